This design comes from an exercise in tuning for a short achievable clock period on the open sky130 flow, not from production work. Where RTL was checked, it was by simulation tests only, not by an equivalence proof against the original. Order is by start time. A run may have started before the one above it ended, and the first run may already hold edits. Some runs may be left out. An edit can pass the tests and still lose a function that they never use. No functional check of the RTL was part of run 1. Power is estimated from default activity; no workload was simulated.

==> flow/design.v <==
module uartprobe #(
    parameter [31:0] GPO_ON_RESET      = 32'hDEAD_BEEF,
    parameter [31:0] AXI_ADDR_ON_RESET = 32'b0
)(
input             clk,
input             m_aresetn,
input             rx_valid,
input      [ 7:0] rx_data,
output            rx_ready,
output            tx_valid,
output     [ 7:0] tx_data,
input             tx_ready,
output reg [31:0] gpo,
input      [31:0] gpi,
output     [31:0] m_axi_araddr,
input             m_axi_arready,
output     [ 2:0] m_axi_arsize,
output            m_axi_arvalid,
output     [31:0] m_axi_awaddr,
input             m_axi_awready,
output     [ 2:0] m_axi_awsize,
output            m_axi_awvalid,
output            m_axi_bready,
input      [ 1:0] m_axi_bresp,
input             m_axi_bvalid,
input      [31:0] m_axi_rdata,
output            m_axi_rready,
input      [ 1:0] m_axi_rresp,
input             m_axi_rvalid,
output reg [31:0] m_axi_wdata,
input             m_axi_wready,
output     [ 3:0] m_axi_wstrb,
output            m_axi_wvalid
);
reg         st_idle;
reg         st_oth;
reg  [3:0]  st_gpi_rd;       
reg  [3:0]  st_gpo_rd;       
reg  [3:0]  st_gpo_wr;       
reg  [3:0]  st_adr_rd;       
reg  [3:0]  st_adr_wr;       
reg  [3:0]  st_dat_rd;       
reg  [3:0]  st_dat_wr;       
reg         st_rst_rd;       
reg         st_rct_wr;       
reg         st_wst_rd;       
reg         st_wct_wr;       
reg         st_rd;           
reg         st_wr;           
reg         rx_ready_r;
reg  [ 7:0] tx_oth;          
reg         axi_rd_go;
reg         axi_wr_go;
reg         axi_wa_go;
reg  [31:0] axi_addr;
reg  [31:0] axi_data;
reg         axi_ctrl_ae;
reg         axi_ctrl_rv;
reg         axi_ctrl_wv;
reg  [ 1:0] axi_ctrl_rr;
reg  [ 1:0] axi_ctrl_wr;
assign rx_ready      = rx_ready_r & rx_valid;
assign tx_valid      = st_rd;
assign tx_data       = ({8{st_gpi_rd[0]}} & gpi[ 7: 0]) |
                       ({8{st_gpi_rd[1]}} & gpi[15: 8]) |
                       ({8{st_gpi_rd[2]}} & gpi[23:16]) |
                       ({8{st_gpi_rd[3]}} & gpi[31:24]) |
                       tx_oth;
assign m_axi_arsize  = 3'b0;
assign m_axi_arvalid = axi_rd_go;
assign m_axi_awsize  = 3'b0;
assign m_axi_awvalid = axi_wa_go;
assign m_axi_bready  = m_axi_bvalid;
assign m_axi_rready  = m_axi_rvalid;
assign m_axi_wstrb   = 4'b1111;
assign m_axi_wvalid  = axi_wr_go;
assign m_axi_araddr  = axi_addr;
assign m_axi_awaddr  = axi_addr;
wire [5:0]  rc    = rx_data[5:0];
wire        rxr   = rx_ready;
wire        enter = st_idle & rxr;            
wire        hold_rd = ~tx_ready;              
wire        hold_wr = ~rxr;                   
wire        hold  = (st_rd & hold_rd) | (st_wr & hold_wr);
wire        n_idle = st_idle ? (~rxr | (rc == 6'h01)) : ~hold;
wire        n_oth  = enter & ((rc == 6'h00) | (rc >= 6'h22));
reg  [3:0]  n_gpi_rd, n_gpo_rd, n_gpo_wr, n_adr_rd, n_adr_wr, n_dat_rd, n_dat_wr;
integer i;
always @(*) begin
    for (i = 0; i < 4; i = i + 1) begin
        n_gpi_rd[i] = (enter & (rc == 6'h02 + i)) | (st_gpi_rd[i] & hold_rd);
        n_gpo_rd[i] = (enter & (rc == 6'h06 + i)) | (st_gpo_rd[i] & hold_rd);
        n_gpo_wr[i] = (enter & (rc == 6'h0A + i)) | (st_gpo_wr[i] & hold_wr);
        n_adr_rd[i] = (enter & (rc == 6'h0E + i)) | (st_adr_rd[i] & hold_rd);
        n_adr_wr[i] = (enter & (rc == 6'h12 + i)) | (st_adr_wr[i] & hold_wr);
        n_dat_rd[i] = (enter & (rc == 6'h16 + i)) | (st_dat_rd[i] & hold_rd);
        n_dat_wr[i] = (enter & (rc == 6'h1A + i)) | (st_dat_wr[i] & hold_wr);
    end
end
wire        n_rst_rd = (enter & (rc == 6'h1E)) | (st_rst_rd & hold_rd);
wire        n_rct_wr = (enter & (rc == 6'h1F)) | (st_rct_wr & hold_wr);
wire        n_wst_rd = (enter & (rc == 6'h20)) | (st_wst_rd & hold_rd);
wire        n_wct_wr = (enter & (rc == 6'h21)) | (st_wct_wr & hold_wr);
wire        rc_rd = ((rc >= 6'h02) & (rc <= 6'h09)) |
                    ((rc >= 6'h0E) & (rc <= 6'h11)) |
                    ((rc >= 6'h16) & (rc <= 6'h19)) |
                    (rc == 6'h1E) | (rc == 6'h20);
wire        rc_wr = ((rc >= 6'h0A) & (rc <= 6'h0D)) |
                    ((rc >= 6'h12) & (rc <= 6'h15)) |
                    ((rc >= 6'h1A) & (rc <= 6'h1D)) |
                    (rc == 6'h1F) | (rc == 6'h21);
wire        n_rd  = (enter & rc_rd) | (st_rd & hold_rd);
wire        n_wr  = (enter & rc_wr) | (st_wr & hold_wr);
always @(posedge clk, negedge m_aresetn) begin : p_fsm
    if (!m_aresetn) begin
        st_idle   <= 1'b0;
        st_oth    <= 1'b1;
        st_gpi_rd <= 4'b0;
        st_gpo_rd <= 4'b0;
        st_gpo_wr <= 4'b0;
        st_adr_rd <= 4'b0;
        st_adr_wr <= 4'b0;
        st_dat_rd <= 4'b0;
        st_dat_wr <= 4'b0;
        st_rst_rd <= 1'b0;
        st_rct_wr <= 1'b0;
        st_wst_rd <= 1'b0;
        st_wct_wr <= 1'b0;
        st_rd     <= 1'b0;
        st_wr     <= 1'b0;
    end else begin
        st_idle   <= n_idle;
        st_oth    <= n_oth;
        st_gpi_rd <= n_gpi_rd;
        st_gpo_rd <= n_gpo_rd;
        st_gpo_wr <= n_gpo_wr;
        st_adr_rd <= n_adr_rd;
        st_adr_wr <= n_adr_wr;
        st_dat_rd <= n_dat_rd;
        st_dat_wr <= n_dat_wr;
        st_rst_rd <= n_rst_rd;
        st_rct_wr <= n_rct_wr;
        st_wst_rd <= n_wst_rd;
        st_wct_wr <= n_wct_wr;
        st_rd     <= n_rd;
        st_wr     <= n_wr;
    end
end
always @(posedge clk) rx_ready_r <= rx_valid;
wire        ctl_wr  = st_rct_wr | st_wct_wr;
wire        rv_d    = m_axi_rvalid | (axi_ctrl_rv & ~(st_rst_rd & tx_ready));
wire        wv_d    = m_axi_bvalid | (axi_ctrl_wv & ~(st_wst_rd & tx_ready));
wire [ 1:0] rr_d    = m_axi_rvalid ? m_axi_rresp : axi_ctrl_rr;
wire [ 1:0] wr_d    = m_axi_bvalid ? m_axi_bresp : axi_ctrl_wr;
wire [31:0] data_d  = m_axi_rvalid ? m_axi_rdata : axi_data;
wire        inc     = (m_axi_rvalid | m_axi_bvalid) & axi_ctrl_ae;
wire [31:0] addr_p4 = axi_addr + 32'h4;
wire [31:0] addr_ri = inc ? addr_p4 : axi_addr;
reg  [31:0] n_axi_addr;
always @(*) begin
    n_axi_addr = axi_addr;
    if (rxr) begin
        if (st_adr_wr[0]) n_axi_addr[ 7: 0] = rx_data;
        if (st_adr_wr[1]) n_axi_addr[15: 8] = rx_data;
        if (st_adr_wr[2]) n_axi_addr[23:16] = rx_data;
        if (st_adr_wr[3]) n_axi_addr[31:24] = rx_data;
    end
    if (inc) n_axi_addr = addr_p4;
end
always @(posedge clk, negedge m_aresetn) begin : p_axi_go
    if (!m_aresetn) begin
        axi_rd_go <= 1'b0;
        axi_wa_go <= 1'b0;
        axi_wr_go <= 1'b0;
    end else begin
        if (m_axi_arready)
            axi_rd_go <= 1'b0;
        else if (st_rct_wr && rx_valid && rx_data[0])
            axi_rd_go <= 1'b1;
        if (m_axi_awready)
            axi_wa_go <= 1'b0;
        else if (st_wct_wr && rx_valid && rx_data[0])
            axi_wa_go <= 1'b1;
        if (m_axi_wready)
            axi_wr_go <= 1'b0;
        else if (st_wct_wr && rx_valid && rx_data[0])
            axi_wr_go <= 1'b1;
    end
end
always @(posedge clk, negedge m_aresetn) begin : p_axi_ctrl
    if (!m_aresetn) begin
        axi_ctrl_ae <= 1'b1;
        axi_ctrl_rv <= 1'b1;
        axi_ctrl_wv <= 1'b1;
    end else begin
        if (ctl_wr && rx_valid)
            axi_ctrl_ae <= rx_data[1];
        axi_ctrl_rv <= rv_d;
        axi_ctrl_wv <= wv_d;
    end
end
always @(posedge clk) begin : p_axi_resp
    axi_ctrl_rr <= rr_d;
    axi_ctrl_wr <= wr_d;
    axi_data    <= data_d;
end
always @(posedge clk) begin : p_axi_wdata
    if (st_dat_wr[0] && rx_valid) m_axi_wdata[ 7: 0] <= rx_data;
    if (st_dat_wr[1] && rx_valid) m_axi_wdata[15: 8] <= rx_data;
    if (st_dat_wr[2] && rx_valid) m_axi_wdata[23:16] <= rx_data;
    if (st_dat_wr[3] && rx_valid) m_axi_wdata[31:24] <= rx_data;
end
always @(posedge clk, negedge m_aresetn) begin : p_axi_addr
    if (!m_aresetn)
        axi_addr <= AXI_ADDR_ON_RESET;
    else
        axi_addr <= n_axi_addr;
end
always @(posedge clk, negedge m_aresetn) begin : p_gpo
    if (!m_aresetn) begin
        gpo <= GPO_ON_RESET;
    end else begin
        if (st_gpo_wr[0] && rx_valid) gpo[ 7: 0] <= rx_data;
        if (st_gpo_wr[1] && rx_valid) gpo[15: 8] <= rx_data;
        if (st_gpo_wr[2] && rx_valid) gpo[23:16] <= rx_data;
        if (st_gpo_wr[3] && rx_valid) gpo[31:24] <= rx_data;
    end
end
wire [ 7:0] rst_d = {rr_d[0], 2'b00, rv_d, 2'b00, axi_ctrl_ae, 1'b0};
wire [ 7:0] wst_d = {wr_d[0], 2'b00, wv_d, 2'b00, axi_ctrl_ae, 1'b0};
wire [ 7:0] n_tx_oth =
    ({8{n_gpo_rd[0]}} & gpo[ 7: 0])     |
    ({8{n_gpo_rd[1]}} & gpo[15: 8])     |
    ({8{n_gpo_rd[2]}} & gpo[23:16])     |
    ({8{n_gpo_rd[3]}} & gpo[31:24])     |
    ({8{n_adr_rd[0]}} & addr_ri[ 7: 0]) |
    ({8{n_adr_rd[1]}} & addr_ri[15: 8]) |
    ({8{n_adr_rd[2]}} & addr_ri[23:16]) |
    ({8{n_adr_rd[3]}} & addr_ri[31:24]) |
    ({8{n_dat_rd[0]}} & data_d[ 7: 0])  |
    ({8{n_dat_rd[1]}} & data_d[15: 8])  |
    ({8{n_dat_rd[2]}} & data_d[23:16])  |
    ({8{n_dat_rd[3]}} & data_d[31:24])  |
    ({8{n_rst_rd}}    & rst_d)          |
    ({8{n_wst_rd}}    & wst_d)          ;
always @(posedge clk, negedge m_aresetn) begin : p_tx_oth
    if (!m_aresetn)
        tx_oth <= 8'b0;
    else
        tx_oth <= n_tx_oth;
end
endmodule
==> flow/run.sh <==
#!/bin/bash
# synth_recipe.tcl (not shown) runs the flow's synth.tcl, then flattens the netlist and writes it again
# the make line also repeats each setting of config.mk as NAME=value (left out here)
make -C /OpenROAD-flow-scripts/flow DESIGN_CONFIG=/design/flow/config.mk WORK_HOME=/design/flow/orfs CLKGATE_MAP_FILE= SYNTH_SCRIPT=/design/flow/synth_recipe.tcl finish
==> flow/config.mk <==
export PLATFORM = sky130hd
export DESIGN_NAME = uartprobe
export DESIGN_NICKNAME = uartprobe
export VERILOG_FILES = /design/flow/design.v
export SDC_FILE = /design/flow/constraint.sdc
export NUM_CORES = 4
export LEC_CHECK = 0
export ABC_CLOCK_PERIOD_IN_PS = 2000
export CAP_MARGIN = 20
export CORE_MARGIN = 2
export CORE_UTILIZATION = 40
export SETUP_SLACK_MARGIN = 2.4
export SLEW_MARGIN = 20
==> flow/constraint.sdc <==
create_clock -name core_clock -period 4.5 [get_ports {clk}]
set_input_delay 0.9000 -clock core_clock [delete_from_list [all_inputs] [get_ports {clk}]]
set_output_delay 0.9000 -clock core_clock [all_outputs]
set_load 0.01 [all_outputs]
==> flow_summary.yaml, run 1 <==
sta:
  post-route-period-util_pct: 55.3
  slew_headroom_pct: 38.7
  hold_viol_final: 0
  fin_skew_ns: 0.0128
  setup_viol: 0
  max_freq_mhz: 402
  worst_pin_slew_ns: 0.919
  setup-tns-final_ns: 0
  drv_slew: 0
  rsz0062_at_grt: "yes"
  min_period_ns: 2.49
flow_run:
  drv_cap: 0
global_routing:
  top_usage_layer: "met2"
  grt_pass1_vias: 8649
  grt_pass1_wl_um: 53700
  grtUsageMet2_pct: 44.6
  antenna_found_initial: 0
  met1_usage_pct: 41.2
  grt_max_degree: 69
  grt.overflow.total: 0
  grt_util_met3_pct: 5.94
  track_usage_pct: 29.0
floorplan:
  ios: 238
  die-area_mm2: 0.0249
  die_h_um: 158
  core_mm2: 0.0233
  start_util_pct: 40.5
  rows: 56
  die_x_um: 158
pwr:
  p_leak_nw: 6.24
  power_w: 0.00593
  cellPowerDensity_mw_per_mm2: 416
  vdd_ir_drop_max_v: 0.000301
run_status:
  status: "timing/DRC/antenna clean"
min_path:
  min_from: "axi_data[17]$_DFF_P_"
  hold_class: "reg2reg"
  worstHoldPathCells: 1
logic_synthesis:
  syn_inst: 909
  synth_seq_area_share_pct: 47.8
  synth_top_area_cell: "dfrtp_1"
  yosys-top-cells-area: "dfrtp_1 23%, edfxtp_1 10%, dfstp_2 7.5%"
  ys.flop_type: "dfrtp_1"
  synth_area_mm2: 0.00945
  synth.top_cell.area_share_pct: 22.8
  synth_seq_cells: 180
  async_reset_ff_share_pct: 62.8
  synth_edf_count: 32
  syn_area_per_cell_um2: 10.4
  ys_types: 79
  yosys_warnings: 1
placed_design:
  dp_hpwl_um: 24000
  portBuffers: 225
  gp_congestion: 0.924
clock_network:
  worstSkewPairLatency_ns: 0.45
  clock_sink_count: 180
  clk_pin_slew_ns: 0.07
  clockBufferDepth: 2
  numCtsBuffers: 17
  htree_levels: 4
  root_buffer: "clkbuf_16"
  cts_tree: "built"
routing:
  first_pass_iters: 7
  vias_per_cell: 5.83
  drt_iter0_markers: 926
  route.detailed.drc: 0
  routed_wl_um: 36800
  wl_per_cell_um: 23.3
  ant_nets: 0
  vias: 9210
critical_path:
  crit_type: "reg2out"
  arrival_ns: 1.59
  crit_start: "st_gpi_rd[1]$_DFF_PN0_"
  rr_worst_depth: 7
  cp_data_required_time_ns: 3.60
  crit_fanout: 6
  reg2reg_from: "st_idle$_DFF_PN0_"
  critPathLaunchType: "flip-flop"
  crit_path_end_kind: "primary output"
final_layout:
  final_common_cell: "buf_4"
  nets: 1334
  syn_to_final_growth_pct: 50.6
  drive_above_1_share_pct: 41.4
  mostFrequentLayoutCells: "146 x buf_4, 109 x dlygate4sd2_1, 61 x nand2_1"
  diodes: 0
worst max-delay path, cell delays in order (launching register included):
cell and delay (ns):
dfrtp_2 0.47, buf_6 0.16, a222oi_1 0.30, nand2_1 0.07
buf_2 0.14
logic make-up after synthesis:
kind of cell	Yosys count	share of synthesized area, %
flops	180	47.8
buf+inv	124	7.15
compound gates	255	19.3
simple gates	248	14.5
other cells	2	0.0794
mux	72	8.50
fa+ha+maj	1	0.132
xor+xnor	27	2.50
layer usage:
layer / wire (um) / vias to the layer above
met5: 0 / -
met4: 992 / 0
met3: 3400 / 74
met2: 16700 / 542
met1: 15700 / 4542
li1: - / 4052
final timing paths:
| kind | end | slack [ns] |
|---|---|---|
| worst max-delay path | tx_data[0] | 2.01 |
| worst min-delay path | axi_data[17]$_DFF_P_ | 0.50 |
| worst max register to register | tx_oth[3]$_DFF_PN0_ | 2.17 |
| worst min register to register | axi_data[17]$_DFF_P_ | 0.50 |
| max in group asynchronous | gpo[27]$_DFFE_PN1P_ | 2.98 |
| min in group asynchronous | tx_oth[1]$_DFF_PN0_ | 0.58 |
where the power goes:
group	internal, W	switching (W)
clock	0.000756	0.000769
sequential	0.00191	0.000176
combinational	0.00110	0.00122
total	0.00377	0.00216
final cells by class:
| type | instances | area, um^2 |
|---|---|---|
| Clock buffer | 17 | 425 |
| Clock inverter | 15 | 169 |
| Fill cell | 1976 | 9100 |
| Inverter | 24 | 101 |
| Multi-Input combinational cell | 613 | 4940 |
| Sequential cell | 180 | 4560 |
| Tap cell | 319 | 399 |
| Timing Repair Buffer | 412 | 3630 |
through the flow:
| stage | util (%) | instances | worst slack, ns | hold WS, ns | instance area (um^2) |
|---|---|---|---|---|---|
| 5_1_grt | 61.0 | 1580 | 1.94 | 0.509 | 14200 |
| 4_1_cts | 58.2 | 1538 | 1.98 | 0.492 | 13600 |
| 3_5_place_dp | 51.1 | 1394 | 0.646 | 0.474 | 11900 |
| 2_1_floorplan | - | 917 | 2.08 | 0.440 | 9690 |
| 3_3_place_gp | 51.1 | 1394 | 0.664 | 0.471 | 11900 |
| 6_report | 61.0 | 1580 | 2.01 | 0.495 | 14200 |
synthesized netlist by cell type, types with 4 or more instances:
library cell and instances:
nand2_1 65, dfstp_2 27, o22ai_1 8, nor3_1 11
o22a_1 7, dfxtp_1 35, nor2b_1 10, a222oi_1 13
clkbuf_1 23, a211oi_1 6, nor2_1 53, a32o_1 12
and3_1 10, a221o_1 7, nand4_1 13, nand4b_1 5
o21ai_0 41, xnor2_1 19, nand3_1 24, buf_4 44
a31oi_1 14, or2_2 4, dfrtp_1 86, o211ai_1 6
mux2_2 62, nor4_2 4, a22o_1 11, a41oi_1 4
xor2_1 8, mux2i_1 9, a2111oi_0 4, nand2b_1 6
buf_1 7, buf_2 24, and2_1 15, edfxtp_1 32
inv_1 23, a32oi_1 5, a22oi_1 26, a21oi_1 60
sequential cells by signal (all words and copies together) (netlist names), 4 cells and up:
register / cells
st_dat_wr: 4
st_adr_rd: 4
st_gpo_rd: 4
tx_oth: 8
axi_data: 32
st_adr_wr: 4
st_gpo_wr: 4
axi_addr: 32
m_axi_wdata: 32
st_gpi_rd: 4
gpo: 32
st_dat_rd: 4
timing repair:
action | 4_1_cts | 5_1_grt
setup buffers | 107 | 41
gates resized for setup | 511 | 114
pin swaps | 55 | 41
cloned | 5 | 1
setup endpoints to repair | 222 | 47
hold buffers | 0 | 0
==> run 2: changes to the inputs <==
==> flow/design.v (replaced) <==
module uartprobe #(
    parameter [31:0] GPO_ON_RESET      = 32'hDEAD_BEEF,
    parameter [31:0] AXI_ADDR_ON_RESET = 32'b0
)(
input             clk,
input             m_aresetn,
input             rx_valid,
input      [ 7:0] rx_data,
output            rx_ready,
output            tx_valid,
output     [ 7:0] tx_data,
input             tx_ready,
output reg [31:0] gpo,
input      [31:0] gpi,
output     [31:0] m_axi_araddr,
input             m_axi_arready,
output     [ 2:0] m_axi_arsize,
output            m_axi_arvalid,
output     [31:0] m_axi_awaddr,
input             m_axi_awready,
output     [ 2:0] m_axi_awsize,
output            m_axi_awvalid,
output            m_axi_bready,
input      [ 1:0] m_axi_bresp,
input             m_axi_bvalid,
input      [31:0] m_axi_rdata,
output            m_axi_rready,
input      [ 1:0] m_axi_rresp,
input             m_axi_rvalid,
output reg [31:0] m_axi_wdata,
input             m_axi_wready,
output     [ 3:0] m_axi_wstrb,
output            m_axi_wvalid
);
reg         st_idle;
reg  [3:0]  st_gpo_rd;       
reg  [3:0]  st_gpo_wr;       
reg  [3:0]  st_adr_rd;       
reg  [3:0]  st_adr_wr;       
reg  [3:0]  st_dat_rd;       
reg  [3:0]  st_dat_wr;       
reg         st_rst_rd;       
reg         st_rct_wr;       
reg         st_wst_rd;       
reg         st_wct_wr;       
reg         st_rd;           
reg         st_wr;           
reg         tx_valid_q;      
reg  [31:0] st_gpi_rd;       
reg         rx_ready_r;      
reg         idle_rr;         
reg         wr_rr;           
reg  [ 7:0] tx_oth;          
reg         axi_rd_go;
reg         axi_wr_go;
reg         axi_wa_go;
reg  [31:0] axi_addr;
reg  [31:0] axi_data;
reg         axi_ctrl_ae;
reg         axi_ctrl_rv;
reg         axi_ctrl_wv;
reg  [ 1:0] axi_ctrl_rr;
reg  [ 1:0] axi_ctrl_wr;
uartprobe_and2 u_rx_ready (.a(rx_ready_r), .b(rx_valid), .y(rx_ready));
assign tx_valid      = tx_valid_q;
genvar gb;
generate
    for (gb = 0; gb < 8; gb = gb + 1) begin : g_tx
        wire n0, n1, n2, n3;
        uartprobe_nand2 u_n0 (.a(st_gpi_rd[     gb]), .b(gpi[     gb]), .y(n0));
        uartprobe_nand2 u_n1 (.a(st_gpi_rd[ 8 + gb]), .b(gpi[ 8 + gb]), .y(n1));
        uartprobe_nand2 u_n2 (.a(st_gpi_rd[16 + gb]), .b(gpi[16 + gb]), .y(n2));
        uartprobe_a21oi u_n3 (.a1(st_gpi_rd[24 + gb]), .a2(gpi[24 + gb]),
                              .b1(tx_oth[gb]), .y(n3));
        uartprobe_nand4 u_o  (.a(n0), .b(n1), .c(n2), .d(n3), .y(tx_data[gb]));
    end
endgenerate
assign m_axi_arsize  = 3'b0;
assign m_axi_arvalid = axi_rd_go;
assign m_axi_awsize  = 3'b0;
assign m_axi_awvalid = axi_wa_go;
assign m_axi_bready  = m_axi_bvalid;
assign m_axi_rready  = m_axi_rvalid;
assign m_axi_wstrb   = 4'b1111;
assign m_axi_wvalid  = axi_wr_go;
assign m_axi_araddr  = axi_addr;
assign m_axi_awaddr  = axi_addr;
wire [5:0]  rc      = rx_data[5:0];
wire        enter;                            
wire        wr_acc;                           
uartprobe_and2 u_enter  (.a(idle_rr), .b(rx_valid), .y(enter));
uartprobe_and2 u_wr_acc (.a(wr_rr),   .b(rx_valid), .y(wr_acc));
wire        hold_rd = ~tx_ready;              
wire        hold_wr = ~wr_acc;                
wire        hold    = (st_rd & hold_rd) | (st_wr & hold_wr);
wire        n_idle  = st_idle ? ~(idle_rr & rx_valid & (rc != 6'h01)) : ~hold;
reg  [3:0]  d_gpi_rd, d_gpo_rd, d_gpo_wr, d_adr_rd, d_adr_wr, d_dat_rd, d_dat_wr;
integer i;
always @(*) begin
    for (i = 0; i < 4; i = i + 1) begin
        d_gpi_rd[i] = (rc == 6'h02 + i);
        d_gpo_rd[i] = (rc == 6'h06 + i);
        d_gpo_wr[i] = (rc == 6'h0A + i);
        d_adr_rd[i] = (rc == 6'h0E + i);
        d_adr_wr[i] = (rc == 6'h12 + i);
        d_dat_rd[i] = (rc == 6'h16 + i);
        d_dat_wr[i] = (rc == 6'h1A + i);
    end
end
wire        d_rst_rd = (rc == 6'h1E);
wire        d_rct_wr = (rc == 6'h1F);
wire        d_wst_rd = (rc == 6'h20);
wire        d_wct_wr = (rc == 6'h21);
wire        d_rd     = (|d_gpi_rd) | (|d_gpo_rd) | (|d_adr_rd) | (|d_dat_rd) |
                       d_rst_rd | d_wst_rd;
wire        d_wr     = (|d_gpo_wr) | (|d_adr_wr) | (|d_dat_wr) |
                       d_rct_wr | d_wct_wr;
wire [3:0]  n_gpo_rd = enter ? d_gpo_rd : st_gpo_rd & {4{hold_rd}};
wire [3:0]  n_gpo_wr = enter ? d_gpo_wr : st_gpo_wr & {4{hold_wr}};
wire [3:0]  n_adr_rd = enter ? d_adr_rd : st_adr_rd & {4{hold_rd}};
wire [3:0]  n_adr_wr = enter ? d_adr_wr : st_adr_wr & {4{hold_wr}};
wire [3:0]  n_dat_rd = enter ? d_dat_rd : st_dat_rd & {4{hold_rd}};
wire [3:0]  n_dat_wr = enter ? d_dat_wr : st_dat_wr & {4{hold_wr}};
wire        n_rst_rd = enter ? d_rst_rd : st_rst_rd & hold_rd;
wire        n_rct_wr = enter ? d_rct_wr : st_rct_wr & hold_wr;
wire        n_wst_rd = enter ? d_wst_rd : st_wst_rd & hold_rd;
wire        n_wct_wr = enter ? d_wct_wr : st_wct_wr & hold_wr;
wire        n_rd     = enter ? d_rd     : st_rd & hold_rd;
wire        n_wr     = enter ? d_wr     : st_wr & hold_wr;
always @(posedge clk, negedge m_aresetn) begin : p_fsm
    if (!m_aresetn) begin
        st_idle    <= 1'b0;
        st_gpo_rd  <= 4'b0;
        st_gpo_wr  <= 4'b0;
        st_adr_rd  <= 4'b0;
        st_adr_wr  <= 4'b0;
        st_dat_rd  <= 4'b0;
        st_dat_wr  <= 4'b0;
        st_rst_rd  <= 1'b0;
        st_rct_wr  <= 1'b0;
        st_wst_rd  <= 1'b0;
        st_wct_wr  <= 1'b0;
        st_rd      <= 1'b0;
        st_wr      <= 1'b0;
        tx_valid_q <= 1'b0;
        st_gpi_rd  <= 32'b0;
        idle_rr    <= 1'b0;
        wr_rr      <= 1'b0;
    end else begin
        st_idle    <= n_idle;
        st_gpo_rd  <= n_gpo_rd;
        st_gpo_wr  <= n_gpo_wr;
        st_adr_rd  <= n_adr_rd;
        st_adr_wr  <= n_adr_wr;
        st_dat_rd  <= n_dat_rd;
        st_dat_wr  <= n_dat_wr;
        st_rst_rd  <= n_rst_rd;
        st_rct_wr  <= n_rct_wr;
        st_wst_rd  <= n_wst_rd;
        st_wct_wr  <= n_wct_wr;
        st_rd      <= n_rd;
        st_wr      <= n_wr;
        tx_valid_q <= enter ? d_rd : tx_valid_q & hold_rd;
        for (i = 0; i < 32; i = i + 1)
            st_gpi_rd[i] <= enter ? d_gpi_rd[i / 8] : st_gpi_rd[i] & hold_rd;
        idle_rr    <= n_idle & rx_valid;
        wr_rr      <= n_wr & rx_valid;
    end
end
always @(posedge clk) rx_ready_r <= rx_valid;
wire        ctl_wr  = st_rct_wr | st_wct_wr;
wire        go_set  = st_wct_wr & rx_valid & rx_data[0];
wire        rv_d    = m_axi_rvalid | (axi_ctrl_rv & ~(st_rst_rd & tx_ready));
wire        wv_d    = m_axi_bvalid | (axi_ctrl_wv & ~(st_wst_rd & tx_ready));
wire [ 1:0] rr_d    = m_axi_rvalid ? m_axi_rresp : axi_ctrl_rr;
wire [ 1:0] wr_d    = m_axi_bvalid ? m_axi_bresp : axi_ctrl_wr;
wire [31:0] data_d  = m_axi_rvalid ? m_axi_rdata : axi_data;
wire        inc     = (m_axi_rvalid | m_axi_bvalid) & axi_ctrl_ae;
wire [31:0] addr_p4;
assign addr_p4[1:0] = axi_addr[1:0];
uartprobe_inc30 u_inc (.a(axi_addr[31:2]), .y(addr_p4[31:2]));
reg  [31:0] addr_wr;         
always @(*) begin
    addr_wr = axi_addr;
    if (wr_acc) begin
        if (st_adr_wr[0]) addr_wr[ 7: 0] = rx_data;
        if (st_adr_wr[1]) addr_wr[15: 8] = rx_data;
        if (st_adr_wr[2]) addr_wr[23:16] = rx_data;
        if (st_adr_wr[3]) addr_wr[31:24] = rx_data;
    end
end
wire [31:0] addr_d;          
wire [31:0] addr_ri;         
generate
    for (gb = 0; gb < 32; gb = gb + 1) begin : g_addr
        uartprobe_mux2 u_d  (.s(inc), .a(addr_wr[gb]),  .b(addr_p4[gb]), .y(addr_d[gb]));
        uartprobe_mux2 u_ri (.s(inc), .a(axi_addr[gb]), .b(addr_p4[gb]), .y(addr_ri[gb]));
    end
endgenerate
always @(posedge clk, negedge m_aresetn) begin : p_axi_go
    if (!m_aresetn) begin
        axi_rd_go <= 1'b0;
        axi_wa_go <= 1'b0;
        axi_wr_go <= 1'b0;
    end else begin
        if (m_axi_arready)
            axi_rd_go <= 1'b0;
        else if (st_rct_wr && rx_valid && rx_data[0])
            axi_rd_go <= 1'b1;
        if (m_axi_awready)
            axi_wa_go <= 1'b0;
        else if (go_set)
            axi_wa_go <= 1'b1;
        if (m_axi_wready)
            axi_wr_go <= 1'b0;
        else if (go_set)
            axi_wr_go <= 1'b1;
    end
end
always @(posedge clk, negedge m_aresetn) begin : p_axi_ctrl
    if (!m_aresetn) begin
        axi_ctrl_ae <= 1'b1;
        axi_ctrl_rv <= 1'b1;
        axi_ctrl_wv <= 1'b1;
    end else begin
        if (ctl_wr && rx_valid)
            axi_ctrl_ae <= rx_data[1];
        axi_ctrl_rv <= rv_d;
        axi_ctrl_wv <= wv_d;
    end
end
always @(posedge clk) begin : p_axi_resp
    axi_ctrl_rr <= rr_d;
    axi_ctrl_wr <= wr_d;
    axi_data    <= data_d;
end
always @(posedge clk) begin : p_axi_wdata
    if (st_dat_wr[0] && rx_valid) m_axi_wdata[ 7: 0] <= rx_data;
    if (st_dat_wr[1] && rx_valid) m_axi_wdata[15: 8] <= rx_data;
    if (st_dat_wr[2] && rx_valid) m_axi_wdata[23:16] <= rx_data;
    if (st_dat_wr[3] && rx_valid) m_axi_wdata[31:24] <= rx_data;
end
always @(posedge clk, negedge m_aresetn) begin : p_axi_addr
    if (!m_aresetn)
        axi_addr <= AXI_ADDR_ON_RESET;
    else
        axi_addr <= addr_d;
end
always @(posedge clk, negedge m_aresetn) begin : p_gpo
    if (!m_aresetn) begin
        gpo <= GPO_ON_RESET;
    end else begin
        if (st_gpo_wr[0] && rx_valid) gpo[ 7: 0] <= rx_data;
        if (st_gpo_wr[1] && rx_valid) gpo[15: 8] <= rx_data;
        if (st_gpo_wr[2] && rx_valid) gpo[23:16] <= rx_data;
        if (st_gpo_wr[3] && rx_valid) gpo[31:24] <= rx_data;
    end
end
wire [ 7:0] rst_d   = {rr_d[0], 2'b00, rv_d, 2'b00, axi_ctrl_ae, 1'b0};
wire [ 7:0] wst_d   = {wr_d[0], 2'b00, wv_d, 2'b00, axi_ctrl_ae, 1'b0};
wire [ 7:0] n_tx_oth;
generate
    for (gb = 0; gb < 8; gb = gb + 1) begin : g_tx_oth
        wire e0, e1, e2, e3, e4, e5, e6, ey0, ey1;    
        wire s0, s1, s2, s3, s4, s5, s6, sy0, sy1;    
        wire ne0, ne1, ns;
        uartprobe_a22oi u_e0 (.a1(d_gpo_rd[0]), .a2(gpo[gb]),          .b1(d_gpo_rd[1]), .b2(gpo[8 + gb]),      .y(e0));
        uartprobe_a22oi u_e1 (.a1(d_gpo_rd[2]), .a2(gpo[16 + gb]),     .b1(d_gpo_rd[3]), .b2(gpo[24 + gb]),     .y(e1));
        uartprobe_a22oi u_e2 (.a1(d_adr_rd[0]), .a2(addr_ri[gb]),      .b1(d_adr_rd[1]), .b2(addr_ri[8 + gb]),  .y(e2));
        uartprobe_a22oi u_e3 (.a1(d_adr_rd[2]), .a2(addr_ri[16 + gb]), .b1(d_adr_rd[3]), .b2(addr_ri[24 + gb]), .y(e3));
        uartprobe_a22oi u_e4 (.a1(d_dat_rd[0]), .a2(data_d[gb]),       .b1(d_dat_rd[1]), .b2(data_d[8 + gb]),   .y(e4));
        uartprobe_a22oi u_e5 (.a1(d_dat_rd[2]), .a2(data_d[16 + gb]),  .b1(d_dat_rd[3]), .b2(data_d[24 + gb]),  .y(e5));
        uartprobe_a22oi u_s0 (.a1(st_gpo_rd[0]), .a2(gpo[gb]),          .b1(st_gpo_rd[1]), .b2(gpo[8 + gb]),      .y(s0));
        uartprobe_a22oi u_s1 (.a1(st_gpo_rd[2]), .a2(gpo[16 + gb]),     .b1(st_gpo_rd[3]), .b2(gpo[24 + gb]),     .y(s1));
        uartprobe_a22oi u_s2 (.a1(st_adr_rd[0]), .a2(addr_ri[gb]),      .b1(st_adr_rd[1]), .b2(addr_ri[8 + gb]),  .y(s2));
        uartprobe_a22oi u_s3 (.a1(st_adr_rd[2]), .a2(addr_ri[16 + gb]), .b1(st_adr_rd[3]), .b2(addr_ri[24 + gb]), .y(s3));
        uartprobe_a22oi u_s4 (.a1(st_dat_rd[0]), .a2(data_d[gb]),       .b1(st_dat_rd[1]), .b2(data_d[8 + gb]),   .y(s4));
        uartprobe_a22oi u_s5 (.a1(st_dat_rd[2]), .a2(data_d[16 + gb]),  .b1(st_dat_rd[3]), .b2(data_d[24 + gb]),  .y(s5));
        if (gb == 1 || gb == 4 || gb == 7) begin : g_st
            uartprobe_a22oi u_e6 (.a1(d_rst_rd),  .a2(rst_d[gb]), .b1(d_wst_rd),  .b2(wst_d[gb]), .y(e6));
            uartprobe_a22oi u_s6 (.a1(st_rst_rd), .a2(rst_d[gb]), .b1(st_wst_rd), .b2(wst_d[gb]), .y(s6));
            uartprobe_nand3 u_ey1 (.a(e4), .b(e5), .c(e6), .y(ey1));
            uartprobe_nand3 u_sy1 (.a(s4), .b(s5), .c(s6), .y(sy1));
        end else begin : g_nst
            uartprobe_nand2 u_ey1 (.a(e4), .b(e5), .y(ey1));
            uartprobe_nand2 u_sy1 (.a(s4), .b(s5), .y(sy1));
        end
        uartprobe_nand4 u_ey0 (.a(e0), .b(e1), .c(e2), .d(e3), .y(ey0));
        uartprobe_nand4 u_sy0 (.a(s0), .b(s1), .c(s2), .d(s3), .y(sy0));
        uartprobe_nand2 u_ne0 (.a(enter), .b(ey0), .y(ne0));
        uartprobe_nand2 u_ne1 (.a(enter), .b(ey1), .y(ne1));
        uartprobe_o21ai u_ns  (.a1(sy0), .a2(sy1), .b1(hold_rd), .y(ns));
        uartprobe_nand3 u_n   (.a(ne0), .b(ne1), .c(ns), .y(n_tx_oth[gb]));
    end
endgenerate
always @(posedge clk, negedge m_aresetn) begin : p_tx_oth
    if (!m_aresetn)
        tx_oth <= 8'b0;
    else
        tx_oth <= n_tx_oth;
end
endmodule
module uartprobe_nand2 (input a, input b, output y);
    assign y = ~(a & b);
endmodule
module uartprobe_and2 (input a, input b, output y);
    assign y = a & b;
endmodule
module uartprobe_a21oi (input a1, input a2, input b1, output y);
    assign y = ~((a1 & a2) | b1);
endmodule
module uartprobe_nand4 (input a, input b, input c, input d, output y);
    assign y = ~(a & b & c & d);
endmodule
module uartprobe_inc30 (input [29:0] a, output [29:0] y);
    wire p1_1;
    wire p1_2;
    wire p1_3;
    wire p1_4;
    wire p1_5;
    wire p1_6;
    wire p1_7;
    wire p1_8;
    wire p1_9;
    wire p1_10;
    wire p1_11;
    wire p1_12;
    wire p1_13;
    wire p1_14;
    wire p1_15;
    wire p1_16;
    wire p1_17;
    wire p1_18;
    wire p1_19;
    wire p1_20;
    wire p1_21;
    wire p1_22;
    wire p1_23;
    wire p1_24;
    wire p1_25;
    wire p1_26;
    wire p1_27;
    wire p1_28;
    wire i_a_0;
    wire p2_2;
    wire p2_3;
    wire p2_4;
    wire p2_5;
    wire p2_6;
    wire p2_7;
    wire p2_8;
    wire p2_9;
    wire p2_10;
    wire p2_11;
    wire p2_12;
    wire p2_13;
    wire p2_14;
    wire p2_15;
    wire p2_16;
    wire p2_17;
    wire p2_18;
    wire p2_19;
    wire p2_20;
    wire p2_21;
    wire p2_22;
    wire p2_23;
    wire p2_24;
    wire p2_25;
    wire p2_26;
    wire p2_27;
    wire p2_28;
    wire p3_4;
    wire i_p1_1;
    wire p3_5;
    wire p3_6;
    wire p3_7;
    wire p3_8;
    wire p3_9;
    wire p3_10;
    wire p3_11;
    wire p3_12;
    wire p3_13;
    wire p3_14;
    wire p3_15;
    wire p3_16;
    wire p3_17;
    wire p3_18;
    wire p3_19;
    wire p3_20;
    wire p3_21;
    wire p3_22;
    wire p3_23;
    wire p3_24;
    wire p3_25;
    wire p3_26;
    wire p3_27;
    wire p3_28;
    wire p4_8;
    wire p4_9;
    wire i_p2_2;
    wire p4_10;
    wire i_p2_3;
    wire p4_11;
    wire p4_12;
    wire p4_13;
    wire p4_14;
    wire p4_15;
    wire p4_16;
    wire p4_17;
    wire p4_18;
    wire p4_19;
    wire p4_20;
    wire p4_21;
    wire p4_22;
    wire p4_23;
    wire p4_24;
    wire p4_25;
    wire p4_26;
    wire p4_27;
    wire p4_28;
    wire p5_16;
    wire p5_17;
    wire p5_18;
    wire p5_19;
    wire i_p3_4;
    wire p5_20;
    wire i_p3_5;
    wire p5_21;
    wire i_p3_6;
    wire p5_22;
    wire i_p3_7;
    wire p5_23;
    wire p5_24;
    wire p5_25;
    wire p5_26;
    wire p5_27;
    wire p5_28;
    uartprobe_nand2 u1 (.a(a[1]), .b(a[0]), .y(p1_1));
    uartprobe_nand2 u2 (.a(a[2]), .b(a[1]), .y(p1_2));
    uartprobe_nand2 u3 (.a(a[3]), .b(a[2]), .y(p1_3));
    uartprobe_nand2 u4 (.a(a[4]), .b(a[3]), .y(p1_4));
    uartprobe_nand2 u5 (.a(a[5]), .b(a[4]), .y(p1_5));
    uartprobe_nand2 u6 (.a(a[6]), .b(a[5]), .y(p1_6));
    uartprobe_nand2 u7 (.a(a[7]), .b(a[6]), .y(p1_7));
    uartprobe_nand2 u8 (.a(a[8]), .b(a[7]), .y(p1_8));
    uartprobe_nand2 u9 (.a(a[9]), .b(a[8]), .y(p1_9));
    uartprobe_nand2 u10 (.a(a[10]), .b(a[9]), .y(p1_10));
    uartprobe_nand2 u11 (.a(a[11]), .b(a[10]), .y(p1_11));
    uartprobe_nand2 u12 (.a(a[12]), .b(a[11]), .y(p1_12));
    uartprobe_nand2 u13 (.a(a[13]), .b(a[12]), .y(p1_13));
    uartprobe_nand2 u14 (.a(a[14]), .b(a[13]), .y(p1_14));
    uartprobe_nand2 u15 (.a(a[15]), .b(a[14]), .y(p1_15));
    uartprobe_nand2 u16 (.a(a[16]), .b(a[15]), .y(p1_16));
    uartprobe_nand2 u17 (.a(a[17]), .b(a[16]), .y(p1_17));
    uartprobe_nand2 u18 (.a(a[18]), .b(a[17]), .y(p1_18));
    uartprobe_nand2 u19 (.a(a[19]), .b(a[18]), .y(p1_19));
    uartprobe_nand2 u20 (.a(a[20]), .b(a[19]), .y(p1_20));
    uartprobe_nand2 u21 (.a(a[21]), .b(a[20]), .y(p1_21));
    uartprobe_nand2 u22 (.a(a[22]), .b(a[21]), .y(p1_22));
    uartprobe_nand2 u23 (.a(a[23]), .b(a[22]), .y(p1_23));
    uartprobe_nand2 u24 (.a(a[24]), .b(a[23]), .y(p1_24));
    uartprobe_nand2 u25 (.a(a[25]), .b(a[24]), .y(p1_25));
    uartprobe_nand2 u26 (.a(a[26]), .b(a[25]), .y(p1_26));
    uartprobe_nand2 u27 (.a(a[27]), .b(a[26]), .y(p1_27));
    uartprobe_nand2 u28 (.a(a[28]), .b(a[27]), .y(p1_28));
    uartprobe_inv u29 (.a(a[0]), .y(i_a_0));
    uartprobe_nor2 u30 (.a(p1_2), .b(i_a_0), .y(p2_2));
    uartprobe_nor2 u31 (.a(p1_3), .b(p1_1), .y(p2_3));
    uartprobe_nor2 u32 (.a(p1_4), .b(p1_2), .y(p2_4));
    uartprobe_nor2 u33 (.a(p1_5), .b(p1_3), .y(p2_5));
    uartprobe_nor2 u34 (.a(p1_6), .b(p1_4), .y(p2_6));
    uartprobe_nor2 u35 (.a(p1_7), .b(p1_5), .y(p2_7));
    uartprobe_nor2 u36 (.a(p1_8), .b(p1_6), .y(p2_8));
    uartprobe_nor2 u37 (.a(p1_9), .b(p1_7), .y(p2_9));
    uartprobe_nor2 u38 (.a(p1_10), .b(p1_8), .y(p2_10));
    uartprobe_nor2 u39 (.a(p1_11), .b(p1_9), .y(p2_11));
    uartprobe_nor2 u40 (.a(p1_12), .b(p1_10), .y(p2_12));
    uartprobe_nor2 u41 (.a(p1_13), .b(p1_11), .y(p2_13));
    uartprobe_nor2 u42 (.a(p1_14), .b(p1_12), .y(p2_14));
    uartprobe_nor2 u43 (.a(p1_15), .b(p1_13), .y(p2_15));
    uartprobe_nor2 u44 (.a(p1_16), .b(p1_14), .y(p2_16));
    uartprobe_nor2 u45 (.a(p1_17), .b(p1_15), .y(p2_17));
    uartprobe_nor2 u46 (.a(p1_18), .b(p1_16), .y(p2_18));
    uartprobe_nor2 u47 (.a(p1_19), .b(p1_17), .y(p2_19));
    uartprobe_nor2 u48 (.a(p1_20), .b(p1_18), .y(p2_20));
    uartprobe_nor2 u49 (.a(p1_21), .b(p1_19), .y(p2_21));
    uartprobe_nor2 u50 (.a(p1_22), .b(p1_20), .y(p2_22));
    uartprobe_nor2 u51 (.a(p1_23), .b(p1_21), .y(p2_23));
    uartprobe_nor2 u52 (.a(p1_24), .b(p1_22), .y(p2_24));
    uartprobe_nor2 u53 (.a(p1_25), .b(p1_23), .y(p2_25));
    uartprobe_nor2 u54 (.a(p1_26), .b(p1_24), .y(p2_26));
    uartprobe_nor2 u55 (.a(p1_27), .b(p1_25), .y(p2_27));
    uartprobe_nor2 u56 (.a(p1_28), .b(p1_26), .y(p2_28));
    uartprobe_nand2 u57 (.a(p2_4), .b(a[0]), .y(p3_4));
    uartprobe_inv u58 (.a(p1_1), .y(i_p1_1));
    uartprobe_nand2 u59 (.a(p2_5), .b(i_p1_1), .y(p3_5));
    uartprobe_nand2 u60 (.a(p2_6), .b(p2_2), .y(p3_6));
    uartprobe_nand2 u61 (.a(p2_7), .b(p2_3), .y(p3_7));
    uartprobe_nand2 u62 (.a(p2_8), .b(p2_4), .y(p3_8));
    uartprobe_nand2 u63 (.a(p2_9), .b(p2_5), .y(p3_9));
    uartprobe_nand2 u64 (.a(p2_10), .b(p2_6), .y(p3_10));
    uartprobe_nand2 u65 (.a(p2_11), .b(p2_7), .y(p3_11));
    uartprobe_nand2 u66 (.a(p2_12), .b(p2_8), .y(p3_12));
    uartprobe_nand2 u67 (.a(p2_13), .b(p2_9), .y(p3_13));
    uartprobe_nand2 u68 (.a(p2_14), .b(p2_10), .y(p3_14));
    uartprobe_nand2 u69 (.a(p2_15), .b(p2_11), .y(p3_15));
    uartprobe_nand2 u70 (.a(p2_16), .b(p2_12), .y(p3_16));
    uartprobe_nand2 u71 (.a(p2_17), .b(p2_13), .y(p3_17));
    uartprobe_nand2 u72 (.a(p2_18), .b(p2_14), .y(p3_18));
    uartprobe_nand2 u73 (.a(p2_19), .b(p2_15), .y(p3_19));
    uartprobe_nand2 u74 (.a(p2_20), .b(p2_16), .y(p3_20));
    uartprobe_nand2 u75 (.a(p2_21), .b(p2_17), .y(p3_21));
    uartprobe_nand2 u76 (.a(p2_22), .b(p2_18), .y(p3_22));
    uartprobe_nand2 u77 (.a(p2_23), .b(p2_19), .y(p3_23));
    uartprobe_nand2 u78 (.a(p2_24), .b(p2_20), .y(p3_24));
    uartprobe_nand2 u79 (.a(p2_25), .b(p2_21), .y(p3_25));
    uartprobe_nand2 u80 (.a(p2_26), .b(p2_22), .y(p3_26));
    uartprobe_nand2 u81 (.a(p2_27), .b(p2_23), .y(p3_27));
    uartprobe_nand2 u82 (.a(p2_28), .b(p2_24), .y(p3_28));
    uartprobe_nor2 u83 (.a(p3_8), .b(i_a_0), .y(p4_8));
    uartprobe_nor2 u84 (.a(p3_9), .b(p1_1), .y(p4_9));
    uartprobe_inv u85 (.a(p2_2), .y(i_p2_2));
    uartprobe_nor2 u86 (.a(p3_10), .b(i_p2_2), .y(p4_10));
    uartprobe_inv u87 (.a(p2_3), .y(i_p2_3));
    uartprobe_nor2 u88 (.a(p3_11), .b(i_p2_3), .y(p4_11));
    uartprobe_nor2 u89 (.a(p3_12), .b(p3_4), .y(p4_12));
    uartprobe_nor2 u90 (.a(p3_13), .b(p3_5), .y(p4_13));
    uartprobe_nor2 u91 (.a(p3_14), .b(p3_6), .y(p4_14));
    uartprobe_nor2 u92 (.a(p3_15), .b(p3_7), .y(p4_15));
    uartprobe_nor2 u93 (.a(p3_16), .b(p3_8), .y(p4_16));
    uartprobe_nor2 u94 (.a(p3_17), .b(p3_9), .y(p4_17));
    uartprobe_nor2 u95 (.a(p3_18), .b(p3_10), .y(p4_18));
    uartprobe_nor2 u96 (.a(p3_19), .b(p3_11), .y(p4_19));
    uartprobe_nor2 u97 (.a(p3_20), .b(p3_12), .y(p4_20));
    uartprobe_nor2 u98 (.a(p3_21), .b(p3_13), .y(p4_21));
    uartprobe_nor2 u99 (.a(p3_22), .b(p3_14), .y(p4_22));
    uartprobe_nor2 u100 (.a(p3_23), .b(p3_15), .y(p4_23));
    uartprobe_nor2 u101 (.a(p3_24), .b(p3_16), .y(p4_24));
    uartprobe_nor2 u102 (.a(p3_25), .b(p3_17), .y(p4_25));
    uartprobe_nor2 u103 (.a(p3_26), .b(p3_18), .y(p4_26));
    uartprobe_nor2 u104 (.a(p3_27), .b(p3_19), .y(p4_27));
    uartprobe_nor2 u105 (.a(p3_28), .b(p3_20), .y(p4_28));
    uartprobe_nand2 u106 (.a(p4_16), .b(a[0]), .y(p5_16));
    uartprobe_nand2 u107 (.a(p4_17), .b(i_p1_1), .y(p5_17));
    uartprobe_nand2 u108 (.a(p4_18), .b(p2_2), .y(p5_18));
    uartprobe_nand2 u109 (.a(p4_19), .b(p2_3), .y(p5_19));
    uartprobe_inv u110 (.a(p3_4), .y(i_p3_4));
    uartprobe_nand2 u111 (.a(p4_20), .b(i_p3_4), .y(p5_20));
    uartprobe_inv u112 (.a(p3_5), .y(i_p3_5));
    uartprobe_nand2 u113 (.a(p4_21), .b(i_p3_5), .y(p5_21));
    uartprobe_inv u114 (.a(p3_6), .y(i_p3_6));
    uartprobe_nand2 u115 (.a(p4_22), .b(i_p3_6), .y(p5_22));
    uartprobe_inv u116 (.a(p3_7), .y(i_p3_7));
    uartprobe_nand2 u117 (.a(p4_23), .b(i_p3_7), .y(p5_23));
    uartprobe_nand2 u118 (.a(p4_24), .b(p4_8), .y(p5_24));
    uartprobe_nand2 u119 (.a(p4_25), .b(p4_9), .y(p5_25));
    uartprobe_nand2 u120 (.a(p4_26), .b(p4_10), .y(p5_26));
    uartprobe_nand2 u121 (.a(p4_27), .b(p4_11), .y(p5_27));
    uartprobe_nand2 u122 (.a(p4_28), .b(p4_12), .y(p5_28));
    uartprobe_inv u123 (.a(a[0]), .y(y[0]));
    uartprobe_xor2 u124 (.a(a[1]), .b(a[0]), .y(y[1]));
    uartprobe_xnor2 u125 (.a(a[2]), .b(p1_1), .y(y[2]));
    uartprobe_xor2 u126 (.a(a[3]), .b(p2_2), .y(y[3]));
    uartprobe_xor2 u127 (.a(a[4]), .b(p2_3), .y(y[4]));
    uartprobe_xnor2 u128 (.a(a[5]), .b(p3_4), .y(y[5]));
    uartprobe_xnor2 u129 (.a(a[6]), .b(p3_5), .y(y[6]));
    uartprobe_xnor2 u130 (.a(a[7]), .b(p3_6), .y(y[7]));
    uartprobe_xnor2 u131 (.a(a[8]), .b(p3_7), .y(y[8]));
    uartprobe_xor2 u132 (.a(a[9]), .b(p4_8), .y(y[9]));
    uartprobe_xor2 u133 (.a(a[10]), .b(p4_9), .y(y[10]));
    uartprobe_xor2 u134 (.a(a[11]), .b(p4_10), .y(y[11]));
    uartprobe_xor2 u135 (.a(a[12]), .b(p4_11), .y(y[12]));
    uartprobe_xor2 u136 (.a(a[13]), .b(p4_12), .y(y[13]));
    uartprobe_xor2 u137 (.a(a[14]), .b(p4_13), .y(y[14]));
    uartprobe_xor2 u138 (.a(a[15]), .b(p4_14), .y(y[15]));
    uartprobe_xor2 u139 (.a(a[16]), .b(p4_15), .y(y[16]));
    uartprobe_xnor2 u140 (.a(a[17]), .b(p5_16), .y(y[17]));
    uartprobe_xnor2 u141 (.a(a[18]), .b(p5_17), .y(y[18]));
    uartprobe_xnor2 u142 (.a(a[19]), .b(p5_18), .y(y[19]));
    uartprobe_xnor2 u143 (.a(a[20]), .b(p5_19), .y(y[20]));
    uartprobe_xnor2 u144 (.a(a[21]), .b(p5_20), .y(y[21]));
    uartprobe_xnor2 u145 (.a(a[22]), .b(p5_21), .y(y[22]));
    uartprobe_xnor2 u146 (.a(a[23]), .b(p5_22), .y(y[23]));
    uartprobe_xnor2 u147 (.a(a[24]), .b(p5_23), .y(y[24]));
    uartprobe_xnor2 u148 (.a(a[25]), .b(p5_24), .y(y[25]));
    uartprobe_xnor2 u149 (.a(a[26]), .b(p5_25), .y(y[26]));
    uartprobe_xnor2 u150 (.a(a[27]), .b(p5_26), .y(y[27]));
    uartprobe_xnor2 u151 (.a(a[28]), .b(p5_27), .y(y[28]));
    uartprobe_xnor2 u152 (.a(a[29]), .b(p5_28), .y(y[29]));
endmodule
module uartprobe_mux2 (input s, input a, input b, output y);
    assign y = s ? b : a;
endmodule
module uartprobe_nor2 (input a, input b, output y);
    assign y = ~(a | b);
endmodule
module uartprobe_inv (input a, output y);
    assign y = ~a;
endmodule
module uartprobe_xor2 (input a, input b, output y);
    assign y = a ^ b;
endmodule
module uartprobe_xnor2 (input a, input b, output y);
    assign y = ~(a ^ b);
endmodule
module uartprobe_nand3 (input a, input b, input c, output y);
    assign y = ~(a & b & c);
endmodule
module uartprobe_a22oi (input a1, input a2, input b1, input b2, output y);
    assign y = ~((a1 & a2) | (b1 & b2));
endmodule
module uartprobe_o21ai (input a1, input a2, input b1, output y);
    assign y = ~((a1 | a2) & b1);
endmodule
--- a/flow/config.mk
+++ b/flow/config.mk
@@ -7,3 +7,3 @@
 export LEC_CHECK = 0
-export ABC_CLOCK_PERIOD_IN_PS = 2000
+export ABC_CLOCK_PERIOD_IN_PS = 1500
 export CAP_MARGIN = 20
@@ -11,3 +11,4 @@
 export CORE_UTILIZATION = 40
-export SETUP_SLACK_MARGIN = 2.4
+export SETUP_SLACK_MARGIN = 2.6
 export SLEW_MARGIN = 20
+export SYNTH_HIERARCHICAL = 1
==> run 2 against run 1 <==
Compared with the run above: global-route usage decreased by 4.4 points; maximum frequency increased by 9.4%; utilization increased by 1.5 points; sequential share of layout area decreased by 2.0 points.
==> flow_summary.yaml, run 2 <==
critical_path:
  cp_data_required_time_ns: 4.89
  crit_path_end_kind: "flip-flop"
  reg2reg_to: "tx_oth[1]$_DFF_PN0_"
  reg2reg_from: "axi_addr[2]$_DFF_PN0_"
  crit_type: "reg2reg"
  crit_start: "axi_addr[2]$_DFF_PN0_"
  arrival_ns: 2.66
  crit_fanout: 4
  rrSetupSlack_ns: 2.22
  rr_worst_depth: 12
  crit_path_end: "tx_oth[1]$_DFF_PN0_"
  critPathLaunchType: "flip-flop"
placed_design:
  dp_slack_ns: 0.805
  dpl.cell_count: 1546
  portBuffers: 225
  dp_hpwl_um: 24300
  gp_congestion: 0.860
final_layout:
  syn_to_final_growth_pct: 55.0
  finalNonFillerCells: 1800
  nets: 1483
  diodes: 0
  drive_above_1_share_pct: 64.1
  mostFrequentLayoutCells: "190 x buf_6, 113 x buf_4, 102 x a22oi_2"
  final_common_cell: "buf_6"
global_routing:
  track_usage_pct: 24.6
  grt.overflow.total: 0
  met1_usage_pct: 33.9
  grtUsageMet2_pct: 40.3
  antenna_found_initial: 0
  grt_max_degree: 83
  grt_pass1_wl_um: 57900
  top_usage_layer: "met2"
  grt_pass1_vias: 9607
  grt_util_met3_pct: 4.36
sta:
  drv_slew: 0
  slew_headroom_pct: 45.6
  timing.final.ws_setup_ns: 2.22
  worst_pin_slew_ns: 0.815
  setup_viol: 0
  setup-tns-final_ns: 0
  max_freq_mhz: 439
  hold_viol_final: 0
  min_period_ns: 2.28
  rsz0062_at_grt: "yes"
  post-route-period-util_pct: 50.6
  fin_skew_ns: 0.0220
floorplan:
  core_mm2: 0.0285
  ios: 238
  die_x_um: 173
  rows: 62
  die_h_um: 173
  die-area_mm2: 0.0301
  start_util_pct: 40.3
logic_synthesis:
  async_reset_ff_share_pct: 68.2
  synth_edf_count: 32
  yosys_warnings: 7
  synth_area_mm2: 0.0115
  yosysMostFrequentCell: "nand2_1"
  syn_inst: 993
  synth_seq_cells: 211
  synth_common_cells: "152 x nand2_1, 117 x dfrtp_1, 102 x a22oi_2"
  synth_seq_area_share_pct: 46.1
  ys.flop_type: "dfrtp_1"
  yosys-top-cells-area: "dfrtp_1 25%, a22oi_2 11%, mux2_2 8.8%"
  synth_top_area_cell: "dfrtp_1"
  synth.top_cell.area_share_pct: 25.5
  ys_types: 50
  syn_area_per_cell_um2: 11.6
clock_network:
  htree_levels: 1
  numCtsBuffers: 24
  worstSkewPairLatency_ns: 0.52
  clk_pin_slew_ns: 0.06
  cts_tree: "built"
  root_buffer: "clkbuf_16"
  clock_sink_count: 211
  clockBufferDepth: 3
routing:
  ant_nets: 0
  vias: 9790
  wl_per_cell_um: 21.9
  routed_wl_um: 39500
  route.detailed.drc: 0
  drt_iter0_markers: 673
  vias_per_cell: 5.44
  first_pass_iters: 5
pwr:
  cellPowerDensity_mw_per_mm2: 456
  vdd_ir_drop_max_v: 0.000299
  p_leak_nw: 8.14
  power_w: 0.00812
min_path:
  hold_class: "in2async"
run_status:
  status: "timing/DRC/antenna clean"
flow_run:
  drv_cap: 0
==> run 2: changes by cell type after synthesis, sizes merged, moves of 31 or more <==
cell and delta:
a21o +32, a21oi -51, a22oi +76, dfrtp +31, mux2 +91, nand2 +86
==> run 2: critical path: stages (launching register included) <==
cell     delay, ns
dfrtp_2       0.40
buf_6         0.13
buf_6         0.12
inv_2         0.06
nor2_4        0.14
nand2_1       0.13
nor2_1        0.20
xor2_1        0.11
mux2_4        0.28
a22oi_2       0.18
nand4_1       0.16
o21ai_1       0.15
nand3_1       0.09
==> run 2: timing repair <==
action,4_1_cts,5_1_grt
endpoints found under the hold margin,0,0
setup endpoints to repair,280,215
gates cloned,5,0
pin swaps,97,90
hold buffers,0,0
gates resized for setup,1015,140
setup buffers,144,61
==> run 2: modules after synthesis, one instance, submodules excluded, a selection <==
module           area, um^2  flops+latches  cells
uartprobe              7990            211    568
uartprobe_mux2         15.0              0      1
uartprobe_a22oi        12.5              0      1
uartprobe_a21oi        8.76              0      1
uartprobe_xnor2        8.76              0      1
uartprobe_xor2         8.76              0      1
uartprobe_and2         6.26              0      1
uartprobe_nand4        6.26              0      1
uartprobe_nand3        5.00              0      1
uartprobe_o21ai        5.00              0      1
uartprobe_inv          3.75              0      1
uartprobe_nand2        3.75              0      1
==> run 2: area by class of cell <==
cell class | count | area, um^2
inverters | 11 | 48.8
flip-flops and latches | 211 | 5340
multi-input cells | 700 | 6630
repair buffers | 450 | 4510
well taps | 384 | 480
fillers | 2224 | 10700
clock inverters | 7 | 37.5
clock buffers | 37 | 743
==> run 2: logic make-up (layout without fill, tap and decap cells) <==
| logic type | after synthesis | in the layout | synth area share, % |
|---|---|---|---|
| AO/OA/AOI/OAI | 207 | 207 | 17.9 |
| XOR/XNOR | 30 | 30 | 2.29 |
| buffers and inverters | 91 | 505 | 4.53 |
| flip-flops | 211 | 211 | 46.1 |
| multiplexers | 155 | 155 | 17.3 |
| other | 2 | 10 | 0.0654 |
| AND/OR/NAND/NOR | 297 | 298 | 11.7 |
==> run 2: worst min path at each step <==
stage	start	end	slack, ns	depth (start not counted)
3_3_place_gp	st_adr_wr[1]$_DFF_PN0_	st_adr_wr[1]$_DFF_PN0_	0.46	2
6_report	m_aresetn	st_wst_rd$_DFF_PN0_	0.43	1
3_5_place_dp	st_gpi_rd[14]$_DFF_PN0_	st_gpi_rd[14]$_DFF_PN0_	0.47	1
2_1_floorplan	st_dat_wr[0]$_DFF_PN0_	st_dat_wr[0]$_DFF_PN0_	0.44	2
4_1_cts	m_aresetn	st_wst_rd$_DFF_PN0_	0.46	1
5_1_grt	st_gpi_rd[10]$_DFF_PN0_	st_gpi_rd[10]$_DFF_PN0_	0.49	1
==> run 2: report_power, final <==
part / switching [W] / total [W] / leakage (nW) / internal (W)
combinational: 0.00159 / 0.00369 / 5.33 / 0.00209
clock: 0.000794 / 0.00193 / 0.390 / 0.00114
sequential: 0.000242 / 0.00250 / 2.43 / 0.00226
total: 0.00263 / 0.00812 / 8.14 / 0.00549
==> run 2: metrics by stage <==
stage               hold WS (ns)  util, %  cell area (um^2)
finish                     0.431     62.5             17800
global route               0.491     62.5             17800
CTS                        0.464     59.2             16800
detailed placement         0.466     49.8             14200
global placement           0.458     49.8             14200
floorplan                  0.440        -             12000
==> run 2: routing by layer <==
metal / part of all wire (%) / wire length, um
met1: 43 / 16900
met2: 48 / 18800
met3: 6.5 / 2580
met4: 3.0 / 1190
met5: 0 / 0
==> run 3: changes to the inputs <==
--- a/flow/design.v
+++ b/flow/design.v
@@ -56,3 +56,4 @@
 reg         axi_wa_go;
-reg  [31:0] axi_addr;
+reg  [31:0] axi_addr;        
+reg  [31:0] addr_i;          
 reg  [31:0] axi_data;
@@ -179,7 +180,7 @@
 wire [31:0] addr_p4;
-assign addr_p4[1:0] = axi_addr[1:0];
-uartprobe_inc30 u_inc (.a(axi_addr[31:2]), .y(addr_p4[31:2]));
+assign addr_p4[1:0] = addr_i[1:0];
+uartprobe_inc30 u_inc (.a(addr_i[31:2]), .y(addr_p4[31:2]));
 reg  [31:0] addr_wr;         
 always @(*) begin
-    addr_wr = axi_addr;
+    addr_wr = addr_i;
     if (wr_acc) begin
@@ -192,2 +193,3 @@
 wire [31:0] addr_d;          
+wire [31:0] addr_di;         
 wire [31:0] addr_ri;         
@@ -195,4 +197,5 @@
     for (gb = 0; gb < 32; gb = gb + 1) begin : g_addr
-        uartprobe_mux2 u_d  (.s(inc), .a(addr_wr[gb]),  .b(addr_p4[gb]), .y(addr_d[gb]));
-        uartprobe_mux2 u_ri (.s(inc), .a(axi_addr[gb]), .b(addr_p4[gb]), .y(addr_ri[gb]));
+        uartprobe_mux2 u_d  (.s(inc), .a(addr_wr[gb]), .b(addr_p4[gb]), .y(addr_d[gb]));
+        uartprobe_mux2 u_di (.s(inc), .a(addr_wr[gb]), .b(addr_p4[gb]), .y(addr_di[gb]));
+        uartprobe_mux2 u_ri (.s(inc), .a(addr_i[gb]),  .b(addr_p4[gb]), .y(addr_ri[gb]));
     end
@@ -243,6 +246,9 @@
 always @(posedge clk, negedge m_aresetn) begin : p_axi_addr
-    if (!m_aresetn)
+    if (!m_aresetn) begin
         axi_addr <= AXI_ADDR_ON_RESET;
-    else
+        addr_i   <= AXI_ADDR_ON_RESET;
+    end else begin
         axi_addr <= addr_d;
+        addr_i   <= addr_di;
+    end
 end
--- a/flow/config.mk
+++ b/flow/config.mk
@@ -10,3 +10,3 @@
 export CORE_MARGIN = 2
-export CORE_UTILIZATION = 40
+export CORE_UTILIZATION = 60
 export SETUP_SLACK_MARGIN = 2.6
==> run 3 against run 2 <==
Compared with the run above: clock power is 9% higher; first-iteration DRC count grew 22%; power is 0.61% higher; critical path type unchanged; critical endpoint is now tx_oth[6]$_DFF_PN0_; largest cell class unchanged.
==> flow_summary.yaml, run 3 <==
clock_network:
  cts_hold_buf: 0
  htree_levels: 1
  cts_tree: "built"
  clk_pin_slew_ns: 0.06
  root_buffer: "clkbuf_16"
  worstSkewPairLatency_ns: 0.52
  numCtsBuffers: 25
  clockBufferDepth: 3
  clock_sink_count: 243
routing:
  ant_nets: 0
  vias_per_cell: 6.06
  route.detailed.drc: 0
  vias: 10300
  drt_iter0_markers: 821
  first_pass_iters: 5
  routed_wl_um: 39500
  wl_per_cell_um: 23.2
floorplan:
  core_mm2: 0.0210
  die_x_um: 150
  rows: 53
  die_h_um: 150
  die-area_mm2: 0.0225
  ios: 238
  start_util_pct: 61.0
critical_path:
  reg2reg_to: "tx_oth[6]$_DFF_PN0_"
  cp_slowest_cell: "dfrtp_1"
  rrSetupSlack_ns: 2.17
  slowest_delay_ns: 0.40
  crit_type: "reg2reg"
  reg2reg_from: "addr_i[22]$_DFF_PN0_"
  crit_path_end_kind: "flip-flop"
  path_cells: "nand2_1, nor2_1, nand2_1, nor2_2, nand2_2, xnor2_2, mux2_4, a22oi_2, nand4_1, o21ai_1, nand3_1"
  critPathLaunchType: "flip-flop"
  crit_fanout: 3
  rr_worst_depth: 11
  cp_common_cell: "nand2_1"
  cp_data_required_time_ns: 4.90
  arrival_ns: 2.72
placed_design:
  gp_congestion: 0.928
  dp_hpwl_um: 24700
  portBuffers: 225
logic_synthesis:
  yosys-top-cells-area: "dfrtp_1 29%, mux2_4 11%, a22oi_2 10%"
  synth_seq_cells: 243
  yosysMostFrequentCell: "nand2_1"
  synth_top_area_cell: "dfrtp_1"
  synth_edf_count: 32
  ys_types: 47
  ys.flop_type: "dfrtp_1"
  synth_common_cells: "161 x nand2_1, 149 x dfrtp_1, 102 x a22oi_2"
  syn_area_per_cell_um2: 11.9
  syn_inst: 1071
  yosys_warnings: 7
  async_reset_ff_share_pct: 72.4
  synth_area_mm2: 0.0128
  synth_seq_area_share_pct: 47.7
  synth.top_cell.area_share_pct: 29.2
min_path:
  hold_class: "in2async"
global_routing:
  grt.overflow.total: 0
  grt_pass1_wl_um: 58000
  met1_usage_pct: 42.2
  antenna_found_initial: 0
  grt_max_degree: 95
  grt_pass1_vias: 10200
  grt_util_met3_pct: 5.06
  grtUsageMet2_pct: 58.1
  top_usage_layer: "met2"
  track_usage_pct: 33.9
sta:
  min_period_ns: 2.33
  max_freq_mhz: 430
  setup-tns-final_ns: 0
  post-route-period-util_pct: 51.7
  fin_skew_ns: 0.0177
  drv_slew: 0
  rsz0062_at_grt: "yes"
  holdWs_ns: 0.428
  hold_viol_final: 0
  setup_viol: 0
  worst_pin_slew_ns: 0.824
  slew_headroom_pct: 45.1
final_layout:
  mostFrequentLayoutCells: "127 x nand2_1, 125 x dfrtp_1, 120 x buf_4"
  fillerInstances: 1222
  final_common_cell: "nand2_1"
  diodes: 0
  syn_to_final_growth_pct: 34.9
  postLayoutCoreUtil_pct: 82.2
  drive_above_1_share_pct: 57.8
  nets: 1495
pwr:
  vdd_ir_drop_max_v: 0.000435
  p_leak_nw: 7.98
  cellPowerDensity_mw_per_mm2: 474
run_status:
  status: "timing/DRC/antenna clean"
flow_run:
  drv_cap: 0
[run 3: cell families (layout without fill, tap and decap cells)]
logic type	Yosys count	after routing	share of synthesized area [%]
xor+xnor	29	29	1.99
flops	243	243	47.7
other cells	2	10	0.0588
buf+inv	83	431	3.96
simple gates	317	317	11.2
mux	187	187	19.3
compound gates	210	211	15.7
[run 3: power breakdown]
part | leakage (nW) | switching (W) | internal (W) | total [W]
logic | 4.69 | 0.00142 | 0.00167 | 0.00309
clock network | 0.409 | 0.000854 | 0.00126 | 0.00211
registers | 2.88 | 0.000321 | 0.00265 | 0.00297
total | 7.98 | 0.00260 | 0.00557 | 0.00817
[run 3: how the worst max path moves through the flow]
stage	cells after the start	slack, ns	end	startpoint
2_1_floorplan	8	1.28	tx_oth[0]$_DFF_PN0_	m_axi_rvalid
3_3_place_gp	10	1.05	tx_oth[7]$_DFF_PN0_	rx_data[1]
3_5_place_dp	10	1.00	tx_oth[6]$_DFF_PN0_	rx_data[1]
4_1_cts	4	2.21	tx_data[0]	gpi[24]
5_1_grt	11	2.08	tx_oth[7]$_DFF_PN0_	addr_i[20]$_DFF_PN0_
6_report	11	2.17	tx_oth[6]$_DFF_PN0_	addr_i[22]$_DFF_PN0_
[run 3: timing repair]
item                       4_1_cts  5_1_grt
hold endpoints to repair         0        0
setup endpoints to repair      347      228
buffers inserted               100       23
pin swaps                       80       44
resized for setup              873       88
cloned                           5        0
[run 3: final cells by class]
class	count	area [um^2]	area share, %
multi-input cells	754	6720	39.0
flip-flops and latches	243	6130	35.6
repair buffers	375	3170	18.4
clock buffers	35	703	4.08
well taps	275	344	2.00
clock inverters	10	123	0.711
inverters	11	45.0	0.261
[run 3: modules after synthesis (local to each module, per instance), a selection]
module           cell area (um^2)  cells  flops+latches
uartprobe_xnor2              8.76      1              0
uartprobe_a22oi              12.5      1              0
uartprobe_inv                3.75      1              0
uartprobe                    8810    614            243
uartprobe_nand4              6.26      1              0
uartprobe_mux2               15.0      1              0
uartprobe_a21oi              8.76      1              0
[run 3: per-layer routing]
metal  vias to the layer above  wire, um
met4                         0      2160
met3                       153      3050
li1                       4510         -
met2                       562     19200
met1                      5100     15100
met5                         -         0
[run 3: per-stage QoR]
step | cells | setup slack (ns) | area [um^2] | total power (W)
floorplan | 1079 | 1.28 | 12900 | 0.00452
global placement | 1530 | 1.05 | 15200 | 0.00540
detailed placement | 1530 | 1.00 | 15200 | 0.00546
CTS | 1680 | 2.21 | 16900 | 0.00799
global route | 1703 | 2.08 | 17200 | 0.00845
finish | 1703 | 2.17 | 17200 | 0.00817
[run 3: worst max-delay path: cells and delay by family (launching register included)]
| family | cells | cell delay, ns |
|---|---|---|
| compound gates | 2 | 0.30 |
| xor+xnor | 1 | 0.15 |
| simple gates | 7 | 1.05 |
| flops | 1 | 0.40 |
| mux | 1 | 0.30 |
==> run 4: changes to the inputs <==
--- a/flow/config.mk
+++ b/flow/config.mk
@@ -10,3 +10,3 @@
 export CORE_MARGIN = 2
-export CORE_UTILIZATION = 60
+export CORE_UTILIZATION = 40
 export SETUP_SLACK_MARGIN = 2.6
==> run 4 against run 3 <==
Compared with the run above: still clean on timing, DRC and antenna; critical path type is now in2out; highest routed layer unchanged; via count decreased by 5.0%; register-to-register slack improved by 0.08 ns; first-iteration DRC count decreased by 31%; design area grew 2.9%; flip-flop and latch count unchanged.
==> flow_summary.yaml, run 4 <==
logic_synthesis:
  syn_area_per_cell_um2: 11.9
  synth_seq_cells: 243
  synth_edf_count: 32
  synth_area_mm2: 0.0128
  synth_top_area_cell: "dfrtp_1"
  ys.flop_type: "dfrtp_1"
  synth.top_cell.area_share_pct: 29.2
  yosysMostFrequentCell: "nand2_1"
  yosys_warnings: 7
  synth_seq_area_share_pct: 47.7
  yosys-top-cells-area: "dfrtp_1 29%, mux2_4 11%, a22oi_2 10%"
  synth_common_cells: "161 x nand2_1, 149 x dfrtp_1, 102 x a22oi_2"
  syn_inst: 1071
  async_reset_ff_share_pct: 72.4
  ys_types: 47
final_layout:
  final_common_cell: "dfrtp_1"
  drive_above_1_share_pct: 57.7
  mostFrequentLayoutCells: "127 x dfrtp_1, 116 x nand2_1, 116 x buf_4"
  multi_input_area_mm2: 0.00680
  nets: 1500
  syn_to_final_growth_pct: 38.8
  finalNonFillerCells: 1839
  fillerInstances: 2655
  area.sequential_mm2: 0.00613
routing:
  vias: 9808
  ant_nets: 0
  wl_per_cell_um: 22.0
  drt_iter0_markers: 566
  first_pass_iters: 5
  route.detailed.drc: 0
  routed_wl_um: 40500
  vias_per_cell: 5.33
sta:
  fin_skew_ns: 0.0186
  min_period_ns: 2.30
  setup_viol: 0
  setup-tns-final_ns: 0
  hold_viol_final: 0
  slew_headroom_pct: 38.7
  max_freq_mhz: 435
  rsz0062_at_grt: "yes"
  worst_pin_slew_ns: 0.919
  post-route-period-util_pct: 51.1
  drv_slew: 0
global_routing:
  grt_pass1_wl_um: 60200
  antenna_found_initial: 1
  track_usage_pct: 23.6
  grt_max_degree: 90
  grt.overflow.total: 0
  grt_pass1_vias: 10000
critical_path:
  crit_start: "gpi[24]"
  slowest_delay_ns: 0.15
  reg2reg_to: "tx_oth[2]$_DFF_PN0_"
  crit_fanout: 1
  rrSetupSlack_ns: 2.25
  critPathLaunchType: "input pin"
  crit_type: "in2out"
  cp_data_required_time_ns: 3.60
  crit_path_end_kind: "primary output"
  cp_slowest_cell: "buf_2"
  reg2reg_from: "addr_i[10]$_DFF_PN0_"
  path_cells: "buf_6, a21oi_4, nand4_1, buf_2"
  arrival_ns: 1.40
  rr_worst_depth: 12
  crit_path_end: "tx_data[0]"
pwr:
  pwr-share-clk_pct: 25.4
  switchingPower_w: 0.00263
  switching_share_pct: 32.1
  p_leak_nw: 8.15
  pwr-share-comb_pct: 38.3
  cellPowerDensity_mw_per_mm2: 461
  vdd_ir_drop_max_v: 0.000275
  p_int_w: 0.00555
  pwr-share-seq_pct: 36.4
clock_network:
  cts_hold_buf: 0
  cts_tree: "built"
  htree_levels: 1
  clock_sink_count: 243
  worstSkewPairLatency_ns: 0.54
  numCtsBuffers: 27
  clk_pin_slew_ns: 0.06
  clockBufferDepth: 3
  root_buffer: "clkbuf_16"
floorplan:
  ios: 238
  die_x_um: 183
  start_util_pct: 40.6
  die_h_um: 183
  rows: 65
  die-area_mm2: 0.0334
  core_mm2: 0.0315
placed_design:
  dp_hpwl_um: 27000
  dpl.cell_count: 1661
  gp_congestion: 0.912
  portBuffers: 225
run_status:
  status: "timing/DRC/antenna clean"
flow_run:
  drv_cap: 0
min_path:
  hold_class: "in2async"
run 4: cell types whose count changed in the layout (fill, tap and decap cells not counted), sizes merged, moves of 2 or more:
cell	change
clkbuf	-12
clkdlybuf4s15	+12
bufinv	-3
buf	-2
diode	+2
clkinv	+4
bufbuf	+4
run 4: layout make-up:
class / instances / share of cell area [%]
antenna: 2 / 0.0282
clock buffer: 36 / 4.23
clock inverter: 13 / 0.402
inverter: 11 / 0.247
multi-input combinational: 754 / 38.4
sequential: 243 / 34.6
tap: 402 / 2.84
timing repair buffer: 378 / 19.3
run 4: what timing repair did:
| action | CTS | global route |
|---|---|---|
| endpoints found under the setup margin | 344 | 202 |
| pin swaps | 81 | 62 |
| gates cloned | 10 | 3 |
| gates resized for setup | 881 | 82 |
| setup buffers | 96 | 18 |
run 4: per-layer routing:
layer | vias up | track usage, % | part of all wire [%]
met1 | 4918 | 31.4 | 43
met2 | 302 | 39.7 | 48
met3 | 73 | 3.63 | 5.5
met4 | 0 | 7.74 | 3.2
li1 | 4515 | - | -
met5 | - | 0 | 0
run 4: worst min path at each step:
stage,slack [ns],end,cells after the start,start
after global routing,0.48,st_gpi_rd[10]$_DFF_PN0_,1,m_aresetn
final,0.40,st_gpi_rd[10]$_DFF_PN0_,1,m_aresetn
after global placement,0.46,st_gpi_rd[9]$_DFF_PN0_,1,st_gpi_rd[9]$_DFF_PN0_
after floorplan,0.44,st_dat_wr[2]$_DFF_PN0_,2,st_dat_wr[2]$_DFF_PN0_
after detailed placement,0.47,st_gpi_rd[12]$_DFF_PN0_,1,st_gpi_rd[12]$_DFF_PN0_
after CTS,0.47,st_gpi_rd[2]$_DFF_PN0_,1,m_aresetn
run 4: through the flow:
step,hold slack (ns),power [W],setup slack [ns],area (um^2),utilization [%]
floorplan,0.442,0.00452,1.28,12900,-
finish,0.399,0.00817,2.20,17700,56.3
global route,0.476,0.00855,2.14,17700,56.3
detailed placement,0.466,0.00547,1.05,15400,48.8
global placement,0.461,0.00544,0.993,15400,48.8
CTS,0.468,0.00802,2.21,17300,55.0
run 4: worst max-delay path: cells and delay by family:
| kind | cells | cell delay, ns |
|---|---|---|
| buffers and inverters | 2 | 0.25 |
| AND/OR/NAND/NOR | 1 | 0.11 |
| AO/OA/AOI/OAI | 1 | 0.14 |
run 4: power by group through the flow:
stage	Clock, W	Combinational [W]	Sequential, W
after floorplan	0	0.00146	0.00305
after CTS	0.00212	0.00296	0.00295
after global placement	0	0.00237	0.00307
final	0.00207	0.00313	0.00297
after global routing	0.00223	0.00330	0.00302
after detailed placement	0	0.00239	0.00308
run 4: kinds of logic (layout without fill, tap and decap cells):
family	Yosys count	count (layout)	share of synthesized area (%)
DFF	243	243	47.7
and+or+nand+nor	317	318	11.2
other	2	12	0.0588
xor gates and xnor gates	29	29	1.99
muxes	187	187	19.3
AOI/OAI and AO/OA	210	210	15.7
buffers and inverters	83	438	3.96
run 4: Yosys stat by module (local to each module, per instance), a selection:
module	cells	times used	flip-flops and latches	cell area [um^2]
uartprobe	614	1	243	8810
uartprobe_mux2	1	96	0	15.0
uartprobe_a22oi	1	102	0	12.5
uartprobe_a21oi	1	8	0	8.76
uartprobe_xnor2	1	18	0	8.76
uartprobe_xor2	1	11	0	8.76
uartprobe_and2	1	3	0	6.26
uartprobe_nand4	1	24	0	6.26
uartprobe_nand3	1	14	0	5.00
uartprobe_o21ai	1	8	0	5.00
uartprobe_inv	1	9	0	3.75
uartprobe_nand2	1	116	0	3.75
uartprobe_nor2	1	48	0	3.75
==> run 5: changes to the inputs <==
--- a/flow/design.v
+++ b/flow/design.v
@@ -58,2 +58,3 @@
 reg  [31:0] addr_i;          
+reg  [31:2] p4_q;            
 reg  [31:0] axi_data;
@@ -179,5 +180,5 @@
 wire        inc     = (m_axi_rvalid | m_axi_bvalid) & axi_ctrl_ae;
-wire [31:0] addr_p4;
-assign addr_p4[1:0] = addr_i[1:0];
-uartprobe_inc30 u_inc (.a(addr_i[31:2]), .y(addr_p4[31:2]));
+wire [31:0] addr_p4 = {p4_q, addr_i[1:0]};
+wire [31:2] p4_p4;           
+uartprobe_inc30 u_inc (.a(p4_q), .y(p4_p4));
 reg  [31:0] addr_wr;         
@@ -202,2 +203,35 @@
 endgenerate
+wire [7:0]  rx_p1  = rx_data + 8'd1;
+wire [7:2]  rx_p10 = rx_data[7:2] + 6'd1;
+wire        rx_one = &rx_data;
+wire        rx_one0 = &rx_data[7:2];
+wire [3:0]  a_one  = {&addr_i[31:24], &addr_i[23:16], &addr_i[15:8], &addr_i[7:2]};
+wire [31:0] a_p1   = {addr_i[31:24] + 8'd1, addr_i[23:16] + 8'd1,
+                      addr_i[15:8] + 8'd1, addr_i[7:2] + 6'd1, 2'b00};
+reg  [31:0] p4w;
+reg         cy;
+integer n, k;
+always @(*) begin
+    p4w = addr_p4;
+    for (n = 0; n < 4; n = n + 1) begin
+        if (st_adr_wr[n]) begin
+            cy = 1'b1;
+            for (k = 0; k < n; k = k + 1)
+                cy = cy & a_one[k];
+            if (n == 0) begin
+                p4w[7:2] = rx_p10;
+                cy = rx_one0;
+            end else begin
+                p4w[8 * n +: 8] = cy ? rx_p1 : rx_data;
+                cy = cy & rx_one;
+            end
+            for (k = n + 1; k < 4; k = k + 1) begin
+                p4w[8 * k +: 8] = cy ? a_p1[8 * k +: 8] : addr_i[8 * k +: 8];
+                cy = cy & a_one[k];
+            end
+        end
+    end
+end
+wire        adr_wr_acc = wr_acc & (|st_adr_wr);
+wire [31:2] p4_d = inc ? p4_p4 : adr_wr_acc ? p4w[31:2] : p4_q;
 always @(posedge clk, negedge m_aresetn) begin : p_axi_go
@@ -249,2 +283,3 @@
         addr_i   <= AXI_ADDR_ON_RESET;
+        p4_q     <= AXI_ADDR_ON_RESET[31:2] + 30'd1;
     end else begin
@@ -252,2 +287,3 @@
         addr_i   <= addr_di;
+        p4_q     <= p4_d;
     end
==> run 5 against run 4 <==
Compared with the run above: first-iteration DRC count grew 120%; sequential power grew 15%; die area grew 20%; critical path type unchanged; critical endpoint is now tx_data[4]; largest power group is now registers.
==> flow_summary.yaml, run 5 <==
final_layout:
  nets: 1902
  postLayoutCoreUtil_pct: 56.5
  area.sequential_mm2: 0.00690
  finalNonFillerCells: 2339
  drive_above_1_share_pct: 49.6
  diodes: 0
  fillerInstances: 3211
  syn_to_final_growth_pct: 38.5
  final_common_cell: "nand2_1"
  multi_input_area_mm2: 0.00898
  mostFrequentLayoutCells: "206 x nand2_1, 144 x dfrtp_1, 132 x buf_4"
global_routing:
  antenna_found_initial: 0
  grt.overflow.total: 0
  grt_pass1_wl_um: 81400
  track_usage_pct: 26.2
  grt_util_met3_pct: 4.47
  met1_usage_pct: 34.7
  top_usage_layer: "met2"
  grt_pass1_vias: 12800
  grtUsageMet2_pct: 42.9
  grt_max_degree: 76
pwr:
  pwr-share-comb_pct: 34.6
  p_int_w: 0.00607
  pwr-share-seq_pct: 37.4
  cellPowerDensity_mw_per_mm2: 429
  vdd_ir_drop_max_v: 0.000267
  switchingPower_w: 0.00308
  p_leak_nw: 9.37
  switching_share_pct: 33.6
  pwr-share-clk_pct: 28.0
logic_synthesis:
  async_reset_ff_share_pct: 75.5
  syn_inst: 1447
  yosysMostFrequentCell: "nand2_1"
  synthAdderAreaFrac_pct: 1.06
  ys.flop_type: "dfrtp_1"
  synth_common_cells: "232 x nand2_1, 178 x dfrtp_1, 102 x a22oi_2"
  synth_top_area_cell: "dfrtp_1"
  yosys-top-cells-area: "dfrtp_1 29%, mux2_4 9.4%, a22oi_2 8.3%"
  synth_top_family_by_area: "compound AO/OA/AOI/OAI gates"
  synthXorXnorAreaFrac_pct: 4.21
  synth_seq_area_share_pct: 44.5
  synth_seq_cells: 273
  synth-compound-area-share_pct: 18.1
  syn_area_per_cell_um2: 10.6
  synth.area.mux_share_pct: 14.7
  synth_area_mm2: 0.0154
  synth_edf_count: 32
  synthSimpleGateAreaFrac_pct: 13.2
  synth.top_cell.area_share_pct: 28.9
  ys_types: 64
  yosys_warnings: 7
clock_network:
  clockBufferDepth: 3
  clk_pin_slew_ns: 0.06
  htree_levels: 1
  cts_hold_buf: 0
  root_buffer: "clkbuf_16"
  numCtsBuffers: 30
  worstSkewPairLatency_ns: 0.59
  clock_sink_count: 273
  cts_tree: "built"
sta:
  holdWs_ns: 0.352
  slew_headroom_pct: 36.7
  fin_skew_ns: 0.0229
  setup_viol: 0
  setup-tns-final_ns: 0
  min_period_ns: 2.26
  drv_slew: 0
  hold_viol_final: 0
  max_freq_mhz: 442
  post-route-period-util_pct: 50.2
  rsz0062_at_grt: "yes"
  worst_pin_slew_ns: 0.950
routing:
  ant_nets: 0
  vias_per_cell: 5.60
  first_pass_iters: 6
  drt_iter0_markers: 1218
  wl_per_cell_um: 23.4
  vias: 13100
  route.detailed.drc: 0
  routed_wl_um: 54800
placed_design:
  dpl.cell_count: 2114
  portBuffers: 225
  gp_congestion: 0.944
  dp_hpwl_um: 35700
critical_path:
  crit_fanout: 1
  cp_data_required_time_ns: 3.60
  crit_path_end_kind: "primary output"
  arrival_ns: 1.36
  crit_type: "in2out"
  critPathLaunchType: "input pin"
floorplan:
  die_x_um: 200
  ios: 238
  rows: 71
  die-area_mm2: 0.0401
  start_util_pct: 40.8
  die_h_um: 200
  core_mm2: 0.0378
flow_run:
  drv_cap: 0
run_status:
  status: "timing/DRC/antenna clean"
min_path:
  hold_class: "in2async"
## run 5: layout make-up
class,instances,area share [%]
Clock inverter,15,0.774
Timing Repair Buffer,411,16.8
Multi-Input combinational cell,1066,42.1
Sequential cell,273,32.3
Clock buffer,41,4.09
Tap cell,511,3.00
Inverter,18,0.639
Timing Repair inverter,4,0.276
## run 5: Yosys stat by module (local to each module, per instance), excerpt
module | times used | flip-flops and latches | area [um^2] | cells inside
uartprobe_nor2 | 48 | 0 | 3.75 | 1
uartprobe | 1 | 273 | 11400 | 990
uartprobe_and2 | 3 | 0 | 6.26 | 1
uartprobe_a21oi | 8 | 0 | 8.76 | 1
uartprobe_xnor2 | 18 | 0 | 8.76 | 1
uartprobe_inv | 9 | 0 | 3.75 | 1
uartprobe_a22oi | 102 | 0 | 12.5 | 1
## run 5: power by group through the flow
stage | Clock [W] | Sequential [W] | Combinational (W)
after floorplan | 0 | 0.00344 | 0.00160
after global placement | 0 | 0.00353 | 0.00255
after detailed placement | 0 | 0.00355 | 0.00258
after CTS | 0.00261 | 0.00341 | 0.00299
after global routing | 0.00272 | 0.00347 | 0.00335
final | 0.00256 | 0.00342 | 0.00317
## run 5: repair_timing
action / in CTS / in global routing
endpoints found under the hold margin: 0 / 0
gates cloned: 11 / 5
gates resized for setup: 938 / 123
setup endpoints to repair: 316 / 227
pin swaps: 74 / 51
buffers inserted: 101 / 52
## run 5: final timing paths
path	from	to	slack (ns)	cells past startpoint
hold reg to reg	st_gpi_rd[0]$_DFF_PN0_	st_gpi_rd[0]$_DFF_PN0_	0.48	1
setup / recovery	gpi[28]	tx_data[4]	2.24	4
max in group asynchronous	m_aresetn	gpo[28]$_DFFE_PN1P_	3.16	2
min in group core_clock	st_gpi_rd[0]$_DFF_PN0_	st_gpi_rd[0]$_DFF_PN0_	0.48	1
setup reg to reg	st_adr_wr[3]$_DFF_PN0_	p4_q[31]$_DFFE_PN0P_	2.38	6
hold / removal	m_aresetn	st_gpi_rd[21]$_DFF_PN0_	0.35	1
## run 5: through the flow
stage                     worst slack (ns)  total power, W  area [um^2]
after floorplan                       1.71         0.00504        16100
after global placement               0.603         0.00609        18300
after detailed placement             0.543         0.00613        18300
after CTS                             2.24         0.00900        20400
after global routing                  2.18         0.00954        21300
final                                 2.24         0.00915        21300
## run 5: logic make-up (layout without fill, tap and decap cells)
kind of cell	count (synthesis)	in the layout
simple gates	456	463
xor+xnor	74	74
buf+inv	123	489
mux	169	169
compound gates	337	337
other cells	2	10
flops	273	273
fa+ha+maj	13	13
## run 5: per-layer routing
layer  vias up  wire (um)
li1       5912          -
met1      6475      23200
met2       566      25500
met3       145       3640
met4         0       2500
met5         -          0
## run 5: critical path, cell delays in order
cell and delay, ns:
buf_6 0.10, a21oi_4 0.13, nand4_1 0.08, buf_2 0.15
==> run 6: changes to the inputs <==
--- a/flow/config.mk
+++ b/flow/config.mk
@@ -11,3 +11,3 @@
 export CORE_UTILIZATION = 40
-export SETUP_SLACK_MARGIN = 2.6
+export SETUP_SLACK_MARGIN = 2.35
 export SLEW_MARGIN = 20
==> run 6 against run 5 <==
Compared with the run above: still clean on timing, DRC and antenna; final cell count down 3.6%; design area down 6.4%; clock-buffer cell count up 6; maximum frequency down 0.91%; utilization down 3.6 points; combinational power down 12%; register-to-register slack worse by 0.02 ns; critical path type unchanged; critical endpoint is now tx_data[1]; largest power group unchanged.
==> flow_summary.yaml, run 6 <==
sta:
  post-route-period-util_pct: 50.7
  timing.final.ws_setup_ns: 2.22
  rsz0062_at_grt: "yes"
  min_period_ns: 2.28
  hold_viol_final: 0
  setup-tns-final_ns: 0
  fin_skew_ns: 0.0125
  drv_slew: 0
  worst_pin_slew_ns: 0.945
  setup_viol: 0
  slew_headroom_pct: 36.8
  max_freq_mhz: 438
pwr:
  p_leak_nw: 8.56
  vdd_ir_drop_max_v: 0.000333
  cellPowerDensity_mw_per_mm2: 441
final_layout:
  drive_above_1_share_pct: 36.7
  nets: 1816
  diodes: 0
  finalNonFillerCells: 2254
  area.sequential_mm2: 0.00687
  fillerInstances: 3397
  final_common_cell: "nand2_1"
  mostFrequentLayoutCells: "223 x nand2_1, 165 x dfrtp_1, 102 x a22oi_2"
  syn_to_final_growth_pct: 29.7
  multi_input_area_mm2: 0.00829
  design_area_mm2: 0.0200
routing:
  route.detailed.drc: 0
  routed_wl_um: 49800
  ant_nets: 0
  wl_per_cell_um: 22.1
  vias_per_cell: 5.54
  drt_iter0_markers: 1016
  first_pass_iters: 5
  vias: 12500
placed_design:
  dpl.cell_count: 2121
  gp_congestion: 0.984
  portBuffers: 225
  dpl_cell_area_mm2: 0.0182
  dp_hpwl_um: 34900
  dp_slack_ns: 0.713
logic_synthesis:
  synth_common_cells: "232 x nand2_1, 178 x dfrtp_1, 102 x a22oi_2"
  synth_seq_area_share_pct: 44.5
  synth_top_area_cell: "dfrtp_1"
  synth.top_cell.area_share_pct: 28.9
  yosys-top-cells-area: "dfrtp_1 29%, mux2_4 9.4%, a22oi_2 8.3%"
  synthXorXnorAreaFrac_pct: 4.21
  synth-compound-area-share_pct: 18.1
  synth_top_family_by_area: "compound AO/OA/AOI/OAI gates"
  yosys_warnings: 7
  ys_types: 64
  ys.flop_type: "dfrtp_1"
  synthAdderAreaFrac_pct: 1.06
  synth_edf_count: 32
  synthSimpleGateAreaFrac_pct: 13.2
  synth_seq_cells: 273
  synth_area_mm2: 0.0154
  syn_area_per_cell_um2: 10.6
  yosysMostFrequentCell: "nand2_1"
  async_reset_ff_share_pct: 75.5
  syn_inst: 1447
  synth.area.mux_share_pct: 14.7
critical_path:
  arrival_ns: 1.38
  cp_data_required_time_ns: 3.60
  rrSetupSlack_ns: 2.36
  cp_slowest_cell: "buf_2"
  crit_fanout: 1
  critPathLaunchType: "input pin"
  path_cells: "buf_6, a21oi_2, nand4_1, buf_2"
  slowest_delay_ns: 0.15
  crit_path_end_kind: "primary output"
  crit_type: "in2out"
min_path:
  hold_class: "in2async"
global_routing:
  grt.overflow.total: 0
  grt_pass1_wl_um: 76100
  track_usage_pct: 24.2
  grt_pass1_vias: 12300
  grt_max_degree: 112
  antenna_found_initial: 0
clock_network:
  worstSkewPairLatency_ns: 0.59
  clock_sink_count: 273
  clk_pin_slew_ns: 0.06
  root_buffer: "clkbuf_16"
  htree_levels: 1
  numCtsBuffers: 31
  cts_tree: "built"
  clockBufferDepth: 3
floorplan:
  rows: 71
  ios: 238
  die_h_um: 200
  core_mm2: 0.0378
  start_util_pct: 40.8
  die_x_um: 200
  die-area_mm2: 0.0401
run_status:
  status: "timing/DRC/antenna clean"
flow_run:
  drv_cap: 0
==> run 6: cell counts after synthesis <==
No cell type changed its count.
==> run 6: final cells by class <==
type                            instances  share of cell area [%]
Clock inverter                         11                   0.651
Tap cell                              511                    3.20
Multi-Input combinational cell       1060                    41.5
Timing Repair inverter                  3                   0.169
Inverter                               18                   0.576
Sequential cell                       273                    34.4
Clock buffer                           47                    4.64
Timing Repair Buffer                  331                    14.9
==> run 6: path summary, 6_finish.rpt <==
path | start | to | cells past startpoint
hold / removal | m_aresetn | st_dat_rd[0]$_DFF_PN0_ | 1
setup / recovery | gpi[25] | tx_data[1] | 4
setup reg to reg | p4_q[2]$_DFFE_PN1P_ | p4_q[29]$_DFFE_PN0P_ | 9
max in group asynchronous | m_aresetn | p4_q[3]$_DFFE_PN0P_ | 2
min in group core_clock | st_gpi_rd[15]$_DFF_PN0_ | st_gpi_rd[15]$_DFF_PN0_ | 1
hold reg to reg | st_gpi_rd[15]$_DFF_PN0_ | st_gpi_rd[15]$_DFF_PN0_ | 1
==> run 6: logic make-up (layout without fill, tap and decap cells) <==
logic type	Yosys count	count (layout)
multiplexers	169	169
adder cells (fa/ha/maj)	13	13
other	2	10
buffers and inverters	123	410
flip-flops	273	273
XOR/XNOR	74	74
AND/OR/NAND/NOR	456	457
AO/OA/AOI/OAI	337	337
==> run 6: stage by stage <==
step	total power, W	utilization (%)	hold WS [ns]
after floorplan	0.00501	-	0.442
after global placement	0.00603	48.2	0.460
after detailed placement	0.00605	48.2	0.467
after CTS	0.00882	52.6	0.465
after global routing	0.00921	52.9	0.491
final	0.00881	52.9	0.445
==> run 6: modules after synthesis (local to each module, per instance), a selection <==
module | cells inside | times used
uartprobe_and2 | 1 | 3
uartprobe_nand4 | 1 | 24
uartprobe_mux2 | 1 | 96
uartprobe_inv | 1 | 9
uartprobe_a22oi | 1 | 102
uartprobe_o21ai | 1 | 8
uartprobe_xor2 | 1 | 11
uartprobe_a21oi | 1 | 8
uartprobe_xnor2 | 1 | 18
uartprobe_nand3 | 1 | 14
uartprobe_nand2 | 1 | 116
uartprobe | 990 | 1
uartprobe_nor2 | 1 | 48
==> run 6: power breakdown <==
| group | leakage, nW | switching [W] | internal, W |
|---|---|---|---|
| sequential | 3.23 | 0.000462 | 0.00294 |
| combinational | 4.82 | 0.00137 | 0.00142 |
| clock | 0.517 | 0.00106 | 0.00154 |
| total | 8.56 | 0.00290 | 0.00591 |
==> run 6: metal layers <==
| metal | global-route usage (%) | vias to the layer above | wire, um |
|---|---|---|---|
| li1 | - | 5716 | - |
| met1 | 31.8 | 6202 | 21300 |
| met2 | 40.6 | 467 | 23600 |
| met3 | 4.00 | 113 | 3230 |
| met4 | 7.76 | 0 | 1740 |
| met5 | 0 | - | 0 |
==> run 6: repair_timing <==
item / in CTS / in global routing
gates resized for setup: 603 / 69
setup buffers: 59 / 10
pin swaps: 29 / 8
setup endpoints to repair: 311 / 136
cloned: 3 / 2
hold buffers: 0 / 0
==> run 6: worst max-delay path, delay by kind of cell <==
family,cells,cell delay [ns]
buf+inv,2,0.24
compound gates,1,0.14
simple gates,1,0.10
==> run 7: changes to the inputs <==
--- a/flow/design.v
+++ b/flow/design.v
@@ -215,2 +215,3 @@
     p4w = addr_p4;
+    cy  = 1'b0;
     for (n = 0; n < 4; n = n + 1) begin
--- a/flow/config.mk
+++ b/flow/config.mk
@@ -11,3 +11,3 @@
 export CORE_UTILIZATION = 40
-export SETUP_SLACK_MARGIN = 2.35
+export SETUP_SLACK_MARGIN = 2.6
 export SLEW_MARGIN = 20
==> run 7 against run 6 <==
Compared with the run above: final cell count increased by 4.2%; maximum frequency is 1.9% lower; setup slack worse by 0.045 ns; synthesized cell count is 1.7% higher; critical path depth up 5; power increased by 7.4%; area after synthesis up 0.81%; sequential power rose by 5%; worst hold slack lost 0.059 ns.
==> flow_summary.yaml, run 7 <==
clock_network:
  clockBufferDepth: 3
  clk_pin_slew_ns: 0.06
  root_buffer: "clkbuf_16"
  numCtsBuffers: 31
  worstSkewPairLatency_ns: 0.57
  htree_levels: 1
  cts_tree: "built"
  clock_sink_count: 273
routing:
  routed_wl_um: 54500
  wl_met1_um: 23700
  route.detailed.drc: 0
  met3_length_um: 3510
  vias_per_cell: 5.55
  wl_per_cell_um: 23.2
  wl_met2_um: 25800
  vias: 13000
  first_pass_iters: 5
  ant_nets: 0
  highest_layer: "met4"
  drt_iter0_markers: 1049
logic_synthesis:
  yosysMostFrequentCell: "nand2_1"
  async_reset_ff_share_pct: 75.5
  ys.flop_type: "dfrtp_1"
  synth_area_mm2: 0.0155
  synth_edf_count: 32
  syn_area_per_cell_um2: 10.6
  ys_types: 65
  synth_seq_cells: 273
  yosys_warnings: 7
  synth_top_area_cell: "dfrtp_1"
  synth_common_cells: "228 x nand2_1, 178 x dfrtp_1, 103 x nor2_1"
  yosys-top-cells-area: "dfrtp_1 29%, mux2_4 9.3%, a22oi_2 8.2%"
  syn_inst: 1471
  synth.top_cell.area_share_pct: 28.7
  synth_seq_area_share_pct: 44.1
critical_path:
  cp_data_required_time_ns: 4.94
  rrSetupSlack_ns: 2.21
  crit_fanout: 4
  crit_path_end_kind: "flip-flop"
  critPathLaunchType: "input pin"
  crit_type: "in2reg"
  arrival_ns: 2.76
final_layout:
  nets: 1903
  finalNonFillerCells: 2348
  syn_to_final_growth_pct: 36.1
  mostFrequentLayoutCells: "210 x nand2_1, 160 x dfrtp_1, 127 x buf_4"
  drive_above_1_share_pct: 45.2
  postLayoutCoreUtil_pct: 55.0
  diodes: 0
  design_area_mm2: 0.0211
  final_common_cell: "nand2_1"
placed_design:
  dpl.cell_count: 2145
  dp_hpwl_um: 37100
  portBuffers: 225
  dpl_cell_area_mm2: 0.0186
  gp_congestion: 0.961
sta:
  min_period_ns: 2.33
  slew_headroom_pct: 49.5
  rsz0062_at_grt: "yes"
  hold_viol_final: 0
  drv_slew: 0
  worst_pin_slew_ns: 0.758
  setup_viol: 0
  fin_skew_ns: 0.00820
  setup-tns-final_ns: 0
  max_freq_mhz: 430
  post-route-period-util_pct: 51.7
floorplan:
  ios: 238
  start_util_pct: 40.4
  core_mm2: 0.0385
  rows: 72
  die-area_mm2: 0.0404
  die_x_um: 201
  die_h_um: 201
global_routing:
  grt_pass1_wl_um: 80700
  grt_max_degree: 88
  grt_pass1_vias: 12900
  track_usage_pct: 26.0
  antenna_found_initial: 0
  grt.overflow.total: 0
min_path:
  hold_class: "in2async"
run_status:
  status: "timing/DRC/antenna clean"
flow_run:
  drv_cap: 0
pwr:
  vdd_ir_drop_max_v: 0.000278
  p_leak_nw: 9.16
  cellPowerDensity_mw_per_mm2: 447
-- run 7: cell types whose count changed in the layout (fill, tap and decap cells not counted), sizes merged, moves of 6 or more --
cell | previous run | this run
clkdlybuf4s15 | 96 | 18
and3 | 9 | 15
a21oi | 33 | 45
o21ai | 98 | 88
buf | 176 | 335
nor2 | 95 | 104
clkbuf | 66 | 51
-- run 7: per-layer routing --
| layer | vias to the layer above | track usage (%) |
|---|---|---|
| met1 | 6505 | 35.4 |
| met3 | 92 | 4.79 |
| li1 | 5937 | - |
| met5 | - | 0 |
| met4 | 0 | 7.04 |
| met2 | 488 | 42.4 |
-- run 7: Yosys stat by module, one instance, submodules excluded, a selection --
module,area [um^2],cells inside,flops+latches
uartprobe,11600,1014,273
uartprobe_a21oi,8.76,1,0
uartprobe_a22oi,12.5,1,0
uartprobe_and2,6.26,1,0
uartprobe_inv,3.75,1,0
uartprobe_mux2,15.0,1,0
uartprobe_nand2,3.75,1,0
uartprobe_nand3,5.00,1,0
uartprobe_nand4,6.26,1,0
uartprobe_nor2,3.75,1,0
uartprobe_o21ai,5.00,1,0
uartprobe_xnor2,8.76,1,0
uartprobe_xor2,8.76,1,0
-- run 7: repair_timing --
| action | CTS | global route |
|---|---|---|
| setup endpoints to repair | 312 | 247 |
| hold buffers | 0 | 0 |
| buffers inserted | 93 | 41 |
| resized for setup | 865 | 90 |
| pin swaps | 51 | 44 |
| cloned | 6 | 5 |
-- run 7: kinds of logic (layout without fill, tap and decap cells) --
family / count (synthesis) / count (layout) / share of synthesized area, %
multiplexers: 166 / 166 / 14.3
other: 2 / 10 / 0.0484
buffers and inverters: 133 / 481 / 4.42
AND/OR/NAND/NOR: 467 / 470 / 13.6
flip-flops: 273 / 273 / 44.1
XOR/XNOR: 75 / 75 / 4.23
AO/OA/AOI/OAI: 342 / 342 / 18.2
adder cells (fa/ha/maj): 13 / 13 / 1.05
-- run 7: per-stage QoR --
stage                     hold slack (ns)  setup WS (ns)  power, W
final                               0.386           2.17   0.00946
after detailed placement            0.468          0.815   0.00657
after CTS                           0.402           2.15   0.00928
after global placement              0.459          0.802   0.00653
after floorplan                     0.450           1.74   0.00543
after global routing                0.429           2.13   0.00987
-- run 7: critical path, stage by stage --
cell,delay (ns)
buf_8,0.07
buf_6,0.09
ha_4,0.18
nand4_4,0.09
or4_4,0.56
a21oi_4,0.16
mux2_4,0.32
a2111oi_4,0.29
a21oi_1,0.10
-- run 7: layout make-up --
class	count	area, um^2
Timing Repair inverter	3	41.3
Multi-Input combinational cell	1076	8870
Clock inverter	13	174
Timing Repair Buffer	398	3500
Tap cell	518	648
Sequential cell	273	6880
Inverter	22	155
Clock buffer	45	878
Fill cell	3423	17300
-- run 7: final timing paths --
kind | end | cells past startpoint | from
max in group asynchronous | p4_q[2]$_DFFE_PN1P_ | 2 | m_aresetn
min | st_gpi_rd[9]$_DFF_PN0_ | 1 | m_aresetn
max | p4_q[25]$_DFFE_PN0P_ | 9 | rx_data[2]
min in group core_clock | st_gpi_rd[5]$_DFF_PN0_ | 1 | st_gpi_rd[5]$_DFF_PN0_
min reg2reg | st_gpi_rd[5]$_DFF_PN0_ | 1 | st_gpi_rd[5]$_DFF_PN0_
max reg2reg | p4_q[25]$_DFFE_PN0P_ | 5 | st_adr_wr[1]$_DFF_PN0_
-- run 7: where the power goes --
group	internal [W]	leakage, nW	switching (W)
logic	0.00167	5.48	0.00159
registers	0.00296	3.16	0.000634
clock network	0.00158	0.517	0.00103
total	0.00621	9.16	0.00325
==> run 8: changes to the inputs <==
--- a/flow/config.mk
+++ b/flow/config.mk
@@ -10,3 +10,3 @@
 export CORE_MARGIN = 2
-export CORE_UTILIZATION = 40
+export CORE_UTILIZATION = 30
 export SETUP_SLACK_MARGIN = 2.6
==> run 8 against run 7 <==
Compared with the run above: combinational power rose by 5%; final cell count rose by 6.7%; critical path type is now in2out; clock-buffer cell count rose by 4; design area rose by 2.0%.
==> flow_summary.yaml, run 8 <==
floorplan:
  start_util_pct: 30.3
  core_mm2: 0.0512
  die_x_um: 232
  die-area_mm2: 0.0536
  die_h_um: 232
  rows: 83
  ios: 238
sta:
  rsz0062_at_grt: "yes"
  min_period_ns: 2.34
  hold_viol_final: 0
  slew_headroom_pct: 43.7
  setup_viol: 0
  post-route-period-util_pct: 52.0
  worst_pin_slew_ns: 0.845
  drv_slew: 0
  fin_skew_ns: 0.0101
  max_freq_mhz: 427
  timing.final.ws_setup_ns: 2.16
  setup-tns-final_ns: 0
critical_path:
  crit_fanout: 1
  reg2reg_from: "addr_i[10]$_DFF_PN0_"
  critPathLaunchType: "input pin"
  crit_type: "in2out"
  crit_start: "gpi[13]"
  crit_path_end_kind: "primary output"
  cp_data_required_time_ns: 3.60
  arrival_ns: 1.44
clock_network:
  clk_pin_slew_ns: 0.06
  numCtsBuffers: 31
  worstSkewPairLatency_ns: 0.59
  cts_tree: "built"
  clockBufferDepth: 3
  clock_sink_count: 273
  root_buffer: "clkbuf_16"
  htree_levels: 1
logic_synthesis:
  synth_area_mm2: 0.0155
  async_reset_ff_share_pct: 75.5
  syn_inst: 1471
  yosysMostFrequentCell: "nand2_1"
  yosys-top-cells-area: "dfrtp_1 29%, mux2_4 9.3%, a22oi_2 8.2%"
  synth_seq_area_share_pct: 44.1
  synth_top_area_cell: "dfrtp_1"
  yosys_warnings: 7
  ys_types: 65
  synth_edf_count: 32
  ys.flop_type: "dfrtp_1"
  synth.top_cell.area_share_pct: 28.7
  syn_area_per_cell_um2: 10.6
  synth_seq_cells: 273
  synth_common_cells: "228 x nand2_1, 178 x dfrtp_1, 103 x nor2_1"
pwr:
  p_leak_nw: 9.20
  vdd_ir_drop_max_v: 0.000364
  cellPowerDensity_mw_per_mm2: 444
routing:
  routed_wl_um: 56200
  vias: 13000
  vias_per_cell: 5.20
  drt_iter0_markers: 925
  first_pass_iters: 6
  ant_nets: 0
  wl_per_cell_um: 22.4
  route.detailed.drc: 0
global_routing:
  antenna_found_initial: 0
  grt_max_degree: 96
  grt_pass1_vias: 12900
  grt_pass1_wl_um: 83200
  grt.overflow.total: 0
  track_usage_pct: 20.3
min_path:
  hold_class: "in2async"
final_layout:
  syn_to_final_growth_pct: 38.9
  final_common_cell: "nand2_1"
  nets: 1898
  finalNonFillerCells: 2505
  diodes: 0
  postLayoutCoreUtil_pct: 42.1
  fillerInstances: 4853
  drive_above_1_share_pct: 46.7
  mostFrequentLayoutCells: "208 x nand2_1, 152 x dfrtp_1, 121 x buf_4"
run_status:
  status: "timing/DRC/antenna clean"
placed_design:
  portBuffers: 225
  dpl.cell_count: 2306
  dp_slack_ns: 0.739
  gp_congestion: 0.965
  dp_hpwl_um: 38700
flow_run:
  drv_cap: 0
run 8: cell types whose count changed in the layout (fill, tap and decap cells not counted), moves of 6 or more:
| cell | before | now |
|---|---|---|
| dfrtp_2 | 16 | 25 |
| mux2_2 | 54 | 63 |
| o21ai_0 | 60 | 66 |
| mux2_4 | 108 | 99 |
| buf_4 | 127 | 121 |
| dfrtp_1 | 160 | 152 |
run 8: cell families (layout without fill, tap and decap cells):
kind of cell / Yosys count / in the layout / synth area share [%]
compound gates: 342 / 342 / 18.2
xor+xnor: 75 / 75 / 4.23
fa+ha+maj: 13 / 13 / 1.05
buf+inv: 133 / 478 / 4.42
flops: 273 / 273 / 44.1
mux: 166 / 166 / 14.3
other cells: 2 / 10 / 0.0484
simple gates: 467 / 468 / 13.6
run 8: worst max-delay path, stage by stage:
cell           delay [ns]
dlygate4sd2_1        0.23
nand2_1              0.05
nand4_1              0.10
buf_2                0.16
run 8: timing repair:
item / in CTS / in global routing
gates resized for setup: 899 / 82
endpoints found under the setup margin: 339 / 209
pin swaps: 77 / 50
gates cloned: 7 / 1
hold buffers: 0 / 0
setup buffers: 90 / 43
run 8: path summary, 6_finish.rpt:
check	end	slack, ns	cells past startpoint
max	tx_data[5]	2.16	4
min	st_gpi_rd[1]$_DFF_PN0_	0.40	1
max reg2reg	p4_q[25]$_DFFE_PN0P_	2.28	6
min reg2reg	st_rd$_DFF_PN0_	0.48	1
max in group asynchronous	gpo[18]$_DFFE_PN1P_	3.11	2
min in group core_clock	st_rd$_DFF_PN0_	0.48	1
run 8: area by class of cell:
class	instances	area, um^2	area share [%]
clock buffer	49	997	4.62
clock inverter	9	66.3	0.307
inverter	22	156	0.725
multi-input combinational	1074	8980	41.6
sequential	273	6890	31.9
tap	680	851	3.94
timing repair buffer	398	3640	16.9
run 8: layer usage:
| metal | track usage (%) | wire [um] | vias to the layer above |
|---|---|---|---|
| met5 | 0 | 0 | - |
| met3 | 3.51 | 3590 | 123 |
| met2 | 33.2 | 26400 | 473 |
| li1 | - | - | 5927 |
| met4 | 7.02 | 2180 | 0 |
| met1 | 27.0 | 24000 | 6501 |
run 8: through the flow:
step / cell area [um^2] / hold WS (ns) / total power [W]
2_1_floorplan: 16300 / 0.450 / 0.00543
3_3_place_gp: 18800 / 0.460 / 0.00660
3_5_place_dp: 18800 / 0.466 / 0.00664
4_1_cts: 20900 / 0.417 / 0.00947
5_1_grt: 21600 / 0.458 / 0.0100
6_report: 21600 / 0.396 / 0.00958
run 8: power by group:
part / total, W / leakage [nW] / internal (W) / switching [W]
combinational: 0.00341 / 5.53 / 0.00175 / 0.00166
sequential: 0.00358 / 3.15 / 0.00297 / 0.000611
clock: 0.00259 / 0.528 / 0.00152 / 0.00107
total: 0.00958 / 9.20 / 0.00624 / 0.00334
run 8: Yosys stat by module (local to each module, per instance), excerpt:
module,flip-flops and latches,cells inside,times used,cell area [um^2]
uartprobe_xnor2,0,1,18,8.76
uartprobe,273,1014,1,11600
uartprobe_nand3,0,1,14,5.00
uartprobe_and2,0,1,3,6.26
uartprobe_mux2,0,1,96,15.0
uartprobe_a21oi,0,1,8,8.76
uartprobe_a22oi,0,1,102,12.5
uartprobe_o21ai,0,1,8,5.00
uartprobe_inv,0,1,9,3.75
uartprobe_nand2,0,1,116,3.75
uartprobe_xor2,0,1,11,8.76
uartprobe_nand4,0,1,24,6.26
uartprobe_nor2,0,1,48,3.75
==> run 9: changes to the inputs <==
--- a/flow/design.v
+++ b/flow/design.v
@@ -203,36 +203,35 @@
 endgenerate
-wire [7:0]  rx_p1  = rx_data + 8'd1;
-wire [7:2]  rx_p10 = rx_data[7:2] + 6'd1;
-wire        rx_one = &rx_data;
+wire [7:0]  rx_p1;
+wire [7:0]  rx_p10;          
+uartprobe_inc8 u_rx_p1  (.a(rx_data), .y(rx_p1));
+uartprobe_inc8 u_rx_p10 (.a({2'b00, rx_data[7:2]}), .y(rx_p10));
+wire        rx_one  = &rx_data;
 wire        rx_one0 = &rx_data[7:2];
-wire [3:0]  a_one  = {&addr_i[31:24], &addr_i[23:16], &addr_i[15:8], &addr_i[7:2]};
-wire [31:0] a_p1   = {addr_i[31:24] + 8'd1, addr_i[23:16] + 8'd1,
-                      addr_i[15:8] + 8'd1, addr_i[7:2] + 6'd1, 2'b00};
+wire [3:0]  a_one   = {&addr_i[31:24], &addr_i[23:16], &addr_i[15:8], &addr_i[7:2]};
+wire [31:0] a_p1    = {addr_i[31:24] + 8'd1, addr_i[23:16] + 8'd1,
+                       addr_i[15:8] + 8'd1, addr_i[7:2] + 6'd1, 2'b00};
+wire [3:0]  cyin    = {a_one[0] & a_one[1] & a_one[2], a_one[0] & a_one[1], a_one[0], 1'b1};
+wire [3:0]  below   = {|st_adr_wr[2:0], |st_adr_wr[1:0], st_adr_wr[0], 1'b0};
+wire [3:0]  e0      = {st_adr_wr[0] & a_one[1] & a_one[2], st_adr_wr[0] & a_one[1],
+                       st_adr_wr[0], 1'b0};
+wire [3:0]  e1      = {(st_adr_wr[1] & cyin[1] & a_one[2]) | (st_adr_wr[2] & cyin[2]),
+                       st_adr_wr[1] & cyin[1], 2'b00};
+wire [3:0]  cy_hi   = (e0 & {4{rx_one0}}) | (e1 & {4{rx_one}});
 reg  [31:0] p4w;
-reg         cy;
-integer n, k;
+integer k;
 always @(*) begin
-    p4w = addr_p4;
-    cy  = 1'b0;
-    for (n = 0; n < 4; n = n + 1) begin
-        if (st_adr_wr[n]) begin
-            cy = 1'b1;
-            for (k = 0; k < n; k = k + 1)
-                cy = cy & a_one[k];
-            if (n == 0) begin
-                p4w[7:2] = rx_p10;
-                cy = rx_one0;
-            end else begin
-                p4w[8 * n +: 8] = cy ? rx_p1 : rx_data;
-                cy = cy & rx_one;
-            end
-            for (k = n + 1; k < 4; k = k + 1) begin
-                p4w[8 * k +: 8] = cy ? a_p1[8 * k +: 8] : addr_i[8 * k +: 8];
-                cy = cy & a_one[k];
-            end
-        end
-    end
+    p4w[1:0] = 2'b00;
+    p4w[7:2] = st_adr_wr[0] ? rx_p10[5:0] : p4_q[7:2];
+    for (k = 1; k < 4; k = k + 1)
+        p4w[8 * k +: 8] = st_adr_wr[k] ? (cyin[k] ? rx_p1 : rx_data) :
+                          below[k]     ? (cy_hi[k] ? a_p1[8 * k +: 8] : addr_i[8 * k +: 8]) :
+                                         p4_q[8 * k +: 8];
 end
-wire        adr_wr_acc = wr_acc & (|st_adr_wr);
-wire [31:2] p4_d = inc ? p4_p4 : adr_wr_acc ? p4w[31:2] : p4_q;
+wire [31:2] p4_w, p4_d;
+generate
+    for (gb = 2; gb < 32; gb = gb + 1) begin : g_p4
+        uartprobe_mux2 u_w (.s(wr_acc), .a(p4_q[gb]), .b(p4w[gb]),  .y(p4_w[gb]));
+        uartprobe_mux2 u_d (.s(inc),    .a(p4_w[gb]), .b(p4_p4[gb]), .y(p4_d[gb]));
+    end
+endgenerate
 always @(posedge clk, negedge m_aresetn) begin : p_axi_go
@@ -633,2 +632,5 @@
 endmodule
+module uartprobe_inc8 (input [7:0] a, output [7:0] y);
+    assign y = a + 8'd1;
+endmodule
 module uartprobe_mux2 (input s, input a, input b, output y);
--- a/flow/config.mk
+++ b/flow/config.mk
@@ -10,3 +10,3 @@
 export CORE_MARGIN = 2
-export CORE_UTILIZATION = 30
+export CORE_UTILIZATION = 40
 export SETUP_SLACK_MARGIN = 2.6
==> run 9 against run 8 <==
Compared with the run above: maximum frequency is 6.1% lower; combinational power is 15% higher; clock skew increased by 0.013 ns; die area down 23%; global-route usage increased by 5.1 points; register-to-register slack got worse by 0.27 ns; non-clock buffer count is 21 higher; worst hold slack got worse by 0.080 ns.
==> flow_summary.yaml, run 9 <==
routing:
  route.detailed.drc: 0
  vias_per_cell: 5.54
  drt_iter0_markers: 795
  wl_per_cell_um: 23.6
  vias: 12700
  first_pass_iters: 5
  ant_nets: 0
  routed_wl_um: 54300
sta:
  hold_viol_final: 0
  rsz0062_at_grt: "yes"
  slew_headroom_pct: 54.4
  worst_pin_slew_ns: 0.677
  drv_slew: 0
  setup-tns-final_ns: 0
  min_period_ns: 2.49
  post-route-period-util_pct: 55.4
  fin_skew_ns: 0.0229
  max_freq_mhz: 401
  setup_viol: 0
critical_path:
  arrival_ns: 2.97
  crit_path_end_kind: "flip-flop"
  crit_type: "reg2reg"
  slowest_delay_ns: 0.37
  path_cells: "nand4_1, buf_4, buf_6, buf_4, buf_6, nor2_4, buf_6, mux2_4, a21o_1, mux2_4, mux2_4"
  critPathLaunchType: "flip-flop"
  crit_fanout: 4
  critPathTopFamily: "multiplexers"
  cp_data_required_time_ns: 4.97
  crit_buf_inv: 5
  cp_slowest_cell: "dfrtp_1"
floorplan:
  die_x_um: 203
  die_h_um: 203
  start_util_pct: 40.7
  rows: 72
  core_mm2: 0.0389
  ios: 238
  die-area_mm2: 0.0412
global_routing:
  grt_pass1_vias: 12700
  grt_pass1_wl_um: 79600
  track_usage_pct: 25.4
  grt_max_degree: 74
  antenna_found_initial: 1
  grt.overflow.total: 0
final_layout:
  fillerInstances: 3371
  area.sequential_mm2: 0.00687
  multi_input_area_mm2: 0.00909
  syn_to_final_growth_pct: 35.9
  nets: 1849
  diodes: 0
  mostFrequentLayoutCells: "180 x nand2_1, 169 x mux2_4, 160 x dfrtp_1"
  finalNonFillerCells: 2301
  final_common_cell: "nand2_1"
  drive_above_1_share_pct: 52.2
logic_synthesis:
  syn_area_per_cell_um2: 11.5
  syn_inst: 1381
  yosys_warnings: 7
  synth_area_mm2: 0.0159
clock_network:
  numCtsBuffers: 30
  cts_hold_buf: 0
  clk_pin_slew_ns: 0.07
  clockBufferDepth: 3
  root_buffer: "clkbuf_16"
  cts_tree: "built"
  htree_levels: 1
  worstSkewPairLatency_ns: 0.60
  clock_sink_count: 273
pwr:
  p_leak_nw: 9.58
  vdd_ir_drop_max_v: 0.000289
  cellPowerDensity_mw_per_mm2: 461
min_path:
  hold_class: "in2async"
placed_design:
  gp_congestion: 0.927
  portBuffers: 225
  dpl.cell_count: 2076
  dp_hpwl_um: 34400
run_status:
  status: "timing/DRC/antenna clean"
flow_run:
  drv_cap: 0
[run 9: path summary, 6_finish.rpt]
check	from	endpoint	slack [ns]	depth (start not counted)
worst max-delay path	addr_i[2]$_DFF_PN0_	p4_q[14]$_DFF_PN0_	2.01	11
worst min-delay path	m_aresetn	axi_wr_go$_DFFE_PN0P_	0.32	1
worst max register to register	addr_i[2]$_DFF_PN0_	p4_q[14]$_DFF_PN0_	2.01	11
worst min register to register	st_idle$_DFF_PN0_	st_idle$_DFF_PN0_	0.46	1
max in group asynchronous	m_aresetn	gpo[30]$_DFFE_PN1P_	3.27	2
min in group core_clock	st_idle$_DFF_PN0_	st_idle$_DFF_PN0_	0.46	1
[run 9: repair_timing]
action	CTS	global route
endpoints found under the setup margin	341	255
resized for setup	944	60
buffers inserted	108	46
cloned	13	2
pin swaps	70	44
[run 9: power breakdown]
group / internal (W) / leakage, nW / total (W) / switching, W
sequential: 0.00302 / 3.29 / 0.00368 / 0.000662
clock: 0.00131 / 0.449 / 0.00235 / 0.00104
combinational: 0.00224 / 5.84 / 0.00391 / 0.00167
[run 9: per-stage QoR]
step	hold slack, ns	cell area (um^2)	util, %	power, W	setup slack (ns)
2_1_floorplan	0.427	16100	-	0.00594	0.950
3_3_place_gp	0.440	18600	47.8	0.00708	0.426
3_5_place_dp	0.451	18600	47.8	0.00714	0.417
4_1_cts	0.333	20900	53.7	0.00980	2.07
5_1_grt	0.357	21500	55.4	0.0104	1.91
6_report	0.315	21500	55.4	0.00994	2.01
[run 9: worst reg2reg max path, stage by stage, from the launching register on]
cell     delay (ns)
dfrtp_1        0.37
nand4_1        0.17
buf_4          0.19
buf_6          0.11
buf_4          0.13
buf_6          0.11
nor2_4         0.19
buf_6          0.15
mux2_4         0.30
a21o_1         0.15
mux2_4         0.25
mux2_4         0.26
[run 9: final cells by class]
| cell class | count | area share, % |
|---|---|---|
| multi-input cells | 1016 | 42.2 |
| flip-flops and latches | 273 | 31.9 |
| repair buffers | 419 | 18.3 |
| clock buffers | 48 | 3.99 |
| well taps | 518 | 3.01 |
| inverters | 19 | 0.331 |
| clock inverters | 8 | 0.314 |
[run 9: metal layers]
metal | vias up | track usage (%) | part of all wire [%]
met5 | - | 0 | 0
met4 | 0 | 6.78 | 2.7
met3 | 100 | 3.55 | 5.9
met2 | 460 | 43.9 | 50
met1 | 6453 | 33.4 | 42
li1 | 5731 | - | -
==> run 10: changes to the inputs <==
--- a/flow/config.mk
+++ b/flow/config.mk
@@ -11,3 +11,3 @@
 export CORE_UTILIZATION = 40
-export SETUP_SLACK_MARGIN = 2.6
+export SETUP_SLACK_MARGIN = 3.0
 export SLEW_MARGIN = 20
==> run 10 against run 9 <==
Compared with the run above: critical endpoint is now p4_q[31]$_DFF_PN0_; sequential share of layout area decreased by 1.9 points; register-to-register slack improved by 0.02 ns; largest cell class unchanged; area after synthesis unchanged; setup slack about the same; flip-flop and latch count unchanged; power increased by 10%; critical path type is now in2reg; die area unchanged.
==> flow_summary.yaml, run 10 <==
floorplan:
  core_mm2: 0.0389
  ios: 238
  die_x_um: 203
  start_util_pct: 40.7
  die-area_mm2: 0.0412
  rows: 72
  die_h_um: 203
critical_path:
  cp_data_required_time_ns: 4.97
  path_cells: "buf_8, nand4_1, buf_6, nor4_4, buf_6, o21ai_4, a211oi_2, xnor2_1, o221ai_1, mux2_4, mux2_4"
  crit_type: "in2reg"
  critPathLaunchType: "input pin"
  rr_worst_depth: 10
  crit_path_end_kind: "flip-flop"
  critPathTopFamily: "multiplexers"
  crit_cells: 11
  crit_buf_inv: 3
  slowest_delay_ns: 0.30
  arrival_ns: 2.96
  cp_slowest_cell: "nor4_4"
  crit_fanout: 10
logic_synthesis:
  synth_area_mm2: 0.0159
  syn_inst: 1381
  yosys_warnings: 7
  syn_area_per_cell_um2: 11.5
run_status:
  status: "timing/DRC/antenna clean"
sta:
  slew_headroom_pct: 27.1
  fin_skew_ns: 0.0112
  setup_viol: 0
  post-route-period-util_pct: 55.4
  min_period_ns: 2.49
  drv_slew: 0
  max_freq_mhz: 401
  hold_viol_final: 0
  rsz0062_at_grt: "yes"
  setup-tns-final_ns: 0
  worst_pin_slew_ns: 1.08
  holdWs_ns: 0.257
clock_network:
  clk_pin_slew_ns: 0.06
  numCtsBuffers: 31
  cts_tree: "built"
  cts_hold_buf: 0
  htree_levels: 1
  root_buffer: "clkbuf_16"
  clock_sink_count: 273
  worstSkewPairLatency_ns: 0.59
  clockBufferDepth: 3
global_routing:
  antenna_found_initial: 0
  grt.overflow.total: 0
  grt_pass1_wl_um: 81900
  grt_pass1_vias: 12800
  track_usage_pct: 26.1
  grt_max_degree: 111
placed_design:
  dp_hpwl_um: 35800
  portBuffers: 225
  dpl.cell_count: 2084
  gp_congestion: 0.917
final_layout:
  drive_above_1_share_pct: 55.6
  mostFrequentLayoutCells: "220 x mux2_4, 178 x nand2_1, 164 x dfrtp_1"
  finalNonFillerCells: 2350
  nets: 1897
  syn_to_final_growth_pct: 44.3
  diodes: 0
  final_common_cell: "mux2_4"
pwr:
  p_leak_nw: 10.3
  vdd_ir_drop_max_v: 0.000336
  cellPowerDensity_mw_per_mm2: 479
routing:
  first_pass_iters: 5
  vias: 13000
  routed_wl_um: 56900
  route.detailed.drc: 0
  ant_nets: 0
  wl_per_cell_um: 24.2
  drt_iter0_markers: 999
  vias_per_cell: 5.53
min_path:
  hold_class: "in2async"
flow_run:
  drv_cap: 0
[run 10: layout make-up]
| type | instances | area [um^2] |
|---|---|---|
| fillers | 3212 | 16000 |
| flip-flops and latches | 273 | 6870 |
| repair buffers | 466 | 4670 |
| well taps | 518 | 648 |
| multi-input cells | 1016 | 9520 |
| inverters | 19 | 83.8 |
| clock buffers | 36 | 845 |
| clock inverters | 22 | 228 |
[run 10: worst register-to-register path: stages, from the launching register on]
cell and delay [ns]:
dfrtp_1 0.37, nand4_1 0.19, nor4_2 0.31, buf_4 0.19, buf_12 0.13, buf_6 0.09
mux2_4 0.29, a22oi_2 0.14, o21ai_1 0.09, mux2_4 0.29, mux2_4 0.26
[run 10: path summary, 6_finish.rpt]
path	start	to	slack, ns
min	m_aresetn	st_rst_rd$_DFF_PN0_	0.26
max reg2reg	addr_i[2]$_DFF_PN0_	p4_q[22]$_DFF_PN0_	2.03
min in group core_clock	st_idle$_DFF_PN0_	st_idle$_DFF_PN0_	0.46
max	rx_data[0]	p4_q[31]$_DFF_PN0_	2.01
min reg2reg	st_idle$_DFF_PN0_	st_idle$_DFF_PN0_	0.46
max in group asynchronous	m_aresetn	gpo[9]$_DFFE_PN1P_	3.38
[run 10: power by group]
| group | total (W) | switching (W) | internal [W] |
|---|---|---|---|
| Combinational | 0.00461 | 0.00192 | 0.00270 |
| Sequential | 0.00367 | 0.000652 | 0.00302 |
| Clock | 0.00267 | 0.00110 | 0.00157 |
| Total | 0.0109 | 0.00366 | 0.00728 |
[run 10: what timing repair did]
| action | in CTS | in global routing |
|---|---|---|
| gates resized for setup | 1005 | 114 |
| cloned | 21 | 10 |
| endpoints found under the hold margin | 0 | 0 |
| pin swaps | 78 | 49 |
| buffers inserted | 127 | 50 |
| endpoints found under the setup margin | 413 | 360 |
[run 10: per-layer routing]
layer  part of all wire [%]  GRT usage (%)  wire (um)
met4                    4.7           9.91       2650
met3                    6.4           3.88       3640
met2                     49           44.2      27600
met1                     40           33.8      22900
met5                      0              0          0
[run 10: metrics by stage]
step	util, %	setup WS, ns	area, um^2	power [W]
finish	58.8	2.01	22900	0.0109
global route	58.8	1.96	22900	0.0114
CTS	56.2	2.10	21900	0.0106
detailed placement	48.5	0.605	18900	0.00722
global placement	48.5	0.636	18900	0.00716
floorplan	-	0.951	16400	0.00600
==> run 11: changes to the inputs <==
--- a/flow/design.v
+++ b/flow/design.v
@@ -59,2 +59,4 @@
 reg  [31:2] p4_q;            
+reg  [3:0]  a_one;           
+reg  [31:2] a_p1;            
 reg  [31:0] axi_data;
@@ -209,6 +211,11 @@
 wire        rx_one0 = &rx_data[7:2];
-wire [3:0]  a_one   = {&addr_i[31:24], &addr_i[23:16], &addr_i[15:8], &addr_i[7:2]};
-wire [31:0] a_p1    = {addr_i[31:24] + 8'd1, addr_i[23:16] + 8'd1,
-                       addr_i[15:8] + 8'd1, addr_i[7:2] + 6'd1, 2'b00};
 wire [3:0]  cyin    = {a_one[0] & a_one[1] & a_one[2], a_one[0] & a_one[1], a_one[0], 1'b1};
+function [3:0] a_one_of;
+    input [31:0] a;
+    a_one_of = {&a[31:24], &a[23:16], &a[15:8], &a[7:2]};
+endfunction
+function [31:2] a_p1_of;
+    input [31:0] a;
+    a_p1_of = {a[31:24] + 8'd1, a[23:16] + 8'd1, a[15:8] + 8'd1, a[7:2] + 6'd1};
+endfunction
 wire [3:0]  below   = {|st_adr_wr[2:0], |st_adr_wr[1:0], st_adr_wr[0], 1'b0};
@@ -284,2 +291,4 @@
         p4_q     <= AXI_ADDR_ON_RESET[31:2] + 30'd1;
+        a_one    <= a_one_of(AXI_ADDR_ON_RESET);
+        a_p1     <= a_p1_of(AXI_ADDR_ON_RESET);
     end else begin
@@ -288,2 +297,4 @@
         p4_q     <= p4_d;
+        a_one    <= a_one_of(addr_di);
+        a_p1     <= a_p1_of(addr_di);
     end
--- a/flow/config.mk
+++ b/flow/config.mk
@@ -11,3 +11,3 @@
 export CORE_UTILIZATION = 40
-export SETUP_SLACK_MARGIN = 3.0
+export SETUP_SLACK_MARGIN = 2.6
 export SLEW_MARGIN = 20
==> run 11 against run 10 <==
Compared with the run above: area after synthesis grew 5.7%; sequential power grew 8.7%; clock power grew 6%; register-to-register slack gained 0.20 ns; global-route usage is essentially flat; critical path depth shrank 2; via count grew 7.6%; non-clock buffer count shrank 5; power grew 3.6%; critical path type is now reg2reg; die area grew 5.6%; clock-buffer cell count grew 15; clock skew grew 0.013 ns; still clean.
==> flow_summary.yaml, run 11 <==
critical_path:
  crit_type: "reg2reg"
  path_cells: "o21a_4, buf_12, buf_12, buf_16, mux2_4, a22oi_2, nand4_1, o21ai_2, nand3_1"
  slowest_delay_ns: 0.54
  cp_data_required_time_ns: 4.91
  crit_fanout: 8
  critPathLaunchType: "flip-flop"
  crit_buf_inv: 3
  cp_common_cell: "buf_12"
  crit_path_end_kind: "flip-flop"
  critPathTopFamily: "flip-flops"
  cp_slowest_cell: "dfstp_2"
  arrival_ns: 2.68
sta:
  setup_viol: 0
  setup-tns-final_ns: 0
  slew_headroom_pct: 59.9
  max_freq_mhz: 440
  worst_pin_slew_ns: 0.599
  min_period_ns: 2.27
  rsz0062_at_grt: "yes"
  fin_skew_ns: 0.0245
  timing.final.ws_setup_ns: 2.23
  hold_viol_final: 0
  post-route-period-util_pct: 50.5
  drv_slew: 0
flow_run:
  drv_cap: 0
final_layout:
  syn_to_final_growth_pct: 41.7
  diodes: 0
  design_area_mm2: 0.0237
  nets: 2015
  final_common_cell: "nand2_1"
  mostFrequentLayoutCells: "223 x nand2_1, 192 x dfrtp_1, 167 x mux2_4"
  drive_above_1_share_pct: 50.7
  postLayoutCoreUtil_pct: 57.7
logic_synthesis:
  synth_area_mm2: 0.0168
  syn_area_per_cell_um2: 11.1
  yosys_warnings: 7
  syn_inst: 1511
routing:
  vias: 14000
  ant_nets: 0
  routed_wl_um: 58700
  drt_iter0_markers: 1022
  vias_per_cell: 5.63
  route.detailed.drc: 0
  wl_per_cell_um: 23.6
  first_pass_iters: 5
floorplan:
  die_x_um: 209
  die-area_mm2: 0.0435
  die_h_um: 209
  start_util_pct: 40.8
  rows: 74
  ios: 238
  core_mm2: 0.0411
global_routing:
  grt_pass1_wl_um: 87500
  grt_pass1_vias: 14200
  antenna_found_initial: 0
  track_usage_pct: 26.2
  grt_max_degree: 125
  grt.overflow.total: 0
clock_network:
  htree_levels: 2
  cts_tree: "built"
  clk_pin_slew_ns: 0.07
  numCtsBuffers: 35
  root_buffer: "clkbuf_16"
  worstSkewPairLatency_ns: 0.54
  clockBufferDepth: 3
  clock_sink_count: 300
pwr:
  cellPowerDensity_mw_per_mm2: 478
  vdd_ir_drop_max_v: 0.000242
  p_leak_nw: 10.5
placed_design:
  dp_hpwl_um: 37600
  dp_slack_ns: 0.711
  gp_congestion: 0.914
  portBuffers: 225
  dpl_cell_area_mm2: 0.0197
min_path:
  hold_class: "in2async"
run_status:
  status: "timing/DRC/antenna clean"
[run 11: cell count changes in the layout (fill, tap and decap cells not counted), moves of 8 or more]
cell	previous run	this run
a21o_1	37	49
dfrtp_1	164	192
buf_6	86	77
o21ai_0	12	73
nand2_1	178	223
a311oi_2	0	8
nand2_8	11	2
nand4_1	26	40
nand3_4	2	20
o21ai_2	14	4
xnor2_1	39	23
a22o_1	2	11
mux2_4	220	167
a21oi_2	13	3
[run 11: final timing paths]
path / startpoint / depth (start not counted) / slack, ns / to
min in group core_clock: st_gpi_rd[13]$_DFF_PN0_ / 1 / 0.47 / st_gpi_rd[13]$_DFF_PN0_
worst max register to register: axi_ctrl_ae$_DFFE_PN1P_ / 9 / 2.23 / tx_oth[5]$_DFF_PN0_
worst min register to register: st_gpi_rd[13]$_DFF_PN0_ / 1 / 0.47 / st_gpi_rd[13]$_DFF_PN0_
worst max-delay path: axi_ctrl_ae$_DFFE_PN1P_ / 9 / 2.23 / tx_oth[5]$_DFF_PN0_
max in group asynchronous: m_aresetn / 3 / 3.10 / gpo[3]$_DFFE_PN1P_
worst min-delay path: m_aresetn / 1 / 0.22 / addr_i[1]$_DFF_PN0_
[run 11: metrics by stage]
stage	total power (W)	std cells	hold WS [ns]
2_1_floorplan	0.00635	1519	0.448
3_3_place_gp	0.00759	2226	0.462
3_5_place_dp	0.00765	2226	0.466
4_1_cts	0.0111	2440	0.479
5_1_grt	0.0118	2484	0.217
6_report	0.0113	2484	0.218
[run 11: worst reg2reg max path, cell delays in order (launching register included)]
cell     delay [ns]
dfstp_2        0.54
o21a_4         0.19
buf_12         0.17
buf_12         0.14
buf_16         0.13
mux2_4         0.33
a22oi_2        0.17
nand4_1        0.20
o21ai_2        0.17
nand3_1        0.09
[run 11: metal layers]
metal | global-route usage [%] | share of wire (%) | wire length, um | vias up
met2 | 43.9 | 49 | 28600 | 538
met4 | 11.5 | 4.4 | 2600 | 0
met3 | 4.13 | 6.0 | 3510 | 163
met1 | 33.5 | 41 | 24100 | 7019
li1 | - | - | - | 6274
met5 | 0 | 0 | 0 | -
[run 11: area by class of cell]
type	instances	area [um^2]
Clock buffer	51	1050
Clock inverter	13	85.1
Fill cell	3476	17400
Inverter	27	124
Multi-Input combinational cell	1100	9760
Sequential cell	300	7550
Tap cell	532	666
Timing Repair Buffer	461	4510
[run 11: what timing repair did]
item / in CTS / in global routing
cloned: 17 / 2
buffers inserted: 133 / 41
pin swaps: 124 / 82
hold buffers: 0 / 0
setup endpoints to repair: 367 / 217
hold endpoints to repair: 0 / 0
resized for setup: 1031 / 83
[run 11: power breakdown]
group,total (W),internal (W),switching [W]
Sequential,0.00399,0.00334,0.000646
Combinational,0.00452,0.00249,0.00203
Clock,0.00283,0.00162,0.00120
==> run 12: changes to the inputs <==
--- a/flow/design.v
+++ b/flow/design.v
@@ -100,23 +100,12 @@
 wire        n_idle  = st_idle ? ~(idle_rr & rx_valid & (rc != 6'h01)) : ~hold;
-reg  [3:0]  d_gpi_rd, d_gpo_rd, d_gpo_wr, d_adr_rd, d_adr_wr, d_dat_rd, d_dat_wr;
+wire [3:0]  d_gpi_rd, d_gpo_rd, d_gpo_wr, d_adr_rd, d_adr_wr, d_dat_rd, d_dat_wr;
+wire        d_rst_rd, d_rct_wr, d_wst_rd, d_wct_wr, d_rd, d_wr;
+uartprobe_dec u_dec (
+    .rc(rc),
+    .gpi_rd(d_gpi_rd), .gpo_rd(d_gpo_rd), .gpo_wr(d_gpo_wr), .adr_rd(d_adr_rd),
+    .adr_wr(d_adr_wr), .dat_rd(d_dat_rd), .dat_wr(d_dat_wr),
+    .rst_rd(d_rst_rd), .rct_wr(d_rct_wr), .wst_rd(d_wst_rd), .wct_wr(d_wct_wr),
+    .rd(d_rd), .wr(d_wr)
+);
 integer i;
-always @(*) begin
-    for (i = 0; i < 4; i = i + 1) begin
-        d_gpi_rd[i] = (rc == 6'h02 + i);
-        d_gpo_rd[i] = (rc == 6'h06 + i);
-        d_gpo_wr[i] = (rc == 6'h0A + i);
-        d_adr_rd[i] = (rc == 6'h0E + i);
-        d_adr_wr[i] = (rc == 6'h12 + i);
-        d_dat_rd[i] = (rc == 6'h16 + i);
-        d_dat_wr[i] = (rc == 6'h1A + i);
-    end
-end
-wire        d_rst_rd = (rc == 6'h1E);
-wire        d_rct_wr = (rc == 6'h1F);
-wire        d_wst_rd = (rc == 6'h20);
-wire        d_wct_wr = (rc == 6'h21);
-wire        d_rd     = (|d_gpi_rd) | (|d_gpo_rd) | (|d_adr_rd) | (|d_dat_rd) |
-                       d_rst_rd | d_wst_rd;
-wire        d_wr     = (|d_gpo_wr) | (|d_adr_wr) | (|d_dat_wr) |
-                       d_rct_wr | d_wct_wr;
 wire [3:0]  n_gpo_rd = enter ? d_gpo_rd : st_gpo_rd & {4{hold_rd}};
@@ -643,2 +632,26 @@
 endmodule
+module uartprobe_dec (
+    input  [5:0] rc,
+    output reg [3:0] gpi_rd, gpo_rd, gpo_wr, adr_rd, adr_wr, dat_rd, dat_wr,
+    output rst_rd, rct_wr, wst_rd, wct_wr, rd, wr
+);
+    integer i;
+    always @(*) begin
+        for (i = 0; i < 4; i = i + 1) begin
+            gpi_rd[i] = (rc == 6'h02 + i);
+            gpo_rd[i] = (rc == 6'h06 + i);
+            gpo_wr[i] = (rc == 6'h0A + i);
+            adr_rd[i] = (rc == 6'h0E + i);
+            adr_wr[i] = (rc == 6'h12 + i);
+            dat_rd[i] = (rc == 6'h16 + i);
+            dat_wr[i] = (rc == 6'h1A + i);
+        end
+    end
+    assign rst_rd = (rc == 6'h1E);
+    assign rct_wr = (rc == 6'h1F);
+    assign wst_rd = (rc == 6'h20);
+    assign wct_wr = (rc == 6'h21);
+    assign rd     = (|gpi_rd) | (|gpo_rd) | (|adr_rd) | (|dat_rd) | rst_rd | wst_rd;
+    assign wr     = (|gpo_wr) | (|adr_wr) | (|dat_wr) | rct_wr | wct_wr;
+endmodule
 module uartprobe_inc8 (input [7:0] a, output [7:0] y);
--- a/flow/config.mk
+++ b/flow/config.mk
@@ -10,3 +10,3 @@
 export CORE_MARGIN = 2
-export CORE_UTILIZATION = 40
+export CORE_UTILIZATION = 35
 export SETUP_SLACK_MARGIN = 2.6
==> run 12 against run 11 <==
Compared with the run above: still clean on timing, DRC and antenna; clock power grew 13%; flip-flop and latch count is the same; design area grew 2.9%; utilization shrank 6.2 points; maximum frequency shrank 0.79%; critical endpoint is now tx_data[5]; largest power group is now registers.
==> flow_summary.yaml, run 12 <==
final_layout:
  final_common_cell: "nand2_1"
  postLayoutCoreUtil_pct: 51.5
  mostFrequentLayoutCells: "194 x nand2_1, 187 x dfrtp_1, 163 x mux2_4"
  fillerInstances: 4137
  nets: 2029
  syn_to_final_growth_pct: 45.8
  diodes: 0
  drive_above_1_share_pct: 51.9
  finalNonFillerCells: 2583
  multi_input_area_mm2: 0.00991
  area.sequential_mm2: 0.00756
floorplan:
  die_x_um: 223
  rows: 80
  ios: 238
  die-area_mm2: 0.0496
  core_mm2: 0.0474
  die_h_um: 223
  start_util_pct: 35.3
routing:
  route.detailed.drc: 0
  vias: 14000
  vias_per_cell: 5.41
  first_pass_iters: 6
  wl_per_cell_um: 23.5
  drt_iter0_markers: 1229
  ant_nets: 0
  routed_wl_um: 60600
sta:
  drv_slew: 0
  max_freq_mhz: 437
  min_period_ns: 2.29
  hold_viol_final: 0
  worst_pin_slew_ns: 1.01
  setup_viol: 0
  slew_headroom_pct: 32.4
  rsz0062_at_grt: "yes"
  setup-tns-final_ns: 0
  fin_skew_ns: 0.0198
  post-route-period-util_pct: 50.9
min_path:
  hold_class: "in2async"
critical_path:
  reg2reg_from: "axi_ctrl_ae$_DFFE_PN1P_"
  rrSetupSlack_ns: 2.34
  crit_start: "gpi[29]"
  crit_type: "in2out"
  crit_fanout: 1
  critPathLaunchType: "input pin"
  arrival_ns: 1.39
  cp_data_required_time_ns: 3.60
  crit_path_end_kind: "primary output"
clock_network:
  clockBufferDepth: 3
  root_buffer: "clkbuf_16"
  htree_levels: 2
  cts_tree: "built"
  worstSkewPairLatency_ns: 0.57
  clk_pin_slew_ns: 0.06
  clock_sink_count: 300
  numCtsBuffers: 37
flow_run:
  drv_cap: 0
pwr:
  vdd_ir_drop_max_v: 0.000275
  power_w: 0.0103
  cellPowerDensity_mw_per_mm2: 421
  p_leak_nw: 10.7
global_routing:
  met1_usage_pct: 29.8
  track_usage_pct: 23.5
  grtUsageMet2_pct: 38.7
  grt_max_degree: 119
  grt_pass1_vias: 14100
  grt_pass1_wl_um: 88400
  top_usage_layer: "met2"
  grt_util_met3_pct: 5.50
  antenna_found_initial: 0
  grt.overflow.total: 0
placed_design:
  portBuffers: 225
  dpl.cell_count: 2292
  dp_hpwl_um: 37300
  gp_congestion: 0.898
logic_synthesis:
  syn_inst: 1512
  syn_area_per_cell_um2: 11.1
  synth_area_mm2: 0.0168
  yosys_warnings: 8
run_status:
  status: "timing/DRC/antenna clean"
==> run 12: power breakdown <==
group	internal [W]	switching [W]	leakage (nW)	total, W
clock	0.00193	0.00126	0.629	0.00319
combinational	0.00190	0.00155	6.37	0.00345
sequential	0.00318	0.000471	3.67	0.00365
==> run 12: area by class of cell <==
cell class / instances / share of cell area, %
Clock buffer: 55 / 4.31
Multi-Input combinational cell: 1104 / 40.6
Clock inverter: 13 / 0.983
Timing Repair Buffer: 472 / 19.6
Inverter: 24 / 0.476
Tap cell: 615 / 3.15
Sequential cell: 300 / 30.9
==> run 12: worst paths after layout <==
kind	endpoint	depth (start not counted)
min in group core_clock	st_idle$_DFF_PN0_	1
worst min register to register	st_idle$_DFF_PN0_	1
worst min-delay path	axi_wr_go$_DFFE_PN0P_	1
worst max-delay path	tx_data[5]	4
worst max register to register	tx_oth[3]$_DFF_PN0_	8
max in group asynchronous	a_p1[24]$_DFF_PN1_	2
==> run 12: per-stage QoR <==
step | hold slack, ns | cell area [um^2] | setup slack [ns]
global placement | 0.448 | 19700 | 0.735
floorplan | 0.429 | 17100 | 0.883
CTS | 0.420 | 23300 | 2.20
global route | 0.413 | 24400 | 2.16
finish | 0.350 | 24400 | 2.21
detailed placement | 0.451 | 19700 | 0.715
==> run 12: what timing repair did <==
action                                  in CTS  in global routing
hold buffers                                 0                  0
hold endpoints to repair                     0                  0
buffers inserted                           154                 50
endpoints found under the setup margin     401                255
pin swaps                                  106                 81
resized for setup                         1030                139
cloned                                      16                  3
==> run 12: routing by layer <==
metal / wire [um] / vias up
met4: 2340 / 2
met1: 24900 / 7004
met5: 57 / -
met3: 3990 / 129
met2: 29400 / 531
li1: - / 6298
==> run 12: critical path: stages <==
cell and delay (ns):
buf_6 0.10, a21oi_2 0.15, nand4_1 0.09, buf_2 0.15
==> run 13: changes to the inputs <==
--- a/flow/config.mk
+++ b/flow/config.mk
@@ -10,3 +10,3 @@
 export CORE_MARGIN = 2
-export CORE_UTILIZATION = 35
+export CORE_UTILIZATION = 40
 export SETUP_SLACK_MARGIN = 2.6
==> run 13 against run 12 <==
Compared with the run above: still clean; sequential power about the same; global-route usage grew 2.6 points; setup slack improved by 0.0023 ns; sequential share of layout area up 0.84 points; area after synthesis stayed put; worst hold slack better by 0.016 ns; register-to-register slack got worse by 0.09 ns; largest cell class unchanged.
==> flow_summary.yaml, run 13 <==
critical_path:
  reg2reg_from: "p4_q[7]$_DFF_PN0_"
  crit_fanout: 1
  crit_path_end_kind: "primary output"
  crit_type: "in2out"
  critPathLaunchType: "input pin"
  reg2reg_to: "p4_q[27]$_DFF_PN0_"
  cp_data_required_time_ns: 3.60
  arrival_ns: 1.39
  rrSetupSlack_ns: 2.25
  rr_worst_depth: 7
clock_network:
  cts_tree: "built"
  worstSkewPairLatency_ns: 0.55
  clock_sink_count: 300
  cts_hold_buf: 0
  numCtsBuffers: 36
  htree_levels: 2
  root_buffer: "clkbuf_16"
  clk_pin_slew_ns: 0.05
  clockBufferDepth: 3
flow_run:
  drv_cap: 0
sta:
  max_freq_mhz: 437
  rsz0062_at_grt: "yes"
  post-route-period-util_pct: 50.8
  slew_headroom_pct: 42.6
  worst_pin_slew_ns: 0.862
  min_period_ns: 2.29
  fin_skew_ns: 0.0142
  setup-tns-final_ns: 0
  drv_slew: 0
  timing.final.ws_setup_ns: 2.21
  hold_viol_final: 0
  holdWs_ns: 0.366
  setup_viol: 0
placed_design:
  dp_hpwl_um: 36400
  dpl_cell_area_mm2: 0.0196
  dp_slack_ns: 0.730
  portBuffers: 225
  gp_congestion: 0.934
global_routing:
  track_usage_pct: 26.1
  antenna_found_initial: 0
  grt.overflow.total: 0
  grt_pass1_wl_um: 86900
  grt_max_degree: 104
  grt_pass1_vias: 14100
floorplan:
  die_x_um: 209
  die-area_mm2: 0.0435
  rows: 74
  die_h_um: 209
  core_mm2: 0.0411
  ios: 238
  start_util_pct: 40.8
routing:
  vias: 14000
  first_pass_iters: 5
  routed_wl_um: 58600
  vias_per_cell: 5.59
  ant_nets: 0
  wl_per_cell_um: 23.4
  route.detailed.drc: 0
  drt_iter0_markers: 1014
pwr:
  p_leak_nw: 10.6
  cellPowerDensity_mw_per_mm2: 420
  vdd_ir_drop_max_v: 0.000265
final_layout:
  drive_above_1_share_pct: 50.5
  postLayoutCoreUtil_pct: 57.9
  final_common_cell: "nand2_1"
  area.sequential_mm2: 0.00756
  design_area_mm2: 0.0238
  syn_to_final_growth_pct: 42.0
  multi_input_area_mm2: 0.00965
  diodes: 0
  mostFrequentLayoutCells: "210 x nand2_1, 190 x dfrtp_1, 164 x mux2_4"
  fillerInstances: 3424
  nets: 2031
run_status:
  status: "timing/DRC/antenna clean"
min_path:
  hold_class: "in2async"
logic_synthesis:
  syn_area_per_cell_um2: 11.1
  syn_inst: 1512
  synth_area_mm2: 0.0168
  yosys_warnings: 8
-- run 13: repair_timing --
item / 4_1_cts / 5_1_grt
pin swaps: 110 / 64
gates cloned: 15 / 2
buffers inserted: 158 / 47
resized for setup: 1023 / 79
setup endpoints to repair: 389 / 229
-- run 13: through the flow --
| step | instances | power, W |
|---|---|---|
| 3_5_place_dp | 2213 | 0.00632 |
| 3_3_place_gp | 2213 | 0.00628 |
| 2_1_floorplan | 1520 | 0.00536 |
| 4_1_cts | 2452 | 0.00980 |
| 5_1_grt | 2501 | 0.0104 |
| 6_report | 2501 | 0.00999 |
-- run 13: area by class of cell --
class	instances	share of cell area, %
multi-input combinational	1104	40.6
sequential	300	31.8
timing repair buffer	475	19.3
clock buffer	53	4.50
tap	532	2.80
clock inverter	13	0.589
inverter	24	0.473
-- run 13: how the worst max path moves through the flow --
stage / from / endpoint / cells after the start / slack (ns)
floorplan: m_axi_rvalid / a_p1[22]$_DFF_PN0_ / 7 / 0.88
global placement: rx_data[1] / p4_q[28]$_DFF_PN0_ / 11 / 0.77
detailed placement: rx_data[1] / p4_q[28]$_DFF_PN0_ / 11 / 0.73
CTS: gpi[28] / tx_data[4] / 4 / 2.21
global route: gpi[26] / tx_data[2] / 4 / 2.18
finish: gpi[28] / tx_data[4] / 4 / 2.21
-- run 13: metal layers --
| layer | up-vias | track usage (%) | part of all wire, % |
|---|---|---|---|
| li1 | 6306 | - | - |
| met1 | 7021 | 32.3 | 41 |
| met2 | 500 | 44.4 | 49 |
| met3 | 150 | 5.03 | 5.8 |
| met4 | 0 | 11.4 | 4.4 |
| met5 | - | 0 | 0 |
-- run 13: critical path, stage by stage --
cell,delay (ns)
buf_6,0.10
a21oi_2,0.14
nand4_1,0.09
buf_2,0.16
-- run 13: report_power, final --
group          total [W]  switching, W  internal [W]
Combinational    0.00338       0.00150       0.00188
Sequential       0.00364      0.000459       0.00318
Clock            0.00297       0.00119       0.00178
==> run 14: changes to the inputs <==
--- a/flow/design.v
+++ b/flow/design.v
@@ -59,2 +59,3 @@
 reg  [31:2] p4_q;            
+reg  [31:2] p4_c;            
 reg  [3:0]  a_one;           
@@ -173,3 +174,3 @@
 wire [31:2] p4_p4;           
-uartprobe_inc30 u_inc (.a(p4_q), .y(p4_p4));
+uartprobe_inc30 u_inc (.a(p4_c), .y(p4_p4));
 reg  [31:0] addr_wr;         
@@ -225,7 +226,8 @@
 end
-wire [31:2] p4_w, p4_d;
+wire [31:2] p4_w, p4_d, p4_dc;
 generate
     for (gb = 2; gb < 32; gb = gb + 1) begin : g_p4
-        uartprobe_mux2 u_w (.s(wr_acc), .a(p4_q[gb]), .b(p4w[gb]),  .y(p4_w[gb]));
-        uartprobe_mux2 u_d (.s(inc),    .a(p4_w[gb]), .b(p4_p4[gb]), .y(p4_d[gb]));
+        uartprobe_mux2 u_w  (.s(wr_acc), .a(p4_q[gb]), .b(p4w[gb]),   .y(p4_w[gb]));
+        uartprobe_mux2 u_d  (.s(inc),    .a(p4_w[gb]), .b(p4_p4[gb]), .y(p4_d[gb]));
+        uartprobe_mux2 u_dc (.s(inc),    .a(p4_w[gb]), .b(p4_p4[gb]), .y(p4_dc[gb]));
     end
@@ -280,2 +282,3 @@
         p4_q     <= AXI_ADDR_ON_RESET[31:2] + 30'd1;
+        p4_c     <= AXI_ADDR_ON_RESET[31:2] + 30'd1;
         a_one    <= a_one_of(AXI_ADDR_ON_RESET);
@@ -286,2 +289,3 @@
         p4_q     <= p4_d;
+        p4_c     <= p4_dc;
         a_one    <= a_one_of(addr_di);
--- a/flow/config.mk
+++ b/flow/config.mk
@@ -10,3 +10,3 @@
 export CORE_MARGIN = 2
-export CORE_UTILIZATION = 40
+export CORE_UTILIZATION = 35
 export SETUP_SLACK_MARGIN = 2.6
==> run 14 against run 13 <==
Compared with the run above: via count grew 5.7%; area after synthesis grew 7.2%; worst hold slack lost 0.079 ns; wire length grew 8.9%; largest power group unchanged.
==> flow_summary.yaml, run 14 <==
final_layout:
  diodes: 0
  nets: 2114
  design_area_mm2: 0.0260
  multi_input_area_mm2: 0.0104
  final_common_cell: "dfrtp_1"
  fillerInstances: 4321
  drive_above_1_share_pct: 53.1
  syn_to_final_growth_pct: 44.9
  area.sequential_mm2: 0.00830
  mostFrequentLayoutCells: "217 x dfrtp_1, 202 x nand2_1, 190 x mux2_4"
sta:
  setup_viol: 0
  fin_skew_ns: 0.0176
  rsz0062_at_grt: "yes"
  max_freq_mhz: 439
  slew_headroom_pct: 54.9
  min_period_ns: 2.28
  hold_viol_final: 0
  post-route-period-util_pct: 50.6
  worst_pin_slew_ns: 0.676
  setup-tns-final_ns: 0
  drv_slew: 0
clock_network:
  htree_levels: 2
  root_buffer: "clkbuf_16"
  worstSkewPairLatency_ns: 0.57
  cts_tree: "built"
  clk_pin_slew_ns: 0.06
  clockBufferDepth: 3
  numCtsBuffers: 39
  clock_sink_count: 330
pwr:
  pwr-share-clk_pct: 30.7
  p_int_w: 0.00770
  vdd_ir_drop_max_v: 0.000263
  pwr-share-comb_pct: 33.7
  switching_share_pct: 31.4
  pwr-share-seq_pct: 35.6
  power_w: 0.0112
  switchingPower_w: 0.00353
  cellPowerDensity_mw_per_mm2: 432
  p_leak_nw: 11.6
floorplan:
  core_mm2: 0.0510
  start_util_pct: 35.2
  die_h_um: 231
  die-area_mm2: 0.0531
  rows: 83
  ios: 238
  die_x_um: 231
placed_design:
  dpl_cell_area_mm2: 0.0210
  portBuffers: 225
  dp_hpwl_um: 39400
  gp_congestion: 0.885
critical_path:
  arrival_ns: 1.38
  rrSetupSlack_ns: 2.32
  crit_path_end_kind: "primary output"
  crit_type: "in2out"
  reg2reg_to: "p4_c[20]$_DFF_PN0_"
  rr_worst_depth: 7
  reg2reg_from: "a_one[0]$_DFF_PN0_"
  crit_fanout: 1
  cp_data_required_time_ns: 3.60
  critPathLaunchType: "input pin"
routing:
  drt_iter0_markers: 990
  ant_nets: 0
  first_pass_iters: 5
  routed_wl_um: 63700
  vias_per_cell: 5.40
  wl_per_cell_um: 23.3
  vias: 14800
  route.detailed.drc: 0
logic_synthesis:
  syn_area_per_cell_um2: 11.4
  syn_inst: 1572
  synth_area_mm2: 0.0180
  yosys_warnings: 8
min_path:
  hold_class: "in2async"
global_routing:
  track_usage_pct: 22.4
  antenna_found_initial: 0
  grt_max_degree: 109
  grt_pass1_wl_um: 90700
  grt.overflow.total: 0
  grt_pass1_vias: 14400
run_status:
  status: "timing/DRC/antenna clean"
flow_run:
  drv_cap: 0
[run 14: cell types whose count changed in the layout (fill, tap and decap cells not counted), moves of 6 or more]
| cell | change |
|---|---|
| buf_12 | -6 |
| buf_4 | -17 |
| buf_6 | +28 |
| clkbuf_16 | +10 |
| dfrtp_1 | +27 |
| mux2_4 | +26 |
| nand2_1 | -8 |
| nand3_1 | -8 |
| o21ai_1 | -15 |
| o21ai_2 | +14 |
[run 14: stage by stage]
stage / setup slack [ns] / std cells / hold slack, ns / utilization [%]
after floorplan: 0.545 / 1580 / 0.429 / -
after global placement: 0.609 / 2419 / 0.450 / 41.2
after detailed placement: 0.627 / 2419 / 0.466 / 41.2
after CTS: 2.21 / 2644 / 0.308 / 48.1
after global routing: 2.18 / 2735 / 0.322 / 51.0
final: 2.22 / 2735 / 0.287 / 51.0
[run 14: power groups by stage]
stage               sequential (W)  clock (W)  combinational (W)
finish                     0.00400    0.00345            0.00378
global route               0.00407    0.00364            0.00397
CTS                        0.00399    0.00350            0.00336
detailed placement         0.00407          0            0.00292
global placement           0.00406          0            0.00289
floorplan                  0.00397          0            0.00199
[run 14: per-layer routing]
metal / wire length (um) / share of wire (%) / vias to the layer above / global-route usage, %
li1: - / - / 6565 / -
met1: 26000 / 41 / 7474 / 29.0
met2: 31000 / 49 / 565 / 37.3
met3: 3970 / 6.2 / 171 / 3.90
met4: 2780 / 4.4 / 0 / 8.49
met5: 0 / 0 / - / 0
[run 14: worst max-delay path: stages]
cell and delay, ns:
buf_6 0.09, a21oi_2 0.14, nand4_1 0.10, buf_2 0.15
[run 14: worst max path at each step]
stage	startpoint	to	slack [ns]	depth (start not counted)
floorplan	m_axi_rvalid	a_p1[22]$_DFF_PN0_	0.55	7
finish	gpi[26]	tx_data[2]	2.22	4
global placement	rx_data[0]	p4_c[19]$_DFF_PN0_	0.61	7
CTS	gpi[26]	tx_data[2]	2.21	4
global route	rx_data[2]	p4_c[31]$_DFF_PN0_	2.18	11
detailed placement	rx_data[0]	p4_q[18]$_DFF_PN0_	0.63	7
[run 14: what timing repair did]
action | 4_1_cts | 5_1_grt
pin swaps | 118 | 113
buffers inserted | 136 | 77
gates resized for setup | 1036 | 150
gates cloned | 17 | 14
endpoints found under the hold margin | 0 | 0
hold buffers | 0 | 0
endpoints found under the setup margin | 430 | 257
[run 14: final cells by class]
type | count | area share [%]
inverters | 24 | 0.462
clock buffers | 55 | 4.22
multi-input cells | 1138 | 39.9
clock inverters | 17 | 1.10
flip-flops and latches | 330 | 31.9
repair buffers | 491 | 19.2
well taps | 680 | 3.27
==> run 15: changes to the inputs <==
--- a/flow/config.mk
+++ b/flow/config.mk
@@ -10,3 +10,3 @@
 export CORE_MARGIN = 2
-export CORE_UTILIZATION = 35
+export CORE_UTILIZATION = 40
 export SETUP_SLACK_MARGIN = 2.6
==> run 15 against run 14 <==
Compared with the run above: via count fell by 2.3%; critical path depth did not move; clock power fell by 12%; critical path type unchanged; global-route usage rose by 3.0 points; maximum frequency fell by 0.27%; sequential power barely moved; register-to-register slack got worse by 0.08 ns; final cell count fell by 3.1%; power fell by 3.3%; synthesized cell count did not move.
==> flow_summary.yaml, run 15 <==
sta:
  worst_pin_slew_ns: 0.823
  max_freq_mhz: 438
  setup-tns-final_ns: 0
  drv_slew: 0
  min_period_ns: 2.28
  setup_viol: 0
  post-route-period-util_pct: 50.7
  hold_viol_final: 0
  rsz0062_at_grt: "yes"
  fin_skew_ns: 0.0164
  slew_headroom_pct: 45.2
critical_path:
  arrival_ns: 1.38
  crit_path_end_kind: "primary output"
  critPathLaunchType: "input pin"
  cp_data_required_time_ns: 3.60
  crit_type: "in2out"
  crit_fanout: 1
floorplan:
  rows: 77
  core_mm2: 0.0442
  die_h_um: 216
  die-area_mm2: 0.0466
  ios: 238
  start_util_pct: 40.6
  die_x_um: 216
clock_network:
  numCtsBuffers: 38
  worstSkewPairLatency_ns: 0.56
  clock_sink_count: 330
  root_buffer: "clkbuf_16"
  clk_pin_slew_ns: 0.05
  cts_tree: "built"
  clockBufferDepth: 3
  htree_levels: 2
placed_design:
  dp_hpwl_um: 38700
  dpl.cell_count: 2330
  gp_congestion: 0.920
  portBuffers: 225
global_routing:
  track_usage_pct: 25.3
  grt.overflow.total: 0
  grt_pass1_wl_um: 90200
  grt_pass1_vias: 14500
  grt_max_degree: 101
  antenna_found_initial: 2
routing:
  vias: 14400
  routed_wl_um: 61200
  vias_per_cell: 5.45
  drt_iter0_markers: 1065
  route.detailed.drc: 0
  wl_per_cell_um: 23.1
  ant_nets: 0
  first_pass_iters: 5
pwr:
  p_int_w: 0.00744
  cellPowerDensity_mw_per_mm2: 425
  vdd_ir_drop_max_v: 0.000278
  pwr-share-clk_pct: 27.9
  switching_share_pct: 31.5
  p_leak_nw: 11.3
  switchingPower_w: 0.00342
  pwr-share-comb_pct: 35.3
  pwr-share-seq_pct: 36.8
logic_synthesis:
  syn_area_per_cell_um2: 11.4
  synth_area_mm2: 0.0180
  syn_inst: 1572
  yosys_warnings: 8
run_status:
  status: "timing/DRC/antenna clean"
min_path:
  hold_class: "in2async"
final_layout:
  finalNonFillerCells: 2649
  drive_above_1_share_pct: 52.1
  nets: 2118
  final_common_cell: "dfrtp_1"
  syn_to_final_growth_pct: 42.2
  mostFrequentLayoutCells: "219 x dfrtp_1, 207 x nand2_1, 193 x mux2_4"
flow_run:
  drv_cap: 0
## run 15: final cells by class
| cell class | instances | area [um^2] |
|---|---|---|
| Tap cell | 592 | 741 |
| Sequential cell | 330 | 8300 |
| Antenna cell | 1 | 2.50 |
| Timing Repair Buffer | 503 | 4920 |
| Multi-Input combinational cell | 1131 | 10200 |
| Clock inverter | 11 | 90.1 |
| Fill cell | 3543 | 18700 |
| Clock buffer | 57 | 1120 |
| Inverter | 24 | 113 |
## run 15: path summary, 6_finish.rpt
kind	from	end	slack, ns	depth (start not counted)
hold reg to reg	st_gpi_rd[17]$_DFF_PN0_	st_gpi_rd[17]$_DFF_PN0_	0.47	1
hold / removal	m_aresetn	axi_wa_go$_DFFE_PN0P_	0.36	1
max in group asynchronous	m_aresetn	a_p1[24]$_DFF_PN1_	3.11	2
min in group core_clock	st_gpi_rd[17]$_DFF_PN0_	st_gpi_rd[17]$_DFF_PN0_	0.47	1
setup reg to reg	axi_ctrl_ae$_DFFE_PN1P_	tx_oth[3]$_DFF_PN0_	2.24	10
setup / recovery	gpi[30]	tx_data[6]	2.22	4
## run 15: timing repair
action,in CTS,in global routing
gates resized for setup,1070,106
setup buffers,176,61
pin swaps,129,90
hold buffers,0,0
endpoints found under the setup margin,392,309
gates cloned,13,0
## run 15: power groups by stage
stage	Sequential [W]	Clock, W	Combinational [W]
floorplan	0.00397	0	0.00199
global placement	0.00406	0	0.00289
detailed placement	0.00407	0	0.00292
CTS	0.00398	0.00310	0.00355
global route	0.00406	0.00321	0.00403
finish	0.00400	0.00303	0.00383
## run 15: layer usage
metal	vias up	GRT usage, %	share of wire (%)
li1	6556	-	-
met1	7255	32.9	42
met2	481	42.2	49
met3	139	4.88	5.8
met4	2	8.87	3.5
met5	-	0	0.016
## run 15: per-stage QoR
step / util [%] / hold slack (ns) / setup slack (ns) / area, um^2 / total power [W]
3_5_place_dp: 47.3 / 0.467 / 0.616 / 20900 / 0.00699
4_1_cts: 55.6 / 0.383 / 2.22 / 24600 / 0.0106
5_1_grt: 57.7 / 0.412 / 2.16 / 25500 / 0.0113
2_1_floorplan: - / 0.429 / 0.545 / 18300 / 0.00596
3_3_place_gp: 47.3 / 0.442 / 0.644 / 20900 / 0.00695
6_report: 57.7 / 0.355 / 2.22 / 25500 / 0.0109
## run 15: critical path, cell delays in order
cell	delay, ns
buf_8	0.10
a21oi_4	0.14
nand4_1	0.09
buf_2	0.15

==> what the ideal ports hide <==
Ports are ideal in the flow. The routed layouts listed here were re-timed in OpenROAD.
Step 1 (the two cells are an assumption about what drives the block):
set clk [get_ports {clk}]
set_driving_cell -lib_cell sky130_fd_sc_hd__clkbuf_16 $clk
set_driving_cell -lib_cell sky130_fd_sc_hd__buf_2 [delete_from_list [all_inputs] $clk]
Step 2 adds t to the input delays and takes it off the output delays; t is the mean of the earliest and latest rising clock arrival at the registers after step 1. Input paths then give back, and output paths get back, about the clock's delay inside the block.
a / b / c = ideal / step 1 / step 2; a / b = the first two.
run | t, ns | slack for setup (ns) | hold WS [ns] | clock arrival spread, ns | slew at the worst register clock pin (ns)
run 1 | 0.487 | 2.010 / 1.964 / 1.530 | 0.495 / 0.495 / 0.495 | 0.014 / 0.013 | 0.08 / 0.08
run 2 | 0.562 | 2.224 / 2.202 / 1.821 | 0.431 / 0.431 / 0.474 | 0.022 / 0.022 | 0.07 / 0.07
run 3 | 0.564 | 2.173 / 2.173 / 1.784 | 0.428 / 0.418 / 0.476 | 0.018 / 0.018 | 0.07 / 0.07
run 4 | 0.584 | 2.201 / 2.150 / 1.726 | 0.399 / 0.388 / 0.481 | 0.019 / 0.018 | 0.07 / 0.07
run 5 | 0.634 | 2.239 / 2.205 / 1.800 | 0.352 / 0.329 / 0.478 | 0.026 / 0.026 | 0.08 / 0.08
run 6 | 0.640 | 2.218 / 2.173 / 1.735 | 0.445 / 0.428 / 0.476 | 0.014 / 0.014 | 0.07 / 0.07
run 7 | 0.619 | 2.173 / 2.178 / 1.559 | 0.386 / 0.369 / 0.478 | 0.011 / 0.010 | 0.06 / 0.06
run 8 | 0.643 | 2.160 / 2.126 / 1.611 | 0.396 / 0.384 / 0.478 | 0.010 / 0.011 | 0.07 / 0.07
run 9 | 0.636 | 2.006 / 2.006 / 1.421 | 0.315 / 0.306 / 0.464 | 0.024 / 0.024 | 0.07 / 0.07
run 10 | 0.639 | 2.006 / 2.009 / 1.370 | 0.257 / 0.274 / 0.459 | 0.011 / 0.011 | 0.07 / 0.07
run 11 | 0.583 | 2.229 / 2.193 / 1.664 | 0.218 / 0.213 / 0.473 | 0.030 / 0.031 | 0.07 / 0.07
run 12 | 0.621 | 2.211 / 2.168 / 1.669 | 0.350 / 0.347 / 0.459 | 0.025 / 0.025 | 0.07 / 0.07
run 13 | 0.598 | 2.213 / 2.176 / 1.638 | 0.366 / 0.362 / 0.474 | 0.019 / 0.020 | 0.06 / 0.06
run 14 | 0.619 | 2.223 / 2.185 / 1.593 | 0.287 / 0.288 / 0.475 | 0.017 / 0.017 | 0.06 / 0.06
run 15 | 0.606 | 2.217 / 2.163 / 1.557 | 0.355 / 0.364 / 0.474 | 0.018 / 0.018 | 0.06 / 0.06
After both steps every run listed still meets setup and hold. For run 15, which loses most, drivers alone change the setup slack by -0.054 ns; drivers and shift together by -0.660 ns.
